Source: an optimization exercise on an open RTL-to-GDS flow (aim: small area). Production flows keep margins and buffers that such runs may drop. At most, simulation tests tie the RTL to the original design; equivalence was not proved. Runs are listed by start time; runs that overlapped did not see each other's results, and the first one shown may already differ from the original design. The series may have gaps, and a smaller design here may also do less where the tests do not look. For run 1, only the layout was checked, not whether the RTL still works. The clock input has no modelled driver; a real chip could not lean on it and would need a root buffer or a full tree.

$ cat flow/config.mk
export PLATFORM = sky130hd
export DESIGN_NAME = calculator
export DESIGN_NICKNAME = calculator
export VERILOG_FILES = /design/flow/design.v
export SDC_FILE = /design/flow/constraint.sdc
export NUM_CORES = 4
export LEC_CHECK = 0
export CAP_MARGIN = 20
export CORE_MARGIN = 2
export CORE_UTILIZATION = 40
export SLEW_MARGIN = 20
$ cat flow/constraint.sdc
create_clock -name core_clock -period 12.0 [get_ports {clk}]
set_input_delay 2.4000 -clock core_clock [delete_from_list [all_inputs] [get_ports {clk}]]
set_output_delay 2.4000 -clock core_clock [all_outputs]
set_load 0.01 [all_outputs]
$ cat flow/design.v
module bin2bcd #(parameter NO_BITS_IN=14,
                           NO_BCD_DIGITS=4,
			     BIT_CNT_WIDTH=4)
                 (input clk,rst_n,start,
                  output done,
                  input [NO_BITS_IN-1:0] data_in,
                  output reg [4*NO_BCD_DIGITS-1:0] data_bcd);
reg [4*NO_BCD_DIGITS-1:0] temp_bcd;
reg [BIT_CNT_WIDTH-1:0] bit_cnt;
 reg busy;     
function [4*NO_BCD_DIGITS-1:0] BCD     
                               (input [4*NO_BCD_DIGITS-1:0] din,
				  input modin);     
integer i;
reg modout;
reg [3:0] digit,digit2;
begin
 modout=modin;
 for (i=0;i<NO_BCD_DIGITS;i=i+1)
 begin 
  digit2[0]=din[4*i];
  digit2[1]=din[4*i+1];
  digit2[2]=din[4*i+2];
  digit2[3]=din[4*i+3];
  case(digit2) 
    4'd5: digit={3'b000,modout};
    4'd6: digit={3'b001,modout};
    4'd7: digit={3'b010,modout};
    4'd8: digit={3'b011,modout};
    4'd9: digit={3'b100,modout}; 
    default: digit={digit2[2:0],modout};
  endcase
  modout=(digit2>4'd4)?1'b1:1'b0;
  BCD[4*i]=digit[0];
  BCD[4*i+1]=digit[1];
  BCD[4*i+2]=digit[2];
  BCD[4*i+3]=digit[3];
 end
end
endfunction
always @(posedge clk)
if(~rst_n) busy<=1'b0;
else
begin
   if(start&~busy) 
   begin
	 busy<=1'b1; bit_cnt<=NO_BITS_IN-1; temp_bcd=0;
   end 
   if(busy)
   begin
	    temp_bcd=BCD(temp_bcd,data_in[bit_cnt]);
    if(bit_cnt!=0) bit_cnt<=bit_cnt-1;
    else 
	  begin 
	    data_bcd<=temp_bcd;           
		  busy<=1'b0;  
	  end
   end
end
assign done=~busy;
endmodule
`timescale 1ns / 1ps
module kalkulator(
input clk,
input [0:15] keys,
output reg [7:0] data_lcd,
output reg send_lcd,
output reg [7:0] data_to_bcd,
output reg start_bcd,
input bcd_done,
input [11:0]  data_bcd,
input res
    );
 reg [7:0] set;  
 reg [7:0] number; 
 reg [7:0] data1;
 reg [7:0] data2;
 reg [3:0] i;
 reg [2:0] value;
 reg [2:0] add;
 reg [2:0] sub;
 reg [2:0] multi;
 reg [2:0] div;
 reg [7:0] data1_;
 reg [7:0] data2_;
 reg [2:0] funct;    
always @(posedge clk) 
begin
if (!res)
begin
 number [7:0] <= 8'b00000000; 
 data1 [7:0] <= 8'b00000000;
 data2 [7:0] <= 8'b00000000;
 i [3:0] <= 4'b0000;
 value [2:0] <= 3'b000;
 add [2:0] <= 3'b000;
 sub [2:0] <= 3'b000;
 multi [2:0] <= 3'b000;
 div [2:0] <= 3'b000;
 data1_ [7:0] <= 8'b00000000;
 data2_ [7:0] <= 8'b00000000;
 funct [2:0] <= 3'b000;
 data_lcd [7:0] <=  8'b00000000;
 send_lcd <= 0;
 data_to_bcd [7:0] <= 8'b00000000;
 start_bcd <= 0;
 set <=0;
end
else
begin
begin
case (set)
0:
begin
set<=5;
end
5:              
begin
if (keys[0]==1)      
begin
number <= 'd48;
set <= 10;
end
if (keys[1]==1)      
begin
number <= 'd49;
set <= 10;
end
if (keys[2]==1)      
begin
number <= 'd50;
set <= 10;
end
if (keys[3]==1)      
begin
number <= 'd51;
set <= 10;
end
if (keys[4]==1)      
begin
number <= 'd52;
set <= 10;
end
if (keys[5]==1)      
begin
number <= 'd53;
set <= 10;
end
if (keys[6]==1)      
begin
number <= 'd54;
set <= 10;
end
if (keys[7]==1)      
begin
number <= 'd55;
set <= 10;
end
if (keys[8]==1)      
begin
number <= 'd56;
set <= 10;
end
if (keys[9]==1)      
begin
number <= 'd57;
set <= 10;
end
if (keys[10]==1)      
begin
number <= 'd43;
set <= 20;
end
if (keys[11]==1)      
begin 
number <= 'd45;
set <= 21;
end
if (keys[12]==1)      
begin
set <= 60;
end
if (keys[13]==1)     
begin
number <= 'd42;
set <= 22;
end
if (keys[14]==1)      
begin
number <= 'd61;
set <= 26;
end
if (keys[15]==1)     
begin
number <= 'd47;
set <= 23;
end
end
10:
begin
if (keys == 0)
begin
if ((add == 0) && (sub == 0) && (multi == 0) && (div == 0))               
begin
if (value == 0)
begin
set <=50;
data1 [3:0] <= number [3:0];
data1_ [3:0] <= number [3:0];
data1 [7:4] <= 4'b0000;
data1_ [7:4] <= 4'b0000;
value <= value + 1;
end
if (value == 1)
begin
set <=50;
data1 [7:0] <= (data1_ * 4'b1010) + {4'b0000, number [3:0]};
value <= 3;
end
if (value == 3)
set <=0;
end
if ((add == 1) || (sub == 1) || (multi == 1) || (div == 1))                
begin
if (value == 0)
begin
set <=50;
data2 [3:0] <= number [3:0];
data2_ [3:0] <= number [3:0];
data2 [7:4] <= 4'b0000;
data2_ [7:4] <= 4'b0000;
value <= value + 1;
end
if (value == 1)
begin
set <=50;
data2 [7:0] <= (data2_ * 4'b1010) + {4'b0000, number [3:0]};
value <= 3;
end
if (value == 3)
set <=0;
end
end
end
20:
begin
if (keys == 0)
begin
value <= 0;
add <= 1;
sub <= 0;
multi <= 0;
div <= 0;
set <= 50;
funct <= 0;
end
end
21:
begin
if (keys == 0)
begin
value <= 0;
add <= 0;
sub <= 1;
multi <= 0;
div <= 0;
set <= 50;
funct <= 0;
end
end
22:
begin
if (keys == 0)
begin
value <= 0;
sub <= 0;
add <= 0;
multi <= 1;
div <= 0;
set <= 50;
funct <= 0;
end
end
23:
begin
if (keys == 0)
begin
value <= 0;
sub <= 0;
add <= 0;
multi <= 0;
div <= 1;
set <= 50;
funct <= 0;
end
end
26:
begin
if (keys == 0)
begin
data_lcd [7:0] <= 'd61;
set <= 28;
end
end
28:
begin
send_lcd <= 1;
set <= 30;
end
30:
begin
send_lcd <= 0;
set <=32;
end
32:
begin
if (add == 1)
begin
data_to_bcd [7:0] <= data1 [7:0] + data2 [7:0];
set <= 34;
end
else if (sub == 1)
begin
data_to_bcd [7:0] <= data1 [7:0] + (~data2 [7:0] + 1);
set <= 34;
end 
else if (multi == 1)
begin
data_to_bcd [7:0] <= data1 [7:0] * data2 [7:0];
set <= 34;
end
else if (div == 1)
begin
if (data2 == 0)
data_to_bcd [7:0] <= 8'hff;
else
data_to_bcd [7:0] <= data1 [7:0] / data2 [7:0];
set <= 34;
end
else
begin
data_to_bcd [7:0] <= data1 [7:0];
set <= 34;
end
end
34:
begin
start_bcd <= 1;
set <= 35;
end
35:
begin
start_bcd <= 0;
set <= 36;
end
36:
begin
if (bcd_done)
begin
data2 [3:0] <= data_bcd [3:0];
data1 [3:0] <= data_bcd [7:4];
data1 [7:4] <= 4'b0011;
data2 [7:4] <= 4'b0011;
set <= 37;
end
end
37:
begin
data_lcd [7:0] <= data1 [7:0];
set <= 38;
end
38:
begin
send_lcd <= 1;
set <= 39;
end
39:
begin
send_lcd <= 0;
set <=40;
end
40:
begin
data_lcd [7:0] <= data2 [7:0];
set <= 41;
end
41:
begin
send_lcd <= 1;
set <= 42;
end
42:
begin
send_lcd <= 0;
set <=43;
end
43: 
begin
 number [7:0] <= 8'b00000000; 
 data1 [7:0] <= 8'b00000000;
 data2 [7:0] <= 8'b00000000;
 i [3:0] <= 4'b0000;
 value [2:0] <= 3'b000;
 add [2:0] <= 3'b000;
 sub [2:0] <= 3'b000;
 multi [2:0] <= 3'b000;
 div [2:0] <= 3'b000;
 data1_ [7:0] <= 8'b00000000;
 data2_ [7:0] <= 8'b00000000;
 funct [2:0] <= 3'b000;
 data_lcd [7:0] <=  8'b00000000;
 send_lcd <= 0;
 data_to_bcd [7:0] <= 8'b00000000;
 start_bcd <= 0;
 set <=0;
end
50:
begin
data_lcd [7:0] <= number [7:0];
set <= 52;
end
52:
begin
send_lcd <= 1;
set <= 54;
end
54:
begin
send_lcd <= 0;
set <=0;
end
60:
begin
if (keys == 0)
begin
if (i==0)
data_lcd [7:0] <= 'h1b;
if(i==1)
data_lcd [7:0] <= 'h5b;
if(i==2)
data_lcd [7:0] <= 'h6a;
set <= 62;
end
end
62:
begin
send_lcd <= 1;
set <= 64;
end
64:
begin
send_lcd <= 0;
if (i ==2)
begin 
 number [7:0] <= 8'b00000000; 
 data1 [7:0] <= 8'b00000000;
 data2 [7:0] <= 8'b00000000;
 i [3:0] <= 4'b0000;
 value [2:0] <= 3'b000;
 add [2:0] <= 3'b000;
 sub [2:0] <= 3'b000;
 multi [2:0] <= 3'b000;
 div [2:0] <= 3'b000;
 data1_ [7:0] <= 8'b00000000;
 data2_ [7:0] <= 8'b00000000;
 funct [2:0] <= 3'b000;
 data_lcd [7:0] <=  8'b00000000;
 send_lcd <= 0;
 data_to_bcd [7:0] <= 8'b00000000;
 start_bcd <= 0;
 set <=0;
end
else
begin
i<=i+1;
set <= 60;
end
end
endcase
end
end 
end
endmodule
`timescale 1ns / 1ps
module calculator (
  input         clk,
  input         res,
  input  [0:15] keys,
  output [7:0]  data_lcd,
  output        send_lcd
);
wire [7:0]  data_to_bcd;
wire        start_bcd;
wire        bcd_done;
wire [11:0] data_bcd;
kalkulator u_calc (
  .clk(clk),
  .keys(keys),
  .data_lcd(data_lcd),
  .send_lcd(send_lcd),
  .data_to_bcd(data_to_bcd),
  .start_bcd(start_bcd),
  .bcd_done(bcd_done),
  .data_bcd(data_bcd),
  .res(res)
);
bin2bcd #(.NO_BITS_IN(8), .NO_BCD_DIGITS(3), .BIT_CNT_WIDTH(4)) u_bcd (
  .clk(clk),
  .rst_n(res),
  .start(start_bcd),
  .done(bcd_done),
  .data_in(data_to_bcd),
  .data_bcd(data_bcd)
);
endmodule
$ cat flow/run.sh
#!/bin/bash
# synth_recipe.tcl (not shown) runs the flow's synth.tcl, then flattens the netlist and writes it again
# the make line also repeats each setting of config.mk as NAME=value (left out here)
make -C /OpenROAD-flow-scripts/flow DESIGN_CONFIG=/design/flow/config.mk WORK_HOME=/design/flow/orfs CLKGATE_MAP_FILE= SYNTH_SCRIPT=/design/flow/synth_recipe.tcl finish
==> impl_metrics.prom, run 1 <==
# TYPE chip_impl_metric gauge
chip_impl_metric{name="max_freq",unit="MHz"} 92.1
chip_impl_metric{name="crit_arrival",unit="ns"} 11.09
chip_impl_info{name="layout_commonest_cell",value="nand2_1"} 1
chip_impl_metric{name="final_hpwl_from_detailed_placement",unit="um"} 18400
chip_impl_metric{name="wire_per_inst",unit="um"} 17.6
chip_impl_metric{name="met3_length",unit="um"} 1010
chip_impl_metric{name="fp.dieH",unit="um"} 153
chip_impl_metric{name="finalSetupViolCount",unit=""} 0
chip_impl_metric{name="timing.critical_path.required",unit="ns"} 12.23
chip_impl_metric{name="grt_first_pass_wirelength",unit="um"} 40800
chip_impl_metric{name="globalplace.congestion",unit=""} 0.903
chip_impl_info{name="netlist_top_cells_area",value="dfxtp_1 15%, ha_1 12%, edfxtp_1 6.8%"} 1
chip_impl_info{name="cts-root-buf",value="clkbuf_16"} 1
chip_impl_metric{name="layout-drive-gt1-share",unit=""} 0.0563
chip_impl_metric{name="post_synth_instance_area",unit="um2"} 8900
chip_impl_metric{name="drt_drc_violations_left",unit=""} 0
chip_impl_metric{name="critical_path_peak_fanout",unit=""} 11
chip_impl_metric{name="wire_length_reported_by_the_detailed_router",unit="um"} 24400
chip_impl_metric{name="insertedDiodeCount",unit=""} 0
chip_impl_metric{name="num-nets-final",unit=""} 1221
chip_impl_metric{name="ys_warn_count",unit=""} 2
chip_impl_metric{name="cpPeakStageDelay",unit="ns"} 0.63
chip_impl_info{name="synth_ff_type",value="dfxtp_1"} 1
chip_impl_metric{name="r2r_worst_path_depth",unit=""} 42
chip_impl_metric{name="die-area",unit="um2"} 23400
chip_impl_info{name="critical-path-top-delay-family",value="compound AO/OA/AOI/OAI gates"} 1
chip_impl_info{name="final_cell_mix",value="90 x nand2_1, 88 x ha_1, 84 x nor2_1, 79 x a21oi_1"} 1
chip_impl_metric{name="syn_nets",unit=""} 1236
chip_impl_metric{name="grt_overflow",unit=""} 0
chip_impl_metric{name="finish.instance_area",unit="um2"} 9590
chip_impl_metric{name="timing_hold_violations_final",unit=""} 0
chip_impl_info{name="grt_setup_unrepaired",value="false"} 1
chip_impl_metric{name="worstPathBufferInverterCount",unit=""} 1
chip_impl_metric{name="floorplan.initialDensity",unit=""} 0.408
chip_impl_metric{name="placedInstanceArea",unit="um2"} 9310
chip_impl_metric{name="grt_util_all_layers",unit=""} 0.211
chip_impl_metric{name="antenna_found_initial",unit=""} 0
chip_impl_metric{name="grt_pass1_vias",unit=""} 7868
chip_impl_metric{name="die_width",unit="um"} 153
chip_impl_metric{name="avgSynthCellArea",unit="um2"} 8.00
chip_impl_info{name="cp_common_cell",value="ha_1"} 1
chip_impl_metric{name="postSynth.asyncResetShare",unit=""} 0
chip_impl_metric{name="hold_ws",unit="ns"} 0.444
chip_impl_info{name="synth_top_cell_by_area",value="dfxtp_1"} 1
chip_impl_metric{name="totalNegativeSetupSlack",unit="ns"} 0
chip_impl_metric{name="synth_to_layout_area_growth",unit="%"} 7.85
chip_impl_metric{name="grt_max_degree",unit=""} 95
chip_impl_metric{name="postSynthRegisterBits",unit=""} 88
chip_impl_info{name="worst_setup_path_start_kind",value="flop"} 1
chip_impl_metric{name="clock_sinks",unit=""} 88
chip_impl_metric{name="syn-instance-count",unit=""} 1112
chip_impl_info{name="min-delay-path-class",value="flop to flop"} 1
chip_impl_metric{name="first_pass_iters",unit=""} 5
chip_impl_info{name="worst-setup-path-type",value="flop to flop"} 1
chip_impl_metric{name="viasPerCell",unit=""} 5.80
chip_impl_info{name="tritoncts_clock_tree",value="built"} 1
chip_impl_info{name="worst_setup_path_end_kind",value="flop"} 1
chip_impl_metric{name="core",unit="um2"} 21800
chip_impl_info{name="critical_path.reg2reg.startpoint",value="u_calc.data2[7]"} 1
chip_impl_metric{name="period_minus_slack",unit="ns"} 10.86
chip_impl_metric{name="clock_skew",unit="ns"} 0.00942
chip_impl_metric{name="skew_pair_late_insertion_delay",unit="ns"} 0.35
chip_impl_info{name="status",value="finished clean"} 1
chip_impl_metric{name="route.met2.wl",unit="um"} 11400
chip_impl_info{name="end_point_of_the_worst_hold_path",value="u_calc.data_to_bcd[4]"} 1
chip_impl_metric{name="cts-root-to-sink-buffers",unit=""} 2
chip_impl_metric{name="detail_route.iter0.violations",unit=""} 752
chip_impl_metric{name="layout_worst_path_cycle_share",unit=""} 0.905
chip_impl_metric{name="cap_viol_max_count",unit=""} 0
chip_impl_metric{name="yosysUniqueCellTypes",unit=""} 77
chip_impl_metric{name="ff2ff_setup_slack",unit="ns"} 1.14
chip_impl_metric{name="number_of_max_slew_violations_in_the_final_report",unit=""} 0
chip_impl_metric{name="timing.slew.headroom",unit=""} 0.374
chip_impl_info{name="critical_path.startpoint",value="u_calc.data2[7]"} 1
chip_impl_metric{name="detailroute.via_count",unit=""} 8011
chip_impl_metric{name="cts_setup_buffers",unit=""} 0
chip_impl_metric{name="cts_htree_levels",unit=""} 3
chip_impl_metric{name="route.layer.met1.wl",unit="um"} 11500
chip_impl_info{name="dr.max_layer_used",value="met4"} 1
chip_impl_metric{name="numCtsBuffers",unit=""} 9
chip_impl_metric{name="floorplan.rows",unit=""} 54
chip_impl_metric{name="placement.io_buffers",unit=""} 26
chip_impl_metric{name="ant_nets",unit=""} 0
chip_impl_info{name="rr_endpoint",value="u_calc.data_to_bcd[0]"} 1
chip_impl_info{name="hold_path_startpoint",value="u_calc.data_to_bcd[4]"} 1
chip_impl_metric{name="synth_top_area_share",unit=""} 0.153
chip_impl_metric{name="worst_slew_pin_slew",unit="ns"} 0.939
chip_impl_metric{name="count_of_flip_flops_with_a_built_in_enable_after_synthesis",unit=""} 20
chip_impl_metric{name="timing.hold.worst_path_depth",unit=""} 2
chip_impl_metric{name="seq_area_frac_synth",unit=""} 0.221
chip_impl_metric{name="final.fill_count",unit=""} 2242
chip_impl_metric{name="boundaryPins",unit=""} 27
chip_impl_info{name="critical-path-slowest-cell",value="nor4_1"} 1
chip_impl_metric{name="clk_pin_slew_worst_paths",unit="ns"} 0.07
worst max path at each step:
stage | to | cells past startpoint
detailed placement | u_calc.data_to_bcd[0] | 43
CTS | u_calc.data_to_bcd[0] | 43
global route | u_calc.data_to_bcd[0] | 42
finish | u_calc.data_to_bcd[0] | 42
floorplan | u_calc.data_to_bcd[0] | 44
global placement | u_calc.data_to_bcd[0] | 43
synthesized netlist by cell type (11+ instances only):
library cell / n
fa_1: 18
nor2b_1: 32
nand3_1: 26
and2_1: 21
ha_1: 88
xor2_1: 25
xnor2_1: 29
edfxtp_1: 20
o211ai_1: 18
nor2_1: 84
a22oi_1: 12
clkbuf_1: 50
dfxtp_1: 68
nand2b_1: 16
o21ai_0: 71
a21o_1: 22
mux2i_1: 18
nand2_1: 90
o211a_1: 11
inv_1: 71
nor4_1: 11
a22o_1: 17
nor3_1: 31
a21oi_1: 79
worst register-to-register path: cells and delay by family (launching register included):
kind	cells	cell delay, ns
buffers and inverters	1	0.21
adders and majority gates	7	2.18
and+or+nand+nor	8	2.22
DFF	1	0.44
AOI/OAI and AO/OA	24	4.91
muxes	2	0.79
state kept, by name, indices dropped and copies added, names as in the netlist, 4 cells and up:
| name | count |
|---|---|
| u_calc.number | 6 |
| u_calc.data1 | 8 |
| u_calc.data1_ | 4 |
| u_calc.data_lcd | 8 |
| u_calc.data_to_bcd | 8 |
| u_calc.data2 | 8 |
| u_bcd.data_bcd | 8 |
| u_calc.set | 8 |
| u_bcd.bit_cnt | 4 |
| u_calc.data2_ | 4 |
| u_calc.i | 4 |
| u_bcd.temp_bcd | 8 |
area by class of cell:
type,instances,area (um2),share of cell area
Tap cell,280,350,0.0365
Timing Repair Buffer,37,338,0.0352
Clock buffer,10,229,0.0239
Inverter,71,267,0.0278
Sequential cell,88,1960,0.205
Clock inverter,6,42.5,0.00443
Multi-Input combinational cell,890,6400,0.668
routing by layer:
| metal | vias to the layer above | global-route usage |
|---|---|---|
| met5 | - | 0 |
| met4 | 0 | 0.0551 |
| met3 | 38 | 0.0272 |
| met2 | 163 | 0.354 |
| met1 | 3806 | 0.288 |
| li1 | 4004 | - |
logic make-up (layout without fill, tap and decap cells):
group                      count (synthesis)  count (layout)  synth area share
DFF                                       88              88             0.221
buffers and inverters                    134             124            0.0617
muxes                                     27              27            0.0342
xor gates and xnor gates                  54              54            0.0532
AOI/OAI and AO/OA                        337             337             0.254
and+or+nand+nor                          366             366             0.212
adders and majority gates                106             106             0.164
metrics by stage:
stage               setup WS, ns   util  instances
floorplan                   1.82      -       1112
global placement            1.21  0.426       1366
detailed placement         0.827  0.426       1366
CTS                        0.781  0.439       1382
global route              0.0499  0.440       1382
finish                      1.14  0.440       1382
repair_timing:
action	in CTS	in global routing
hold buffers	0	0
setup endpoints to repair	0	1
resized for setup	0	3
Power of run 1 is not shown: the default activity estimate is doubtful for this run.
==> inputs of run 2 (changes only) <==
==> flow/design.v (replaced) <==
module calculator (
  input         clk,
  input         res,
  input  [0:15] keys,
  output [7:0]  data_lcd,
  output        send_lcd
);
reg [3:0] k;
integer j;
always @* begin
  k = 4'd0;
  for (j = 0; j < 16; j = j + 1)
    if (keys[j]) k = j;
end
wire any   = |keys;
wire digit = (k < 4'd10);
reg  [7:0] L;
reg  [6:0] D;
reg  [7:0] H;
reg  [2:0] op;      
reg  [1:0] c;       
reg        prev, e, run;
reg  [4:0] s;
wire op_none = (op == 3'b000);
wire is_addsub = op[2];
wire is_sub = op[2] & op[0];
wire is_mul = op[1] & ~op[0];
wire is_div = op[1] & op[0];
wire is_clr = ~op[2] & ~op[1] & op[0];
wire start = any & ~prev;
wire p0 = run & (s[4:3] == 2'd0);
wire p1 = run & (s[4:3] == 2'd1);
wire p2 = run & (s[4:3] == 2'd2);
wire p3 = run & (s[4:3] == 2'd3);
wire last0 = p0 & (s[2:0] == 3'd7);
wire fin = run & (s == 5'd31);
wire mulm = p0 & is_mul;
wire divm = p0 & is_div;
wire rotadd = p0 & ~op[1];
wire hin = L[7] & ~(mulm | p1);
wire [7:0] Hs = {H[6:0], hin};
wire gD  = (last0 & is_addsub) | (mulm & L[7]) | divm;
wire inv = (last0 & is_sub) | (divm & ~H[7]);
wire c0 = H[3] | (H[2] & (H[1] | H[0]));
wire c1 = H[7] | (H[6] & (H[5] | H[4]));
wire [7:0] Y = ({1'b0, {7{gD}} & D} ^ {8{inv}}) |
               ({8{p2}} & {1'b0, c1, c1, 2'b00, c0, c0, 1'b0});
wire [7:0] S = Hs + Y + {7'd0, inv};
wire lin = p1 ? H[7] : ~S[7];
wire lsh = p0 | (p1 & ~is_div) | p2;
wire [3:0] x = op_none ? L[3:0] : D[3:0];
wire [6:0] nv = (c[0] ? x * 7'd10 : 7'd0) + {3'd0, k};
wire take = start & digit & ~c[1];
wire opkey = start & ~digit & ~(k == 4'd12) & ~(k == 4'd14);
wire clr = ~res | fin;
always @(posedge clk) begin
  prev <= any;
  H <= S;
  if (clr) begin
    L <= 8'd0; D <= 7'd0; op <= 3'd0; c <= 2'd0;
  end else begin
    if (take & op_none) L <= {1'b0, nv};
    else if (lsh) L <= {L[6:0], lin};
    if (take & ~op_none) D <= nv;
    if (take) c <= {c[0], ~c[0]};
    if (opkey) begin
      c <= 2'd0;
      op <= {~k[2], k[2], k[1] & k[0]};   
    end
    if (start & (k == 4'd12)) op <= 3'b001;
  end
  if (~res) begin
    e <= 1'b0; run <= 1'b0; s <= 5'd0;
  end else begin
    e <= take | (start & ~digit);
    if (start & (k[3:2] == 2'b11) & ~k[0]) run <= 1'b1;   
    else if (fin) run <= 1'b0;
    if (run) s <= s + 5'd1;
  end
end
reg [7:0] echo;
always @* begin
  case (k)
    4'd10: echo = 8'h2B;
    4'd11: echo = 8'h2D;
    4'd12: echo = 8'h1B;
    4'd13: echo = 8'h2A;
    4'd14: echo = 8'h3D;
    4'd15: echo = 8'h2F;
    default: echo = {4'h3, k};
  endcase
end
assign send_lcd = e | (p3 & (s[1:0] == 2'd0));
assign data_lcd = e ? echo : is_clr ? (s[2] ? 8'h6A : 8'h5B) : {4'h3, H[7:4]};
endmodule
==> impl_metrics.prom, run 2 <==
# TYPE chip_impl_metric gauge
chip_impl_info{name="netlist_top_cells_area",value="dfxtp_1 27%, ha_1 7.5%, nor2_1 4.8%"} 1
chip_impl_metric{name="cts-root-to-sink-buffers",unit=""} 2
chip_impl_info{name="cts-root-buf",value="clkbuf_8"} 1
chip_impl_info{name="min-delay-path-class",value="flop to flop"} 1
chip_impl_metric{name="core",unit="um2"} 6420
chip_impl_metric{name="final_core_utilization",unit=""} 0.472
chip_impl_metric{name="timing.slew.headroom",unit=""} 0.384
chip_impl_metric{name="synth_to_layout_area_growth",unit="%"} 13.3
chip_impl_metric{name="layout_worst_path_cycle_share",unit=""} 0.612
chip_impl_info{name="final_cell_mix",value="36 x dfxtp_1, 34 x nor2_1, 29 x nand2_1, 25 x clkdlybuf4s50_1"} 1
chip_impl_info{name="critical-path-top-delay-family",value="simple AND/OR/NAND/NOR gates"} 1
chip_impl_metric{name="instances_no_fill",unit=""} 416
chip_impl_metric{name="totalNegativeSetupSlack",unit="ns"} 0
chip_impl_metric{name="timing_hold_violations_final",unit=""} 0
chip_impl_info{name="status",value="finished clean"} 1
chip_impl_metric{name="holdBufCountCts",unit=""} 0
chip_impl_metric{name="fp.dieH",unit="um"} 85.7
chip_impl_info{name="layout_top_registers",value="H (8), L (8), D (7)"} 1
chip_impl_metric{name="r2r_worst_path_depth",unit=""} 12
chip_impl_metric{name="num-nets-final",unit=""} 376
chip_impl_metric{name="timing.hold.worst_path_depth",unit=""} 2
chip_impl_metric{name="period_minus_slack",unit="ns"} 7.34
chip_impl_info{name="path_cells",value="clkdlybuf4s50_1 -> or4_4 -> nor3_4 -> nand2_1 -> or2_0 -> a41oi_1 -> clkdlybuf4s50_1"} 1
chip_impl_metric{name="die_width",unit="um"} 85.7
chip_impl_metric{name="floorplan.rows",unit=""} 29
chip_impl_metric{name="die-area",unit="um2"} 7350
chip_impl_metric{name="grt_util_all_layers",unit=""} 0.180
chip_impl_metric{name="wire_length_reported_by_the_detailed_router",unit="um"} 6060
chip_impl_metric{name="placement.io_buffers",unit=""} 25
chip_impl_metric{name="cts_htree_levels",unit=""} 2
chip_impl_metric{name="cpPeakStageDelay",unit="ns"} 0.61
chip_impl_metric{name="yosysUniqueCellTypes",unit=""} 62
chip_impl_metric{name="number_of_max_slew_violations_in_the_final_report",unit=""} 0
chip_impl_metric{name="floorplan.initialDensity",unit=""} 0.416
chip_impl_metric{name="worst_slew_pin_slew",unit="ns"} 0.919
chip_impl_metric{name="ant_nets",unit=""} 0
chip_impl_info{name="synth_top_cell_by_area",value="dfxtp_1"} 1
chip_impl_metric{name="clk_pin_slew_worst_paths",unit="ns"} 0.07
chip_impl_metric{name="syn-instance-count",unit=""} 318
chip_impl_metric{name="cts_repair_resize_count",unit=""} 0
chip_impl_metric{name="viasPerCell",unit=""} 5.39
chip_impl_info{name="grt_setup_unrepaired",value="false"} 1
chip_impl_metric{name="worst-path-stages",unit=""} 7
chip_impl_metric{name="timing.critical_path.required",unit="ns"} 9.60
chip_impl_metric{name="grt_pass1_vias",unit=""} 2164
chip_impl_metric{name="clock_skew",unit="ns"} 0.00626
chip_impl_info{name="layout_commonest_cell",value="dfxtp_1"} 1
chip_impl_metric{name="cap_viol_max_count",unit=""} 0
chip_impl_info{name="worst_setup_path_start_kind",value="input pin"} 1
chip_impl_info{name="tritoncts_clock_tree",value="built"} 1
chip_impl_metric{name="setup_slack",unit="ns"} 4.66
chip_impl_metric{name="critical_path_peak_fanout",unit=""} 8
chip_impl_metric{name="postSynthRegisterBits",unit=""} 36
chip_impl_metric{name="layout-drive-gt1-share",unit=""} 0.0885
chip_impl_metric{name="boundaryPins",unit=""} 27
chip_impl_info{name="synth.top_cells.by_count",value="36 x dfxtp_1, 34 x nor2_1, 29 x nand2_1"} 1
chip_impl_metric{name="detail_route.iter0.violations",unit=""} 114
chip_impl_metric{name="cell_count_post_placement",unit=""} 409
chip_impl_metric{name="crit_arrival",unit="ns"} 4.94
chip_impl_metric{name="antenna_found_initial",unit=""} 0
chip_impl_metric{name="numCtsBuffers",unit=""} 5
chip_impl_info{name="worst-setup-path-type",value="input pin to primary output"} 1
chip_impl_metric{name="avgSynthCellArea",unit="um2"} 8.40
chip_impl_metric{name="wire_per_inst",unit="um"} 14.6
chip_impl_metric{name="max_freq",unit="MHz"} 136
chip_impl_metric{name="globalplace.congestion",unit=""} 0.856
chip_impl_metric{name="ys_warn_count",unit=""} 1
chip_impl_metric{name="postSynth.asyncResetShare",unit=""} 0
chip_impl_metric{name="synth_top_area_share",unit=""} 0.270
chip_impl_metric{name="clock_sinks",unit=""} 36
chip_impl_info{name="cp_common_cell",value="clkdlybuf4s50_1"} 1
chip_impl_info{name="dominant_cell_by_count_in_the_synthesized_netlist",value="dfxtp_1"} 1
chip_impl_metric{name="final_hpwl_from_detailed_placement",unit="um"} 4790
chip_impl_metric{name="detailroute.via_count",unit=""} 2241
chip_impl_info{name="critical-path-slowest-cell",value="or4_4"} 1
chip_impl_metric{name="cts_setup_buffers",unit=""} 0
chip_impl_metric{name="insertedDiodeCount",unit=""} 0
chip_impl_info{name="synth_ff_type",value="dfxtp_1"} 1
chip_impl_metric{name="finalSetupViolCount",unit=""} 0
chip_impl_info{name="worst_setup_path_end_kind",value="primary output"} 1
chip_impl_metric{name="syn_nets",unit=""} 355
chip_impl_metric{name="seq_area_frac_synth",unit=""} 0.270
chip_impl_metric{name="grt_max_degree",unit=""} 19
chip_impl_metric{name="skew_pair_late_insertion_delay",unit="ns"} 0.29
chip_impl_metric{name="worstPathBufferInverterCount",unit=""} 2
chip_impl_metric{name="place_ws",unit="ns"} 4.65
chip_impl_metric{name="count_of_flip_flops_with_a_built_in_enable_after_synthesis",unit=""} 0
chip_impl_metric{name="drt_drc_violations_left",unit=""} 0
chip_impl_metric{name="first_pass_iters",unit=""} 22
chip_impl_metric{name="post_synth_instance_area",unit="um2"} 2670
chip_impl_metric{name="grt_overflow",unit=""} 0
chip_impl_metric{name="grt_first_pass_wirelength",unit="um"} 10600
==> run 2: changes by cell type after synthesis, sizes merged, moves of 25 or more <==
cell,previous run,this run
dfxtp,68,36
nor2,84,34
inv,71,16
o21ai,75,14
a21oi,80,15
nor2b,32,7
nand2,90,29
clkbuf,52,4
ha,88,16
==> run 2: area by class of cell <==
type | count | area (um2)
fill | 637 | 3390
sequential | 36 | 721
multi-input combinational | 255 | 1820
clock inverter | 2 | 12.5
timing repair buffer | 25 | 250
clock buffer | 5 | 68.8
inverter | 16 | 60.1
tap | 77 | 96.3
==> run 2: final timing paths <==
path,startpoint,to,slack (ns)
hold reg to reg,D[6],D[6],0.48
setup / recovery,keys[12],data_lcd[2],4.66
hold / removal,D[6],D[6],0.48
setup reg to reg,run,L[0],8.53
==> run 2: worst register-to-register path, stage by stage, from the launching register on <==
cell      delay, ns
dfxtp_1        0.69
or3b_4         0.46
a21oi_1        0.42
nand2_1        0.14
xnor2_1        0.16
nand2_1        0.08
ha_1           0.33
o21ai_0        0.17
a21boi_0       0.12
and3_1         0.21
a221oi_2       0.35
or3b_1         0.17
nand3_1        0.06
==> run 2: kinds of logic after synthesis <==
family | count (synthesis) | synth area share
flops | 36 | 0.270
mux | 22 | 0.0871
other cells | 1 | 0.00140
compound gates | 69 | 0.178
fa+ha+maj | 19 | 0.0974
buf+inv | 27 | 0.0492
xor+xnor | 18 | 0.0669
simple gates | 126 | 0.250
==> run 2: per-stage QoR <==
step | hold slack [ns] | cell area, um2
after floorplan | 0.446 | 2670
after global placement | 0.461 | 2950
after detailed placement | 0.481 | 2950
after CTS | 0.493 | 3030
after global routing | 0.556 | 3030
final | 0.483 | 3030
==> run 2: metal layers <==
layer,vias up,wire (um),track usage
met5,-,0,0
met4,0,61,0.0491
met3,5,136,0.0318
met2,30,2770,0.283
met1,1036,3090,0.256
li1,1170,-,-
Power of run 2 is not shown: the default activity estimate is doubtful for this run.
==> inputs of run 3 (changes only) <==
==> flow/design.v (replaced) <==
module calculator (
  input         clk,
  input         res,
  input  [0:15] keys,
  output [7:0]  data_lcd,
  output        send_lcd
);
reg [3:0] k;
integer j;
always @* begin
  k = 4'd0;
  for (j = 0; j < 16; j = j + 1)
    if (keys[j]) k = j;
end
wire any   = |keys;
wire digit = any & (k < 4'd10);
reg  [7:0] L;
reg  [6:0] D;
reg  [7:0] H;
reg  [2:0] op;      
reg  [1:0] c;       
reg        prev, e, run, m;
reg  [4:0] s;
wire op_none = (op == 3'b000);
wire is_addsub = op[2];
wire is_sub = op[2] & op[0];
wire is_mul = op[1] & ~op[0];
wire is_div = op[1] & op[0];
wire is_clr = ~op[2] & ~op[1] & op[0];
wire c11 = c[1] & c[0];
wire start = any & ~prev;
wire opkey = any & ~digit & ~(k[3:2] == 2'b11 & ~k[0]);   
wire eqclr = any & (k[3:2] == 2'b11) & ~k[0];            
wire take  = start & digit & ~c[1];
wire mov   = start & opkey & op_none;
wire eq   = run & m;                  
wire mv   = run & ~m & c11;           
wire dg   = run & ~m & ~c11;          
wire p0 = eq & (s[4:3] == 2'd0);
wire p1 = eq & (s[4:3] == 2'd1);
wire p2 = eq & (s[4:3] == 2'd2);
wire p3 = eq & (s[4:3] == 2'd3);
wire last0 = p0 & (s[2:0] == 3'd7);
wire fin = (eq & (s == 5'd31)) | (mv & (s[2:0] == 3'd7)) | (dg & (s[1:0] == 2'd2));
wire mulm = p0 & is_mul;
wire divm = p0 & is_div;
wire [1:0] di = take ? 2'd3 : ~s[1:0] - 2'd1;
wire dbit = k[di];
wire hin = take | dg ? dbit :
           (p0 & ~op_none & ~is_mul) | p2 ? L[7] : 1'b0;
wire [7:0] Hs = {H[6:0], hin};
wire gD  = (take & c[0]) | (dg & s[1:0] == 2'd1 & c[1]) | mov |
           (last0 & ~op[1]) | (mulm & L[7]) | divm;
wire inv = (last0 & is_sub) | (divm & ~H[7]);
wire c0 = H[3] | (H[2] & (H[1] | H[0]));
wire c1 = H[7] | (H[6] & (H[5] | H[4]));
wire [7:0] Y = ({1'b0, {7{gD}} & D} ^ {8{inv}}) |
               ({8{p2}} & {1'b0, c1, c1, 2'b00, c0, c0, 1'b0});
wire [7:0] S = Hs + Y + {7'd0, inv};
wire lin = (p1 | mv) ? H[7] : ~S[7];
wire lsh = p0 | (p1 & ~is_div) | p2 | mv;
always @(posedge clk) begin
  prev <= any;
  H <= S;
  if (lsh) L <= {L[6:0], lin};
  if (~res) begin
    D <= 7'd0; op <= 3'd0; c <= 2'd0;
    e <= 1'b0; run <= 1'b0; m <= 1'b0; s <= 5'd0;
  end else begin
    e <= start & ~(digit & c[1]);
    if (fin) D <= S[6:0];
    if (take) c <= {c[0], ~c[0]};
    if (start & opkey) begin
      c <= {op_none, op_none};
      op <= {~k[2], k[2], k[1] & k[0]};   
    end
    if (start & eqclr) begin
      m <= 1'b1;
      if (~k[1]) op <= 3'b001;
    end
    if (take | mov | (start & eqclr)) run <= 1'b1;
    if (start) s <= 5'd0;
    else if (run) s <= s + 5'd1;
    if (fin) begin
      run <= 1'b0;
      if (~dg) c <= 2'd0;
      if (eq) begin op <= 3'd0; m <= 1'b0; end
    end
  end
end
reg [7:0] echo;
always @* begin
  case (k)
    4'd10: echo = 8'h2B;
    4'd11: echo = 8'h2D;
    4'd12: echo = 8'h1B;
    4'd13: echo = 8'h2A;
    4'd14: echo = 8'h3D;
    4'd15: echo = 8'h2F;
    default: echo = {4'h3, k};
  endcase
end
assign send_lcd = e | (p3 & (s[1:0] == 2'd0));
assign data_lcd = e ? echo : is_clr ? (s[2] ? 8'h6A : 8'h5B) : {4'h3, H[7:4]};
endmodule
==> impl_metrics.prom, run 3 <==
# TYPE chip_impl_metric gauge
chip_impl_info{name="status",value="finished clean"} 1
chip_impl_info{name="final_cell_mix",value="35 x nand2_1, 35 x nor2_1, 29 x dfxtp_1, 25 x clkdlybuf4s50_1, 18 x inv_1"} 1
chip_impl_info{name="worst_setup_path_end_kind",value="primary output"} 1
chip_impl_metric{name="avgSynthCellArea",unit="um2"} 8.30
chip_impl_metric{name="ff2ff_setup_slack",unit="ns"} 8.32
chip_impl_metric{name="final_core_utilization",unit=""} 0.483
chip_impl_metric{name="post_synth_instance_area",unit="um2"} 2450
chip_impl_metric{name="clock_skew",unit="ns"} 0.00731
chip_impl_metric{name="cts_htree_levels",unit=""} 2
chip_impl_metric{name="placedInstanceArea",unit="um2"} 2750
chip_impl_metric{name="cts-root-to-sink-buffers",unit=""} 2
chip_impl_info{name="tritoncts_clock_tree",value="built"} 1
chip_impl_metric{name="crit_arrival",unit="ns"} 4.84
chip_impl_info{name="critical_path.startpoint",value="keys[5]"} 1
chip_impl_metric{name="detailroute.via_count",unit=""} 2117
chip_impl_metric{name="ys_warn_count",unit=""} 1
chip_impl_metric{name="skew_pair_late_insertion_delay",unit="ns"} 0.29
chip_impl_metric{name="floorplan.rows",unit=""} 28
chip_impl_info{name="synth.top_cells.by_count",value="35 x nand2_1, 35 x nor2_1, 29 x dfxtp_1"} 1
chip_impl_metric{name="postSynth.asyncResetShare",unit=""} 0
chip_impl_metric{name="synth_top_area_share",unit=""} 0.237
chip_impl_info{name="layout_top_registers",value="H (8), L (8), D (7)"} 1
chip_impl_metric{name="timing.slew.headroom",unit=""} 0.449
chip_impl_metric{name="count_of_flip_flops_with_a_built_in_enable_after_synthesis",unit=""} 8
chip_impl_metric{name="boundaryPins",unit=""} 27
chip_impl_metric{name="antenna_found_initial",unit=""} 0
chip_impl_metric{name="yosysUniqueCellTypes",unit=""} 63
chip_impl_info{name="min-delay-path-class",value="flop to flop"} 1
chip_impl_metric{name="finish.instance_area",unit="um2"} 2860
chip_impl_metric{name="number_of_max_slew_violations_in_the_final_report",unit=""} 0
chip_impl_metric{name="placement.io_buffers",unit=""} 25
chip_impl_metric{name="syn_nets",unit=""} 327
chip_impl_metric{name="totalNegativeSetupSlack",unit="ns"} 0
chip_impl_metric{name="num-nets-final",unit=""} 350
chip_impl_metric{name="postSynthRegisterBits",unit=""} 37
chip_impl_metric{name="holdBufCountCts",unit=""} 0
chip_impl_metric{name="wire_per_inst",unit="um"} 14.6
chip_impl_info{name="cts-root-buf",value="clkbuf_8"} 1
chip_impl_metric{name="timing_hold_violations_final",unit=""} 0
chip_impl_metric{name="first_pass_iters",unit=""} 4
chip_impl_info{name="synth_ff_type",value="dfxtp_1"} 1
chip_impl_metric{name="max_freq",unit="MHz"} 138
chip_impl_metric{name="finalSetupViolCount",unit=""} 0
chip_impl_metric{name="period_minus_slack",unit="ns"} 7.24
chip_impl_info{name="critical_path.reg2reg.startpoint",value="run"} 1
chip_impl_metric{name="grt_util_all_layers",unit=""} 0.185
chip_impl_metric{name="layout-drive-gt1-share",unit=""} 0.0533
chip_impl_metric{name="detail_route.iter0.violations",unit=""} 100
chip_impl_metric{name="layout_worst_path_cycle_share",unit=""} 0.603
chip_impl_metric{name="syn-instance-count",unit=""} 295
chip_impl_metric{name="final.fill_count",unit=""} 571
chip_impl_info{name="grt_setup_unrepaired",value="false"} 1
chip_impl_metric{name="ant_nets",unit=""} 0
chip_impl_metric{name="synth_to_layout_area_growth",unit="%"} 16.9
chip_impl_info{name="worst_setup_path_start_kind",value="input pin"} 1
chip_impl_metric{name="timing.critical_path.required",unit="ns"} 9.60
chip_impl_info{name="netlist_top_cells_area",value="dfxtp_1 24%, edfxtp_1 9.8%, ha_1 6.6%"} 1
chip_impl_metric{name="seq_area_frac_synth",unit=""} 0.335
chip_impl_metric{name="numCtsBuffers",unit=""} 5
chip_impl_info{name="hold_path_startpoint",value="L[6]"} 1
chip_impl_info{name="synth_top_cell_by_area",value="dfxtp_1"} 1
chip_impl_metric{name="die-area",unit="um2"} 6760
chip_impl_metric{name="drt_drc_violations_left",unit=""} 0
chip_impl_metric{name="cts_repair_resize_count",unit=""} 0
chip_impl_metric{name="cts_setup_buffers",unit=""} 0
chip_impl_metric{name="insertedDiodeCount",unit=""} 0
chip_impl_metric{name="final_hpwl_from_detailed_placement",unit="um"} 4360
chip_impl_metric{name="viasPerCell",unit=""} 5.37
chip_impl_metric{name="grt_max_degree",unit=""} 15
chip_impl_metric{name="clock_sinks",unit=""} 37
chip_impl_metric{name="grt_overflow",unit=""} 0
chip_impl_metric{name="critical_path_peak_fanout",unit=""} 5
chip_impl_metric{name="floorplan.initialDensity",unit=""} 0.413
chip_impl_metric{name="clk_pin_slew_worst_paths",unit="ns"} 0.08
chip_impl_metric{name="grt_first_pass_wirelength",unit="um"} 9560
chip_impl_metric{name="cap_viol_max_count",unit=""} 0
chip_impl_metric{name="worst_slew_pin_slew",unit="ns"} 0.822
chip_impl_info{name="worst-setup-path-type",value="input pin to primary output"} 1
chip_impl_metric{name="grt_pass1_vias",unit=""} 2034
chip_impl_metric{name="core",unit="um2"} 5920
chip_impl_metric{name="globalplace.congestion",unit=""} 0.838
chip_impl_metric{name="wire_length_reported_by_the_detailed_router",unit="um"} 5750
chip_impl_metric{name="fp.dieH",unit="um"} 82.2
chip_impl_metric{name="die_width",unit="um"} 82.2
run 3: changes by cell type after synthesis, sizes merged, moves of 5 or more:
cell and delta:
a21boi -5, and2 -9, dfxtp -7, edfxtp +8, mux2 -10, nand2 +6
xor2 -5
run 3: per-stage QoR:
step	hold WS [ns]	setup WS, ns	instances
after floorplan	0.400	6.03	295
after detailed placement	0.412	4.79	386
after global routing	0.433	4.53	394
final	0.426	4.76	394
after CTS	0.425	4.78	394
after global placement	0.407	4.86	386
run 3: worst max-delay path, stage by stage:
cell             delay (ns)
clkdlybuf4s50_1        0.54
nor2_1                 0.07
a221oi_1               0.35
nor2_1                 0.09
o21ai_0                0.43
nor3_1                 0.08
o21ai_0                0.16
nand2_1                0.06
o21ai_0                0.09
clkdlybuf4s50_1        0.56
run 3: routing by layer:
metal  vias up  wire length [um]  GRT usage
met5         -                 0          0
li1       1097                 -          -
met1       970              2850      0.254
met3         5               284     0.0283
met4         0                62     0.0650
met2        45              2550      0.294
run 3: layout make-up:
cell class,instances,area (um2),area share
Tap cell,75,93.8,0.0328
Sequential cell,37,821,0.287
Timing Repair Buffer,25,250,0.0875
Inverter,18,67.6,0.0236
Clock inverter,3,41.3,0.0144
Multi-Input combinational cell,231,1520,0.531
Clock buffer,5,68.8,0.0240
run 3: cell families (layout without fill, tap and decap cells):
kind of cell / after synthesis / in the layout / synth area share
xor+xnor: 15 / 15 / 0.0568
compound gates: 67 / 67 / 0.191
simple gates: 125 / 125 / 0.260
buf+inv: 27 / 51 / 0.0440
mux: 9 / 9 / 0.0368
flops: 37 / 37 / 0.335
fa+ha+maj: 14 / 14 / 0.0746
other cells: 1 / 1 / 0.00153
run 3: worst paths after layout:
path	to	cells past startpoint
worst max-delay path	data_lcd[0]	10
worst min-delay path	L[7]	0
worst max register to register	L[0]	15
worst min register to register	L[7]	0
Power of run 3 is not shown: the default activity estimate is doubtful for this run.
==> inputs of run 4 (changes only) <==
==> flow/flow/run.sh (new file) <==
#!/bin/bash
# Standard layout, but with the smallest buffer on the ports.
set -euo pipefail
export BUFFER_PORTS_ARGS="-buffer_cell sky130_fd_sc_hd__buf_1"
bash standard.sh finish BUFFER_PORTS_ARGS="$BUFFER_PORTS_ARGS" > standard.log 2>&1
==> flow/standard.sh (new file) <==
#!/bin/bash
# synth_recipe.tcl (not shown) runs the flow's synth.tcl, then flattens the netlist and writes it again
# the make line also repeats each setting of config.mk as NAME=value (left out here)
make -C /OpenROAD-flow-scripts/flow DESIGN_CONFIG=/design/flow/config.mk WORK_HOME=/design/flow/orfs CLKGATE_MAP_FILE= SYNTH_SCRIPT=/design/flow/synth_recipe.tcl "${@:-finish}"
--- a/flow/config.mk
+++ b/flow/config.mk
@@ -8,4 +8,5 @@
 export CAP_MARGIN = 20
 export CORE_MARGIN = 2
 export CORE_UTILIZATION = 40
+export CTS_BUF_LIST = sky130_fd_sc_hd__clkbuf_4
 export SLEW_MARGIN = 20
removed: flow/run.sh
==> impl_metrics.prom, run 4 <==
# TYPE chip_impl_metric gauge
chip_impl_info{name="tritoncts_clock_tree",value="built"} 1
chip_impl_metric{name="crit_arrival",unit="ns"} 4.01
chip_impl_metric{name="synth_to_layout_area_growth",unit="%"} 8.28
chip_impl_metric{name="grt_overflow",unit=""} 0
chip_impl_metric{name="worstPathBufferInverterCount",unit=""} 2
chip_impl_metric{name="avgSynthCellArea",unit="um2"} 8.30
chip_impl_metric{name="cap_viol_max_count",unit=""} 0
chip_impl_metric{name="fp.dieH",unit="um"} 82.2
chip_impl_metric{name="floorplan.rows",unit=""} 28
chip_impl_metric{name="ys_warn_count",unit=""} 1
chip_impl_metric{name="grt_max_degree",unit=""} 15
chip_impl_metric{name="cts_htree_levels",unit=""} 2
chip_impl_metric{name="layout_worst_path_cycle_share",unit=""} 0.534
chip_impl_metric{name="clock_skew",unit="ns"} 0.00654
chip_impl_metric{name="die_width",unit="um"} 82.2
chip_impl_info{name="critical-path-top-delay-family",value="compound AO/OA/AOI/OAI gates"} 1
chip_impl_metric{name="cts_repair_resize_count",unit=""} 0
chip_impl_metric{name="grt_util_all_layers",unit=""} 0.178
chip_impl_metric{name="floorplan.initialDensity",unit=""} 0.413
chip_impl_metric{name="boundaryPins",unit=""} 27
chip_impl_metric{name="clock_sinks",unit=""} 37
chip_impl_metric{name="post_synth_instance_area",unit="um2"} 2450
chip_impl_info{name="cp_common_cell",value="o21ai_0"} 1
chip_impl_metric{name="detail_route.iter0.violations",unit=""} 55
chip_impl_metric{name="count_of_flip_flops_with_a_built_in_enable_after_synthesis",unit=""} 8
chip_impl_metric{name="antenna_found_initial",unit=""} 0
chip_impl_metric{name="final_hpwl_from_detailed_placement",unit="um"} 4220
chip_impl_info{name="min-delay-path-class",value="flop to flop"} 1
chip_impl_metric{name="drt_drc_violations_left",unit=""} 0
chip_impl_metric{name="finalSetupViolCount",unit=""} 0
chip_impl_info{name="synth_top_cell_by_area",value="dfxtp_1"} 1
chip_impl_metric{name="ff2ff_setup_slack",unit="ns"} 8.35
chip_impl_metric{name="postSynthRegisterBits",unit=""} 37
chip_impl_metric{name="viasPerCell",unit=""} 5.39
chip_impl_info{name="worst_setup_path_start_kind",value="input pin"} 1
chip_impl_info{name="grt_setup_unrepaired",value="false"} 1
chip_impl_metric{name="layout-drive-gt1-share",unit=""} 0.0564
chip_impl_metric{name="max_freq",unit="MHz"} 156
chip_impl_info{name="critical-path-slowest-cell",value="o21ai_0"} 1
chip_impl_info{name="cts-root-buf",value="clkbuf_4"} 1
chip_impl_info{name="netlist_top_cells_area",value="dfxtp_1 24%, edfxtp_1 9.8%, ha_1 6.6%"} 1
chip_impl_info{name="worst_setup_path_end_kind",value="primary output"} 1
chip_impl_metric{name="syn_nets",unit=""} 327
chip_impl_metric{name="number_of_max_slew_violations_in_the_final_report",unit=""} 0
chip_impl_metric{name="worst_slew_pin_slew",unit="ns"} 0.890
chip_impl_metric{name="syn-instance-count",unit=""} 295
chip_impl_info{name="status",value="finished clean"} 1
chip_impl_info{name="synth.top_cells.by_count",value="35 x nand2_1, 35 x nor2_1, 29 x dfxtp_1"} 1
chip_impl_metric{name="die-area",unit="um2"} 6760
chip_impl_metric{name="critical_path_peak_fanout",unit=""} 5
chip_impl_metric{name="globalplace.congestion",unit=""} 0.837
chip_impl_info{name="synth_ff_type",value="dfxtp_1"} 1
chip_impl_metric{name="numCtsBuffers",unit=""} 5
chip_impl_metric{name="grt_first_pass_wirelength",unit="um"} 9090
chip_impl_info{name="final_cell_mix",value="35 x nand2_1, 35 x nor2_1, 29 x dfxtp_1, 25 x buf_1, 18 x inv_1"} 1
chip_impl_metric{name="placement.io_buffers",unit=""} 25
chip_impl_metric{name="grt_pass1_vias",unit=""} 1913
chip_impl_metric{name="yosysUniqueCellTypes",unit=""} 63
chip_impl_info{name="layout_top_registers",value="H (8), L (8), D (7)"} 1
chip_impl_metric{name="ant_nets",unit=""} 0
chip_impl_metric{name="cell_count_post_placement",unit=""} 386
chip_impl_metric{name="wire_length_reported_by_the_detailed_router",unit="um"} 5580
chip_impl_metric{name="insertedDiodeCount",unit=""} 0
chip_impl_metric{name="timing.critical_path.required",unit="ns"} 9.60
chip_impl_info{name="worst-setup-path-type",value="input pin to primary output"} 1
chip_impl_metric{name="period_minus_slack",unit="ns"} 6.41
chip_impl_metric{name="num-nets-final",unit=""} 350
chip_impl_metric{name="core",unit="um2"} 5920
chip_impl_metric{name="seq_area_frac_synth",unit=""} 0.335
chip_impl_metric{name="timing_hold_violations_final",unit=""} 0
chip_impl_metric{name="cpPeakStageDelay",unit="ns"} 0.39
chip_impl_metric{name="postSynth.asyncResetShare",unit=""} 0
chip_impl_metric{name="synth_top_area_share",unit=""} 0.237
chip_impl_metric{name="wire_per_inst",unit="um"} 14.2
chip_impl_metric{name="cts-root-to-sink-buffers",unit=""} 2
chip_impl_metric{name="totalNegativeSetupSlack",unit="ns"} 0
chip_impl_metric{name="detailroute.via_count",unit=""} 2122
chip_impl_info{name="path_cells",value="buf_1 -> nor2_1 -> a221oi_1 -> nor2_1 -> o21ai_0 -> nor3_1 -> o21ai_0 -> nand2_1 -> o21ai_0 -> buf_1"} 1
chip_impl_metric{name="cts_setup_buffers",unit=""} 0
chip_impl_metric{name="holdBufCountCts",unit=""} 0
chip_impl_metric{name="timing.slew.headroom",unit=""} 0.404
chip_impl_metric{name="instances_no_fill",unit=""} 394
chip_impl_metric{name="skew_pair_late_insertion_delay",unit="ns"} 0.36
chip_impl_metric{name="clk_pin_slew_worst_paths",unit="ns"} 0.12
chip_impl_metric{name="first_pass_iters",unit=""} 4
[run 4: metal layers]
layer,vias to the layer above,part of all wire,GRT usage
li1,1098,-,-
met1,968,0.51,0.259
met2,51,0.44,0.265
met3,5,0.041,0.0359
met4,0,0.011,0.0550
met5,-,0,0
[run 4: cell families after synthesis]
family | count (synthesis) | share of synthesized area
AOI/OAI and AO/OA | 67 | 0.191
xor gates and xnor gates | 15 | 0.0568
adders and majority gates | 14 | 0.0746
buffers and inverters | 27 | 0.0440
DFF | 37 | 0.335
muxes | 9 | 0.0368
other | 1 | 0.00153
and+or+nand+nor | 125 | 0.260
[run 4: final cells by class]
| class | count | area (um2) |
|---|---|---|
| Clock buffer | 5 | 37.5 |
| Clock inverter | 3 | 17.5 |
| Fill cell | 617 | 3270 |
| Inverter | 18 | 67.6 |
| Multi-Input combinational cell | 231 | 1520 |
| Sequential cell | 37 | 821 |
| Tap cell | 75 | 93.8 |
| Timing Repair Buffer | 25 | 93.8 |
[run 4: metrics by stage]
step           cell area [um2]  setup slack (ns)  hold WS [ns]   util
5_1_grt                   2650              5.32         0.446  0.448
2_1_floorplan             2450              6.03         0.400      -
3_5_place_dp              2590              5.61         0.406  0.438
3_3_place_gp              2590              5.62         0.404  0.438
4_1_cts                   2650              5.59         0.433  0.448
6_report                  2650              5.59         0.432  0.448
[run 4: path summary, 6_finish.rpt]
path                start     endpoint  cells after the start
hold / removal       L[3]         L[4]                      0
setup / recovery  keys[5]  data_lcd[0]                     10
hold reg to reg      L[3]         L[4]                      0
setup reg to reg      run         L[0]                     15
[run 4: worst reg2reg max path, cell delays in order, from the launching register on]
cell      delay (ns)
dfxtp_1         0.65
and3b_1         0.33
nand2b_1        0.10
o31ai_1         0.29
nand2b_1        0.31
nand2_1         0.13
xnor2_1         0.14
nand2_1         0.07
ha_1            0.35
a21o_1          0.20
a21oi_1         0.15
nor2_1          0.07
a211oi_2        0.17
a21oi_1         0.10
xnor2_1         0.25
mux2i_1         0.11
Power of run 4 is not shown: the default activity estimate is doubtful for this run.
==> inputs of run 5 (changes only) <==
==> flow/flow/run.sh (replaced) <==
#!/bin/bash
# Standard layout with two changes: an area-oriented ABC script for the
# standard synthesis (registers are untouched, only the mapping of the
# combinational logic differs), and the smallest buffer (buf_1) on the ports.
set -euo pipefail
rm -rf scripts_area
cp -r "$FLOW_HOME/scripts" scripts_area
cp flow/abc_area.script scripts_area/abc_area.script
bash standard.sh synth SCRIPTS_DIR="$PWD/scripts_area" ABC_AREA=1 > synth.log 2>&1
bash standard.sh finish BUFFER_PORTS_ARGS="-buffer_cell sky130_fd_sc_hd__buf_1" > layout.log 2>&1
==> flow/flow/abc_area.script (new file) <==
&get -n
&st
&syn2
&dch -f
&nf -a -R 1000
&put
topo
dnsize -c
--- a/flow/config.mk
+++ b/flow/config.mk
@@ -5,8 +5,9 @@
 export SDC_FILE = /design/flow/constraint.sdc
 export NUM_CORES = 4
 export LEC_CHECK = 0
+export ABC_AREA = 1
 export CAP_MARGIN = 20
 export CORE_MARGIN = 2
-export CORE_UTILIZATION = 40
+export CORE_UTILIZATION = 65
 export CTS_BUF_LIST = sky130_fd_sc_hd__clkbuf_4
 export SLEW_MARGIN = 20
==> impl_metrics.prom, run 5 <==
# TYPE chip_impl_metric gauge
chip_impl_metric{name="grt_first_pass_wirelength",unit="um"} 6980
chip_impl_metric{name="viasPerCell",unit=""} 5.83
chip_impl_metric{name="cts_repair_resize_count",unit=""} 0
chip_impl_metric{name="numCtsBuffers",unit=""} 5
chip_impl_info{name="cts-root-buf",value="clkbuf_4"} 1
chip_impl_info{name="min-delay-path-class",value="flop to flop"} 1
chip_impl_metric{name="cts_htree_levels",unit=""} 2
chip_impl_metric{name="postSynth.asyncResetShare",unit=""} 0
chip_impl_metric{name="num-nets-final",unit=""} 311
chip_impl_metric{name="timing.critical_path.required",unit="ns"} 9.60
chip_impl_info{name="status",value="finished clean"} 1
chip_impl_metric{name="post_synth_instance_area",unit="um2"} 2090
chip_impl_metric{name="timing.slew.headroom",unit=""} 0.433
chip_impl_metric{name="period_minus_slack",unit="ns"} 6.74
chip_impl_metric{name="seq_area_frac_synth",unit=""} 0.393
chip_impl_metric{name="grt_util_all_layers",unit=""} 0.258
chip_impl_metric{name="clock_skew",unit="ns"} 0.0129
chip_impl_metric{name="antenna_found_initial",unit=""} 0
chip_impl_metric{name="grt_pass1_vias",unit=""} 1607
chip_impl_info{name="tritoncts_clock_tree",value="built"} 1
chip_impl_metric{name="max_freq",unit="MHz"} 148
chip_impl_metric{name="first_pass_iters",unit=""} 5
chip_impl_metric{name="cts_setup_buffers",unit=""} 0
chip_impl_metric{name="globalplace.congestion",unit=""} 0.877
chip_impl_info{name="layout_top_registers",value="H (8), L (8), D (7)"} 1
chip_impl_metric{name="layout_worst_path_cycle_share",unit=""} 0.562
chip_impl_info{name="grt_setup_unrepaired",value="false"} 1
chip_impl_metric{name="boundaryPins",unit=""} 27
chip_impl_metric{name="worst_slew_pin_slew",unit="ns"} 0.846
chip_impl_metric{name="placement.io_buffers",unit=""} 25
chip_impl_info{name="netlist_top_cells_area",value="dfxtp_1 28%, edfxtp_1 11%, ha_1 7.8%"} 1
chip_impl_metric{name="critical_path_peak_fanout",unit=""} 5
chip_impl_metric{name="totalNegativeSetupSlack",unit="ns"} 0
chip_impl_metric{name="grt_overflow",unit=""} 0
chip_impl_metric{name="number_of_max_slew_violations_in_the_final_report",unit=""} 0
chip_impl_metric{name="cts-root-to-sink-buffers",unit=""} 2
chip_impl_metric{name="layout-drive-gt1-share",unit=""} 0.0286
chip_impl_metric{name="drt_drc_violations_left",unit=""} 0
chip_impl_metric{name="final.fill_count",unit=""} 241
chip_impl_info{name="synth.top_cells.by_count",value="37 x nor2_1, 32 x nand2_1, 29 x dfxtp_1"} 1
chip_impl_metric{name="finalSetupViolCount",unit=""} 0
chip_impl_metric{name="syn-instance-count",unit=""} 248
chip_impl_info{name="synth_top_cell_by_area",value="dfxtp_1"} 1
chip_impl_metric{name="wire_length_reported_by_the_detailed_router",unit="um"} 4490
chip_impl_metric{name="die-area",unit="um2"} 3680
chip_impl_metric{name="die_width",unit="um"} 60.7
chip_impl_metric{name="holdBufCountCts",unit=""} 0
chip_impl_metric{name="skew_pair_late_insertion_delay",unit="ns"} 0.34
chip_impl_metric{name="floorplan.rows",unit=""} 20
chip_impl_metric{name="wire_per_inst",unit="um"} 13.9
chip_impl_metric{name="fp.dieH",unit="um"} 60.7
chip_impl_metric{name="detailroute.via_count",unit=""} 1890
chip_impl_metric{name="count_of_flip_flops_with_a_built_in_enable_after_synthesis",unit=""} 8
chip_impl_metric{name="timing_hold_violations_final",unit=""} 0
chip_impl_info{name="layout_commonest_cell",value="nor2_1"} 1
chip_impl_info{name="dominant_cell_by_count_in_the_synthesized_netlist",value="nor2_1"} 1
chip_impl_metric{name="ys_warn_count",unit=""} 1
chip_impl_info{name="worst_setup_path_end_kind",value="primary output"} 1
chip_impl_metric{name="postSynthRegisterBits",unit=""} 37
chip_impl_info{name="worst-setup-path-type",value="input pin to primary output"} 1
chip_impl_info{name="worst_setup_path_start_kind",value="input pin"} 1
chip_impl_metric{name="detail_route.iter0.violations",unit=""} 106
chip_impl_metric{name="syn_nets",unit=""} 280
chip_impl_metric{name="clk_pin_slew_worst_paths",unit="ns"} 0.11
chip_impl_metric{name="grt_max_degree",unit=""} 14
chip_impl_metric{name="ant_nets",unit=""} 0
chip_impl_info{name="final_cell_mix",value="37 x nor2_1, 32 x nand2_1, 29 x dfxtp_1, 25 x buf_1, 22 x a21oi_1"} 1
chip_impl_metric{name="insertedDiodeCount",unit=""} 0
chip_impl_metric{name="synth_to_layout_area_growth",unit="%"} 10.8
chip_impl_metric{name="cap_viol_max_count",unit=""} 0
chip_impl_metric{name="crit_arrival",unit="ns"} 4.34
chip_impl_metric{name="final_hpwl_from_detailed_placement",unit="um"} 3350
chip_impl_metric{name="core",unit="um2"} 3050
chip_impl_metric{name="avgSynthCellArea",unit="um2"} 8.43
chip_impl_info{name="synth_ff_type",value="dfxtp_1"} 1
chip_impl_metric{name="yosysUniqueCellTypes",unit=""} 43
chip_impl_metric{name="floorplan.initialDensity",unit=""} 0.684
chip_impl_metric{name="clock_sinks",unit=""} 37
chip_impl_metric{name="synth_top_area_share",unit=""} 0.278
==> run 5: changes by cell type in the layout (fill, tap and decap cells not counted), moves of 4 or more <==
cell      delta
nor2b_1      -7
o21ai_0      -4
xor2_1       +7
or3_1        -5
a21oi_1      +7
inv_1       -18
mux2i_1      -6
clkinv_1    +14
nor3b_1      -4
xnor2_1      -5
a22o_1       +7
==> run 5: layout make-up <==
class                      instances  area [um2]  area share
multi-input combinational        196        1210       0.522
sequential                        37         821       0.355
timing repair buffer              25        93.8      0.0405
tap                               44        55.1      0.0238
inverter                          14        52.6      0.0227
clock inverter                     3        46.3      0.0200
clock buffer                       5        37.5      0.0162
==> run 5: cell families (layout without fill, tap and decap cells) <==
kind of cell | after synthesis | after routing | synth area share
compound gates | 68 | 68 | 0.211
xor+xnor | 16 | 16 | 0.0671
fa+ha+maj | 14 | 14 | 0.0874
buf+inv | 15 | 47 | 0.0287
flops | 37 | 37 | 0.393
mux | 3 | 3 | 0.0144
other cells | 1 | 1 | 0.00179
simple gates | 94 | 94 | 0.196
==> run 5: per-layer routing <==
layer  wire length (um)  share of wire  GRT usage
met1               2090           0.46      0.345
met2               2100           0.47      0.416
met3                236          0.053     0.0640
met4                 69          0.015     0.0776
met5                  0              0          0
==> run 5: worst paths after layout <==
| check | startpoint | end | slack (ns) | cells after the start |
|---|---|---|---|---|
| max reg2reg | prev | D[6] | 8.31 | 14 |
| min reg2reg | L[3] | L[4] | 0.44 | 0 |
| min | L[3] | L[4] | 0.44 | 0 |
| max | keys[2] | data_lcd[0] | 5.26 | 18 |
==> run 5: worst max-delay path: stages <==
cell and delay (ns):
buf_1 0.10, clkinv_1 0.05, a21oi_1 0.06, nor2_1 0.08
nor2_1 0.04, nor2_1 0.08, nor2_1 0.04, nor2_1 0.08
nor2_1 0.04, nor2_1 0.07, nor2_1 0.04, nor2_1 0.07
nor2_1 0.04, o21bai_1 0.30, clkinv_1 0.22, a221o_1 0.36
o21ai_0 0.07, buf_1 0.17
==> run 5: per-stage QoR <==
step            util  setup slack (ns)  area, um2  hold slack [ns]  instances
3_3_place_gp   0.731              5.32       2230            0.406        316
6_report       0.758              5.26       2310            0.441        324
5_1_grt        0.758              4.88       2310            0.449        324
4_1_cts        0.758              5.27       2310            0.445        324
2_1_floorplan      -              5.68       2090            0.400        248
3_5_place_dp   0.731              5.08       2230            0.406        316
Power of run 5 is not shown: the default activity estimate is doubtful for this run.
==> inputs of run 6 (changes only) <==
--- a/flow/flow/run.sh
+++ b/flow/flow/run.sh
@@ -7,4 +7,4 @@
 cp -r "$FLOW_HOME/scripts" scripts_area
 cp flow/abc_area.script scripts_area/abc_area.script
 bash standard.sh synth SCRIPTS_DIR="$PWD/scripts_area" ABC_AREA=1 > synth.log 2>&1
-bash standard.sh finish BUFFER_PORTS_ARGS="-buffer_cell sky130_fd_sc_hd__buf_1" > layout.log 2>&1
+bash standard.sh finish BUFFER_PORTS_ARGS="-buffer_cell sky130_fd_sc_hd__buf_1" CTS_ARGS="-sink_clustering_enable -repair_clock_nets -buf_list sky130_fd_sc_hd__clkbuf_4 -dont_use_dummy_load" > layout.log 2>&1
==> impl_metrics.prom, run 6 <==
# TYPE chip_impl_metric gauge
chip_impl_metric{name="numCtsBuffers",unit=""} 5
chip_impl_metric{name="timing_hold_violations_final",unit=""} 0
chip_impl_metric{name="grt_pass1_vias",unit=""} 1583
chip_impl_metric{name="final_hpwl_from_detailed_placement",unit="um"} 3350
chip_impl_info{name="synth_ff_type",value="dfxtp_1"} 1
chip_impl_metric{name="holdBufCountCts",unit=""} 0
chip_impl_metric{name="finalSetupViolCount",unit=""} 0
chip_impl_metric{name="synth_to_layout_area_growth",unit="%"} 8.56
chip_impl_metric{name="viasPerCell",unit=""} 5.84
chip_impl_info{name="synth_top_cell_by_area",value="dfxtp_1"} 1
chip_impl_info{name="cp_common_cell",value="nor2_1"} 1
chip_impl_metric{name="clock_skew",unit="ns"} 0.0313
chip_impl_metric{name="floorplan.rows",unit=""} 20
chip_impl_metric{name="postSynth.asyncResetShare",unit=""} 0
chip_impl_metric{name="detail_route.iter0.violations",unit=""} 85
chip_impl_metric{name="die_width",unit="um"} 60.7
chip_impl_metric{name="seq_area_frac_synth",unit=""} 0.393
chip_impl_info{name="critical-path-slowest-cell",value="a221o_1"} 1
chip_impl_metric{name="wire_per_inst",unit="um"} 13.5
chip_impl_info{name="final_cell_mix",value="37 x nor2_1, 32 x nand2_1, 29 x dfxtp_1, 25 x buf_1, 22 x a21oi_1"} 1
chip_impl_info{name="end_point_of_the_worst_hold_path",value="L[3]"} 1
chip_impl_info{name="rr_endpoint",value="D[6]"} 1
chip_impl_metric{name="clock_sinks",unit=""} 37
chip_impl_metric{name="clk_pin_slew_worst_paths",unit="ns"} 0.11
chip_impl_metric{name="hold_ws",unit="ns"} 0.441
chip_impl_metric{name="yosysUniqueCellTypes",unit=""} 43
chip_impl_info{name="status",value="finished clean"} 1
chip_impl_metric{name="cts-root-to-sink-buffers",unit=""} 2
chip_impl_info{name="layout_commonest_cell",value="nor2_1"} 1
chip_impl_metric{name="grt_first_pass_wirelength",unit="um"} 6800
chip_impl_info{name="worst-setup-path-type",value="input pin to primary output"} 1
chip_impl_info{name="worst_setup_path_start_kind",value="input pin"} 1
chip_impl_metric{name="worst_slew_pin_slew",unit="ns"} 0.835
chip_impl_metric{name="finish.instance_area",unit="um2"} 2270
chip_impl_metric{name="avgSynthCellArea",unit="um2"} 8.43
chip_impl_info{name="critical_path.reg2reg.startpoint",value="prev"} 1
chip_impl_metric{name="skew_pair_late_insertion_delay",unit="ns"} 0.34
chip_impl_metric{name="ys_warn_count",unit=""} 1
chip_impl_metric{name="globalplace.congestion",unit=""} 0.877
chip_impl_info{name="critical_path.startpoint",value="keys[2]"} 1
chip_impl_metric{name="grt_overflow",unit=""} 0
chip_impl_info{name="dominant_cell_by_count_in_the_synthesized_netlist",value="nor2_1"} 1
chip_impl_info{name="grt_setup_unrepaired",value="false"} 1
chip_impl_metric{name="layout_worst_path_cycle_share",unit=""} 0.561
chip_impl_metric{name="r2r_worst_path_depth",unit=""} 14
chip_impl_info{name="synth.top_cells.by_count",value="37 x nor2_1, 32 x nand2_1, 29 x dfxtp_1"} 1
chip_impl_info{name="cts-root-buf",value="clkbuf_4"} 1
chip_impl_metric{name="grt_util_all_layers",unit=""} 0.251
chip_impl_metric{name="num-nets-final",unit=""} 311
chip_impl_info{name="tritoncts_clock_tree",value="built"} 1
chip_impl_metric{name="placedInstanceArea",unit="um2"} 2230
chip_impl_metric{name="syn_nets",unit=""} 280
chip_impl_metric{name="totalNegativeSetupSlack",unit="ns"} 0
chip_impl_info{name="worst_setup_path_end_kind",value="primary output"} 1
chip_impl_metric{name="die-area",unit="um2"} 3680
chip_impl_metric{name="count_of_flip_flops_with_a_built_in_enable_after_synthesis",unit=""} 8
chip_impl_metric{name="timing.hold.worst_path_depth",unit=""} 0
chip_impl_metric{name="insertedDiodeCount",unit=""} 0
chip_impl_metric{name="cap_viol_max_count",unit=""} 0
chip_impl_metric{name="instances_no_fill",unit=""} 321
chip_impl_metric{name="cpPeakStageDelay",unit="ns"} 0.35
chip_impl_metric{name="synth_top_area_share",unit=""} 0.278
chip_impl_metric{name="core",unit="um2"} 3050
chip_impl_metric{name="cts_htree_levels",unit=""} 2
chip_impl_info{name="layout_top_registers",value="H (8), L (8), D (7)"} 1
chip_impl_metric{name="grt_max_degree",unit=""} 14
chip_impl_metric{name="wire_length_reported_by_the_detailed_router",unit="um"} 4340
chip_impl_metric{name="postSynthRegisterBits",unit=""} 37
chip_impl_metric{name="ff2ff_setup_slack",unit="ns"} 8.37
chip_impl_metric{name="antenna_found_initial",unit=""} 0
chip_impl_metric{name="period_minus_slack",unit="ns"} 6.73
chip_impl_metric{name="critical_path_peak_fanout",unit=""} 5
chip_impl_metric{name="detailroute.via_count",unit=""} 1874
chip_impl_metric{name="layout-drive-gt1-share",unit=""} 0.0181
chip_impl_info{name="netlist_top_cells_area",value="dfxtp_1 28%, edfxtp_1 11%, ha_1 7.8%"} 1
chip_impl_metric{name="drt_drc_violations_left",unit=""} 0
chip_impl_metric{name="placement.io_buffers",unit=""} 25
chip_impl_metric{name="syn-instance-count",unit=""} 248
chip_impl_metric{name="cts_setup_buffers",unit=""} 0
chip_impl_metric{name="timing.critical_path.required",unit="ns"} 9.60
chip_impl_metric{name="crit_arrival",unit="ns"} 4.33
chip_impl_info{name="path_cells",value="buf_1 -> clkinv_1 -> a21oi_1 -> nor2_1 -> nor2_1 -> nor2_1 -> nor2_1 -> nor2_1 -> nor2_1 -> nor2_1 -> nor2_1 -> nor2_1 -> nor2_1 -> o21bai_1 -> clkinv_1 -> a221o_1 -> o21ai_0 -> buf_1"} 1
chip_impl_metric{name="cts_repair_resize_count",unit=""} 0
chip_impl_metric{name="first_pass_iters",unit=""} 4
chip_impl_info{name="min-delay-path-class",value="flop to flop"} 1
chip_impl_metric{name="ant_nets",unit=""} 0
chip_impl_metric{name="number_of_max_slew_violations_in_the_final_report",unit=""} 0
chip_impl_metric{name="fp.dieH",unit="um"} 60.7
chip_impl_metric{name="boundaryPins",unit=""} 27
chip_impl_metric{name="floorplan.initialDensity",unit=""} 0.684
chip_impl_metric{name="max_freq",unit="MHz"} 148
chip_impl_info{name="hold_path_startpoint",value="L[2]"} 1
chip_impl_metric{name="timing.slew.headroom",unit=""} 0.441
chip_impl_metric{name="post_synth_instance_area",unit="um2"} 2090
chip_impl_metric{name="cell_count_post_placement",unit=""} 316
[run 6: cell count changes in the layout (fill, tap and decap cells not counted)]
| cell | delta |
|---|---|
| bufinv_16 | -1 |
| clkinv_4 | -1 |
| clkinvlp_4 | -1 |
[run 6: metrics by stage]
stage / utilization / worst slack (ns)
2_1_floorplan: - / 5.68
3_3_place_gp: 0.731 / 5.32
4_1_cts: 0.743 / 5.27
5_1_grt: 0.743 / 4.86
6_report: 0.743 / 5.27
3_5_place_dp: 0.731 / 5.08
[run 6: how the worst max path moves through the flow]
stage             endpoint  cells after the start
3_5_place_dp          D[6]                     29
4_1_cts        data_lcd[0]                     18
2_1_floorplan  data_lcd[0]                     16
5_1_grt               D[6]                     29
3_3_place_gp   data_lcd[0]                     18
6_report       data_lcd[0]                     18
[run 6: critical path: cells and delay by family]
kind | cells | cell delay (ns)
compound gates | 4 | 0.78
simple gates | 10 | 0.58
buf+inv | 4 | 0.55
[run 6: cell type report]
class	count	area [um2]
multi-input combinational	196	1210
timing repair buffer	25	93.8
fill	246	785
inverter	14	52.6
tap	44	55.1
clock buffer	5	37.5
sequential	37	821
[run 6: logic make-up after synthesis]
kind of cell | after synthesis | share of synthesized area
AOI/OAI and AO/OA | 68 | 0.211
xor gates and xnor gates | 16 | 0.0671
adders and majority gates | 14 | 0.0874
buffers and inverters | 15 | 0.0287
DFF | 37 | 0.393
muxes | 3 | 0.0144
other | 1 | 0.00179
and+or+nand+nor | 94 | 0.196
[run 6: metal layers]
layer | track usage | share of wire
met3 | 0.0640 | 0.051
met5 | 0 | 0
met2 | 0.396 | 0.45
met1 | 0.341 | 0.48
met4 | 0.0745 | 0.016
Power of run 6 is not shown: the default activity estimate is doubtful for this run.
==> inputs of run 7 (changes only) <==
==> flow/flow/abc_area.script (replaced) <==
&get -n
&st
&deepsyn -T 20
&dch -f
&nf -a -R 1000
&put
mfs3 -a
topo
dnsize -c
==> impl_metrics.prom, run 7 <==
# TYPE chip_impl_metric gauge
chip_impl_info{name="status",value="finished clean"} 1
chip_impl_info{name="final_cell_mix",value="37 x nor2_1, 29 x dfxtp_1, 27 x a21oi_1, 25 x buf_1, 21 x nand2_1"} 1
chip_impl_metric{name="clk_pin_slew_worst_paths",unit="ns"} 0.10
chip_impl_metric{name="holdBufCountCts",unit=""} 0
chip_impl_metric{name="finish.instance_area",unit="um2"} 2230
chip_impl_metric{name="ys_warn_count",unit=""} 1
chip_impl_metric{name="wire_length_reported_by_the_detailed_router",unit="um"} 4140
chip_impl_metric{name="synth_simple_gate_area_frac",unit=""} 0.193
chip_impl_metric{name="share_of_cell_area_taken_by_muxes_after_synthesis",unit=""} 0.0104
chip_impl_metric{name="detailroute.via_count",unit=""} 1789
chip_impl_metric{name="avgSynthCellArea",unit="um2"} 8.52
chip_impl_metric{name="detail_route.iter0.violations",unit=""} 152
chip_impl_metric{name="cts-root-to-sink-buffers",unit=""} 2
chip_impl_metric{name="timing_hold_violations_final",unit=""} 0
chip_impl_metric{name="skew_pair_late_insertion_delay",unit="ns"} 0.33
chip_impl_metric{name="boundaryPins",unit=""} 27
chip_impl_metric{name="core",unit="um2"} 3030
chip_impl_info{name="dominant_cell_by_count_in_the_synthesized_netlist",value="nor2_1"} 1
chip_impl_metric{name="syn-instance-count",unit=""} 240
chip_impl_metric{name="synth_to_layout_area_growth",unit="%"} 9.12
chip_impl_metric{name="layout-drive-gt1-share",unit=""} 0.0222
chip_impl_metric{name="synth_top_area_share",unit=""} 0.284
chip_impl_metric{name="postSynthRegisterBits",unit=""} 37
chip_impl_metric{name="layout_worst_path_cycle_share",unit=""} 0.564
chip_impl_metric{name="cts_htree_levels",unit=""} 2
chip_impl_metric{name="wire_per_inst",unit="um"} 13.2
chip_impl_metric{name="period_minus_slack",unit="ns"} 6.77
chip_impl_metric{name="grt_max_degree",unit=""} 12
chip_impl_metric{name="critical_path_peak_fanout",unit=""} 7
chip_impl_metric{name="clock_skew",unit="ns"} 0.0163
chip_impl_metric{name="syn_nets",unit=""} 272
chip_impl_metric{name="totalNegativeSetupSlack",unit="ns"} 0
chip_impl_metric{name="floorplan.initialDensity",unit=""} 0.675
chip_impl_info{name="netlist_top_cells_area",value="dfxtp_1 28%, edfxtp_1 12%, ha_1 8.0%"} 1
chip_impl_metric{name="final.fill_count",unit=""} 243
chip_impl_metric{name="fp.dieH",unit="um"} 60.1
chip_impl_metric{name="insertedDiodeCount",unit=""} 0
chip_impl_metric{name="cts_setup_buffers",unit=""} 0
chip_impl_info{name="synth_ff_type",value="dfxtp_1"} 1
chip_impl_metric{name="post_synth_fa_ha_maj_area_fraction",unit=""} 0.0894
chip_impl_metric{name="viasPerCell",unit=""} 5.70
chip_impl_metric{name="numCtsBuffers",unit=""} 5
chip_impl_metric{name="placement.io_buffers",unit=""} 25
chip_impl_metric{name="floorplan.rows",unit=""} 20
chip_impl_metric{name="die-area",unit="um2"} 3610
chip_impl_metric{name="die_width",unit="um"} 60.1
chip_impl_metric{name="num-nets-final",unit=""} 304
chip_impl_metric{name="first_pass_iters",unit=""} 5
chip_impl_metric{name="globalplace.congestion",unit=""} 0.925
chip_impl_metric{name="yosys.area_share.xor_xnor",unit=""} 0.0471
chip_impl_info{name="worst_setup_path_start_kind",value="input pin"} 1
chip_impl_metric{name="synth_compound_gate_area_share",unit=""} 0.226
chip_impl_info{name="min-delay-path-class",value="flop to flop"} 1
chip_impl_metric{name="placedInstanceArea",unit="um2"} 2190
chip_impl_metric{name="cap_viol_max_count",unit=""} 0
chip_impl_metric{name="grt_first_pass_wirelength",unit="um"} 6780
chip_impl_info{name="synth.top_cells.by_count",value="37 x nor2_1, 29 x dfxtp_1, 27 x a21oi_1"} 1
chip_impl_info{name="worst_setup_path_end_kind",value="flop"} 1
chip_impl_metric{name="grt_pass1_vias",unit=""} 1488
chip_impl_metric{name="clock_sinks",unit=""} 37
chip_impl_metric{name="seq_area_frac_synth",unit=""} 0.401
chip_impl_metric{name="final_hpwl_from_detailed_placement",unit="um"} 3250
chip_impl_metric{name="timing.slew.headroom",unit=""} 0.530
chip_impl_metric{name="antenna_found_initial",unit=""} 0
chip_impl_metric{name="number_of_max_slew_violations_in_the_final_report",unit=""} 0
chip_impl_metric{name="cts_repair_resize_count",unit=""} 0
chip_impl_info{name="worst-setup-path-type",value="input pin to flop"} 1
chip_impl_metric{name="count_of_flip_flops_with_a_built_in_enable_after_synthesis",unit=""} 8
chip_impl_info{name="tritoncts_clock_tree",value="built"} 1
chip_impl_metric{name="ant_nets",unit=""} 0
chip_impl_info{name="cts-root-buf",value="clkbuf_4"} 1
chip_impl_info{name="layout_top_registers",value="H (8), L (8), D (7)"} 1
chip_impl_info{name="grt_setup_unrepaired",value="false"} 1
chip_impl_metric{name="grt_overflow",unit=""} 0
chip_impl_info{name="synth_top_cell_by_area",value="dfxtp_1"} 1
chip_impl_metric{name="finalSetupViolCount",unit=""} 0
chip_impl_metric{name="timing.critical_path.required",unit="ns"} 12.09
chip_impl_metric{name="crit_arrival",unit="ns"} 6.85
chip_impl_metric{name="yosysUniqueCellTypes",unit=""} 38
chip_impl_metric{name="postSynth.asyncResetShare",unit=""} 0
chip_impl_metric{name="grt_util_all_layers",unit=""} 0.257
chip_impl_info{name="synth_top_family_by_area",value="compound AO/OA/AOI/OAI gates"} 1
chip_impl_metric{name="worst_slew_pin_slew",unit="ns"} 0.702
chip_impl_metric{name="max_freq",unit="MHz"} 148
chip_impl_metric{name="drt_drc_violations_left",unit=""} 0
chip_impl_metric{name="post_synth_instance_area",unit="um2"} 2040
chip_impl_info{name="layout_commonest_cell",value="nor2_1"} 1
run 7: cell types whose count changed in the layout (fill, tap and decap cells not counted), sizes merged, moves of 3 or more:
| cell | previous run | this run |
|---|---|---|
| a21o | 2 | 5 |
| xor2 | 8 | 2 |
| nor3 | 3 | 6 |
| nor2b | 1 | 5 |
| nor4 | 5 | 0 |
| nand2b | 2 | 5 |
| nand2 | 32 | 21 |
| a21oi | 22 | 27 |
| o21ai | 11 | 7 |
| a22o | 7 | 10 |
run 7: path summary, 6_finish.rpt:
check | depth (start not counted) | slack, ns | end | startpoint
worst min-delay path | 0 | 0.43 | L[2] | L[1]
worst min register to register | 0 | 0.43 | L[2] | L[1]
worst max register to register | 18 | 8.01 | L[0] | s[0]
worst max-delay path | 25 | 5.23 | L[0] | keys[15]
run 7: stage by stage:
step	cells	setup WS, ns	hold WS (ns)	utilization
2_1_floorplan	240	5.66	0.400	-
6_report	314	5.23	0.428	0.737
4_1_cts	314	5.24	0.432	0.737
5_1_grt	314	4.80	0.442	0.737
3_5_place_dp	309	4.90	0.405	0.724
3_3_place_gp	309	5.16	0.401	0.724
run 7: critical path, stage by stage:
cell and delay (ns):
buf_1 0.11, nor2_1 0.19, nand2_1 0.11, nor3_1 0.41, nand2_1 0.19, or3_1 0.41
nand2b_1 0.13, a21oi_1 0.09, and2_0 0.24, ha_1 0.19, a31oi_1 0.14, o211ai_1 0.26
a21oi_1 0.23, a21oi_1 0.07, ha_1 0.30, nor2b_1 0.13, o21ai_0 0.16, nand2b_1 0.11
a21o_1 0.18, a21oi_1 0.21, nor2b_1 0.08, o21a_1 0.17, nor2_1 0.12, xnor2_1 0.14
o21ai_0 0.10
run 7: cell type report:
type / count / area [um2] / area share
multi-input combinational: 187 / 1160 / 0.520
sequential: 37 / 821 / 0.368
timing repair buffer: 26 / 101 / 0.0454
inverter: 15 / 56.3 / 0.0252
tap: 44 / 55.1 / 0.0247
clock buffer: 5 / 37.5 / 0.0168
run 7: kinds of logic after synthesis:
logic type	Yosys count
buf+inv	16
other cells	1
mux	2
simple gates	88
flops	37
fa+ha+maj	14
xor+xnor	11
compound gates	71
run 7: layer usage:
layer / wire [um] / track usage / vias up
met2: 1800 / 0.351 / 60
met4: 36 / 0.108 / 0
li1: - / - / 912
met5: 0 / 0 / -
met3: 290 / 0.0584 / 7
met1: 2020 / 0.383 / 810
Power of run 7 is not shown: the default activity estimate is doubtful for this run.
==> inputs of run 8 (changes only) <==
==> flow/design.v (replaced) <==
module calculator (
  input         clk,
  input         res,
  input  [0:15] keys,
  output [7:0]  data_lcd,
  output        send_lcd
);
reg [3:0] k;
integer j;
always @* begin
  k = 4'd0;
  for (j = 0; j < 16; j = j + 1)
    if (keys[j]) k = j;
end
wire any   = |keys;
wire digit = any & (k < 4'd10);
reg  [7:0] L;
reg  [6:0] D;
reg  [7:0] H;
reg  [2:0] op;      
reg  [1:0] c;       
reg        prev, run;
reg  [4:0] s;
wire op_none = (op == 3'b000);
wire is_addsub = op[2];
wire is_sub = op[2] & op[0];
wire is_mul = op[1] & ~op[0];
wire is_div = op[1] & op[0];
wire c11 = c[1] & c[0];
wire start = any & ~prev;
wire opkey = any & ~digit & ~(k[3:2] == 2'b11 & ~k[0]);   
wire eqkey = any & (k == 4'd14);
wire clrkey = any & (k == 4'd12);
wire take  = start & digit & ~c[1];
wire mov   = start & opkey & op_none;
wire eq   = run & ~c11 & (eqkey | s[4] | s[3] | s[2] | (s[1] & s[0]));
wire mv   = run & c11;                
wire dg   = run & ~c11 & ~eq;         
wire p0 = eq & (s[4:3] == 2'd0);
wire p1 = eq & (s[4:3] == 2'd1);
wire p2 = eq & (s[4:3] == 2'd2);
wire p3 = eq & (s[4:3] == 2'd3);
wire last0 = p0 & (s[2:0] == 3'd7);
wire fin = (eq & (s == 5'd31)) | (mv & (s[2:0] == 3'd7)) | (dg & (s[1:0] == 2'd2));
wire mulm = p0 & is_mul;
wire divm = p0 & is_div;
wire hin = ((p0 & ~op_none & ~is_mul) | p2) & L[7];
wire [7:0] Hs = {H[6:0], hin};
wire gD  = (take & c[0]) | (dg & s[1:0] == 2'd1 & c[1]) | mov |
           (last0 & ~op[1]) | (mulm & L[7]) | divm;
wire inv = (last0 & is_sub) | (divm & ~H[7]);
wire c0 = H[3] | (H[2] & (H[1] | H[0]));
wire c1 = H[7] | (H[6] & (H[5] | H[4]));
wire [7:0] Y = ({1'b0, {7{gD}} & D} ^ {8{inv}}) |
               ({8{p2}} & {1'b0, c1, c1, 2'b00, c0, c0, 1'b0}) |
               ({8{dg & s[1] & digit}} & {4'd0, k});
wire [8:0] cy;
wire [7:0] S;
assign cy[0] = inv;
genvar gi;
generate
  for (gi = 0; gi < 8; gi = gi + 1) begin : g_add
    assign S[gi] = Hs[gi] ^ Y[gi] ^ cy[gi];
    assign cy[gi+1] = (Hs[gi] & Y[gi]) | (cy[gi] & (Hs[gi] ^ Y[gi]));
  end
endgenerate
wire lin = (p1 | mv) ? H[7] : ~S[7];
wire lsh = p0 | (p1 & ~is_div) | p2 | mv;
always @(posedge clk) begin
  prev <= any;
  H <= S;
  if (lsh) L <= {L[6:0], lin};
  if (start) s <= 5'd0;
  else s <= s + 5'd1;
  if (~res) begin
    D <= 7'd0; op <= 3'd0; c <= 2'd0;
    run <= 1'b0;
  end else begin
    if (fin & ~(dg & opkey)) D <= S[6:0];
    if (take) c <= {c[0], ~c[0]};
    if (start & opkey) begin
      c <= {op_none, op_none};
      op <= {~k[2], k[2], k[1] & k[0]};   
    end
    if (start & clrkey) begin
      op <= 3'd0; c <= 2'd0;
    end
    if (start & ~(digit & c[1])) run <= 1'b1;
    if (fin) begin
      run <= 1'b0;
      if (~dg) c <= 2'd0;
      if (eq) op <= 3'd0;
    end
  end
end
reg [7:0] echo;
always @* begin
  case (k)
    4'd10: echo = 8'h2B;
    4'd11: echo = 8'h2D;
    4'd12: echo = s[1] ? 8'h6A : s[0] ? 8'h5B : 8'h1B;
    4'd13: echo = 8'h2A;
    4'd14: echo = 8'h3D;
    4'd15: echo = 8'h2F;
    default: echo = {4'h3, k};
  endcase
end
assign send_lcd = (run & (s == 5'd0)) | (dg & clrkey) | (p3 & (s[1:0] == 2'd0));
assign data_lcd = eq & s[4] ? {4'h3, H[7:4]} : echo;
endmodule
==> flow/flow/run.sh (replaced) <==
#!/bin/bash
# The standard layout with three changes:
#  - synthesis: the standard synthesis, but with an area-oriented ABC
#    script and without the adder-cell extraction, so ABC maps all of the
#    combinational logic (the registers are the same as the standard
#    synthesis makes them); if ABC fails, the next script, then the plain
#    standard synthesis, is used;
#  - ports: buffered with the smallest buffer, buf_1;
#  - clock tree: built from CTS_CELL without dummy load cells.
set -uo pipefail
CTS_CELL=sky130_fd_sc_hd__clkbuf_4
CTS_EXTRA=""
rm -rf scripts_area
cp -r "$FLOW_HOME/scripts" scripts_area
ok=0
for a in abc1 abc2; do
  cp "flow/$a.script" scripts_area/abc_area.script
  if bash standard.sh synth SCRIPTS_DIR="$PWD/scripts_area" ABC_AREA=1 ADDER_MAP_FILE= > "synth_$a.log" 2>&1; then
    ok=1
    break
  fi
  rm -rf orfs
done
set -e
if [[ $ok == 0 ]]; then
  bash standard.sh synth > synth_standard.log 2>&1
fi
bash standard.sh finish BUFFER_PORTS_ARGS="-buffer_cell sky130_fd_sc_hd__buf_1" \
  CTS_ARGS="-sink_clustering_enable -repair_clock_nets -buf_list $CTS_CELL -dont_use_dummy_load $CTS_EXTRA" > layout.log 2>&1
==> flow/flow/abc1.script (new file) <==
&get -n
&st
&deepsyn -T 120
&dch -f
&nf -a -R 1000
&put
topo
dnsize -c
==> flow/flow/abc2.script (new file) <==
&get -n
&st
&syn2
&dch -f
&nf -a -R 1000
&put
topo
dnsize -c
--- a/flow/config.mk
+++ b/flow/config.mk
@@ -7,7 +7,6 @@
 export LEC_CHECK = 0
 export ABC_AREA = 1
 export CAP_MARGIN = 20
-export CORE_MARGIN = 2
-export CORE_UTILIZATION = 65
-export CTS_BUF_LIST = sky130_fd_sc_hd__clkbuf_4
+export CORE_AREA = 2.3 2.72 61.64 61.2
+export DIE_AREA = 0 0 64 64
 export SLEW_MARGIN = 20
removed: flow/flow/abc_area.script
==> impl_metrics.prom, run 8 <==
# TYPE chip_impl_metric gauge
chip_impl_info{name="netlist_top_cells_area",value="dfxtp_1 30%, edfxtp_1 13%, nor2_1 6.0%"} 1
chip_impl_metric{name="grt_first_pass_wirelength",unit="um"} 7120
chip_impl_metric{name="syn-instance-count",unit=""} 202
chip_impl_metric{name="yosysUniqueCellTypes",unit=""} 42
chip_impl_metric{name="gr-usage-met2",unit=""} 0.371
chip_impl_metric{name="count_of_flip_flops_with_a_built_in_enable_after_synthesis",unit=""} 8
chip_impl_metric{name="syn_nets",unit=""} 220
chip_impl_metric{name="placedInstanceArea",unit="um2"} 1960
chip_impl_metric{name="floorplan.rows",unit=""} 21
chip_impl_metric{name="holdBufCountCts",unit=""} 0
chip_impl_info{name="min-delay-path-class",value="flop to flop"} 1
chip_impl_metric{name="cts_htree_levels",unit=""} 2
chip_impl_metric{name="r2r_worst_path_depth",unit=""} 14
chip_impl_metric{name="grt_util_all_layers",unit=""} 0.227
chip_impl_info{name="worst-setup-path-type",value="input pin to flop"} 1
chip_impl_metric{name="postSynth.asyncResetShare",unit=""} 0
chip_impl_metric{name="core",unit="um2"} 3390
chip_impl_metric{name="grt_util_met3",unit=""} 0.0546
chip_impl_metric{name="synth_simple_gate_area_frac",unit=""} 0.215
chip_impl_metric{name="grt_pass1_vias",unit=""} 1576
chip_impl_metric{name="postSynthRegisterBits",unit=""} 35
chip_impl_info{name="status",value="finished clean"} 1
chip_impl_info{name="worst_setup_path_start_kind",value="input pin"} 1
chip_impl_metric{name="viasPerCell",unit=""} 5.90
chip_impl_metric{name="finalSetupViolCount",unit=""} 0
chip_impl_metric{name="die-area",unit="um2"} 4100
chip_impl_info{name="critical-path-slowest-cell",value="or4_1"} 1
chip_impl_info{name="grt_setup_unrepaired",value="false"} 1
chip_impl_metric{name="critical_path_peak_fanout",unit=""} 6
chip_impl_metric{name="num-nets-final",unit=""} 251
chip_impl_metric{name="globalRouteMet1Util",unit=""} 0.296
chip_impl_metric{name="boundaryPins",unit=""} 27
chip_impl_info{name="critical_path.reg2reg.startpoint",value="c[1]"} 1
chip_impl_info{name="dominant_cell_by_count_in_the_synthesized_netlist",value="nor2_1"} 1
chip_impl_metric{name="drt_drc_violations_left",unit=""} 0
chip_impl_info{name="final_cell_mix",value="29 x nor2_1, 27 x dfxtp_1, 25 x buf_1, 18 x nand2_1, 13 x o21ai_0"} 1
chip_impl_metric{name="totalNegativeSetupSlack",unit="ns"} 0
chip_impl_metric{name="final_hpwl_from_detailed_placement",unit="um"} 3280
chip_impl_metric{name="cts_repair_resize_count",unit=""} 0
chip_impl_metric{name="clock_skew",unit="ns"} 0.0227
chip_impl_info{name="end_point_of_the_worst_hold_path",value="L[3]"} 1
chip_impl_metric{name="instances_no_fill",unit=""} 277
chip_impl_info{name="path_cells",value="buf_1 -> nor3_1 -> o21ai_0 -> or4_1 -> nor3_1 -> and4_1 -> nor4_1 -> a21oi_1 -> nand3_1 -> and2_0 -> a211o_1 -> maj3_1 -> maj3_1 -> maj3_1 -> maj3_1 -> maj3_1 -> maj3_1 -> xnor2_1 -> a21oi_1"} 1
chip_impl_info{name="critical-path-top-delay-family",value="adder cells"} 1
chip_impl_metric{name="final_core_utilization",unit=""} 0.590
chip_impl_metric{name="synth_top_area_share",unit=""} 0.297
chip_impl_metric{name="worstPathBufferInverterCount",unit=""} 1
chip_impl_info{name="synth_top_family_by_area",value="simple AND/OR/NAND/NOR gates"} 1
chip_impl_metric{name="cts_setup_buffers",unit=""} 0
chip_impl_metric{name="timing.critical_path.required",unit="ns"} 12.09
chip_impl_metric{name="ff2ff_setup_slack",unit="ns"} 6.98
chip_impl_metric{name="avgSynthCellArea",unit="um2"} 9.00
chip_impl_metric{name="globalplace.congestion",unit=""} 0.942
chip_impl_metric{name="timing_hold_violations_final",unit=""} 0
chip_impl_metric{name="post_synth_fa_ha_maj_area_fraction",unit=""} 0.0330
chip_impl_metric{name="post_synth_instance_area",unit="um2"} 1820
chip_impl_info{name="worst_setup_path_end_kind",value="flop"} 1
chip_impl_info{name="cts-root-buf",value="clkbuf_4"} 1
chip_impl_info{name="global_route.peak_usage_layer",value="met2"} 1
chip_impl_metric{name="final.fill_count",unit=""} 331
chip_impl_metric{name="insertedDiodeCount",unit=""} 0
chip_impl_info{name="hold_path_startpoint",value="L[2]"} 1
chip_impl_info{name="synth.top_cells.by_count",value="29 x nor2_1, 27 x dfxtp_1, 18 x nand2_1"} 1
chip_impl_metric{name="worst_slew_pin_slew",unit="ns"} 0.806
chip_impl_metric{name="cell_count_post_placement",unit=""} 272
chip_impl_metric{name="finish.instance_area",unit="um2"} 2000
chip_impl_metric{name="layout_worst_path_cycle_share",unit=""} 0.656
chip_impl_metric{name="wire_per_inst",unit="um"} 15.4
chip_impl_metric{name="timing.slew.headroom",unit=""} 0.449
chip_impl_metric{name="max_freq",unit="MHz"} 127
chip_impl_metric{name="detail_route.iter0.violations",unit=""} 102
chip_impl_metric{name="grt_max_degree",unit=""} 13
chip_impl_info{name="cp_common_cell",value="maj3_1"} 1
chip_impl_metric{name="layout-drive-gt1-share",unit=""} 0.0216
chip_impl_info{name="synth_ff_type",value="dfxtp_1"} 1
chip_impl_metric{name="skew_pair_late_insertion_delay",unit="ns"} 0.33
chip_impl_metric{name="seq_area_frac_synth",unit=""} 0.429
chip_impl_metric{name="synth_to_layout_area_growth",unit="%"} 9.98
chip_impl_metric{name="first_pass_iters",unit=""} 4
chip_impl_metric{name="grt_overflow",unit=""} 0
chip_impl_metric{name="placement.io_buffers",unit=""} 25
chip_impl_metric{name="die_width",unit="um"} 64
chip_impl_metric{name="cap_viol_max_count",unit=""} 0
chip_impl_metric{name="crit_arrival",unit="ns"} 7.96
chip_impl_metric{name="antenna_found_initial",unit=""} 0
chip_impl_metric{name="wire_length_reported_by_the_detailed_router",unit="um"} 4280
chip_impl_metric{name="ys_warn_count",unit=""} 1
chip_impl_metric{name="detailroute.via_count",unit=""} 1634
chip_impl_metric{name="synth_compound_gate_area_share",unit=""} 0.200
chip_impl_metric{name="clock_sinks",unit=""} 35
chip_impl_metric{name="floorplan.initialDensity",unit=""} 0.536
chip_impl_metric{name="number_of_max_slew_violations_in_the_final_report",unit=""} 0
chip_impl_info{name="synth_top_cell_by_area",value="dfxtp_1"} 1
chip_impl_metric{name="numCtsBuffers",unit=""} 5
chip_impl_info{name="rr_endpoint",value="L[0]"} 1
chip_impl_metric{name="period_minus_slack",unit="ns"} 7.87
chip_impl_metric{name="yosys.area_share.xor_xnor",unit=""} 0.0922
chip_impl_metric{name="cpPeakStageDelay",unit="ns"} 0.52
chip_impl_info{name="layout_commonest_cell",value="nor2_1"} 1
chip_impl_metric{name="timing.hold.worst_path_depth",unit=""} 0
chip_impl_metric{name="clk_pin_slew_worst_paths",unit="ns"} 0.10
chip_impl_metric{name="ant_nets",unit=""} 0
chip_impl_metric{name="cts-root-to-sink-buffers",unit=""} 2
chip_impl_info{name="layout_top_registers",value="H (8), L (8), D (7)"} 1
chip_impl_metric{name="share_of_cell_area_taken_by_muxes_after_synthesis",unit=""} 0.0117
chip_impl_info{name="tritoncts_clock_tree",value="built"} 1
chip_impl_metric{name="fp.dieH",unit="um"} 64
-- run 8: cell types whose count changed in the layout (fill, tap and decap cells not counted), sizes merged, moves of 4 or more --
cell and delta:
o21bai -4, clkinv -9, nor2b -4, nor2 -8, ha -13, maj3 +6, a21oi -16, o21ai +6
-- run 8: cells by family (layout without fill, tap and decap cells) --
| kind of cell | count (synthesis) | in the layout |
|---|---|---|
| buffers and inverters | 7 | 36 |
| AND/OR/NAND/NOR | 83 | 83 |
| flip-flops | 35 | 35 |
| adder cells (fa/ha/maj) | 6 | 6 |
| XOR/XNOR | 14 | 14 |
| other | 1 | 1 |
| AO/OA/AOI/OAI | 54 | 54 |
| multiplexers | 2 | 2 |
-- run 8: layout make-up --
type / count / area (um2) / share of cell area
sequential: 35 / 781 / 0.390
multi-input combinational: 160 / 1010 / 0.504
timing repair buffer: 25 / 93.8 / 0.0469
inverter: 6 / 22.5 / 0.0113
clock buffer: 5 / 37.5 / 0.0188
tap: 46 / 57.6 / 0.0288
-- run 8: worst max-delay path by stage --
| stage | cells after the start | endpoint | startpoint | slack [ns] |
|---|---|---|---|---|
| floorplan | 18 | L[0] | keys[12] | 4.52 |
| global placement | 19 | L[0] | keys[12] | 4.11 |
| detailed placement | 19 | L[0] | keys[12] | 3.85 |
| CTS | 19 | L[0] | keys[12] | 4.19 |
| global route | 19 | L[0] | keys[12] | 3.78 |
| finish | 19 | L[0] | keys[12] | 4.13 |
-- run 8: through the flow --
stage	hold WS, ns	setup WS, ns
2_1_floorplan	0.400	4.52
3_3_place_gp	0.409	4.11
3_5_place_dp	0.407	3.85
4_1_cts	0.440	4.19
5_1_grt	0.455	3.78
6_report	0.434	4.13
-- run 8: worst reg2reg max path, stage by stage (launching register included) --
cell and delay (ns):
dfxtp_1 0.36, and2_0 0.18, or3_1 0.39, a21oi_1 0.28, nand3_1 0.36, and2_0 0.33
a211o_1 0.35, maj3_1 0.38, maj3_1 0.41, maj3_1 0.40, maj3_1 0.38, maj3_1 0.38
maj3_1 0.35, xnor2_1 0.18, a21oi_1 0.08
-- run 8: metal layers --
| layer | share of wire | vias up |
|---|---|---|
| met1 | 0.46 | 770 |
| met5 | 0 | - |
| met2 | 0.48 | 54 |
| met4 | 0.012 | 0 |
| li1 | - | 803 |
| met3 | 0.049 | 7 |
Power of run 8 is not shown: the default activity estimate is doubtful for this run.
==> inputs of run 9 (changes only) <==
--- a/flow/design.v
+++ b/flow/design.v
@@ -37,16 +37,16 @@
 wire mv   = run & c11;                
 wire dg   = run & ~c11 & ~eq;         
 wire p0 = eq & (s[4:3] == 2'd0);
-wire p1 = eq & (s[4:3] == 2'd1);
-wire p2 = eq & (s[4:3] == 2'd2);
-wire p3 = eq & (s[4:3] == 2'd3);
+wire p1 = run & (s[4:3] == 2'd1);
+wire p2 = run & (s[4:3] == 2'd2);
+wire p3 = run & (s[4:3] == 2'd3);
 wire last0 = p0 & (s[2:0] == 3'd7);
-wire fin = (eq & (s == 5'd31)) | (mv & (s[2:0] == 3'd7)) | (dg & (s[1:0] == 2'd2));
+wire fin = (run & (s == 5'd31)) | (mv & (s[2:0] == 3'd7)) | (dg & s[1]);
 wire mulm = p0 & is_mul;
 wire divm = p0 & is_div;
 wire hin = ((p0 & ~op_none & ~is_mul) | p2) & L[7];
 wire [7:0] Hs = {H[6:0], hin};
-wire gD  = (take & c[0]) | (dg & s[1:0] == 2'd1 & c[1]) | mov |
+wire gD  = (take & c[0]) | (dg & s[0] & c[1]) | mov |
            (last0 & ~op[1]) | (mulm & L[7]) | divm;
 wire inv = (last0 & is_sub) | (divm & ~H[7]);
 wire c0 = H[3] | (H[2] & (H[1] | H[0]));
@@ -89,7 +89,7 @@
     if (fin) begin
       run <= 1'b0;
       if (~dg) c <= 2'd0;
-      if (eq) op <= 3'd0;
+      if (s[4]) op <= 3'd0;
     end
   end
 end
@@ -105,6 +105,6 @@
     default: echo = {4'h3, k};
   endcase
 end
-assign send_lcd = (run & (s == 5'd0)) | (dg & clrkey) | (p3 & (s[1:0] == 2'd0));
-assign data_lcd = eq & s[4] ? {4'h3, H[7:4]} : echo;
+assign send_lcd = (run & (s == 5'd0)) | (run & clrkey) | (p3 & (s[1:0] == 2'd0));
+assign data_lcd = s[4] ? {4'h3, H[7:4]} : echo;    
 endmodule
==> flow/flow/run.sh (replaced) <==
#!/bin/bash
# The standard layout with three changes:
#  - synthesis: the standard synthesis (standard.sh synth), but with an
#    area-oriented ABC script (flow/abc_area.script) and without the adder-cell
#    extraction, so that ABC maps all of the combinational logic. The registers
#    are the ones the standard synthesis makes. ABC's deepsyn is randomized, so
#    four syntheses with different seeds run side by side (each in try<seed>/,
#    with its own log) and the smallest netlist is laid out. If all fail, a
#    plain area script, then the unchanged standard synthesis, is used.
#  - ports: buffered with the smallest buffer, buf_1.
#  - clock tree: clkbuf_4 buffers, without dummy load cells.
set -uo pipefail
here=$PWD
best=""
bestarea=""
for sd in 1 2 3 4; do
  rm -rf "try$sd"; mkdir -p "try$sd"
  cp -r "$FLOW_HOME/scripts" "try$sd/scripts"
  sed "s/@SEED@/$sd/" flow/abc_area.script > "try$sd/scripts/abc_area.script"
  sed "s#WORK_HOME=[^ ]*#WORK_HOME=$here/try$sd/orfs#" standard.sh > "try$sd/standard.sh"
  ( bash "try$sd/standard.sh" synth SCRIPTS_DIR="$here/try$sd/scripts" ADDER_MAP_FILE= > "try$sd/synth.log" 2>&1; echo $? > "try$sd/rc" ) &
done
wait
for sd in 1 2 3 4; do
  stat="try$sd/orfs/reports/$FLOW_PLATFORM/calculator/base/synth_stat.txt"
  if [[ "$(cat try$sd/rc)" == 0 && -f "$stat" ]]; then
    a=$(grep "Chip area for module" "$stat" | tail -1 | awk '{print $NF}')
    echo "seed $sd: area $a" >> synth_choice.log
    if [[ -z "$best" ]] || awk -v a="$a" -v b="$bestarea" 'BEGIN{exit !(a < b)}'; then best=$sd; bestarea=$a; fi
  else
    echo "seed $sd: failed" >> synth_choice.log
  fi
done
rm -rf orfs
if [[ -n "$best" ]]; then
  echo "chosen: seed $best ($bestarea)" >> synth_choice.log
  mv "try$best/orfs" orfs
else
  rm -rf scripts_area; cp -r "$FLOW_HOME/scripts" scripts_area
  cp flow/abc_fallback.script scripts_area/abc_area.script
  if ! bash standard.sh synth SCRIPTS_DIR="$here/scripts_area" ADDER_MAP_FILE= > synth_fallback.log 2>&1; then
    rm -rf orfs
    bash standard.sh synth > synth_standard.log 2>&1
  fi
fi
set -e
bash standard.sh finish BUFFER_PORTS_ARGS="-buffer_cell sky130_fd_sc_hd__buf_1" \
  CTS_ARGS="-sink_clustering_enable -repair_clock_nets -buf_list sky130_fd_sc_hd__clkbuf_4 -dont_use_dummy_load" > layout.log 2>&1
==> flow/flow/abc_area.script (new file) <==
&get -n
&st
&deepsyn -T 100 -S @SEED@
&dch -f
&nf -a -R 1000
&put
topo
dnsize -c
==> flow/flow/abc_fallback.script (new file) <==
&get -n
&st
&syn2
&dch -f
&nf -a -R 1000
&put
topo
dnsize -c
removed: flow/flow/abc1.script
removed: flow/flow/abc2.script
==> impl_metrics.prom, run 9 <==
# TYPE chip_impl_metric gauge
chip_impl_info{name="status",value="finished clean"} 1
chip_impl_info{name="tritoncts_clock_tree",value="built"} 1
chip_impl_info{name="synth_ff_type",value="dfxtp_1"} 1
chip_impl_metric{name="floorplan.initialDensity",unit=""} 0.531
chip_impl_metric{name="ff2ff_setup_slack",unit="ns"} 6.33
chip_impl_metric{name="boundaryPins",unit=""} 27
chip_impl_info{name="min-delay-path-class",value="flop to flop"} 1
chip_impl_metric{name="syn_nets",unit=""} 218
chip_impl_metric{name="worst_slew_pin_slew",unit="ns"} 0.740
chip_impl_metric{name="instances_no_fill",unit=""} 275
chip_impl_metric{name="postSynth.asyncResetShare",unit=""} 0
chip_impl_metric{name="num-nets-final",unit=""} 249
chip_impl_metric{name="die_width",unit="um"} 64
chip_impl_info{name="cts-root-buf",value="clkbuf_4"} 1
chip_impl_metric{name="final-seq-area",unit="um2"} 781
chip_impl_metric{name="detailroute.via_count",unit=""} 1662
chip_impl_metric{name="drt_drc_violations_left",unit=""} 0
chip_impl_metric{name="cell_count_post_placement",unit=""} 270
chip_impl_metric{name="count_of_flip_flops_with_a_built_in_enable_after_synthesis",unit=""} 8
chip_impl_metric{name="timing_hold_violations_final",unit=""} 0
chip_impl_metric{name="die-area",unit="um2"} 4100
chip_impl_metric{name="insertedDiodeCount",unit=""} 0
chip_impl_metric{name="syn-instance-count",unit=""} 200
chip_impl_metric{name="holdBufCountCts",unit=""} 0
chip_impl_info{name="netlist_top_cells_area",value="dfxtp_1 30%, edfxtp_1 13%, nor2_1 5.6%"} 1
chip_impl_metric{name="cts_htree_levels",unit=""} 2
chip_impl_metric{name="yosysUniqueCellTypes",unit=""} 39
chip_impl_metric{name="antenna_found_initial",unit=""} 0
chip_impl_info{name="layout_top_registers",value="H (8), L (8), D (7)"} 1
chip_impl_metric{name="core",unit="um2"} 3390
chip_impl_metric{name="numCtsBuffers",unit=""} 5
chip_impl_metric{name="final_hpwl_from_detailed_placement",unit="um"} 3250
chip_impl_metric{name="critical_path_peak_fanout",unit=""} 5
chip_impl_metric{name="timing.hold.worst_path_depth",unit=""} 0
chip_impl_metric{name="clk_pin_slew_worst_paths",unit="ns"} 0.10
chip_impl_metric{name="globalplace.congestion",unit=""} 0.881
chip_impl_metric{name="first_pass_iters",unit=""} 4
chip_impl_metric{name="postSynthRegisterBits",unit=""} 35
chip_impl_metric{name="wire_length_reported_by_the_detailed_router",unit="um"} 4150
chip_impl_info{name="hold_path_startpoint",value="L[0]"} 1
chip_impl_metric{name="synth_to_layout_area_growth",unit="%"} 10.1
chip_impl_metric{name="grt_pass1_vias",unit=""} 1500
chip_impl_info{name="synth.top_cells.by_count",value="27 x dfxtp_1, 27 x nor2_1, 25 x nand2_1"} 1
chip_impl_metric{name="cap_viol_max_count",unit=""} 0
chip_impl_info{name="rr_endpoint",value="L[0]"} 1
chip_impl_metric{name="post_synth_instance_area",unit="um2"} 1800
chip_impl_metric{name="seq_area_frac_synth",unit=""} 0.434
chip_impl_metric{name="final.fill_count",unit=""} 315
chip_impl_info{name="worst-setup-path-type",value="input pin to flop"} 1
chip_impl_metric{name="layout-drive-gt1-share",unit=""} 0.0218
chip_impl_metric{name="wire_per_inst",unit="um"} 15.1
chip_impl_metric{name="grt_first_pass_wirelength",unit="um"} 7040
chip_impl_metric{name="floorplan.rows",unit=""} 21
chip_impl_metric{name="number_of_max_slew_violations_in_the_final_report",unit=""} 0
chip_impl_metric{name="fp.dieH",unit="um"} 64
chip_impl_metric{name="avgSynthCellArea",unit="um2"} 9.00
chip_impl_info{name="worst_setup_path_start_kind",value="input pin"} 1
chip_impl_metric{name="area_of_combinational_cells_with_multiple_inputs",unit="um2"} 986
chip_impl_info{name="end_point_of_the_worst_hold_path",value="L[1]"} 1
chip_impl_metric{name="r2r_worst_path_depth",unit=""} 15
chip_impl_metric{name="placement.io_buffers",unit=""} 25
chip_impl_metric{name="skew_pair_late_insertion_delay",unit="ns"} 0.34
chip_impl_metric{name="finalSetupViolCount",unit=""} 0
chip_impl_info{name="grt_setup_unrepaired",value="false"} 1
chip_impl_metric{name="grt_overflow",unit=""} 0
chip_impl_metric{name="ys_warn_count",unit=""} 1
chip_impl_metric{name="viasPerCell",unit=""} 6.04
chip_impl_metric{name="max_freq",unit="MHz"} 138
chip_impl_metric{name="synth_top_area_share",unit=""} 0.300
chip_impl_metric{name="ant_nets",unit=""} 0
chip_impl_info{name="final_cell_mix",value="27 x dfxtp_1, 27 x nor2_1, 25 x nand2_1, 25 x buf_1, 14 x a21oi_1"} 1
chip_impl_info{name="synth_top_cell_by_area",value="dfxtp_1"} 1
chip_impl_metric{name="detail_route.iter0.violations",unit=""} 134
chip_impl_metric{name="clock_skew",unit="ns"} 0.0174
chip_impl_info{name="critical_path.reg2reg.startpoint",value="s[4]"} 1
chip_impl_metric{name="period_minus_slack",unit="ns"} 7.27
chip_impl_metric{name="cts_setup_buffers",unit=""} 0
chip_impl_metric{name="crit_arrival",unit="ns"} 7.36
chip_impl_metric{name="timing.critical_path.required",unit="ns"} 12.09
chip_impl_metric{name="cts_repair_resize_count",unit=""} 0
chip_impl_metric{name="grt_util_all_layers",unit=""} 0.223
chip_impl_metric{name="timing.slew.headroom",unit=""} 0.505
chip_impl_metric{name="clock_sinks",unit=""} 35
chip_impl_metric{name="grt_max_degree",unit=""} 13
chip_impl_metric{name="totalNegativeSetupSlack",unit="ns"} 0
chip_impl_metric{name="cts-root-to-sink-buffers",unit=""} 2
chip_impl_metric{name="layout_worst_path_cycle_share",unit=""} 0.605
chip_impl_info{name="worst_setup_path_end_kind",value="flop"} 1
[run 9: routing by layer]
metal | routed length, um | vias to the layer above | GRT usage
li1 | - | 802 | -
met1 | 1840 | 786 | 0.301
met2 | 1990 | 63 | 0.361
met3 | 243 | 11 | 0.0423
met4 | 75 | 0 | 0.0734
met5 | 0 | - | 0
[run 9: worst max path at each step]
stage | from | endpoint | slack, ns
floorplan | keys[12] | L[0] | 4.99
global placement | keys[12] | L[0] | 4.61
detailed placement | keys[12] | L[0] | 4.41
CTS | keys[12] | L[0] | 4.78
global route | keys[12] | L[0] | 4.40
finish | keys[12] | L[0] | 4.73
[run 9: cell type report]
class                   count  area share
flip-flops and latches     35       0.394
multi-input cells         157       0.497
clock buffers               5      0.0189
well taps                  46      0.0290
inverters                   7      0.0133
repair buffers             25      0.0473
[run 9: kinds of logic after synthesis]
family          share of synthesized area
compound gates                      0.207
buf+inv                            0.0188
fa+ha+maj                          0.0334
xor+xnor                           0.0959
simple gates                        0.203
other cells                       0.00208
flops                               0.434
mux                               0.00625
[run 9: critical path, stage by stage]
cell and delay (ns):
buf_1 0.13, nor2_1 0.09, a211oi_1 0.44, nand2_1 0.23, nor3_1 0.23, and4_1 0.27
nor4_1 0.09, a21oi_1 0.23, a31oi_1 0.16, a2111o_1 0.47, maj3_1 0.38, maj3_1 0.40
maj3_1 0.38, maj3_1 0.40, maj3_1 0.40, maj3_1 0.37, xnor2_1 0.19, a21oi_1 0.09
[run 9: per-stage QoR]
| stage | instance area (um2) | hold slack (ns) | utilization | setup WS, ns |
|---|---|---|---|---|
| 6_report | 1980 | 0.439 | 0.585 | 4.73 |
| 3_3_place_gp | 1940 | 0.411 | 0.574 | 4.61 |
| 4_1_cts | 1980 | 0.445 | 0.585 | 4.78 |
| 3_5_place_dp | 1940 | 0.406 | 0.574 | 4.41 |
| 5_1_grt | 1980 | 0.455 | 0.585 | 4.40 |
| 2_1_floorplan | 1800 | 0.400 | - | 4.99 |
Power of run 9 is not shown: the default activity estimate is doubtful for this run.
==> inputs of run 10 (changes only) <==
--- a/flow/flow/run.sh
+++ b/flow/flow/run.sh
@@ -4,24 +4,25 @@
 #    area-oriented ABC script (flow/abc_area.script) and without the adder-cell
 #    extraction, so that ABC maps all of the combinational logic. The registers
 #    are the ones the standard synthesis makes. ABC's deepsyn is randomized, so
-#    four syntheses with different seeds run side by side (each in try<seed>/,
-#    with its own log) and the smallest netlist is laid out. If all fail, a
-#    plain area script, then the unchanged standard synthesis, is used.
+#    eight syntheses with different seeds run, four at a time (each in
+#    try<seed>/, with its own log), and the smallest netlist is laid out. If all
+#    fail, a plain area script, then the unchanged standard synthesis, is used.
 #  - ports: buffered with the smallest buffer, buf_1.
 #  - clock tree: clkbuf_4 buffers, without dummy load cells.
 set -uo pipefail
 here=$PWD
 best=""
 bestarea=""
-for sd in 1 2 3 4; do
+for sd in 1 2 3 4 5 6 7 8; do
   rm -rf "try$sd"; mkdir -p "try$sd"
   cp -r "$FLOW_HOME/scripts" "try$sd/scripts"
   sed "s/@SEED@/$sd/" flow/abc_area.script > "try$sd/scripts/abc_area.script"
   sed "s#WORK_HOME=[^ ]*#WORK_HOME=$here/try$sd/orfs#" standard.sh > "try$sd/standard.sh"
   ( bash "try$sd/standard.sh" synth SCRIPTS_DIR="$here/try$sd/scripts" ADDER_MAP_FILE= > "try$sd/synth.log" 2>&1; echo $? > "try$sd/rc" ) &
+  if [[ $sd == 4 ]]; then wait; fi
 done
 wait
-for sd in 1 2 3 4; do
+for sd in 1 2 3 4 5 6 7 8; do
   stat="try$sd/orfs/reports/$FLOW_PLATFORM/calculator/base/synth_stat.txt"
   if [[ "$(cat try$sd/rc)" == 0 && -f "$stat" ]]; then
     a=$(grep "Chip area for module" "$stat" | tail -1 | awk '{print $NF}')
==> flow/flow/abc_area.script (replaced) <==
&get -n
&st
&deepsyn -T 30 -S @SEED@
&dch -f
&nf -a -R 1000
&put
topo
dnsize -c
==> impl_metrics.prom, run 10 <==
# TYPE chip_impl_metric gauge
chip_impl_metric{name="boundaryPins",unit=""} 27
chip_impl_metric{name="ant_nets",unit=""} 0
chip_impl_metric{name="grt_first_pass_wirelength",unit="um"} 6910
chip_impl_metric{name="skew_pair_late_insertion_delay",unit="ns"} 0.34
chip_impl_metric{name="count_of_flip_flops_with_a_built_in_enable_after_synthesis",unit=""} 8
chip_impl_metric{name="synth_top_area_share",unit=""} 0.300
chip_impl_metric{name="detail_route.iter0.violations",unit=""} 114
chip_impl_info{name="critical-path-slowest-cell",value="a2111oi_0"} 1
chip_impl_metric{name="numCtsBuffers",unit=""} 5
chip_impl_metric{name="viasPerCell",unit=""} 5.69
chip_impl_metric{name="timing.hold.worst_path_depth",unit=""} 0
chip_impl_metric{name="totalNegativeSetupSlack",unit="ns"} 0
chip_impl_metric{name="critical_path_peak_fanout",unit=""} 8
chip_impl_metric{name="max_freq",unit="MHz"} 139
chip_impl_metric{name="globalplace.congestion",unit=""} 0.824
chip_impl_metric{name="synth_compound_gate_area_share",unit=""} 0.194
chip_impl_metric{name="share_of_cell_area_taken_by_muxes_after_synthesis",unit=""} 0.0173
chip_impl_metric{name="holdBufCountCts",unit=""} 0
chip_impl_metric{name="clock_skew",unit="ns"} 0.0249
chip_impl_metric{name="first_pass_iters",unit=""} 4
chip_impl_metric{name="ff2ff_setup_slack",unit="ns"} 7.07
chip_impl_metric{name="finalSetupViolCount",unit=""} 0
chip_impl_metric{name="syn_nets",unit=""} 231
chip_impl_metric{name="wire_length_reported_by_the_detailed_router",unit="um"} 4050
chip_impl_info{name="cp_common_cell",value="a21oi_1"} 1
chip_impl_metric{name="cts_setup_buffers",unit=""} 0
chip_impl_metric{name="seq_area_frac_synth",unit=""} 0.433
chip_impl_metric{name="grt_max_degree",unit=""} 18
chip_impl_metric{name="insertedDiodeCount",unit=""} 0
chip_impl_info{name="worst-setup-path-type",value="input pin to flop"} 1
chip_impl_metric{name="yosysUniqueCellTypes",unit=""} 38
chip_impl_info{name="synth.top_cells.by_count",value="32 x nor2_1, 27 x dfxtp_1, 23 x a21oi_1"} 1
chip_impl_info{name="min-delay-path-class",value="flop to flop"} 1
chip_impl_metric{name="fp.dieH",unit="um"} 64
chip_impl_info{name="layout_top_registers",value="H (8), L (8), D (7)"} 1
chip_impl_metric{name="final_hpwl_from_detailed_placement",unit="um"} 3070
chip_impl_info{name="netlist_top_cells_area",value="dfxtp_1 30%, edfxtp_1 13%, nor2_1 6.7%"} 1
chip_impl_metric{name="clock_sinks",unit=""} 35
chip_impl_metric{name="post_synth_instance_area",unit="um2"} 1800
chip_impl_info{name="path_cells",value="buf_1 -> nor2_1 -> a21oi_1 -> nand2b_1 -> or4_1 -> nor3_1 -> and4_1 -> nor2_1 -> a41oi_1 -> o311ai_0 -> and2_0 -> a2111oi_0 -> xnor2_1 -> nor2b_1 -> o21ai_0 -> nand2_1 -> nor2b_1 -> a21oi_1 -> a21oi_1 -> maj3_1 -> xor2_1 -> a21oi_1"} 1
chip_impl_info{name="cts-root-buf",value="clkbuf_4"} 1
chip_impl_metric{name="period_minus_slack",unit="ns"} 7.19
chip_impl_metric{name="avgSynthCellArea",unit="um2"} 8.47
chip_impl_info{name="final_cell_mix",value="32 x nor2_1, 27 x dfxtp_1, 25 x buf_1, 23 x a21oi_1, 15 x nand2_1"} 1
chip_impl_metric{name="grt_overflow",unit=""} 0
chip_impl_info{name="rr_endpoint",value="L[0]"} 1
chip_impl_metric{name="cts_repair_resize_count",unit=""} 0
chip_impl_metric{name="crit_arrival",unit="ns"} 7.29
chip_impl_metric{name="layout_worst_path_cycle_share",unit=""} 0.599
chip_impl_info{name="worst_setup_path_start_kind",value="input pin"} 1
chip_impl_metric{name="layout-drive-gt1-share",unit=""} 0.0207
chip_impl_info{name="global_route.peak_usage_layer",value="met2"} 1
chip_impl_metric{name="floorplan.initialDensity",unit=""} 0.532
chip_impl_metric{name="ys_warn_count",unit=""} 1
chip_impl_info{name="hold_path_startpoint",value="L[3]"} 1
chip_impl_info{name="end_point_of_the_worst_hold_path",value="L[4]"} 1
chip_impl_info{name="synth_top_cell_by_area",value="dfxtp_1"} 1
chip_impl_metric{name="die-area",unit="um2"} 4100
chip_impl_info{name="grt_setup_unrepaired",value="false"} 1
chip_impl_metric{name="detailroute.via_count",unit=""} 1639
chip_impl_metric{name="cap_viol_max_count",unit=""} 0
chip_impl_metric{name="die_width",unit="um"} 64
chip_impl_metric{name="cts_htree_levels",unit=""} 2
chip_impl_metric{name="drt_drc_violations_left",unit=""} 0
chip_impl_metric{name="timing.critical_path.required",unit="ns"} 12.10
chip_impl_metric{name="gr-usage-met2",unit=""} 0.348
chip_impl_metric{name="floorplan.rows",unit=""} 21
chip_impl_metric{name="timing_hold_violations_final",unit=""} 0
chip_impl_info{name="worst_setup_path_end_kind",value="flop"} 1
chip_impl_metric{name="number_of_max_slew_violations_in_the_final_report",unit=""} 0
chip_impl_metric{name="placement.io_buffers",unit=""} 25
chip_impl_metric{name="clk_pin_slew_worst_paths",unit="ns"} 0.11
chip_impl_info{name="tritoncts_clock_tree",value="built"} 1
chip_impl_metric{name="post_synth_fa_ha_maj_area_fraction",unit=""} 0.0111
chip_impl_info{name="synth_ff_type",value="dfxtp_1"} 1
chip_impl_metric{name="final.fill_count",unit=""} 335
chip_impl_info{name="status",value="finished clean"} 1
chip_impl_info{name="critical_path.startpoint",value="keys[13]"} 1
chip_impl_metric{name="antenna_found_initial",unit=""} 0
chip_impl_metric{name="synth_to_layout_area_growth",unit="%"} 10.1
chip_impl_metric{name="grt_util_all_layers",unit=""} 0.218
chip_impl_info{name="critical_path.reg2reg.startpoint",value="s[4]"} 1
chip_impl_metric{name="globalRouteMet1Util",unit=""} 0.282
chip_impl_info{name="layout_commonest_cell",value="nor2_1"} 1
chip_impl_metric{name="core",unit="um2"} 3390
chip_impl_metric{name="timing.slew.headroom",unit=""} 0.329
chip_impl_metric{name="postSynth.asyncResetShare",unit=""} 0
chip_impl_metric{name="yosys.area_share.xor_xnor",unit=""} 0.0728
chip_impl_info{name="dominant_cell_by_count_in_the_synthesized_netlist",value="nor2_1"} 1
chip_impl_metric{name="cpPeakStageDelay",unit="ns"} 0.68
chip_impl_info{name="synth_top_family_by_area",value="simple AND/OR/NAND/NOR gates"} 1
chip_impl_metric{name="cts-root-to-sink-buffers",unit=""} 2
chip_impl_metric{name="syn-instance-count",unit=""} 213
chip_impl_metric{name="grt_util_met3",unit=""} 0.0440
chip_impl_metric{name="grt_pass1_vias",unit=""} 1567
chip_impl_metric{name="postSynthRegisterBits",unit=""} 35
chip_impl_metric{name="num-nets-final",unit=""} 262
chip_impl_metric{name="worst_slew_pin_slew",unit="ns"} 0.997
chip_impl_metric{name="r2r_worst_path_depth",unit=""} 18
chip_impl_metric{name="wire_per_inst",unit="um"} 14.0
chip_impl_metric{name="synth_simple_gate_area_frac",unit=""} 0.245
-- run 10: changes by cell type after synthesis, sizes merged, moves of 4 or more --
cell,delta
nand2b,+4
nor2b,+5
a21oi,+9
maj3,-4
nor2,+5
nand2,-10
-- run 10: cell families (layout without fill, tap and decap cells) --
group,count (synthesis),after routing
mux,3,3
fa+ha+maj,2,2
other cells,1,1
flops,35,35
simple gates,90,90
compound gates,56,56
xor+xnor,15,15
buf+inv,11,40
-- run 10: how the worst max path moves through the flow --
stage | end | slack, ns | cells after the start
floorplan | L[0] | 5.31 | 21
global route | L[0] | 4.22 | 22
global placement | L[0] | 4.76 | 22
CTS | L[0] | 4.86 | 22
finish | L[0] | 4.81 | 22
detailed placement | L[0] | 4.50 | 22
-- run 10: metal layers --
metal  share of wire  up-vias
li1                -      824
met1            0.47      764
met2            0.46       43
met3           0.052        8
met4           0.018        0
met5               0        -
-- run 10: worst max-delay path, delay by kind of cell --
family	cells	cell delay (ns)
adder cells (fa/ha/maj)	1	0.36
AND/OR/NAND/NOR	10	2.05
XOR/XNOR	2	0.42
buffers and inverters	1	0.18
AO/OA/AOI/OAI	8	1.87
-- run 10: final cells by class --
cell class / instances / area (um2) / share of cell area
multi-input cells: 167 / 978 / 0.493
flip-flops and latches: 35 / 781 / 0.393
repair buffers: 25 / 93.8 / 0.0473
inverters: 10 / 37.5 / 0.0189
clock buffers: 5 / 37.5 / 0.0189
well taps: 46 / 57.6 / 0.0290
-- run 10: metrics by stage --
step                      utilization  cell area (um2)  cells  hold slack (ns)  worst slack, ns
after floorplan                     -             1800    213            0.400             5.31
after global placement          0.575             1950    283            0.410             4.76
after detailed placement        0.575             1950    283            0.405             4.50
after CTS                       0.586             1990    288            0.431             4.86
after global routing            0.586             1990    288            0.439             4.22
final                           0.586             1990    288            0.429             4.81
Power of run 10 is not shown: the default activity estimate is doubtful for this run.
==> inputs of run 11 (changes only) <==
--- a/flow/design.v
+++ b/flow/design.v
@@ -21,7 +21,8 @@
 reg  [1:0] c;       
 reg        prev, run;
 reg  [4:0] s;
-wire op_none = (op == 3'b000);
+wire op_none = (op[2:1] == 2'b00);
+wire fresh = op_none & op[0];
 wire is_addsub = op[2];
 wire is_sub = op[2] & op[0];
 wire is_mul = op[1] & ~op[0];
@@ -46,8 +47,8 @@
 wire divm = p0 & is_div;
 wire hin = ((p0 & ~op_none & ~is_mul) | p2) & L[7];
 wire [7:0] Hs = {H[6:0], hin};
-wire gD  = (take & c[0]) | (dg & s[0] & c[1]) | mov |
-           (last0 & ~op[1]) | (mulm & L[7]) | divm;
+wire gD  = (take & c[0]) | (dg & s[0] & c[1]) | (mov & ~fresh) |
+           (last0 & ~op[1] & ~fresh) | (mulm & L[7]) | divm;
 wire inv = (last0 & is_sub) | (divm & ~H[7]);
 wire c0 = H[3] | (H[2] & (H[1] | H[0]));
 wire c1 = H[7] | (H[6] & (H[5] | H[4]));
@@ -73,10 +74,11 @@
   if (start) s <= 5'd0;
   else s <= s + 5'd1;
   if (~res) begin
-    D <= 7'd0; op <= 3'd0; c <= 2'd0;
+    op <= 3'b001; c <= 2'd0;
     run <= 1'b0;
   end else begin
     if (fin & ~(dg & opkey)) D <= S[6:0];
+    if (take & fresh) op <= 3'd0;
     if (take) c <= {c[0], ~c[0]};
     if (start & opkey) begin
       c <= {op_none, op_none};
--- a/flow/flow/run.sh
+++ b/flow/flow/run.sh
@@ -4,25 +4,28 @@
 #    area-oriented ABC script (flow/abc_area.script) and without the adder-cell
 #    extraction, so that ABC maps all of the combinational logic. The registers
 #    are the ones the standard synthesis makes. ABC's deepsyn is randomized, so
-#    eight syntheses with different seeds run, four at a time (each in
-#    try<seed>/, with its own log), and the smallest netlist is laid out. If all
-#    fail, a plain area script, then the unchanged standard synthesis, is used.
+#    the synthesis runs with twelve seeds, four at a time (each in try<seed>/,
+#    with its own log), and the smallest netlist is laid out. If all fail, a
+#    plain area script, then the unchanged standard synthesis, is used.
 #  - ports: buffered with the smallest buffer, buf_1.
 #  - clock tree: clkbuf_4 buffers, without dummy load cells.
 set -uo pipefail
 here=$PWD
+SEEDS="1 2 3 4 5 6 7 8 9 10 11 12"
 best=""
 bestarea=""
-for sd in 1 2 3 4 5 6 7 8; do
+n=0
+for sd in $SEEDS; do
   rm -rf "try$sd"; mkdir -p "try$sd"
   cp -r "$FLOW_HOME/scripts" "try$sd/scripts"
   sed "s/@SEED@/$sd/" flow/abc_area.script > "try$sd/scripts/abc_area.script"
   sed "s#WORK_HOME=[^ ]*#WORK_HOME=$here/try$sd/orfs#" standard.sh > "try$sd/standard.sh"
   ( bash "try$sd/standard.sh" synth SCRIPTS_DIR="$here/try$sd/scripts" ADDER_MAP_FILE= > "try$sd/synth.log" 2>&1; echo $? > "try$sd/rc" ) &
-  if [[ $sd == 4 ]]; then wait; fi
+  n=$((n + 1))
+  if (( n % 4 == 0 )); then wait; fi
 done
 wait
-for sd in 1 2 3 4 5 6 7 8; do
+for sd in $SEEDS; do
   stat="try$sd/orfs/reports/$FLOW_PLATFORM/calculator/base/synth_stat.txt"
   if [[ "$(cat try$sd/rc)" == 0 && -f "$stat" ]]; then
     a=$(grep "Chip area for module" "$stat" | tail -1 | awk '{print $NF}')
==> flow/flow/abc_area.script (replaced) <==
&get -n
&st
&deepsyn -J 500 -T 300 -S @SEED@
&dch -f
&nf -a -R 1000
&put
topo
dnsize -c
==> impl_metrics.prom, run 11 <==
# TYPE chip_impl_metric gauge
chip_impl_metric{name="final.fill_count",unit=""} 306
chip_impl_metric{name="count_of_flip_flops_with_a_built_in_enable_after_synthesis",unit=""} 15
chip_impl_metric{name="globalplace.congestion",unit=""} 0.882
chip_impl_info{name="cts-root-buf",value="clkbuf_4"} 1
chip_impl_metric{name="cts-root-to-sink-buffers",unit=""} 2
chip_impl_metric{name="synth_to_layout_area_growth",unit="%"} 9.94
chip_impl_metric{name="post_synth_fa_ha_maj_area_fraction",unit=""} 0.0219
chip_impl_metric{name="syn_nets",unit=""} 219
chip_impl_metric{name="grt_overflow",unit=""} 0
chip_impl_metric{name="boundaryPins",unit=""} 27
chip_impl_metric{name="post_synth_instance_area",unit="um2"} 1830
chip_impl_metric{name="share_of_cell_area_taken_by_muxes_after_synthesis",unit=""} 0.00548
chip_impl_info{name="netlist_top_cells_area",value="edfxtp_1 25%, dfxtp_1 22%, nor2_1 6.2%"} 1
chip_impl_metric{name="finalSetupViolCount",unit=""} 0
chip_impl_metric{name="totalNegativeSetupSlack",unit="ns"} 0
chip_impl_metric{name="syn-instance-count",unit=""} 201
chip_impl_metric{name="grt_first_pass_wirelength",unit="um"} 7030
chip_impl_metric{name="synth_compound_gate_area_share",unit=""} 0.169
chip_impl_metric{name="cap_viol_max_count",unit=""} 0
chip_impl_metric{name="die-area",unit="um2"} 4100
chip_impl_info{name="status",value="finished clean"} 1
chip_impl_info{name="path_cells",value="buf_1 -> nor2_1 -> nand3_1 -> nor3_1 -> and4_1 -> nor4_1 -> nand2_1 -> nand3_1 -> and2_0 -> a21o_1 -> maj3_1 -> nand2_1 -> o21ai_0 -> maj3_1 -> maj3_1 -> maj3_1 -> xor2_1 -> a21oi_1 -> xnor2_1 -> a21oi_1"} 1
chip_impl_metric{name="grt_util_all_layers",unit=""} 0.229
chip_impl_metric{name="clock_skew",unit="ns"} 0.0253
chip_impl_metric{name="cts_htree_levels",unit=""} 2
chip_impl_metric{name="die_width",unit="um"} 64
chip_impl_metric{name="skew_pair_late_insertion_delay",unit="ns"} 0.35
chip_impl_metric{name="finish.instance_area",unit="um2"} 2010
chip_impl_metric{name="worst_slew_pin_slew",unit="ns"} 0.915
chip_impl_metric{name="area_of_combinational_cells_with_multiple_inputs",unit="um2"} 933
chip_impl_metric{name="fp.dieH",unit="um"} 64
chip_impl_metric{name="final_hpwl_from_detailed_placement",unit="um"} 3270
chip_impl_info{name="critical-path-slowest-cell",value="maj3_1"} 1
chip_impl_info{name="final_cell_mix",value="30 x nor2_1, 25 x buf_1, 21 x nand2_1, 20 x dfxtp_1"} 1
chip_impl_metric{name="clk_pin_slew_worst_paths",unit="ns"} 0.11
chip_impl_metric{name="insertedDiodeCount",unit=""} 0
chip_impl_metric{name="placement.io_buffers",unit=""} 25
chip_impl_metric{name="viasPerCell",unit=""} 5.73
chip_impl_metric{name="core",unit="um2"} 3390
chip_impl_metric{name="detail_route.iter0.violations",unit=""} 152
chip_impl_metric{name="floorplan.initialDensity",unit=""} 0.539
chip_impl_metric{name="timing.slew.headroom",unit=""} 0.387
chip_impl_metric{name="ff2ff_setup_slack",unit="ns"} 7.36
chip_impl_metric{name="clock_sinks",unit=""} 35
chip_impl_metric{name="cpPeakStageDelay",unit="ns"} 0.40
chip_impl_info{name="layout_top_registers",value="H (8), L (8), D (7)"} 1
chip_impl_metric{name="layout_worst_path_cycle_share",unit=""} 0.578
chip_impl_metric{name="seq_area_frac_synth",unit=""} 0.466
chip_impl_metric{name="detailroute.via_count",unit=""} 1582
chip_impl_metric{name="wire_per_inst",unit="um"} 15.1
chip_impl_metric{name="ant_nets",unit=""} 0
chip_impl_metric{name="timing_hold_violations_final",unit=""} 0
chip_impl_metric{name="layout-drive-gt1-share",unit=""} 0.0217
chip_impl_metric{name="period_minus_slack",unit="ns"} 6.94
chip_impl_metric{name="postSynth.asyncResetShare",unit=""} 0
chip_impl_info{name="worst_setup_path_start_kind",value="input pin"} 1
chip_impl_metric{name="max_freq",unit="MHz"} 144
chip_impl_info{name="cp_common_cell",value="maj3_1"} 1
chip_impl_info{name="synth.top_cells.by_count",value="30 x nor2_1, 21 x nand2_1, 20 x dfxtp_1"} 1
chip_impl_info{name="dominant_cell_by_count_in_the_synthesized_netlist",value="nor2_1"} 1
chip_impl_metric{name="synth_top_area_share",unit=""} 0.247
chip_impl_metric{name="yosysUniqueCellTypes",unit=""} 40
chip_impl_metric{name="grt_pass1_vias",unit=""} 1557
chip_impl_metric{name="floorplan.rows",unit=""} 21
chip_impl_metric{name="antenna_found_initial",unit=""} 0
chip_impl_info{name="synth_top_family_by_area",value="simple AND/OR/NAND/NOR gates"} 1
chip_impl_metric{name="numCtsBuffers",unit=""} 5
chip_impl_metric{name="yosys.area_share.xor_xnor",unit=""} 0.0973
chip_impl_metric{name="wire_length_reported_by_the_detailed_router",unit="um"} 4170
chip_impl_metric{name="final-seq-area",unit="um2"} 851
chip_impl_info{name="worst-setup-path-type",value="input pin to flop"} 1
chip_impl_metric{name="hold_ws",unit="ns"} 0.432
chip_impl_metric{name="crit_arrival",unit="ns"} 7.05
chip_impl_info{name="min-delay-path-class",value="flop to flop"} 1
chip_impl_info{name="grt_setup_unrepaired",value="false"} 1
chip_impl_metric{name="number_of_max_slew_violations_in_the_final_report",unit=""} 0
chip_impl_info{name="synth_top_cell_by_area",value="edfxtp_1"} 1
chip_impl_metric{name="holdBufCountCts",unit=""} 0
chip_impl_metric{name="grt_max_degree",unit=""} 17
chip_impl_metric{name="first_pass_iters",unit=""} 4
chip_impl_metric{name="num-nets-final",unit=""} 250
chip_impl_metric{name="critical_path_peak_fanout",unit=""} 7
chip_impl_info{name="worst_setup_path_end_kind",value="flop"} 1
chip_impl_metric{name="placedInstanceArea",unit="um2"} 1970
chip_impl_metric{name="cts_setup_buffers",unit=""} 0
chip_impl_metric{name="synth_simple_gate_area_frac",unit=""} 0.216
chip_impl_metric{name="cts_repair_resize_count",unit=""} 0
chip_impl_metric{name="timing.critical_path.required",unit="ns"} 12.11
chip_impl_info{name="tritoncts_clock_tree",value="built"} 1
chip_impl_metric{name="ys_warn_count",unit=""} 1
chip_impl_metric{name="final_core_utilization",unit=""} 0.592
chip_impl_metric{name="drt_drc_violations_left",unit=""} 0
chip_impl_info{name="synth_ff_type",value="dfxtp_1"} 1
chip_impl_metric{name="avgSynthCellArea",unit="um2"} 9.08
chip_impl_metric{name="postSynthRegisterBits",unit=""} 35
chip_impl_info{name="layout_commonest_cell",value="nor2_1"} 1
==> run 11: worst paths after layout <==
check	from	cells after the start	end
worst max register to register	s[4]	18	L[0]
worst min register to register	L[0]	0	L[1]
worst min-delay path	L[0]	0	L[1]
worst max-delay path	keys[12]	20	L[0]
==> run 11: layer usage <==
| metal | vias up | GRT usage | wire length [um] |
|---|---|---|---|
| li1 | 785 | - | - |
| met1 | 731 | 0.271 | 1840 |
| met2 | 46 | 0.365 | 1960 |
| met3 | 20 | 0.0739 | 212 |
| met4 | 0 | 0.130 | 163 |
| met5 | - | 0 | 0 |
==> run 11: layout make-up <==
cell class,count,share of cell area
Multi-Input combinational cell,156,0.465
Tap cell,46,0.0287
Timing Repair Buffer,25,0.0468
Sequential cell,35,0.424
Clock buffer,5,0.0187
Inverter,9,0.0168
==> run 11: critical path, delay by kind of cell <==
| kind | cells | cell delay (ns) |
|---|---|---|
| fa+ha+maj | 4 | 1.58 |
| simple gates | 9 | 2.00 |
| compound gates | 4 | 0.55 |
| xor+xnor | 2 | 0.42 |
| buf+inv | 1 | 0.09 |
==> run 11: kinds of logic (layout without fill, tap and decap cells) <==
group	Yosys count	after routing
buffers and inverters	10	39
and+or+nand+nor	86	86
muxes	1	1
adders and majority gates	4	4
DFF	35	35
other	1	1
AOI/OAI and AO/OA	47	47
xor gates and xnor gates	17	17
==> run 11: through the flow <==
stage	worst slack [ns]	cells
6_report	5.06	276
5_1_grt	4.78	276
4_1_cts	5.14	276
3_5_place_dp	4.76	271
3_3_place_gp	5.01	271
2_1_floorplan	5.41	201
Power of run 11 is not shown: the default activity estimate is doubtful for this run.
==> inputs of run 12 (changes only) <==
--- a/flow/design.v
+++ b/flow/design.v
@@ -21,8 +21,7 @@
 reg  [1:0] c;       
 reg        prev, run;
 reg  [4:0] s;
-wire op_none = (op[2:1] == 2'b00);
-wire fresh = op_none & op[0];
+wire op_none = (op == 3'b000);
 wire is_addsub = op[2];
 wire is_sub = op[2] & op[0];
 wire is_mul = op[1] & ~op[0];
@@ -47,8 +46,8 @@
 wire divm = p0 & is_div;
 wire hin = ((p0 & ~op_none & ~is_mul) | p2) & L[7];
 wire [7:0] Hs = {H[6:0], hin};
-wire gD  = (take & c[0]) | (dg & s[0] & c[1]) | (mov & ~fresh) |
-           (last0 & ~op[1] & ~fresh) | (mulm & L[7]) | divm;
+wire gD  = (take & c[0]) | (dg & s[0] & c[1]) | mov |
+           (last0 & ~op[1]) | (mulm & L[7]) | divm;
 wire inv = (last0 & is_sub) | (divm & ~H[7]);
 wire c0 = H[3] | (H[2] & (H[1] | H[0]));
 wire c1 = H[7] | (H[6] & (H[5] | H[4]));
@@ -74,11 +73,10 @@
   if (start) s <= 5'd0;
   else s <= s + 5'd1;
   if (~res) begin
-    op <= 3'b001; c <= 2'd0;
+    D <= 7'd0; op <= 3'd0; c <= 2'd0;
     run <= 1'b0;
   end else begin
     if (fin & ~(dg & opkey)) D <= S[6:0];
-    if (take & fresh) op <= 3'd0;
     if (take) c <= {c[0], ~c[0]};
     if (start & opkey) begin
       c <= {op_none, op_none};
==> impl_metrics.prom, run 12 <==
# TYPE chip_impl_metric gauge
chip_impl_info{name="status",value="finished clean"} 1
chip_impl_metric{name="detailroute.via_count",unit=""} 1662
chip_impl_metric{name="first_pass_iters",unit=""} 4
chip_impl_metric{name="clock_skew",unit="ns"} 0.0174
chip_impl_metric{name="detail_route.iter0.violations",unit=""} 134
chip_impl_metric{name="boundaryPins",unit=""} 27
chip_impl_metric{name="ff2ff_setup_slack",unit="ns"} 6.33
chip_impl_metric{name="die-area",unit="um2"} 4100
chip_impl_info{name="grt_setup_unrepaired",value="false"} 1
chip_impl_metric{name="synth_top_area_share",unit=""} 0.300
chip_impl_metric{name="syn-instance-count",unit=""} 200
chip_impl_metric{name="cts_htree_levels",unit=""} 2
chip_impl_metric{name="clk_pin_slew_worst_paths",unit="ns"} 0.10
chip_impl_info{name="path_cells",value="buf_1 -> nor2_1 -> a211oi_1 -> nand2_1 -> nor3_1 -> and4_1 -> nor4_1 -> a21oi_1 -> a31oi_1 -> a2111o_1 -> maj3_1 -> maj3_1 -> maj3_1 -> maj3_1 -> maj3_1 -> maj3_1 -> xnor2_1 -> a21oi_1"} 1
chip_impl_metric{name="numCtsBuffers",unit=""} 5
chip_impl_info{name="tritoncts_clock_tree",value="built"} 1
chip_impl_metric{name="layout_worst_path_cycle_share",unit=""} 0.605
chip_impl_metric{name="syn_nets",unit=""} 218
chip_impl_metric{name="floorplan.initialDensity",unit=""} 0.531
chip_impl_metric{name="timing.slew.headroom",unit=""} 0.505
chip_impl_metric{name="grt_first_pass_wirelength",unit="um"} 7040
chip_impl_info{name="worst_setup_path_start_kind",value="input pin"} 1
chip_impl_metric{name="grt_overflow",unit=""} 0
chip_impl_metric{name="antenna_found_initial",unit=""} 0
chip_impl_metric{name="finalSetupViolCount",unit=""} 0
chip_impl_metric{name="yosysUniqueCellTypes",unit=""} 39
chip_impl_info{name="critical_path.reg2reg.startpoint",value="s[4]"} 1
chip_impl_metric{name="cts-root-to-sink-buffers",unit=""} 2
chip_impl_info{name="cp_common_cell",value="maj3_1"} 1
chip_impl_metric{name="grt_util_all_layers",unit=""} 0.223
chip_impl_metric{name="ys_warn_count",unit=""} 1
chip_impl_metric{name="post_synth_instance_area",unit="um2"} 1800
chip_impl_metric{name="holdBufCountCts",unit=""} 0
chip_impl_metric{name="period_minus_slack",unit="ns"} 7.27
chip_impl_info{name="worst_setup_path_end_kind",value="flop"} 1
chip_impl_metric{name="clock_sinks",unit=""} 35
chip_impl_metric{name="count_of_flip_flops_with_a_built_in_enable_after_synthesis",unit=""} 8
chip_impl_info{name="layout_top_registers",value="H (8), L (8), D (7)"} 1
chip_impl_metric{name="postSynth.asyncResetShare",unit=""} 0
chip_impl_metric{name="wire_length_reported_by_the_detailed_router",unit="um"} 4150
chip_impl_metric{name="cap_viol_max_count",unit=""} 0
chip_impl_metric{name="r2r_worst_path_depth",unit=""} 15
chip_impl_metric{name="postSynthRegisterBits",unit=""} 35
chip_impl_metric{name="number_of_max_slew_violations_in_the_final_report",unit=""} 0
chip_impl_metric{name="layout-drive-gt1-share",unit=""} 0.0218
chip_impl_metric{name="core",unit="um2"} 3390
chip_impl_metric{name="cts_repair_resize_count",unit=""} 0
chip_impl_info{name="cts-root-buf",value="clkbuf_4"} 1
chip_impl_metric{name="placement.io_buffers",unit=""} 25
chip_impl_info{name="critical-path-slowest-cell",value="a2111o_1"} 1
chip_impl_metric{name="timing_hold_violations_final",unit=""} 0
chip_impl_info{name="final_cell_mix",value="27 x dfxtp_1, 27 x nor2_1, 25 x nand2_1, 25 x buf_1, 14 x a21oi_1"} 1
chip_impl_info{name="critical_path.startpoint",value="keys[12]"} 1
chip_impl_info{name="netlist_top_cells_area",value="dfxtp_1 30%, edfxtp_1 13%, nor2_1 5.6%"} 1
chip_impl_metric{name="worst-path-stages",unit=""} 18
chip_impl_metric{name="seq_area_frac_synth",unit=""} 0.434
chip_impl_metric{name="worstPathBufferInverterCount",unit=""} 1
chip_impl_info{name="synth_ff_type",value="dfxtp_1"} 1
chip_impl_metric{name="grt_max_degree",unit=""} 13
chip_impl_metric{name="cpPeakStageDelay",unit="ns"} 0.47
chip_impl_metric{name="max_freq",unit="MHz"} 138
chip_impl_metric{name="critical_path_peak_fanout",unit=""} 5
chip_impl_info{name="synth.top_cells.by_count",value="27 x dfxtp_1, 27 x nor2_1, 25 x nand2_1"} 1
chip_impl_metric{name="final_hpwl_from_detailed_placement",unit="um"} 3250
chip_impl_info{name="synth_top_cell_by_area",value="dfxtp_1"} 1
chip_impl_metric{name="avgSynthCellArea",unit="um2"} 9.00
chip_impl_info{name="end_of_the_critical_path",value="L[0]"} 1
chip_impl_metric{name="die_width",unit="um"} 64
chip_impl_metric{name="num-nets-final",unit=""} 249
chip_impl_info{name="worst-setup-path-type",value="input pin to flop"} 1
chip_impl_metric{name="crit_arrival",unit="ns"} 7.36
chip_impl_metric{name="globalplace.congestion",unit=""} 0.881
chip_impl_metric{name="skew_pair_late_insertion_delay",unit="ns"} 0.34
chip_impl_metric{name="drt_drc_violations_left",unit=""} 0
chip_impl_metric{name="viasPerCell",unit=""} 6.04
chip_impl_metric{name="synth_to_layout_area_growth",unit="%"} 10.1
chip_impl_metric{name="worst_slew_pin_slew",unit="ns"} 0.740
chip_impl_info{name="min-delay-path-class",value="flop to flop"} 1
chip_impl_metric{name="cts_setup_buffers",unit=""} 0
chip_impl_metric{name="wire_per_inst",unit="um"} 15.1
chip_impl_metric{name="floorplan.rows",unit=""} 21
chip_impl_metric{name="insertedDiodeCount",unit=""} 0
chip_impl_metric{name="timing.critical_path.required",unit="ns"} 12.09
chip_impl_metric{name="grt_pass1_vias",unit=""} 1500
chip_impl_info{name="critical-path-top-delay-family",value="adder cells"} 1
chip_impl_metric{name="fp.dieH",unit="um"} 64
chip_impl_metric{name="ant_nets",unit=""} 0
chip_impl_metric{name="totalNegativeSetupSlack",unit="ns"} 0
chip_impl_metric{name="final.fill_count",unit=""} 315
chip_impl_info{name="rr_endpoint",value="L[0]"} 1
chip_impl_info{name="hold_path_startpoint",value="L[0]"} 1
-- run 12: changes by cell type after synthesis, sizes merged, moves of 5 or more --
cell | before | now
a21oi | 7 | 14
dfxtp | 20 | 27
nand3 | 10 | 5
edfxtp | 15 | 8
-- run 12: metrics by stage --
step	utilization	worst slack [ns]	hold WS (ns)	instances	instance area (um2)
2_1_floorplan	-	4.99	0.400	200	1800
3_3_place_gp	0.574	4.61	0.411	270	1940
3_5_place_dp	0.574	4.41	0.406	270	1940
4_1_cts	0.585	4.78	0.445	275	1980
5_1_grt	0.585	4.40	0.455	275	1980
6_report	0.585	4.73	0.439	275	1980
-- run 12: kinds of logic after synthesis --
| logic type | count (synthesis) | synth area share |
|---|---|---|
| flip-flops | 35 | 0.434 |
| other | 1 | 0.00208 |
| buffers and inverters | 8 | 0.0188 |
| AO/OA/AOI/OAI | 55 | 0.207 |
| multiplexers | 1 | 0.00625 |
| adder cells (fa/ha/maj) | 6 | 0.0334 |
| AND/OR/NAND/NOR | 81 | 0.203 |
| XOR/XNOR | 13 | 0.0959 |
-- run 12: worst reg2reg max path, delay by kind of cell (launching register included) --
kind | cells | cell delay [ns]
AND/OR/NAND/NOR | 2 | 0.56
XOR/XNOR | 1 | 0.19
adder cells (fa/ha/maj) | 6 | 2.33
buffers and inverters | 1 | 0.36
flip-flops | 1 | 0.59
AO/OA/AOI/OAI | 5 | 1.41
-- run 12: worst min path at each step --
stage	slack, ns	end	cells past startpoint
global placement	0.41	L[3]	0
CTS	0.45	L[6]	0
global route	0.45	L[7]	0
detailed placement	0.41	L[6]	0
finish	0.44	L[1]	0
floorplan	0.40	L[1]	0
-- run 12: per-layer routing --
| layer | track usage | share of wire | up-vias |
|---|---|---|---|
| li1 | - | - | 802 |
| met1 | 0.301 | 0.44 | 786 |
| met5 | 0 | 0 | - |
| met2 | 0.361 | 0.48 | 63 |
| met4 | 0.0734 | 0.018 | 0 |
| met3 | 0.0423 | 0.059 | 11 |
-- run 12: layout make-up --
| class | instances | area [um2] | share of cell area |
|---|---|---|---|
| Tap cell | 46 | 57.6 | 0.0290 |
| Multi-Input combinational cell | 157 | 986 | 0.497 |
| Clock buffer | 5 | 37.5 | 0.0189 |
| Timing Repair Buffer | 25 | 93.8 | 0.0473 |
| Inverter | 7 | 26.3 | 0.0133 |
| Sequential cell | 35 | 781 | 0.394 |
Power of run 12 is not shown: the default activity estimate is doubtful for this run.
==> inputs of run 13 (changes only) <==
--- a/flow/flow/run.sh
+++ b/flow/flow/run.sh
@@ -11,7 +11,7 @@
 #  - clock tree: clkbuf_4 buffers, without dummy load cells.
 set -uo pipefail
 here=$PWD
-SEEDS="1 2 3 4 5 6 7 8 9 10 11 12"
+SEEDS="2"
 best=""
 bestarea=""
 n=0
@@ -49,4 +49,5 @@
 fi
 set -e
 bash standard.sh finish BUFFER_PORTS_ARGS="-buffer_cell sky130_fd_sc_hd__buf_1" \
-  CTS_ARGS="-sink_clustering_enable -repair_clock_nets -buf_list sky130_fd_sc_hd__clkbuf_4 -dont_use_dummy_load" > layout.log 2>&1
+  CTS_ARGS="-sink_clustering_enable -repair_clock_nets -buf_list sky130_fd_sc_hd__clkbuf_4 -dont_use_dummy_load" \
+  POST_CTS_TCL="$here/flow/onebuf.tcl" ONEBUF_CELL=sky130_fd_sc_hd__clkbuf_16 > layout.log 2>&1
==> flow/flow/onebuf.tcl (new file) <==
# Collapse the clock tree CTS built into its root buffer alone: every sink of the
# leaf buffers moves to the root buffer's output, and the leaf buffers go.
set db [ord::get_db]
set block [ord::get_db_block]
set clkport_net [$block findNet clk]
set root ""
foreach it [$clkport_net getITerms] { if {[$it isInputSignal]} { set root [$it getInst] } }
set rootout [[$root findITerm X] getNet]
set leaves {}
foreach it [$rootout getITerms] {
  if {[$it isInputSignal] && [string match "*clkbuf*" [[[$it getInst] getMaster] getName]]} { lappend leaves [$it getInst] }
}
foreach leaf $leaves {
  set lnet [[$leaf findITerm X] getNet]
  set sinks {}
  foreach it [$lnet getITerms] { if {[$it isInputSignal]} { lappend sinks $it } }
  foreach it $sinks { $it disconnect; $it connect $rootout }
  [$leaf findITerm A] disconnect
  [$leaf findITerm X] disconnect
  odb::dbInst_destroy $leaf
  odb::dbNet_destroy $lnet
}
$root swapMaster [$db findMaster $::env(ONEBUF_CELL)]
puts "ONEBUF: removed [llength $leaves] leaf buffers, root [$root getName] is $::env(ONEBUF_CELL)"
# put the buffer at the centre of its sinks; detailed placement legalizes it
set sx 0; set sy 0; set n 0
foreach it [$rootout getITerms] {
  if {[$it isInputSignal]} { set b [[$it getInst] getBBox]; set sx [expr {$sx + ([$b xMin]+[$b xMax])/2}]; set sy [expr {$sy + ([$b yMin]+[$b yMax])/2}]; incr n }
}
$root setLocation [expr {$sx / $n}] [expr {$sy / $n}]
$root setPlacementStatus PLACED
detailed_placement
==> impl_metrics.prom, run 13 <==
# TYPE chip_impl_metric gauge
chip_impl_metric{name="layout-drive-gt1-share",unit=""} 0.00444
chip_impl_metric{name="totalNegativeSetupSlack",unit="ns"} 0
chip_impl_metric{name="core",unit="um2"} 3390
chip_impl_metric{name="clock_sinks",unit=""} 35
chip_impl_metric{name="antenna_found_initial",unit=""} 0
chip_impl_metric{name="avgSynthCellArea",unit="um2"} 9.00
chip_impl_metric{name="post_synth_instance_area",unit="um2"} 1800
chip_impl_metric{name="die_width",unit="um"} 64
chip_impl_metric{name="max_freq",unit="MHz"} 134
chip_impl_info{name="min-delay-path-class",value="flop to flop"} 1
chip_impl_metric{name="globalplace.congestion",unit=""} 0.881
chip_impl_metric{name="yosysUniqueCellTypes",unit=""} 39
chip_impl_info{name="status",value="finished clean"} 1
chip_impl_info{name="worst_setup_path_start_kind",value="input pin"} 1
chip_impl_metric{name="worst_slew_pin_slew",unit="ns"} 0.723
chip_impl_metric{name="layout_worst_path_cycle_share",unit=""} 0.622
chip_impl_metric{name="floorplan.initialDensity",unit=""} 0.531
chip_impl_metric{name="skew_pair_late_insertion_delay",unit="ns"} 0.18
chip_impl_info{name="netlist_top_cells_area",value="dfxtp_1 30%, edfxtp_1 13%, nor2_1 5.6%"} 1
chip_impl_info{name="synth_top_cell_by_area",value="dfxtp_1"} 1
chip_impl_metric{name="clock_skew",unit="ns"} 0.00494
chip_impl_metric{name="setup_slack",unit="ns"} 4.54
chip_impl_metric{name="fp.dieH",unit="um"} 64
chip_impl_info{name="synth_ff_type",value="dfxtp_1"} 1
chip_impl_metric{name="detailroute.via_count",unit=""} 1674
chip_impl_metric{name="clk_pin_slew_worst_paths",unit="ns"} 0.12
chip_impl_info{name="layout_top_registers",value="H (8), L (8), D (7)"} 1
chip_impl_metric{name="grt_overflow",unit=""} 0
chip_impl_metric{name="grt_first_pass_wirelength",unit="um"} 7110
chip_impl_metric{name="postSynth.asyncResetShare",unit=""} 0
chip_impl_metric{name="final.fill_count",unit=""} 317
chip_impl_metric{name="syn-instance-count",unit=""} 200
chip_impl_metric{name="detail_route.iter0.violations",unit=""} 201
chip_impl_metric{name="synth_top_area_share",unit=""} 0.300
chip_impl_metric{name="count_of_flip_flops_with_a_built_in_enable_after_synthesis",unit=""} 8
chip_impl_metric{name="viasPerCell",unit=""} 6.18
chip_impl_info{name="worst_setup_path_end_kind",value="flop"} 1
chip_impl_info{name="cp_common_cell",value="maj3_1"} 1
chip_impl_info{name="critical-path-slowest-cell",value="a2111o_1"} 1
chip_impl_metric{name="route.met2.wl",unit="um"} 2080
chip_impl_info{name="worst-setup-path-type",value="input pin to flop"} 1
chip_impl_info{name="synth.top_cells.by_count",value="27 x dfxtp_1, 27 x nor2_1, 25 x nand2_1"} 1
chip_impl_metric{name="met3_length",unit="um"} 400
chip_impl_info{name="final_cell_mix",value="27 x dfxtp_1, 27 x nor2_1, 25 x nand2_1, 25 x buf_1, 14 x a21oi_1"} 1
chip_impl_info{name="path_cells",value="buf_1 -> nor2_1 -> a211oi_1 -> nand2_1 -> nor3_1 -> and4_1 -> nor4_1 -> a21oi_1 -> a31oi_1 -> a2111o_1 -> maj3_1 -> maj3_1 -> maj3_1 -> maj3_1 -> maj3_1 -> maj3_1 -> xnor2_1 -> a21oi_1"} 1
chip_impl_info{name="grt_setup_unrepaired",value="false"} 1
chip_impl_metric{name="wire_per_inst",unit="um"} 15.8
chip_impl_metric{name="cpPeakStageDelay",unit="ns"} 0.48
chip_impl_metric{name="ant_nets",unit=""} 0
chip_impl_metric{name="crit_arrival",unit="ns"} 7.40
chip_impl_metric{name="die-area",unit="um2"} 4100
chip_impl_metric{name="seq_area_frac_synth",unit=""} 0.434
chip_impl_metric{name="instances_no_fill",unit=""} 271
chip_impl_metric{name="postSynthRegisterBits",unit=""} 35
chip_impl_metric{name="timing.slew.headroom",unit=""} 0.517
chip_impl_metric{name="period_minus_slack",unit="ns"} 7.46
chip_impl_metric{name="cap_viol_max_count",unit=""} 0
chip_impl_metric{name="floorplan.rows",unit=""} 21
chip_impl_metric{name="synth_to_layout_area_growth",unit="%"} 9.38
chip_impl_metric{name="insertedDiodeCount",unit=""} 0
chip_impl_metric{name="final_hpwl_from_detailed_placement",unit="um"} 3250
chip_impl_metric{name="grt_max_degree",unit=""} 36
chip_impl_metric{name="grt_pass1_vias",unit=""} 1498
chip_impl_metric{name="grt_util_all_layers",unit=""} 0.243
chip_impl_metric{name="num-nets-final",unit=""} 245
chip_impl_metric{name="boundaryPins",unit=""} 27
chip_impl_metric{name="hold_ws",unit="ns"} 0.446
chip_impl_metric{name="wire_length_reported_by_the_detailed_router",unit="um"} 4280
chip_impl_metric{name="timing_hold_violations_final",unit=""} 0
chip_impl_metric{name="ys_warn_count",unit=""} 1
chip_impl_metric{name="timing.critical_path.required",unit="ns"} 11.93
chip_impl_metric{name="finalSetupViolCount",unit=""} 0
chip_impl_metric{name="number_of_max_slew_violations_in_the_final_report",unit=""} 0
chip_impl_metric{name="drt_drc_violations_left",unit=""} 0
chip_impl_metric{name="placement.io_buffers",unit=""} 25
chip_impl_metric{name="cell_count_post_placement",unit=""} 270
chip_impl_metric{name="route.layer.met1.wl",unit="um"} 1720
chip_impl_info{name="dr.max_layer_used",value="met4"} 1
chip_impl_metric{name="syn_nets",unit=""} 218
chip_impl_metric{name="critical_path_peak_fanout",unit=""} 5
chip_impl_metric{name="place_ws",unit="ns"} 4.41
chip_impl_metric{name="first_pass_iters",unit=""} 7
[run 13: cell counts after synthesis]
No cell type changed its count.
[run 13: worst paths after layout]
check                               from    to  slack, ns  depth (start not counted)
worst max-delay path            keys[12]  L[0]       4.54                         18
worst max register to register      s[4]  L[0]       6.22                         15
worst min register to register      L[0]  L[1]       0.45                          0
worst min-delay path                L[0]  L[1]       0.45                          0
[run 13: area by class of cell]
type	instances	area, um2	area share
Clock buffer	1	25.0	0.0127
Inverter	7	26.3	0.0133
Multi-Input combinational cell	157	986	0.501
Sequential cell	35	781	0.396
Tap cell	46	57.6	0.0292
Timing Repair Buffer	25	93.8	0.0476
[run 13: worst max-delay path, delay by kind of cell]
kind	cells	cell delay, ns
buf+inv	1	0.13
fa+ha+maj	6	2.33
xor+xnor	1	0.19
simple gates	5	0.93
compound gates	5	1.41
[run 13: per-layer routing]
metal | global-route usage | vias up
li1 | - | 789
met1 | 0.337 | 774
met2 | 0.409 | 100
met3 | 0.0440 | 11
met4 | 0.0245 | 0
met5 | 0 | -
[run 13: logic make-up (layout without fill, tap and decap cells)]
kind of cell | after synthesis | count (layout) | share of synthesized area
buffers and inverters | 8 | 33 | 0.0188
DFF | 35 | 35 | 0.434
and+or+nand+nor | 81 | 81 | 0.203
muxes | 1 | 1 | 0.00625
adders and majority gates | 6 | 6 | 0.0334
AOI/OAI and AO/OA | 55 | 55 | 0.207
other | 1 | 1 | 0.00208
xor gates and xnor gates | 13 | 13 | 0.0959
[run 13: metrics by stage]
| step | area [um2] | utilization |
|---|---|---|
| finish | 1970 | 0.581 |
| global route | 1970 | 0.581 |
| detailed placement | 1940 | 0.574 |
| global placement | 1940 | 0.574 |
| floorplan | 1800 | - |
Power of run 13 is not shown: the default activity estimate is doubtful for this run.
==> inputs of run 14 (changes only) <==
--- a/flow/flow/run.sh
+++ b/flow/flow/run.sh
@@ -8,10 +8,13 @@
 #    with its own log), and the smallest netlist is laid out. If all fail, a
 #    plain area script, then the unchanged standard synthesis, is used.
 #  - ports: buffered with the smallest buffer, buf_1.
-#  - clock tree: clkbuf_4 buffers, without dummy load cells.
+#  - clock tree: CTS builds it from clkbuf_4 buffers without dummy load cells;
+#    then flow/onebuf.tcl (POST_CTS_TCL) collapses it into its root buffer,
+#    sized to clkbuf_16 and moved to the centre of the flip-flops, which drives
+#    every flip-flop's clock pin (the clock port feeds only that buffer).
 set -uo pipefail
 here=$PWD
-SEEDS="2"
+SEEDS="1 2 3 4 5 6 7 8 9 10 11 12"
 best=""
 bestarea=""
 n=0
==> impl_metrics.prom, run 14 <==
# TYPE chip_impl_metric gauge
chip_impl_info{name="status",value="finished clean"} 1
chip_impl_info{name="grt_setup_unrepaired",value="false"} 1
chip_impl_metric{name="grt_max_degree",unit=""} 36
chip_impl_metric{name="timing_hold_violations_final",unit=""} 0
chip_impl_metric{name="detailroute.via_count",unit=""} 1674
chip_impl_metric{name="finalSetupViolCount",unit=""} 0
chip_impl_metric{name="yosysUniqueCellTypes",unit=""} 39
chip_impl_info{name="worst_setup_path_start_kind",value="input pin"} 1
chip_impl_info{name="cp_common_cell",value="maj3_1"} 1
chip_impl_metric{name="max_freq",unit="MHz"} 134
chip_impl_metric{name="postSynth.asyncResetShare",unit=""} 0
chip_impl_info{name="final_cell_mix",value="27 x dfxtp_1, 27 x nor2_1, 25 x nand2_1, 25 x buf_1, 14 x a21oi_1"} 1
chip_impl_metric{name="timing.critical_path.required",unit="ns"} 11.93
chip_impl_metric{name="drt_drc_violations_left",unit=""} 0
chip_impl_metric{name="clock_skew",unit="ns"} 0.00494
chip_impl_metric{name="grt_util_all_layers",unit=""} 0.243
chip_impl_metric{name="hold_ws",unit="ns"} 0.446
chip_impl_metric{name="number_of_max_slew_violations_in_the_final_report",unit=""} 0
chip_impl_metric{name="grt_pass1_vias",unit=""} 1498
chip_impl_metric{name="ant_nets",unit=""} 0
chip_impl_metric{name="route.layer.met1.wl",unit="um"} 1720
chip_impl_metric{name="antenna_found_initial",unit=""} 0
chip_impl_info{name="synth_top_cell_by_area",value="dfxtp_1"} 1
chip_impl_metric{name="ys_warn_count",unit=""} 1
chip_impl_metric{name="layout-drive-gt1-share",unit=""} 0.00444
chip_impl_metric{name="die-area",unit="um2"} 4100
chip_impl_metric{name="grt_overflow",unit=""} 0
chip_impl_info{name="min-delay-path-class",value="flop to flop"} 1
chip_impl_metric{name="synth_to_layout_area_growth",unit="%"} 9.38
chip_impl_metric{name="clock_sinks",unit=""} 35
chip_impl_metric{name="floorplan.initialDensity",unit=""} 0.531
chip_impl_metric{name="placedInstanceArea",unit="um2"} 1940
chip_impl_info{name="synth_ff_type",value="dfxtp_1"} 1
chip_impl_metric{name="globalplace.congestion",unit=""} 0.881
chip_impl_metric{name="timing.slew.headroom",unit=""} 0.517
chip_impl_metric{name="cap_viol_max_count",unit=""} 0
chip_impl_metric{name="totalNegativeSetupSlack",unit="ns"} 0
chip_impl_metric{name="placement.io_buffers",unit=""} 25
chip_impl_metric{name="die_width",unit="um"} 64
chip_impl_metric{name="finish.instance_area",unit="um2"} 1970
chip_impl_metric{name="avgSynthCellArea",unit="um2"} 9.00
chip_impl_metric{name="clk_pin_slew_worst_paths",unit="ns"} 0.12
chip_impl_info{name="worst_setup_path_end_kind",value="flop"} 1
chip_impl_metric{name="viasPerCell",unit=""} 6.18
chip_impl_metric{name="cpPeakStageDelay",unit="ns"} 0.48
chip_impl_metric{name="boundaryPins",unit=""} 27
chip_impl_metric{name="layout_worst_path_cycle_share",unit=""} 0.622
chip_impl_metric{name="grt_first_pass_wirelength",unit="um"} 7110
chip_impl_metric{name="period_minus_slack",unit="ns"} 7.46
chip_impl_info{name="critical-path-slowest-cell",value="a2111o_1"} 1
chip_impl_metric{name="wire_length_reported_by_the_detailed_router",unit="um"} 4280
chip_impl_metric{name="seq_area_frac_synth",unit=""} 0.434
chip_impl_info{name="dr.max_layer_used",value="met4"} 1
chip_impl_info{name="synth.top_cells.by_count",value="27 x dfxtp_1, 27 x nor2_1, 25 x nand2_1"} 1
chip_impl_metric{name="floorplan.rows",unit=""} 21
chip_impl_metric{name="skew_pair_late_insertion_delay",unit="ns"} 0.18
chip_impl_info{name="netlist_top_cells_area",value="dfxtp_1 30%, edfxtp_1 13%, nor2_1 5.6%"} 1
chip_impl_metric{name="count_of_flip_flops_with_a_built_in_enable_after_synthesis",unit=""} 8
chip_impl_metric{name="wire_per_inst",unit="um"} 15.8
chip_impl_metric{name="first_pass_iters",unit=""} 7
chip_impl_metric{name="synth_top_area_share",unit=""} 0.300
chip_impl_metric{name="postSynthRegisterBits",unit=""} 35
chip_impl_info{name="worst-setup-path-type",value="input pin to flop"} 1
chip_impl_info{name="path_cells",value="buf_1 -> nor2_1 -> a211oi_1 -> nand2_1 -> nor3_1 -> and4_1 -> nor4_1 -> a21oi_1 -> a31oi_1 -> a2111o_1 -> maj3_1 -> maj3_1 -> maj3_1 -> maj3_1 -> maj3_1 -> maj3_1 -> xnor2_1 -> a21oi_1"} 1
chip_impl_metric{name="core",unit="um2"} 3390
chip_impl_metric{name="fp.dieH",unit="um"} 64
chip_impl_metric{name="num-nets-final",unit=""} 245
chip_impl_metric{name="worst_slew_pin_slew",unit="ns"} 0.723
chip_impl_metric{name="syn-instance-count",unit=""} 200
chip_impl_metric{name="final.fill_count",unit=""} 317
chip_impl_metric{name="route.met2.wl",unit="um"} 2080
chip_impl_metric{name="syn_nets",unit=""} 218
chip_impl_metric{name="timing.hold.worst_path_depth",unit=""} 0
chip_impl_info{name="layout_top_registers",value="H (8), L (8), D (7)"} 1
chip_impl_metric{name="insertedDiodeCount",unit=""} 0
chip_impl_metric{name="post_synth_instance_area",unit="um2"} 1800
chip_impl_metric{name="met3_length",unit="um"} 400
chip_impl_metric{name="detail_route.iter0.violations",unit=""} 201
chip_impl_metric{name="r2r_worst_path_depth",unit=""} 15
chip_impl_metric{name="critical_path_peak_fanout",unit=""} 5
chip_impl_metric{name="final_hpwl_from_detailed_placement",unit="um"} 3250
chip_impl_metric{name="crit_arrival",unit="ns"} 7.40
run 14: layer usage:
metal | up-vias | global-route usage
li1 | 789 | -
met1 | 774 | 0.337
met2 | 100 | 0.409
met3 | 11 | 0.0440
met4 | 0 | 0.0245
met5 | - | 0
run 14: final cells by class:
class	instances	area, um2	share of cell area
Clock buffer	1	25.0	0.0127
Tap cell	46	57.6	0.0292
Timing Repair Buffer	25	93.8	0.0476
Multi-Input combinational cell	157	986	0.501
Sequential cell	35	781	0.396
Inverter	7	26.3	0.0133
run 14: final timing paths:
path / to / slack (ns) / from
worst max-delay path: L[0] / 4.54 / keys[12]
worst min register to register: L[1] / 0.45 / L[0]
worst min-delay path: L[1] / 0.45 / L[0]
worst max register to register: L[0] / 6.22 / s[4]
run 14: cell families (layout without fill, tap and decap cells):
| group | Yosys count | after routing | share of synthesized area |
|---|---|---|---|
| AND/OR/NAND/NOR | 81 | 81 | 0.203 |
| other | 1 | 1 | 0.00208 |
| flip-flops | 35 | 35 | 0.434 |
| XOR/XNOR | 13 | 13 | 0.0959 |
| adder cells (fa/ha/maj) | 6 | 6 | 0.0334 |
| multiplexers | 1 | 1 | 0.00625 |
| buffers and inverters | 8 | 33 | 0.0188 |
| AO/OA/AOI/OAI | 55 | 55 | 0.207 |
run 14: worst max-delay path: cells and delay by family:
| family | cells | cell delay (ns) |
|---|---|---|
| compound gates | 5 | 1.41 |
| xor+xnor | 1 | 0.19 |
| fa+ha+maj | 6 | 2.33 |
| buf+inv | 1 | 0.13 |
| simple gates | 5 | 0.93 |
run 14: metrics by stage:
| stage | util | instances | setup slack [ns] |
|---|---|---|---|
| detailed placement | 0.574 | 270 | 4.41 |
| floorplan | - | 200 | 4.99 |
| global route | 0.581 | 271 | 4.24 |
| finish | 0.581 | 271 | 4.54 |
| global placement | 0.574 | 270 | 4.61 |
Power of run 14 is not shown: the default activity estimate is doubtful for this run.
==> inputs of run 15 (changes only) <==
==> flow/flow/run.sh (replaced) <==
#!/bin/bash
# The standard layout with three changes:
#  - synthesis: the standard synthesis (standard.sh synth), but with an
#    area-oriented ABC script and without the adder-cell extraction, so that
#    ABC maps all of the combinational logic. The registers are the ones the
#    standard synthesis makes. ABC's deepsyn is randomized, so the synthesis
#    runs for each of two scripts (flow/abc_a.script, flow/abc_b.script) with
#    eight seeds, four runs at a time (each in try_<script>_<seed>/, with its
#    own log), and the smallest netlist is laid out. If all fail, a plain area
#    script, then the unchanged standard synthesis, is used.
#  - ports: buffered with the smallest buffer, buf_1.
#  - clock tree: clkbuf_4 buffers, without dummy load cells.
set -uo pipefail
here=$PWD
RUNS=""
for sd in 1 2 3 4 5 6 7 8; do RUNS="$RUNS a_$sd b_$sd"; done
best=""
bestarea=""
n=0
for r in $RUNS; do
  scr=${r%_*}; sd=${r#*_}; t="try_$r"
  rm -rf "$t"; mkdir -p "$t"
  cp -r "$FLOW_HOME/scripts" "$t/scripts"
  sed "s/@SEED@/$sd/" "flow/abc_$scr.script" > "$t/scripts/abc_area.script"
  sed "s#WORK_HOME=[^ ]*#WORK_HOME=$here/$t/orfs#" standard.sh > "$t/standard.sh"
  ( bash "$t/standard.sh" synth SCRIPTS_DIR="$here/$t/scripts" ADDER_MAP_FILE= > "$t/synth.log" 2>&1; echo $? > "$t/rc" ) &
  n=$((n + 1))
  if (( n % 4 == 0 )); then wait; fi
done
wait
for r in $RUNS; do
  t="try_$r"
  stat="$t/orfs/reports/$FLOW_PLATFORM/calculator/base/synth_stat.txt"
  if [[ "$(cat $t/rc)" == 0 && -f "$stat" ]]; then
    a=$(grep "Chip area for module" "$stat" | tail -1 | awk '{print $NF}')
    echo "$r: area $a" >> synth_choice.log
    if [[ -z "$best" ]] || awk -v a="$a" -v b="$bestarea" 'BEGIN{exit !(a < b)}'; then best=$r; bestarea=$a; fi
  else
    echo "$r: failed" >> synth_choice.log
  fi
done
rm -rf orfs
if [[ -n "$best" ]]; then
  echo "chosen: $best ($bestarea)" >> synth_choice.log
  mv "try_$best/orfs" orfs
else
  rm -rf scripts_area; cp -r "$FLOW_HOME/scripts" scripts_area
  cp flow/abc_fallback.script scripts_area/abc_area.script
  if ! bash standard.sh synth SCRIPTS_DIR="$here/scripts_area" ADDER_MAP_FILE= > synth_fallback.log 2>&1; then
    rm -rf orfs
    bash standard.sh synth > synth_standard.log 2>&1
  fi
fi
set -e
bash standard.sh finish BUFFER_PORTS_ARGS="-buffer_cell sky130_fd_sc_hd__buf_1" \
  CTS_ARGS="-sink_clustering_enable -repair_clock_nets -buf_list sky130_fd_sc_hd__clkbuf_4 -dont_use_dummy_load" > layout.log 2>&1
==> flow/flow/abc_a.script (new file) <==
&get -n
&st
&deepsyn -J 500 -T 300 -S @SEED@
&dch -f
&nf -a -R 1000
&put
topo
dnsize -c
==> flow/flow/abc_b.script (new file) <==
&get -n
&st
&deepsyn -J 500 -T 300 -S @SEED@
&dch -f
&nf -a -R 1000
&st
&dch -f
&nf -a -R 1000
&put
topo
dnsize -c
removed: flow/flow/abc_area.script
removed: flow/flow/onebuf.tcl
==> impl_metrics.prom, run 15 <==
# TYPE chip_impl_metric gauge
chip_impl_info{name="status",value="finished clean"} 1
chip_impl_info{name="cp_common_cell",value="maj3_1"} 1
chip_impl_metric{name="floorplan.initialDensity",unit=""} 0.526
chip_impl_metric{name="crit_arrival",unit="ns"} 7.72
chip_impl_metric{name="globalplace.congestion",unit=""} 0.916
chip_impl_metric{name="period_minus_slack",unit="ns"} 7.63
chip_impl_info{name="layout_commonest_cell",value="dfxtp_1"} 1
chip_impl_metric{name="insertedDiodeCount",unit=""} 0
chip_impl_info{name="layout_top_registers",value="H (8), L (8), D (7)"} 1
chip_impl_metric{name="totalNegativeSetupSlack",unit="ns"} 0
chip_impl_metric{name="timing_hold_violations_final",unit=""} 0
chip_impl_metric{name="detailroute.via_count",unit=""} 1604
chip_impl_metric{name="floorplan.rows",unit=""} 21
chip_impl_info{name="rr_endpoint",value="L[0]"} 1
chip_impl_metric{name="grt_util_all_layers",unit=""} 0.213
chip_impl_metric{name="ys_warn_count",unit=""} 1
chip_impl_metric{name="cts_htree_levels",unit=""} 2
chip_impl_metric{name="r2r_worst_path_depth",unit=""} 18
chip_impl_metric{name="max_freq",unit="MHz"} 131
chip_impl_metric{name="clock_sinks",unit=""} 35
chip_impl_metric{name="boundaryPins",unit=""} 27
chip_impl_metric{name="yosysUniqueCellTypes",unit=""} 41
chip_impl_metric{name="critical_path_peak_fanout",unit=""} 6
chip_impl_info{name="critical_path.startpoint",value="keys[12]"} 1
chip_impl_metric{name="viasPerCell",unit=""} 5.77
chip_impl_metric{name="avgSynthCellArea",unit="um2"} 8.78
chip_impl_metric{name="grt_overflow",unit=""} 0
chip_impl_metric{name="grt_first_pass_wirelength",unit="um"} 6790
chip_impl_metric{name="seq_area_frac_synth",unit=""} 0.438
chip_impl_metric{name="clk_pin_slew_worst_paths",unit="ns"} 0.11
chip_impl_metric{name="synth_top_area_share",unit=""} 0.303
chip_impl_info{name="synth_top_cell_by_area",value="dfxtp_1"} 1
chip_impl_metric{name="placement.io_buffers",unit=""} 25
chip_impl_metric{name="clock_skew",unit="ns"} 0.0150
chip_impl_metric{name="timing.slew.headroom",unit=""} 0.461
chip_impl_metric{name="worstPathBufferInverterCount",unit=""} 1
chip_impl_metric{name="antenna_found_initial",unit=""} 0
chip_impl_metric{name="finalSetupViolCount",unit=""} 0
chip_impl_metric{name="timing.critical_path.required",unit="ns"} 12.09
chip_impl_info{name="netlist_top_cells_area",value="dfxtp_1 30%, edfxtp_1 13%, xnor2_1 6.4%"} 1
chip_impl_metric{name="final_hpwl_from_detailed_placement",unit="um"} 3210
chip_impl_metric{name="ant_nets",unit=""} 0
chip_impl_info{name="critical-path-top-delay-family",value="adder cells"} 1
chip_impl_metric{name="layout_worst_path_cycle_share",unit=""} 0.636
chip_impl_metric{name="cts_setup_buffers",unit=""} 0
chip_impl_info{name="hold_path_startpoint",value="L[0]"} 1
chip_impl_metric{name="post_synth_instance_area",unit="um2"} 1780
chip_impl_metric{name="syn_nets",unit=""} 221
chip_impl_metric{name="worst_slew_pin_slew",unit="ns"} 0.809
chip_impl_metric{name="grt_max_degree",unit=""} 13
chip_impl_metric{name="postSynthRegisterBits",unit=""} 35
chip_impl_info{name="worst_setup_path_start_kind",value="input pin"} 1
chip_impl_metric{name="worst-path-stages",unit=""} 20
chip_impl_metric{name="cts-root-to-sink-buffers",unit=""} 2
chip_impl_metric{name="cap_viol_max_count",unit=""} 0
chip_impl_metric{name="core",unit="um2"} 3390
chip_impl_info{name="worst-setup-path-type",value="input pin to flop"} 1
chip_impl_metric{name="die-area",unit="um2"} 4100
chip_impl_info{name="cts-root-buf",value="clkbuf_4"} 1
chip_impl_info{name="tritoncts_clock_tree",value="built"} 1
chip_impl_metric{name="holdBufCountCts",unit=""} 0
chip_impl_metric{name="die_width",unit="um"} 64
chip_impl_info{name="synth.top_cells.by_count",value="27 x dfxtp_1, 26 x nor2_1, 23 x nand2_1"} 1
chip_impl_metric{name="syn-instance-count",unit=""} 203
chip_impl_info{name="grt_setup_unrepaired",value="false"} 1
chip_impl_metric{name="number_of_max_slew_violations_in_the_final_report",unit=""} 0
chip_impl_info{name="synth_ff_type",value="dfxtp_1"} 1
chip_impl_metric{name="wire_length_reported_by_the_detailed_router",unit="um"} 4150
chip_impl_info{name="critical_path.reg2reg.startpoint",value="s[4]"} 1
chip_impl_metric{name="synth_to_layout_area_growth",unit="%"} 10.2
chip_impl_metric{name="skew_pair_late_insertion_delay",unit="ns"} 0.33
chip_impl_metric{name="count_of_flip_flops_with_a_built_in_enable_after_synthesis",unit=""} 8
chip_impl_metric{name="cts_repair_resize_count",unit=""} 0
chip_impl_info{name="min-delay-path-class",value="flop to flop"} 1
chip_impl_metric{name="layout-drive-gt1-share",unit=""} 0.0216
chip_impl_info{name="dominant_cell_by_count_in_the_synthesized_netlist",value="dfxtp_1"} 1
chip_impl_metric{name="detail_route.iter0.violations",unit=""} 117
chip_impl_info{name="final_cell_mix",value="27 x dfxtp_1, 26 x nor2_1, 25 x buf_1, 23 x nand2_1, 14 x a21oi_1"} 1
chip_impl_info{name="critical-path-slowest-cell",value="a2111oi_0"} 1
chip_impl_metric{name="cpPeakStageDelay",unit="ns"} 0.65
chip_impl_metric{name="numCtsBuffers",unit=""} 5
chip_impl_metric{name="wire_per_inst",unit="um"} 14.9
chip_impl_metric{name="timing.hold.worst_path_depth",unit=""} 0
chip_impl_metric{name="postSynth.asyncResetShare",unit=""} 0
chip_impl_metric{name="fp.dieH",unit="um"} 64
chip_impl_info{name="worst_setup_path_end_kind",value="flop"} 1
chip_impl_info{name="path_cells",value="buf_1 -> nor2_1 -> a211oi_1 -> nand2_1 -> nor3_1 -> and4_1 -> nor4_1 -> a21oi_1 -> a31oi_1 -> a2111oi_0 -> xnor2_1 -> nand2_1 -> o21ai_0 -> maj3_1 -> maj3_1 -> maj3_1 -> maj3_1 -> maj3_1 -> xnor2_1 -> a21oi_1"} 1
chip_impl_metric{name="num-nets-final",unit=""} 252
chip_impl_metric{name="ff2ff_setup_slack",unit="ns"} 6.35
chip_impl_metric{name="drt_drc_violations_left",unit=""} 0
chip_impl_metric{name="first_pass_iters",unit=""} 4
chip_impl_metric{name="grt_pass1_vias",unit=""} 1470
chip_impl_info{name="end_point_of_the_worst_hold_path",value="L[1]"} 1
## run 15: cell types whose count changed after synthesis, sizes merged, moves of 2 or more
cell	before	now
xor2	0	2
clkinv	7	9
nand2	25	23
a211o	2	0
nand2b	1	3
o2111ai	2	0
xor3	3	1
xnor2	9	13
## run 15: logic make-up after synthesis
| group | after synthesis | share of synthesized area |
|---|---|---|
| compound gates | 52 | 0.193 |
| flops | 35 | 0.438 |
| mux | 3 | 0.0183 |
| fa+ha+maj | 5 | 0.0281 |
| buf+inv | 10 | 0.0232 |
| other cells | 1 | 0.00210 |
| simple gates | 81 | 0.210 |
| xor+xnor | 16 | 0.0871 |
## run 15: worst reg2reg max path, delay by kind of cell (launching register included)
| family | cells | cell delay (ns) |
|---|---|---|
| fa+ha+maj | 5 | 1.99 |
| compound gates | 6 | 1.52 |
| flops | 1 | 0.50 |
| buf+inv | 2 | 0.50 |
| simple gates | 3 | 0.49 |
| xor+xnor | 2 | 0.40 |
## run 15: how the worst max path moves through the flow
stage           end  slack [ns]
2_1_floorplan  L[0]        4.78
3_3_place_gp   L[0]        4.29
3_5_place_dp   L[0]        4.03
4_1_cts        L[0]        4.39
5_1_grt        L[0]        3.83
6_report       L[0]        4.37
## run 15: metrics by stage
step	instances	utilization	cell area, um2	setup slack (ns)	hold slack [ns]
2_1_floorplan	203	-	1780	4.78	0.400
3_3_place_gp	273	0.568	1930	4.29	0.418
3_5_place_dp	273	0.568	1930	4.03	0.409
4_1_cts	278	0.579	1960	4.39	0.438
5_1_grt	278	0.579	1960	3.83	0.443
6_report	278	0.579	1960	4.37	0.434
## run 15: layout make-up
type / instances / area (um2)
flip-flops and latches: 35 / 781
multi-input cells: 158 / 960
repair buffers: 25 / 93.8
fillers: 337 / 1430
clock buffers: 5 / 37.5
well taps: 46 / 57.6
inverters: 9 / 33.8
## run 15: routing by layer
layer	vias up	track usage	wire [um]
met5	-	0	0
met4	0	0.0543	10
met3	2	0.0669	195
met2	46	0.336	1920
met1	763	0.282	2030
li1	793	-	-
Power of run 15 is not shown: the default activity estimate is doubtful for this run.
==> inputs of run 16 (changes only) <==
--- a/flow/flow/run.sh
+++ b/flow/flow/run.sh
@@ -9,7 +9,10 @@
 #    own log), and the smallest netlist is laid out. If all fail, a plain area
 #    script, then the unchanged standard synthesis, is used.
 #  - ports: buffered with the smallest buffer, buf_1.
-#  - clock tree: clkbuf_4 buffers, without dummy load cells.
+#  - clock tree: CTS builds it from clkbuf_4 buffers without dummy load cells;
+#    then flow/onebuf.tcl (POST_CTS_TCL) collapses it into its root buffer,
+#    sized to clkbuf_16 and moved to the centre of the flip-flops, which drives
+#    every flip-flop's clock pin (the clock port feeds only that buffer).
 set -uo pipefail
 here=$PWD
 RUNS=""
@@ -53,4 +56,5 @@
 fi
 set -e
 bash standard.sh finish BUFFER_PORTS_ARGS="-buffer_cell sky130_fd_sc_hd__buf_1" \
-  CTS_ARGS="-sink_clustering_enable -repair_clock_nets -buf_list sky130_fd_sc_hd__clkbuf_4 -dont_use_dummy_load" > layout.log 2>&1
+  CTS_ARGS="-sink_clustering_enable -repair_clock_nets -buf_list sky130_fd_sc_hd__clkbuf_4 -dont_use_dummy_load" \
+  POST_CTS_TCL="$here/flow/onebuf.tcl" ONEBUF_CELL=sky130_fd_sc_hd__clkbuf_16 > layout.log 2>&1
==> flow/flow/onebuf.tcl (new file) <==
# Collapse the clock tree CTS built into its root buffer alone: every sink of the
# leaf buffers moves to the root buffer's output, and the leaf buffers go.
set db [ord::get_db]
set block [ord::get_db_block]
set clkport_net [$block findNet clk]
set root ""
foreach it [$clkport_net getITerms] { if {[$it isInputSignal]} { set root [$it getInst] } }
set rootout [[$root findITerm X] getNet]
set leaves {}
foreach it [$rootout getITerms] {
  if {[$it isInputSignal] && [string match "*clkbuf*" [[[$it getInst] getMaster] getName]]} { lappend leaves [$it getInst] }
}
foreach leaf $leaves {
  set lnet [[$leaf findITerm X] getNet]
  set sinks {}
  foreach it [$lnet getITerms] { if {[$it isInputSignal]} { lappend sinks $it } }
  foreach it $sinks { $it disconnect; $it connect $rootout }
  [$leaf findITerm A] disconnect
  [$leaf findITerm X] disconnect
  odb::dbInst_destroy $leaf
  odb::dbNet_destroy $lnet
}
$root swapMaster [$db findMaster $::env(ONEBUF_CELL)]
puts "ONEBUF: removed [llength $leaves] leaf buffers, root [$root getName] is $::env(ONEBUF_CELL)"
# put the buffer at the centre of its sinks; detailed placement legalizes it
set sx 0; set sy 0; set n 0
foreach it [$rootout getITerms] {
  if {[$it isInputSignal]} { set b [[$it getInst] getBBox]; set sx [expr {$sx + ([$b xMin]+[$b xMax])/2}]; set sy [expr {$sy + ([$b yMin]+[$b yMax])/2}]; incr n }
}
$root setLocation [expr {$sx / $n}] [expr {$sy / $n}]
$root setPlacementStatus PLACED
detailed_placement
==> impl_metrics.prom, run 16 <==
# TYPE chip_impl_metric gauge
chip_impl_info{name="status",value="finished clean"} 1
chip_impl_metric{name="syn-instance-count",unit=""} 203
chip_impl_metric{name="first_pass_iters",unit=""} 8
chip_impl_metric{name="clk_pin_slew_worst_paths",unit="ns"} 0.12
chip_impl_metric{name="critical_path_peak_fanout",unit=""} 6
chip_impl_metric{name="postSynth.asyncResetShare",unit=""} 0
chip_impl_info{name="worst_setup_path_end_kind",value="flop"} 1
chip_impl_metric{name="final_hpwl_from_detailed_placement",unit="um"} 3210
chip_impl_info{name="dr.max_layer_used",value="met4"} 1
chip_impl_metric{name="avgSynthCellArea",unit="um2"} 8.78
chip_impl_metric{name="totalNegativeSetupSlack",unit="ns"} 0
chip_impl_metric{name="grt_first_pass_wirelength",unit="um"} 6650
chip_impl_metric{name="die-area",unit="um2"} 4100
chip_impl_info{name="synth_ff_type",value="dfxtp_1"} 1
chip_impl_info{name="layout_commonest_cell",value="dfxtp_1"} 1
chip_impl_info{name="grt_setup_unrepaired",value="false"} 1
chip_impl_metric{name="grt_overflow",unit=""} 0
chip_impl_info{name="dominant_cell_by_count_in_the_synthesized_netlist",value="dfxtp_1"} 1
chip_impl_metric{name="grt_max_degree",unit=""} 36
chip_impl_info{name="critical_path.reg2reg.startpoint",value="s[4]"} 1
chip_impl_info{name="worst_setup_path_start_kind",value="input pin"} 1
chip_impl_metric{name="synth_to_layout_area_growth",unit="%"} 9.48
chip_impl_metric{name="insertedDiodeCount",unit=""} 0
chip_impl_info{name="min-delay-path-class",value="flop to flop"} 1
chip_impl_info{name="critical_path.startpoint",value="keys[12]"} 1
chip_impl_metric{name="drt_drc_violations_left",unit=""} 0
chip_impl_metric{name="timing_hold_violations_final",unit=""} 0
chip_impl_metric{name="num-nets-final",unit=""} 248
chip_impl_metric{name="fp.dieH",unit="um"} 64
chip_impl_metric{name="post_synth_instance_area",unit="um2"} 1780
chip_impl_metric{name="grt_pass1_vias",unit=""} 1479
chip_impl_metric{name="globalplace.congestion",unit=""} 0.916
chip_impl_info{name="worst-setup-path-type",value="input pin to flop"} 1
chip_impl_metric{name="ys_warn_count",unit=""} 1
chip_impl_metric{name="met3_length",unit="um"} 334
chip_impl_metric{name="placement.io_buffers",unit=""} 25
chip_impl_metric{name="period_minus_slack",unit="ns"} 7.81
chip_impl_metric{name="viasPerCell",unit=""} 5.99
chip_impl_metric{name="detail_route.iter0.violations",unit=""} 218
chip_impl_metric{name="max_freq",unit="MHz"} 128
chip_impl_info{name="hold_path_startpoint",value="L[0]"} 1
chip_impl_metric{name="timing.slew.headroom",unit=""} 0.514
chip_impl_metric{name="crit_arrival",unit="ns"} 7.75
chip_impl_metric{name="die_width",unit="um"} 64
chip_impl_metric{name="synth_top_area_share",unit=""} 0.303
chip_impl_metric{name="detailroute.via_count",unit=""} 1640
chip_impl_info{name="synth.top_cells.by_count",value="27 x dfxtp_1, 26 x nor2_1, 23 x nand2_1"} 1
chip_impl_metric{name="count_of_flip_flops_with_a_built_in_enable_after_synthesis",unit=""} 8
chip_impl_metric{name="boundaryPins",unit=""} 27
chip_impl_metric{name="route.met2.wl",unit="um"} 1880
chip_impl_metric{name="postSynthRegisterBits",unit=""} 35
chip_impl_metric{name="clock_skew",unit="ns"} 0.00359
chip_impl_info{name="synth_top_cell_by_area",value="dfxtp_1"} 1
chip_impl_metric{name="layout_worst_path_cycle_share",unit=""} 0.651
chip_impl_metric{name="ant_nets",unit=""} 0
chip_impl_metric{name="core",unit="um2"} 3390
chip_impl_metric{name="skew_pair_late_insertion_delay",unit="ns"} 0.18
chip_impl_metric{name="yosysUniqueCellTypes",unit=""} 41
chip_impl_metric{name="grt_util_all_layers",unit=""} 0.227
chip_impl_metric{name="number_of_max_slew_violations_in_the_final_report",unit=""} 0
chip_impl_metric{name="clock_sinks",unit=""} 35
chip_impl_metric{name="route.layer.met1.wl",unit="um"} 1850
chip_impl_metric{name="seq_area_frac_synth",unit=""} 0.438
chip_impl_metric{name="layout-drive-gt1-share",unit=""} 0.00439
chip_impl_info{name="layout_top_registers",value="H (8), L (8), D (7)"} 1
chip_impl_metric{name="finalSetupViolCount",unit=""} 0
chip_impl_metric{name="floorplan.initialDensity",unit=""} 0.526
chip_impl_metric{name="wire_per_inst",unit="um"} 15.0
chip_impl_info{name="final_cell_mix",value="27 x dfxtp_1, 26 x nor2_1, 25 x buf_1, 23 x nand2_1, 14 x a21oi_1"} 1
chip_impl_metric{name="antenna_found_initial",unit=""} 0
chip_impl_metric{name="wire_length_reported_by_the_detailed_router",unit="um"} 4120
chip_impl_metric{name="cap_viol_max_count",unit=""} 0
chip_impl_metric{name="syn_nets",unit=""} 221
chip_impl_info{name="netlist_top_cells_area",value="dfxtp_1 30%, edfxtp_1 13%, xnor2_1 6.4%"} 1
chip_impl_metric{name="worst_slew_pin_slew",unit="ns"} 0.729
chip_impl_metric{name="timing.critical_path.required",unit="ns"} 11.94
chip_impl_metric{name="floorplan.rows",unit=""} 21
run 16: cell types whose count changed in the layout (fill, tap and decap cells not counted):
| cell | previous run | this run |
|---|---|---|
| clkbuf_16 | 0 | 1 |
| clkbuf_4 | 5 | 0 |
run 16: cell type report:
class                   count  area [um2]
inverters                   9        33.8
flip-flops and latches     35         781
well taps                  46        57.6
fillers                   339        1440
clock buffers               1        25.0
multi-input cells         158         960
repair buffers             25        93.8
run 16: per-stage QoR:
step | hold WS, ns | util | cell area, um2 | setup WS (ns) | cells
after global placement | 0.418 | 0.568 | 1930 | 4.29 | 273
final | 0.437 | 0.575 | 1950 | 4.19 | 274
after floorplan | 0.400 | - | 1780 | 4.78 | 203
after global routing | 0.445 | 0.575 | 1950 | 3.65 | 274
after detailed placement | 0.409 | 0.568 | 1930 | 4.03 | 273
run 16: cell families (layout without fill, tap and decap cells):
logic type | count (synthesis) | after routing | synth area share
flip-flops | 35 | 35 | 0.438
buffers and inverters | 10 | 35 | 0.0232
adder cells (fa/ha/maj) | 5 | 5 | 0.0281
AO/OA/AOI/OAI | 52 | 52 | 0.193
other | 1 | 1 | 0.00210
multiplexers | 3 | 3 | 0.0183
XOR/XNOR | 16 | 16 | 0.0871
AND/OR/NAND/NOR | 81 | 81 | 0.210
run 16: final timing paths:
kind	end	slack, ns	cells after the start
worst min register to register	L[1]	0.44	0
worst max register to register	L[0]	6.28	18
worst max-delay path	L[0]	4.19	20
worst min-delay path	L[1]	0.44	0
run 16: metal layers:
layer | GRT usage | up-vias
li1 | - | 787
met1 | 0.319 | 756
met2 | 0.366 | 85
met3 | 0.0458 | 12
met4 | 0.0380 | 0
met5 | 0 | -
run 16: critical path: stages:
cell and delay (ns):
buf_1 0.14, nor2_1 0.08, a211oi_1 0.51, nand2_1 0.21, nor3_1 0.23, and4_1 0.29
nor4_1 0.09, a21oi_1 0.23, a31oi_1 0.16, a2111oi_0 0.65, xnor2_1 0.20, nand2_1 0.10
o21ai_0 0.15, maj3_1 0.44, maj3_1 0.38, maj3_1 0.40, maj3_1 0.40, maj3_1 0.38
xnor2_1 0.21, a21oi_1 0.09
Power of run 16 is not shown: the default activity estimate is doubtful for this run.

-- afterwards: timing with drivers on the ports --
How much do the figures lean on ideal ports? The routed layouts below were timed once more, with nothing changed but the port constraints. Step 1 (the two cells are an assumption about what drives the block):
set clk [get_ports {clk}]
set_driving_cell -lib_cell sky130_fd_sc_hd__clkbuf_16 $clk
set_driving_cell -lib_cell sky130_fd_sc_hd__buf_2 [delete_from_list [all_inputs] $clk]
Step 2 adds t to the input delays and takes it off the output delays; t is the mean of the earliest and latest rising clock arrival at the registers after step 1. Input paths then give back, and output paths get back, about the clock's delay inside the block. Slacks: ideal ports / drivers / drivers and shift; pairs: ideal ports / drivers.
run | t (ns) | setup slack, ns | worst setup path at the end | worst slew at a driven data input, ns | pins driven straight from the clock port
run 1 | 0.381 | 1.142 / 1.142 / 1.142 | register to register | 0.04 | 1
run 2 | 0.316 | 4.660 / 4.637 / 4.637 | input to output | 0.04 | 1
run 3 | 0.316 | 4.765 / 4.743 / 4.743 | input to output | 0.03 | 1
run 4 | 0.383 | 5.590 / 5.567 / 5.567 | input to output | 0.03 | 1
run 5 | 0.363 | 5.259 / 5.240 / 5.010 | input to register | 0.03 | 1
run 6 | 0.350 | 5.265 / 5.246 / 4.998 | input to register | 0.03 | 1
run 7 | 0.347 | 5.233 / 5.234 / 4.887 | input to register | 0.03 | 1
run 8 | 0.342 | 4.128 / 4.133 / 3.792 | input to register | 0.04 | 1
run 9 | 0.357 | 4.734 / 4.737 / 4.380 | input to register | 0.03 | 1
run 10 | 0.350 | 4.810 / 4.811 / 4.461 | input to register | 0.03 | 1
run 11 | 0.357 | 5.060 / 5.056 / 4.698 | input to register | 0.04 | 1
run 12 | 0.357 | 4.734 / 4.737 / 4.380 | input to register | 0.03 | 1
run 13 | 0.208 | 4.537 / 4.546 / 4.338 | input to register | 0.03 | 1
run 14 | 0.208 | 4.537 / 4.546 / 4.338 | input to register | 0.03 | 1
run 15 | 0.345 | 4.370 / 4.371 / 4.027 | input to register | 0.03 | 1
run 16 | 0.209 | 4.186 / 4.195 / 3.986 | input to register | 0.03 | 1
After both steps setup and hold are still met in every run listed. The setup slack of run 11, which loses most, moves by -0.004 ns with the drivers and by -0.362 ns with both steps.
